Background: an optimization exercise with open tools, aiming at small area. Do not read the settings as production practice. At most, simulation tests tie the RTL to the original design; equivalence was not proved. Order is by start time. A run may have started before the one above it ended, and the first run may already hold edits. Not every run is shown, and edits may drop behaviour that the tests do not exercise. Only the layout flow was run in run 9; the RTL was not checked for function there. Power figures rest on the tool's default switching activity, not on a simulated workload. The flow treats the clock pin as an ideal source, which a real chip does not have.

==> design/flow/config.mk <==
export PLATFORM = sky130hd
export DESIGN_NAME = iiitb_apb
export DESIGN_NICKNAME = iiitb_apb
export VERILOG_FILES = /design/flow/design.v
export SDC_FILE = /design/flow/constraint.sdc
export NUM_CORES = 4
export LEC_CHECK = 0
export CAP_MARGIN = 20
export CORE_MARGIN = 2
export CORE_UTILIZATION = 40
export SLEW_MARGIN = 20
==> design/flow/constraint.sdc <==
create_clock -name core_clock -period 10.0 [get_ports {clk}]
set_input_delay 2.0000 -clock core_clock [delete_from_list [all_inputs] [get_ports {clk}]]
set_output_delay 2.0000 -clock core_clock [all_outputs]
set_load 0.01 [all_outputs]
==> design/flow/design.v <==
module apb_master(
                  addr,
                  data_valid,
                  data,
                  data_dir,
             read_out_data,
             transaction_done,
                  apb_clk,
                  apb_reset,
                  apb_write,
                  apb_selx,
                  apb_en,
                  apb_wdata,
                  apb_rdata,
                  apb_ready,
                  apb_addr,
  				  apb_tranerr
                 );
  input     [7:0]       addr;
  input                 data_valid;  
  input     [31:0]      data;
  input                 data_dir;
  output [31:0]      read_out_data;
  output            transaction_done;
  input                 apb_clk;
  input                 apb_reset;
  output                apb_write;
  output                apb_selx;
  output                apb_en;
  output   [31:0]       apb_wdata;
  input    [31:0]       apb_rdata;
  input                 apb_ready;
  output   [7:0]        apb_addr;
  output   				apb_tranerr;
  reg [31:0]      read_out_data;
  reg            transaction_done;
  reg                apb_write;
  reg                apb_selx;
  reg                apb_en;
  reg 				 apb_tranerr;
  reg   [31:0]       apb_wdata;
  reg   [7:0]        apb_addr;
  reg   [31:0]		 timeout_cnt;
  localparam [31:0]  timeout_limit = 20;
  parameter [1:0]IDLE=2'b00;
  parameter [1:0]SETUP=2'b01;
  parameter [1:0]ACCESS=2'b10;
  reg [2:0] present_state, next_state;
  always@(posedge apb_clk)
  begin
    if( (present_state == ACCESS) && (apb_ready != 1))
    begin
       timeout_cnt <= timeout_cnt+1;    
    end
    else
    begin
       timeout_cnt <= 0;    
    end
  end
  always@(*)
  begin
      next_state = IDLE;
      apb_selx = 0;
      apb_write = 0;
      apb_en = 0;
      apb_wdata = 0;
      apb_addr = 0;
      apb_tranerr = 0;
      case(present_state)
        IDLE:
        begin
       if(apb_reset)
            begin
                next_state=IDLE;
            end
            else if(data_valid == 1)
            begin
                next_state = SETUP;
            end
            else
            begin      
               next_state=IDLE;
            end        
        end
        SETUP:
        begin
            next_state = ACCESS;
            apb_selx = 1;
            apb_tranerr = 0;
            begin
            apb_addr = addr;
            if(data_dir == 1)
            begin
                apb_wdata = data;
                apb_write = 1;
            end
            else
            begin
               apb_wdata = 0;
               apb_write = 0;
            end
            end
        end
        ACCESS:
        begin
          if((apb_ready!=1) && (timeout_cnt>=timeout_limit))
             begin
               apb_tranerr = 1; 
               next_state = IDLE;
             end
            else if(apb_ready == 1)
             begin
                next_state = IDLE;
             end
             else
             begin
                next_state = ACCESS;
             end
             apb_selx = 1;
             apb_addr = addr;
             if(data_dir == 1)
             begin
                 apb_wdata = data;
                 apb_write = 1;
             end
             else
             begin
                apb_wdata = 0;
                apb_write = 0;
             end
             apb_en = 1;
        end
        default:
        begin
           next_state=IDLE;
        end
      endcase
  end  
  always @(posedge apb_clk)
  begin
    if(apb_reset == 1)
      present_state <= IDLE;
    else
      present_state <= next_state;    
  end  
  always @(posedge apb_clk)
  begin
    if( (present_state == ACCESS) && (apb_ready == 1) )
    begin
       transaction_done <=1;
      if(data_dir == 0)
      begin
        read_out_data <= apb_rdata;
      end
    end
    else
    begin
        transaction_done <= 0;
        read_out_data <= 0;
    end
  end
endmodule
module apb_slave(
                 apb_clk,
                 apb_reset,
                 apb_addr,
                 apb_write,
                 apb_en,
                 apb_wdata,
                 apb_rdata,
                 apb_selx,
                 apb_ready,
                 apb_slverr,
  				 wait_cycle
                );
  input apb_clk;
  input apb_reset;
  input [7:0]apb_addr;
  input [31:0]apb_wdata;
  input apb_en;
  output [31:0]apb_rdata;
  output apb_ready;
  output apb_slverr;
  input apb_selx;
  input apb_write;
  input [31:0]wait_cycle;
  reg [31:0]rdata_hold;
  reg [1:0]present_state;
  reg [1:0]next_state;
  reg [31:0]mem[31:0];
  reg apb_ready;
  reg apb_slverr;
  reg mem_rd;
  reg mem_wr;
  parameter [1:0]IDLE=2'b00;
  parameter [1:0]SETUP=2'b01;
  parameter [1:0]ACCESS=2'b10;
  reg  [31:0] l_cnt;
  always@(posedge apb_clk) begin
    if(apb_reset)
      present_state<=IDLE;
    else
      present_state<=next_state;
    if( (present_state == IDLE) && (apb_selx == 1))
    begin
       l_cnt <= l_cnt + 1;    
    end
    else
    begin
       l_cnt <= 0;    
    end
  end
  always@(*) begin
    next_state = IDLE;
    apb_ready  = 0;
    apb_slverr = 0;
    mem_rd = 0;
    mem_wr = 0;
    case(present_state)      
      IDLE:
      begin
          if( (apb_selx == 1) && (l_cnt >= wait_cycle))
          begin          
              next_state = SETUP;          
          end
          else
          begin
            next_state = IDLE;            
          end
          apb_ready  = 0;  
          apb_slverr = 0;    
      end
      SETUP:
      begin
         apb_ready = 0;
         apb_slverr = 0;    
         next_state = ACCESS;
         if(apb_selx == 0)
         begin
             next_state = IDLE;
         end        
      end      
      ACCESS:
      begin
          if( (apb_selx == 1) && (apb_en == 1))
          begin
              next_state = IDLE;
          end
          else if((apb_selx == 1) && (apb_en == 0))
          begin
            next_state = ACCESS;
          end
          else
          begin
            next_state = IDLE;
          end
          apb_ready = 1;          
          if( (apb_selx == 1) && (apb_en == 1))
          begin
             if(apb_addr > 31)
             begin
                apb_slverr = 1;
             end
             else if(apb_write == 0)
             begin
                 mem_rd = 1;
             end
             else
             begin
                 mem_wr = 1;
             end
          end
      end
      default :
      begin
        next_state=IDLE;
      end
    endcase
  end    
  assign apb_rdata = mem_rd ? mem[apb_addr[4:0]] : rdata_hold;
  always @(posedge apb_clk) begin
    if (mem_wr)
      mem[apb_addr[4:0]] <= apb_wdata;
    if (apb_reset)
      rdata_hold <= 0;
    else if (mem_rd)
      rdata_hold <= mem[apb_addr[4:0]];
  end
endmodule
module iiitb_apb (
  input         clk,
  input         reset,
  input  [7:0]  addr,
  input         data_valid,
  input  [31:0] data,
  input         data_dir,
  input  [31:0] wait_cycle,
  output [31:0] read_out_data,
  output        transaction_done,
  output        tranerr,
  output        slverr
);
  wire        apb_ready;
  wire        apb_selx;
  wire        apb_en;
  wire        apb_write;
  wire [7:0]  apb_addr;
  wire [31:0] apb_rdata;
  wire [31:0] apb_wdata;
  apb_master master (
    .addr(addr),
    .data_valid(data_valid),
    .data(data),
    .data_dir(data_dir),
    .transaction_done(transaction_done),
    .read_out_data(read_out_data),
    .apb_clk(clk),
    .apb_reset(reset),
    .apb_write(apb_write),
    .apb_selx(apb_selx),
    .apb_en(apb_en),
    .apb_wdata(apb_wdata),
    .apb_rdata(apb_rdata),
    .apb_ready(apb_ready),
    .apb_addr(apb_addr),
    .apb_tranerr(tranerr)
  );
  apb_slave slave (
    .apb_clk(clk),
    .apb_reset(reset),
    .apb_addr(apb_addr),
    .apb_write(apb_write),
    .apb_en(apb_en),
    .apb_wdata(apb_wdata),
    .apb_rdata(apb_rdata),
    .apb_selx(apb_selx),
    .apb_ready(apb_ready),
    .apb_slverr(slverr),
    .wait_cycle(wait_cycle)
  );
endmodule
==> design/flow/run.sh <==
#!/bin/bash
# synth_recipe.tcl (not shown) runs the flow's synth.tcl, then flattens the netlist and writes it again
# the make line also repeats each setting of config.mk as NAME=value (left out here)
make -C /OpenROAD-flow-scripts/flow DESIGN_CONFIG=/design/flow/config.mk WORK_HOME=/design/flow/orfs CLKGATE_MAP_FILE= SYNTH_SCRIPT=/design/flow/synth_recipe.tcl finish
==> results.yml, run 1 <==
timing:
  timing.setup.tns_ns: 0
  fin_skew_ns: 0.03614
  hold_viol: 0
  setup_viol: 0
  finalMaxSlewViolations: 0
  whs_ns: 0.4644
  tightest_slew_ns: 1.154
  min_period_ns: 5.561
  rsz0062_at_grt: "false"
  max-slew-margin-rel: 0.2287
  finalCritPeriodShare: 0.5561
  fmax_mhz: 179.8
pwr:
  p_leak_nw: 17.86
  irDropWorstVdd_uv: 154.8
  p_per_area_nw_per_um2: 191.7
setup_path:
  worstRegToRegCells: 9
  cp.required_ns: 10.35
  crit_arrival_ns: 5.91
  reg2reg_setup_slack_ns: 4.44
  start_kind: "flop"
  path_max_fanout: 37
  worstSetupPathType: "reg2reg"
  end_kind: "flop"
finish:
  post-route-util: 0.4636
  syn_to_final_growth_pct: 14.92
  fin_nets: 3266
  layout-drive-gt1-share: 0.1272
  fin_cells: 4766
  num_antenna_cells: 0
detailed_routing:
  vias: 29050
  first_pass_iters: 8
  wire_per_inst_um: 30.73
  via_per_inst: 6.096
  drt_iter0_drc: 3918
  antenna_left: 0
  drc: 0
  wl_um: 146400
yosys:
  synthArstFlopShare: 0
  synth_top_cell_area_share: 0.6657
  synth_xor_xnor_area_share: 0.008722
  yosys_warnings: 2
  synth_compound_area_frac: 0.1010
  post_synth_and_or_nand_nor_area_fraction: 0.05940
  syn_area_um2: 46190
  yosysSeqAreaShare: 0.7233
  syn_nets: 3144
  synth_top_family_by_area: "compound AO/OA/AOI/OAI gates"
  ys_types: 67
  synth_area_leaders: "edfxtp_1, dfxtp_1, mux2i_1"
  synthCells: 3029
  synth_seq_cells: 1157
  synth_fa_ha_area_frac: 0.01056
  avgSynthCellArea_um2: 15.25
  synthMuxAreaShare: 0.07235
  synth-main-ff-cell: "edfxtp_1"
  synth_edf_count: 1024
  synth_top_area_cell: "edfxtp_1"
global_route:
  antenna_found_initial: 3
  grt_pass1_vias: 27810
  grtUsageTotal: 0.2442
  grt_pass1_wl_um: 206100
  grt-ovfl-total: 0
  grt_max_degree: 89
die:
  pin_count: 111
  die_w_um: 343.8
  core_um2: 114500
  start_util: 0.4034
  rows: 124
  die_h_um: 343.8
  dieArea_um2: 118200
hold_path:
  holdPathStages: 1
  hold_path_class: "reg2reg"
clocking:
  clock_latency_ns: 0.72
  clk_path_buf_depth: 3
  numCtsBuffers: 116
  cts_tree: "yes"
  cts_num_sinks: 1157
  postCtsSetupRepairBufs: 0
  holdBufCountCts: 0
  clkSlewWorstSetupHoldPaths_ns: 0.06
  cts_max_level: 3
  cts.repair.resized: 0
  cts_root_buffer: "clkbuf_16"
place:
  dp_hpwl_um: 83230
  dp.cells: 4544
  gp_congestion: 0.8339
  port_buffers: 110
outcome:
  status: "finished clean"
flow_run:
  maxCapViolations: 0
## synth_stat cells (all sizes together) (39+ instances only)
cell type	number
edfxtp	1024
mux2i	182
nor2	166
dfxtp	133
a21oi	131
nand2	125
buf	106
mux2	97
o21ai	96
clkbuf	95
a221oi	57
o221ai	54
a211oi	53
nand3	53
inv	50
o22ai	50
and3	44
a21o	41
nor2b	41
a22oi	39
ha	39
## metrics by stage
| stage | cell area [um^2] | total power [W] | setup WS (ns) |
|---|---|---|---|
| 4_1_cts | 53050 | 0.01019 | 4.478 |
| 6_report | 53090 | 0.01018 | 4.439 |
| 2_1_floorplan | 46190 | 0.005687 | 4.910 |
| 5_1_grt | 53090 | 0.01041 | 4.315 |
| 3_3_place_gp | 49280 | 0.005950 | 4.016 |
| 3_5_place_dp | 49310 | 0.005953 | 4.031 |
## path summary, 6_finish.rpt
path	to	startpoint
hold / removal	slave.l_cnt[0]$_SDFF_PN0_	slave.l_cnt[0]$_SDFF_PN0_
setup reg to reg	slave.mem[27][5]$_DFFE_PP_	master.present_state[0]$_SDFF_PP0_
hold reg to reg	slave.l_cnt[0]$_SDFF_PN0_	slave.l_cnt[0]$_SDFF_PN0_
setup / recovery	slave.mem[27][5]$_DFFE_PP_	master.present_state[0]$_SDFF_PP0_
## worst max-delay path, cell delays in order, from the launching register on
cell and delay, ns:
dfxtp_1 0.38, inv_1 0.12, ha_4 0.66, buf_4 0.57
clkinv_2 0.60, nor2_2 0.23, buf_4 0.50, nand2_1 0.59
nor2_4 0.96, buf_4 0.48
## cells in the final DEF, fill, tap and decap left out, types with 51 or more instances in the layout
master	n
a211oi_1	53
nor2_1	131
mux2_2	55
a221oi_1	56
nand3_1	51
buf_4	93
clkbuf_16	116
clkdlybuf4s50_1	105
o221ai_1	54
dfxtp_1	133
nand2_1	120
edfxtp_1	1024
a21oi_1	131
o21ai_0	54
mux2i_1	182
## flip-flops by register name, indices dropped and copies added (netlist names)
register / flops
master.present_state: 2
master.read_out_data: 32
master.timeout_cnt: 32
master.transaction_done: 1
slave.l_cnt: 32
slave.mem: 1024
slave.present_state: 2
slave.rdata_hold: 32
## cell families after synthesis
| family | count (synthesis) |
|---|---|
| flops | 1157 |
| compound gates | 671 |
| simple gates | 567 |
| mux | 298 |
| buf+inv | 251 |
| xor+xnor | 46 |
| fa+ha+maj | 39 |
## cell type report
| type | instances | area, um^2 |
|---|---|---|
| Inverter | 50 | 190.2 |
| Fill cell | 9799 | 61410 |
| Timing Repair Buffer | 205 | 1851 |
| Multi-Input combinational cell | 1621 | 12000 |
| Sequential cell | 1157 | 33410 |
| Clock buffer | 163 | 3179 |
| Tap cell | 1512 | 1892 |
| Clock inverter | 58 | 563.0 |
## routing by layer
metal / up-vias / wire length, um / global-route usage / share of wire
met1: 14910 / 60690 / 0.3437 / 0.41
met4: 2 / 4799 / 0.07826 / 0.033
met3: 294 / 14280 / 0.04708 / 0.097
li1: 12230 / - / - / -
met5: - / 12 / 0 / 0.000082
met2: 1612 / 66660 / 0.3826 / 0.46
## power by group
part	total [W]	switching, W	leakage (nW)	internal [W]
Sequential	0.00525	0.00000180	10.7	0.00524
Clock	0.00431	0.00188	1.82	0.00243
Combinational	0.000618	0.000443	5.36	0.000175
Total	0.0102	0.00233	17.9	0.00785
==> run 2: changes to the inputs <==
==> design/flow/design.v (replaced) <==
module apb_ring3 (
  input             clk,
  input      [1:0]  ph,      
  input      [2:0]  wsel,    
  input      [2:0]  rsel,    
  input      [31:0] wdata,
  output            we,
  output            re,
  output     [31:0] port
);
  reg [31:0] s0, s1, s2;
  assign we = (wsel[0] & (ph == 2'd0)) | (wsel[1] & (ph == 2'd1)) | (wsel[2] & (ph == 2'd2));
  assign re = (rsel[0] & (ph == 2'd0)) | (rsel[1] & (ph == 2'd1)) | (rsel[2] & (ph == 2'd2));
  assign port = s2;
  always @(posedge clk) begin
    s0 <= we ? wdata : s2;
    s1 <= s0;
    s2 <= s1;
  end
endmodule
module apb_ring2 (
  input             clk,
  input             ph,
  input      [1:0]  wsel,
  input      [1:0]  rsel,
  input      [31:0] wdata,
  output            we,
  output            re,
  output     [31:0] port
);
  reg [31:0] s0, s1;
  assign we = (wsel[0] & ~ph) | (wsel[1] & ph);
  assign re = (rsel[0] & ~ph) | (rsel[1] & ph);
  assign port = s1;
  always @(posedge clk) begin
    s0 <= we ? wdata : s1;
    s1 <= s0;
  end
endmodule
module iiitb_apb (
  input         clk,
  input         reset,
  input  [7:0]  addr,
  input         data_valid,
  input  [31:0] data,
  input         data_dir,
  input  [31:0] wait_cycle,
  output [31:0] read_out_data,
  output        transaction_done,
  output        tranerr,
  output        slverr
);
  reg        busy;       
  reg  [4:0] cnt;        
  reg        done;
  reg        done_rd;
  reg  [1:0] ph3;        
  reg        ph2;        
  reg [31:0] rdata;      
  wire le19 = ~|wait_cycle[31:5] & (wait_cycle[4:0] <= 5'd19);
  wire inr  = ~|addr[7:5];
  wire last = busy & (le19 ? (cnt == wait_cycle[4:0]) : (cnt == 5'd19));
  assign tranerr          = last & ~le19;
  assign slverr           = last & le19 & ~inr;
  assign transaction_done = done;
  assign read_out_data    = {32{done_rd}} & rdata;
  wire act = busy & le19 & inr;
  wire wr  = act & data_dir;
  wire rd  = act & ~data_dir;
  wire [31:0] dec = 32'd1 << addr[4:0];
  wire [31:0] wsel = {32{wr}} & dec;
  wire [31:0] rsel = {32{rd}} & dec;
  wire [10:0] we, re;
  wire [31:0] port [0:10];
  genvar r;
  generate
    for (r = 0; r < 10; r = r + 1) begin : ring
      apb_ring3 u (
        .clk(clk), .ph(ph3), .wsel(wsel[3*r+2:3*r]), .rsel(rsel[3*r+2:3*r]),
        .wdata(data), .we(we[r]), .re(re[r]), .port(port[r]));
    end
  endgenerate
  apb_ring2 ring10 (
    .clk(clk), .ph(ph2), .wsel(wsel[31:30]), .rsel(rsel[31:30]),
    .wdata(data), .we(we[10]), .re(re[10]), .port(port[10]));
  reg [31:0] rmux;
  integer k;
  always @(*) begin
    rmux = 32'd0;
    for (k = 0; k < 11; k = k + 1)
      rmux = rmux | ({32{re[k]}} & port[k]);
  end
  always @(posedge clk) begin
    busy    <= ~reset & (busy ? ~last : data_valid);
    cnt     <= busy ? cnt + 5'd1 : 5'd30;
    done    <= last & le19;
    done_rd <= last & le19 & ~data_dir;
    ph3     <= ph3[1] ? 2'd0 : ph3 + 2'd1;
    ph2     <= ~ph2;
    if (reset)
      rdata <= 32'd0;
    else if (|re)
      rdata <= rmux;
  end
endmodule
==> run 2 against run 1 <==
Compared with the run above:
- still clean on timing, DRC and antenna
- maximum frequency fell by 19%
- register-to-register slack improved by 2.0 ns
- sequential share of layout area fell by 1.6 points
- die area fell by 37%
- sequential power fell by 19%
- routed wire length fell by 52%
- non-clock buffer count fell by 66
- hold slack got worse by 0.16 ns
- synthesized area fell by 37%
- synthesized cell count fell by 34%
- largest cell class unchanged
==> results.yml, run 2 <==
outcome:
  status: "finished clean"
yosys:
  avgSynthCellArea_um2: 14.68
  yosysMostFrequentCell: "dfxtp_1"
  yosysSeqAreaShare: 0.7330
  synth_seq_cells: 1067
  synth_top_cell_area_share: 0.7330
  synthCells: 1985
  ys_types: 67
  synthArstFlopShare: 0
  synthTopCellsByCount: "dfxtp_1, mux2_2, clkbuf_1, a222oi_1, buf_2"
  synth_edf_count: 0
  yosys_warnings: 3
  synth-main-ff-cell: "dfxtp_1"
  syn_nets: 2065
  synth_top_area_cell: "dfxtp_1"
  syn_area_um2: 29140
  synth_area_leaders: "dfxtp_1, mux2_2, a222oi_1"
die:
  dieArea_um2: 75030
  die_h_um: 273.9
  core_um2: 71850
  die_w_um: 273.9
  start_util: 0.4056
  rows: 98
  pin_count: 111
timing:
  finalMaxSlewViolations: 0
  finalCritPeriodShare: 0.6829
  max-slew-margin-rel: 0.2996
  hold_viol: 0
  fmax_mhz: 146.4
  rsz0062_at_grt: "false"
  timing.setup.tns_ns: 0
  fin_skew_ns: 0.02985
  setup_viol: 0
  tightest_slew_ns: 1.048
  min_period_ns: 6.829
detailed_routing:
  met1Wirelength_um: 33180
  via_per_inst: 5.040
  drc: 0
  wl_um: 70240
  top_layer: "met5"
  wire_per_inst_um: 22.44
  antenna_left: 0
  wl_met2_um: 31630
  drt_iter0_drc: 1305
  met3_length_um: 3955
  first_pass_iters: 5
  vias: 15780
pwr:
  p_seq_frac: 0.506
  p_comb_frac: 0.011
  power_switching_w: 0.001646
  p_int_w: 0.006764
  irDropWorstVdd_uv: 138.9
  p_clk_frac: 0.484
  p_sw_frac: 0.1957
  p_per_area_nw_per_um2: 241.4
  p_leak_nw: 13.71
clocking:
  cts_tree: "yes"
  clock_latency_ns: 0.66
  cts_root_buffer: "clkbuf_16"
  postCtsSetupRepairBufs: 0
  cts_num_sinks: 1067
  clkSlewWorstSetupHoldPaths_ns: 0.06
  numCtsBuffers: 101
  cts_max_level: 3
  cts.repair.resized: 0
  clk_path_buf_depth: 3
  holdBufCountCts: 0
hold_path:
  hold_path_class: "reg2reg"
  holdPathStages: 0
  min-delay-start: "ring[7].u.s1[14]$_DFF_P_"
  worstHoldEndpoint: "ring[7].u.s2[14]$_DFF_P_"
setup_path:
  end_kind: "primary output"
  crit_arrival_ns: 4.83
  r2r-end: "rdata[26]$_SDFFE_PP0P_"
  reg2reg_setup_slack_ns: 6.48
  start_kind: "input port"
  cp.required_ns: 8.00
  worstRegToRegCells: 10
  timing.rr.start: "ph3[1]$_SDFF_PP0_"
  worstSetupPathType: "in2out"
  path_max_fanout: 6
finish:
  fin_nets: 2175
  layout_commonest_cell: "dfxtp_1"
  syn_to_final_growth_pct: 19.56
  num_antenna_cells: 0
  layout-drive-gt1-share: 0.2683
  fin_cells: 3130
  postLayoutCellArea_um2: 34840
  fillers: 6226
  final_cell_mix: "dfxtp_1, mux2_2, clkdlybuf4s50_1, clkbuf_16, a222oi_1"
  top_regs: "ring.u.s0 (320), ring.u.s1 (320), ring.u.s2 (320)"
global_route:
  grt_max_degree: 34
  grtUsageTotal: 0.1856
  antenna_found_initial: 2
  grt_pass1_vias: 16190
  grt_pass1_wl_um: 104100
  grt-ovfl-total: 0
place:
  gp_congestion: 0.7943
  postPlaceCellArea_um2: 31190
  dp_hpwl_um: 37580
  dp.cells: 2942
  port_buffers: 110
flow_run:
  maxCapViolations: 0
==> run 2: changes by cell type in the layout (fill, tap and decap cells not counted), sizes merged, moves of 43 or more <==
| cell | delta |
|---|---|
| edfxtp | -1024 |
| dfxtp | +934 |
| mux2 | +255 |
| mux2i | -179 |
| nor2 | -160 |
| a21oi | -101 |
| nand2 | -88 |
| o21ai | -88 |
| buf | -70 |
| o221ai | -52 |
| o22ai | -47 |
| a221oi | -44 |
| inv | -43 |
==> run 2: metal layers <==
layer	vias up	global-route usage
li1	7276	-
met1	7968	0.2599
met2	416	0.2917
met3	111	0.03634
met4	4	0.05249
met5	-	0
==> run 2: per-stage QoR <==
step	total power, W	util	hold slack, ns	setup WS (ns)
floorplan	0.004383	-	0.3096	4.588
global placement	0.004435	0.4339	0.3096	3.398
detailed placement	0.004437	0.4340	0.3121	3.283
CTS	0.008479	0.4849	0.3066	3.252
global route	0.008648	0.4849	0.3032	3.022
finish	0.008410	0.4849	0.3093	3.171
==> run 2: power by group through the flow <==
stage	clock [W]	combinational (W)	sequential, W
after floorplan	0	0.0000349	0.00435
after global placement	0	0.0000866	0.00435
after detailed placement	0	0.0000885	0.00435
after CTS	0.00414	0.0000888	0.00425
after global routing	0.00430	0.0000945	0.00425
final	0.00407	0.0000887	0.00425
==> run 2: worst max-delay path by stage <==
| stage | startpoint | to | slack, ns |
|---|---|---|---|
| 2_1_floorplan | wait_cycle[6] | slverr | 4.59 |
| 3_3_place_gp | wait_cycle[5] | slverr | 3.40 |
| 3_5_place_dp | wait_cycle[5] | slverr | 3.28 |
| 4_1_cts | wait_cycle[5] | slverr | 3.25 |
| 5_1_grt | wait_cycle[28] | slverr | 3.02 |
| 6_report | wait_cycle[5] | slverr | 3.17 |
==> run 2: cell families after synthesis <==
logic type / share of synthesized area
AOI/OAI and AO/OA: 0.06964
xor gates and xnor gates: 0.001503
adders and majority gates: 0.001718
buffers and inverters: 0.02134
DFF: 0.7330
muxes: 0.1379
and+or+nand+nor: 0.03487
==> run 2: area by class of cell <==
class	instances	area [um^2]	area share
clock inverter	42	694.4	0.01993
inverter	11	41.29	0.001185
sequential	1067	21360	0.6131
timing repair buffer	139	1314	0.03771
clock buffer	146	2959	0.08493
tap	950	1189	0.03412
multi-input combinational	775	7282	0.2090
==> run 2: critical path, stage by stage <==
cell and delay [ns]:
clkdlybuf4s50_1 0.42, nor4_1 0.38, nand4_1 0.31, o31ai_1 0.35, nand3_1 0.16, nor4_1 0.44
o31a_1 0.24, clkdlybuf4s50_1 0.53
==> run 3: changes to the inputs <==
--- a/design/flow/config.mk
+++ b/design/flow/config.mk
@@ -7,5 +7,6 @@
 export LEC_CHECK = 0
 export CAP_MARGIN = 20
 export CORE_MARGIN = 2
-export CORE_UTILIZATION = 40
+export CORE_UTILIZATION = 60
+export CTS_BUF_LIST = sky130_fd_sc_hd__clkbuf_4
 export SLEW_MARGIN = 20
==> run 3 against run 2 <==
Compared with the run above:
- hold slack got worse by 0.0012 ns
- utilization rose by 22 points
- clock power down 18%
- synthesized cell count unchanged
==> results.yml, run 3 <==
outcome:
  status: "finished clean"
place:
  gp_congestion: 0.7966
  place_ws_ns: 3.066
  port_buffers: 110
  dp_hpwl_um: 36110
  dp.cells: 2610
hold_path:
  hold_path_class: "reg2reg"
  holdPathStages: 0
  worstHoldEndpoint: "ring10.s1[14]$_DFF_P_"
  min-delay-start: "ring10.s0[14]$_DFF_P_"
yosys:
  synthArstFlopShare: 0
  synthCells: 1985
  yosysMostFrequentCell: "dfxtp_1"
  synth-main-ff-cell: "dfxtp_1"
  synth_top_area_cell: "dfxtp_1"
  synth_seq_cells: 1067
  yosys_warnings: 3
  avgSynthCellArea_um2: 14.68
  yosysSeqAreaShare: 0.7330
  ys_types: 67
  synthTopCellsByCount: "dfxtp_1, mux2_2, clkbuf_1, a222oi_1, buf_2"
  synth_edf_count: 0
  synth_top_cell_area_share: 0.7330
  syn_nets: 2065
  syn_area_um2: 29140
  synth_area_leaders: "dfxtp_1, mux2_2, a222oi_1"
flow_run:
  maxCapViolations: 0
global_route:
  grtUsageTotal: 0.2796
  grt_pass1_wl_um: 103600
  antenna_found_initial: 6
  grt_max_degree: 49
  grt_pass1_vias: 17510
  grt-ovfl-total: 0
detailed_routing:
  drt_iter0_drc: 1362
  via_per_inst: 5.490
  drc: 0
  wl_um: 69360
  vias: 16780
  wire_per_inst_um: 22.70
  first_pass_iters: 6
  antenna_left: 0
timing:
  max-slew-margin-rel: 0.2578
  hold_viol: 0
  finalMaxSlewViolations: 0
  tightest_slew_ns: 1.113
  whs_ns: 0.3081
  fin_skew_ns: 0.04336
  fmax_mhz: 143.0
  setup_viol: 0
  timing.setup.tns_ns: 0
  layout_setup_ws_ns: 3.006
  finalCritPeriodShare: 0.6994
  rsz0062_at_grt: "false"
  min_period_ns: 6.994
setup_path:
  worstSetupPathType: "in2out"
  worstRegToRegCells: 8
  crit_arrival_ns: 4.99
  start_kind: "input port"
  cp.required_ns: 8.00
  end_kind: "primary output"
  reg2reg_setup_slack_ns: 5.72
  path_max_fanout: 6
  timing.rr.start: "busy$_DFF_P_"
  r2r-end: "rdata[9]$_SDFFE_PP0P_"
finish:
  fin_nets: 2315
  top_regs: "ring.u.s0 (320), ring.u.s1 (320), ring.u.s2 (320)"
  fin_cells: 3056
  final_cell_mix: "dfxtp_1, clkbuf_4, mux2_2, clkdlybuf4s50_1, clkinv_1"
  syn_to_final_growth_pct: 16.37
  layout_commonest_cell: "dfxtp_1"
  layout-drive-gt1-share: 0.3290
clocking:
  clkSlewWorstSetupHoldPaths_ns: 0.07
  clk_path_buf_depth: 3
  cts_root_buffer: "clkbuf_4"
  numCtsBuffers: 238
  clock_latency_ns: 1.09
  cts_num_sinks: 1067
  cts_tree: "yes"
  cts.repair.resized: 0
  cts_max_level: 4
  holdBufCountCts: 0
  postCtsSetupRepairBufs: 0
die:
  core_um2: 47850
  die_h_um: 224.4
  start_util: 0.6090
  die_w_um: 224.4
  pin_count: 111
  rows: 80
  dieArea_um2: 50350
pwr:
  p_per_area_nw_per_um2: 226.4
  irDropWorstVdd_uv: 143.6
  p_leak_nw: 13.78
==> run 3: cell families (layout without fill, tap and decap cells) <==
| kind of cell | count (synthesis) | after routing | share of synthesized area |
|---|---|---|---|
| flip-flops | 1067 | 1067 | 0.7330 |
| multiplexers | 355 | 355 | 0.1379 |
| adder cells (fa/ha/maj) | 4 | 4 | 0.001718 |
| buffers and inverters | 143 | 593 | 0.02134 |
| AND/OR/NAND/NOR | 173 | 173 | 0.03487 |
| other | 0 | 6 | 0 |
| XOR/XNOR | 5 | 5 | 0.001503 |
| AO/OA/AOI/OAI | 238 | 238 | 0.06964 |
==> run 3: final cells by class <==
cell class                 count  area, um^2
antenna                        6       15.01
clock buffer                 364        2733
clock inverter                76       386.6
fill                        3460       13930
inverter                      11       41.29
multi-input combinational    775        7269
sequential                  1067       21360
tap                          615       769.5
timing repair buffer         142        1336
==> run 3: per-stage QoR <==
step	util	total power (W)	area (um^2)
2_1_floorplan	-	0.004383	29140
3_3_place_gp	0.6431	0.004434	30770
3_5_place_dp	0.6433	0.004436	30780
4_1_cts	0.7084	0.007756	33900
5_1_grt	0.7088	0.007986	33910
6_report	0.7088	0.007679	33910
==> run 3: report_power, final <==
group          internal [W]  switching, W  total [W]
combinational     0.0000357     0.0000521  0.0000879
sequential          0.00425    0.00000317    0.00425
clock               0.00174       0.00160    0.00334
==> run 3: layer usage <==
metal	up-vias	routed length [um]	global-route usage
met2	580	31200	0.4260
met1	8359	31660	0.3741
li1	7711	-	-
met3	122	4644	0.07877
met4	4	1835	0.1228
met5	-	24	0
==> run 3: worst max-delay path, cell delays in order <==
cell             delay (ns)
clkdlybuf4s50_1        0.41
nor4_1                 0.36
nand4_1                0.47
o31ai_1                0.43
nand3_1                0.19
nor4_1                 0.25
buf_4                  0.22
o31a_1                 0.13
clkdlybuf4s50_1        0.53
==> run 3: how the worst max path moves through the flow <==
stage	depth (start not counted)	endpoint	from
6_report	9	slverr	wait_cycle[31]
3_3_place_gp	9	slverr	wait_cycle[21]
2_1_floorplan	6	slverr	wait_cycle[6]
4_1_cts	9	slverr	wait_cycle[31]
3_5_place_dp	9	slverr	wait_cycle[31]
5_1_grt	9	slverr	wait_cycle[31]
==> run 4: changes to the inputs <==
--- a/design/flow/config.mk
+++ b/design/flow/config.mk
@@ -8,5 +8,6 @@
 export CAP_MARGIN = 20
 export CORE_MARGIN = 2
 export CORE_UTILIZATION = 60
-export CTS_BUF_LIST = sky130_fd_sc_hd__clkbuf_4
+export CTS_BUF_LIST = sky130_fd_sc_hd__clkbuf_8
+export CTS_CLUSTER_SIZE = 30
 export SLEW_MARGIN = 20
==> run 4 against run 3 <==
Compared with the run above:
- sequential share of layout area hardly changed
- setup slack got worse by 0.066 ns
- largest cell class unchanged
- clock skew is 0.023 ns lower
- critical endpoint unchanged
- register-to-register slack lost 0.05 ns
==> results.yml, run 4 <==
yosys:
  synth_compound_area_frac: 0.06964
  synth_fa_ha_area_frac: 0.001717
  synth_top_area_cell: "dfxtp_1"
  yosysSeqAreaShare: 0.7330
  synth-main-ff-cell: "dfxtp_1"
  syn_nets: 2065
  syn_area_um2: 29140
  synthArstFlopShare: 0
  synthTopCellsByCount: "dfxtp_1, mux2_2, clkbuf_1, a222oi_1, buf_2"
  yosys_warnings: 3
  synth_top_family_by_area: "multiplexers"
  avgSynthCellArea_um2: 14.68
  synth_top_cell_area_share: 0.7330
  synth_seq_cells: 1067
  synth_edf_count: 0
  ys_types: 67
  post_synth_and_or_nand_nor_area_fraction: 0.03486
  synthCells: 1985
  synth_xor_xnor_area_share: 0.001503
  yosysMostFrequentCell: "dfxtp_1"
  synth_area_leaders: "dfxtp_1, mux2_2, a222oi_1"
  synthMuxAreaShare: 0.1379
timing:
  finalCritPeriodShare: 0.7060
  fin_skew_ns: 0.02080
  fmax_mhz: 141.6
  setup_viol: 0
  whs_ns: 0.3121
  rsz0062_at_grt: "false"
  tightest_slew_ns: 1.105
  timing.setup.tns_ns: 0
  finalMaxSlewViolations: 0
  min_period_ns: 7.060
  hold_viol: 0
  max-slew-margin-rel: 0.2632
detailed_routing:
  drc: 0
  first_pass_iters: 5
  wire_per_inst_um: 23.78
  antenna_left: 0
  via_per_inst: 5.627
  vias: 16250
  drt_iter0_drc: 1345
  wl_um: 68680
place:
  gp_congestion: 0.7966
  port_buffers: 110
  dp_hpwl_um: 36110
global_route:
  grt-ovfl-total: 0
  grt_max_degree: 49
  grt_pass1_wl_um: 102400
  grtUsageTotal: 0.2751
  grt_pass1_vias: 16720
  antenna_found_initial: 4
setup_path:
  worstRegToRegCells: 8
  worstSetupPathType: "in2out"
  path_max_fanout: 6
  cp.required_ns: 8.00
  crit_slowest_cell: "clkdlybuf4s50_1"
  r2r-end: "rdata[9]$_SDFFE_PP0P_"
  cp.depth: 9
  crit_family: "simple AND/OR/NAND/NOR gates"
  crit_end: "slverr"
  worstPathCellList: "clkdlybuf4s50_1 -> nor4_1 -> nand4_1 -> o31ai_1 -> nand3_1 -> nor4_1 -> buf_4 -> o31a_1 -> clkdlybuf4s50_1"
  path_buf_inv: 3
  timing.rr.start: "busy$_DFF_P_"
  crit_arrival_ns: 5.06
  end_kind: "primary output"
  critPathLaunch: "wait_cycle[31]"
  critPathMaxStageDelay_ns: 0.53
  reg2reg_setup_slack_ns: 5.67
  start_kind: "input port"
die:
  die_w_um: 224.4
  rows: 80
  dieArea_um2: 50350
  start_util: 0.6090
  pin_count: 111
  die_h_um: 224.4
  core_um2: 47850
hold_path:
  hold_path_class: "reg2reg"
  holdPathStages: 0
outcome:
  status: "finished clean"
clocking:
  numCtsBuffers: 156
  holdBufCountCts: 0
  cts.repair.resized: 0
  clkSlewWorstSetupHoldPaths_ns: 0.06
  postCtsSetupRepairBufs: 0
  cts_tree: "yes"
  cts_num_sinks: 1067
  cts_root_buffer: "clkbuf_8"
  cts_max_level: 4
  clk_path_buf_depth: 3
  clock_latency_ns: 0.78
finish:
  syn_to_final_growth_pct: 16.37
  layout_commonest_cell: "dfxtp_1"
  top_regs: "ring.u.s0 (320), ring.u.s1 (320), ring.u.s2 (320)"
  post-route-util: 0.7087
  fillers: 3401
  layout-drive-gt1-share: 0.2827
  multi_input_area_um2: 7269
  fin_nets: 2233
  final_cell_mix: "dfxtp_1, mux2_2, clkbuf_8, clkdlybuf4s50_1, inv_1"
  register_area_um2: 21360
flow_run:
  maxCapViolations: 0
pwr:
  irDropWorstVdd_uv: 159.6
  p_leak_nw: 13.74
  p_per_area_nw_per_um2: 227.7
-- run 4: cell types whose count changed in the layout (fill, tap and decap cells not counted), moves of 55 or more --
| cell | before | now |
|---|---|---|
| clkbuf_4 | 364 | 0 |
| clkbuf_8 | 0 | 205 |
| clkinv_1 | 60 | 0 |
| inv_1 | 11 | 66 |
-- run 4: worst min-delay path by stage --
| stage | start | endpoint |
|---|---|---|
| after floorplan | ring10.s0[0]$_DFF_P_ | ring10.s1[0]$_DFF_P_ |
| after global routing | ring[8].u.s1[25]$_DFF_P_ | ring[8].u.s2[25]$_DFF_P_ |
| after detailed placement | ring[0].u.s0[21]$_DFF_P_ | ring[0].u.s1[21]$_DFF_P_ |
| after global placement | ring[9].u.s0[18]$_DFF_P_ | ring[9].u.s1[18]$_DFF_P_ |
| after CTS | ring[8].u.s1[25]$_DFF_P_ | ring[8].u.s2[25]$_DFF_P_ |
| final | ring[1].u.s1[16]$_DFF_P_ | ring[1].u.s2[16]$_DFF_P_ |
-- run 4: area by class of cell --
cell class | count | area share
diodes | 2 | 0.0001476
clock buffers | 205 | 0.08320
clock inverters | 71 | 0.009040
inverters | 11 | 0.001218
multi-input cells | 775 | 0.2144
flip-flops and latches | 1067 | 0.6299
well taps | 615 | 0.02269
repair buffers | 142 | 0.03941
-- run 4: per-stage QoR --
stage	area, um^2	power [W]	setup WS (ns)	cells
after floorplan	29140	0.004383	4.588	1985
final	33910	0.007723	2.940	2888
after detailed placement	30780	0.004436	3.066	2610
after CTS	33910	0.007785	3.050	2886
after global routing	33910	0.007966	2.760	2887
after global placement	30770	0.004434	3.242	2610
-- run 4: kinds of logic after synthesis --
| logic type | count (synthesis) |
|---|---|
| buffers and inverters | 143 |
| DFF | 1067 |
| and+or+nand+nor | 173 |
| adders and majority gates | 4 |
| muxes | 355 |
| xor gates and xnor gates | 5 |
| AOI/OAI and AO/OA | 238 |
-- run 4: report_power, final --
group	switching [W]	internal, W	total [W]
clock network	0.00156	0.00182	0.00338
registers	0.00000310	0.00425	0.00426
logic	0.0000520	0.0000357	0.0000877
total	0.00161	0.00611	0.00772
-- run 4: routing by layer --
layer  vias to the layer above  GRT usage  share of wire
li1                       7422          -              -
met4                         4     0.1186          0.030
met3                       153    0.06140          0.061
met1                      8131     0.3770           0.46
met5                         -          0        0.00038
met2                       540     0.4223           0.45
==> run 5: changes to the inputs <==
==> design/flow/flow/run.sh (new file) <==
#!/bin/bash
# Layout: the standard ORFS flow (standard.sh), with two changes:
#  - port buffers are the smallest buffer cell (buffer_ports -buffer_cell),
#  - clock tree synthesis without dummy loads and with its own buffer list
#    and sink clustering (CTS_ARGS, read by ORFS's cts.tcl).
# Each tool's output goes to a log file in the work folder.
set -euo pipefail
here=$(cd "$(dirname "$0")" && pwd)
export BUFFER_PORTS_ARGS="$(cat "$here/buffer_ports.args")"
export CTS_ARGS="$(cat "$here/cts.args")"
bash standard.sh finish > flow_standard.log 2>&1
==> design/flow/flow/buffer_ports.args (new file) <==
-buffer_cell sky130_fd_sc_hd__buf_1
==> design/flow/flow/cts.args (new file) <==
-sink_clustering_enable -repair_clock_nets -dont_use_dummy_load -buf_list {sky130_fd_sc_hd__clkbuf_4 sky130_fd_sc_hd__clkbuf_8} -sink_clustering_size 20 -sink_clustering_max_diameter 60
==> design/flow/standard.sh (new file) <==
#!/bin/bash
# synth_recipe.tcl (not shown) runs the flow's synth.tcl, then flattens the netlist and writes it again
# the make line also repeats each setting of config.mk as NAME=value (left out here)
make -C /OpenROAD-flow-scripts/flow DESIGN_CONFIG=/design/flow/config.mk WORK_HOME=/design/flow/orfs CLKGATE_MAP_FILE= SYNTH_SCRIPT=/design/flow/synth_recipe.tcl "${@:-finish}"
--- a/design/flow/config.mk
+++ b/design/flow/config.mk
@@ -8,6 +8,4 @@
 export CAP_MARGIN = 20
 export CORE_MARGIN = 2
 export CORE_UTILIZATION = 60
-export CTS_BUF_LIST = sky130_fd_sc_hd__clkbuf_8
-export CTS_CLUSTER_SIZE = 30
 export SLEW_MARGIN = 20
removed: design/flow/run.sh
==> run 5 against run 4 <==
Compared with the run above:
- sequential share of layout area is 6.1 points higher
- die area did not move
- clock skew grew 0.034 ns
- critical endpoint unchanged
- hold slack lost 0.049 ns
- critical path depth stayed put
- highest routed layer unchanged
- still clean
- total power is 22% lower
- critical path type unchanged
- cell area shrank 8.8%
- global-route usage shrank 1.1 points
- via count shrank 5.6%
==> results.yml, run 5 <==
clocking:
  numCtsBuffers: 60
  postCtsSetupRepairBufs: 0
  holdBufCountCts: 0
  cts_max_level: 2
  clkSlewWorstSetupHoldPaths_ns: 0.11
  cts.repair.resized: 0
  clock_latency_ns: 0.71
  clk_path_buf_depth: 3
  cts_num_sinks: 1067
  cts_root_buffer: "clkbuf_8"
  cts_tree: "yes"
finish:
  layout_commonest_cell: "dfxtp_1"
  syn_to_final_growth_pct: 6.071
  layout-drive-gt1-share: 0.2353
  fin_nets: 2135
  fin_cells: 2668
  final_cell_mix: "dfxtp_1, mux2_2, buf_1, clkbuf_8, a222oi_1"
  num_antenna_cells: 0
  fillers: 3645
  register_area_um2: 21360
  multi_input_area_um2: 7272
  top_regs: "ring.u.s0 (320), ring.u.s1 (320), ring.u.s2 (320)"
yosys:
  synthArstFlopShare: 0
  ys_types: 67
  synth_top_area_cell: "dfxtp_1"
  yosys_warnings: 3
  avgSynthCellArea_um2: 14.68
  yosysSeqAreaShare: 0.7330
  synthCells: 1985
  synth_seq_cells: 1067
  synth_edf_count: 0
  synth-main-ff-cell: "dfxtp_1"
  syn_nets: 2065
  synth_top_cell_area_share: 0.7330
  yosysMostFrequentCell: "dfxtp_1"
  synthTopCellsByCount: "dfxtp_1, mux2_2, clkbuf_1, a222oi_1, buf_2"
  synth_area_leaders: "dfxtp_1, mux2_2, a222oi_1"
  syn_area_um2: 29140
timing:
  fmax_mhz: 162.8
  rsz0062_at_grt: "false"
  tightest_slew_ns: 1.156
  hold_viol: 0
  max-slew-margin-rel: 0.2290
  finalCritPeriodShare: 0.6143
  fin_skew_ns: 0.05463
  timing.setup.tns_ns: 0
  finalMaxSlewViolations: 0
  setup_viol: 0
  min_period_ns: 6.143
hold_path:
  hold_path_class: "reg2reg"
  worstHoldEndpoint: "ring[4].u.s1[21]$_DFF_P_"
  min-delay-start: "ring[4].u.s0[21]$_DFF_P_"
  holdPathStages: 0
setup_path:
  reg2reg_setup_slack_ns: 6.18
  worstSetupPathType: "in2out"
  cp.required_ns: 8.00
  end_kind: "primary output"
  crit_arrival_ns: 4.14
  r2r-end: "ring[1].u.s0[27]$_DFF_P_"
  path_max_fanout: 6
  start_kind: "input port"
  worstRegToRegCells: 5
  timing.rr.start: "busy$_DFF_P_"
die:
  core_um2: 47850
  pin_count: 111
  die_h_um: 224.4
  die_w_um: 224.4
  start_util: 0.6090
  dieArea_um2: 50350
  rows: 80
global_route:
  grt_max_degree: 48
  grtUsageTotal: 0.2646
  antenna_found_initial: 1
  grt_pass1_wl_um: 98840
  grt_pass1_vias: 15300
  grt-ovfl-total: 0
pwr:
  p_leak_nw: 12.08
  p_per_area_nw_per_um2: 195.7
  irDropWorstVdd_uv: 141.9
place:
  port_buffers: 110
  gp_congestion: 0.7616
  dp_hpwl_um: 35670
  dp.cells: 2608
detailed_routing:
  first_pass_iters: 6
  vias: 15340
  via_per_inst: 5.749
  drt_iter0_drc: 1215
  drc: 0
  antenna_left: 0
  wire_per_inst_um: 25.09
  wl_um: 66940
flow_run:
  maxCapViolations: 0
outcome:
  status: "finished clean"
run 5: logic make-up after synthesis:
| kind of cell | Yosys count | synth area share |
|---|---|---|
| simple gates | 173 | 0.03487 |
| fa+ha+maj | 4 | 0.001718 |
| flops | 1067 | 0.7330 |
| compound gates | 238 | 0.06964 |
| mux | 355 | 0.1379 |
| buf+inv | 143 | 0.02134 |
| xor+xnor | 5 | 0.001503 |
run 5: worst max-delay path: stages:
cell,delay [ns]
buf_1,0.07
nor4_1,0.37
nand4_1,0.46
nor3_1,0.36
o22ai_1,0.15
nor4_1,0.24
buf_4,0.20
o31a_1,0.13
buf_1,0.15
run 5: area by class of cell:
| cell class | count | area share |
|---|---|---|
| clock buffer | 60 | 0.02672 |
| inverter | 11 | 0.001336 |
| multi-input combinational | 775 | 0.2353 |
| sequential | 1067 | 0.6911 |
| tap | 615 | 0.02489 |
| timing repair buffer | 140 | 0.02068 |
run 5: through the flow:
stage | hold slack, ns | cell area (um^2) | total power, W | setup slack (ns) | util
5_1_grt | 0.2627 | 30910 | 0.006249 | 3.635 | 0.6460
3_3_place_gp | 0.3097 | 30080 | 0.004416 | 3.964 | 0.6287
3_5_place_dp | 0.3121 | 30080 | 0.004417 | 3.838 | 0.6287
6_report | 0.2628 | 30910 | 0.006048 | 3.857 | 0.6460
2_1_floorplan | 0.3096 | 29140 | 0.004383 | 4.588 | -
4_1_cts | 0.2654 | 30910 | 0.006092 | 3.824 | 0.6460
run 5: power by group:
part	switching, W	internal (W)
Sequential	0.00000310	0.00425
Clock	0.00119	0.000539
Combinational	0.0000516	0.0000168
run 5: how the worst max path moves through the flow:
stage / start / endpoint / slack, ns / cells past startpoint
2_1_floorplan: wait_cycle[6] / slverr / 4.59 / 6
6_report: wait_cycle[28] / slverr / 3.86 / 9
3_3_place_gp: wait_cycle[21] / slverr / 3.96 / 9
5_1_grt: wait_cycle[20] / slverr / 3.64 / 9
4_1_cts: wait_cycle[28] / slverr / 3.82 / 9
3_5_place_dp: wait_cycle[28] / slverr / 3.84 / 9
run 5: per-layer routing:
layer / share of wire / wire, um / GRT usage / up-vias
li1: - / - / - / 7096
met1: 0.47 / 31320 / 0.3821 / 7669
met2: 0.45 / 30100 / 0.4181 / 452
met3: 0.059 / 3983 / 0.04010 / 118
met4: 0.023 / 1534 / 0.07093 / 2
met5: 0.00016 / 11 / 0 / -
==> run 6: changes to the inputs <==
==> design/flow/flow/cts.args (replaced) <==
-sink_clustering_enable -repair_clock_nets -dont_use_dummy_load -buf_list {sky130_fd_sc_hd__clkbuf_8} -sink_clustering_size 16 -sink_clustering_max_diameter 50
==> run 6 against run 5 <==
Compared with the run above:
- die area did not move
- sequential power barely moved
- largest power group unchanged
- clock-buffer cell count is 17 higher
- still clean on timing, DRC and antenna
- clock power rose by about 10%
- hold slack improved by 0.040 ns
- maximum frequency decreased by 0.32%
==> results.yml, run 6 <==
outcome:
  status: "finished clean"
yosys:
  synthTopCellsByCount: "dfxtp_1, mux2_2, clkbuf_1, a222oi_1, buf_2"
  synth_top_area_cell: "dfxtp_1"
  synthCells: 1985
  synth_area_leaders: "dfxtp_1, mux2_2, a222oi_1"
  synth-main-ff-cell: "dfxtp_1"
  synth_edf_count: 0
  avgSynthCellArea_um2: 14.68
  yosys_warnings: 3
  syn_area_um2: 29140
  synthArstFlopShare: 0
  synth_seq_cells: 1067
  yosysMostFrequentCell: "dfxtp_1"
  synth_top_cell_area_share: 0.7330
  ys_types: 67
  syn_nets: 2065
  yosysSeqAreaShare: 0.7330
finish:
  final_cell_mix: "dfxtp_1, mux2_2, buf_1, clkbuf_8, a222oi_1"
  layout-drive-gt1-share: 0.2415
  layout_commonest_cell: "dfxtp_1"
  top_regs: "ring.u.s0 (320), ring.u.s1 (320), ring.u.s2 (320)"
  fillers: 3634
  syn_to_final_growth_pct: 6.883
  fin_nets: 2152
global_route:
  grt-ovfl-total: 0
  antenna_found_initial: 2
  grt_pass1_wl_um: 99330
  grt_max_degree: 48
  grtUsageTotal: 0.2673
  grt_pass1_vias: 15420
clocking:
  clk_path_buf_depth: 3
  cts_max_level: 3
  clkSlewWorstSetupHoldPaths_ns: 0.10
  cts_tree: "yes"
  numCtsBuffers: 77
  holdBufCountCts: 0
  cts_root_buffer: "clkbuf_8"
  clock_latency_ns: 0.69
  cts_num_sinks: 1067
  cts.repair.resized: 0
  postCtsSetupRepairBufs: 0
pwr:
  p_leak_nw: 12.20
  p_comb_frac: 0.011
  p_int_w: 0.004957
  p_seq_frac: 0.682
  p_per_area_nw_per_um2: 200.0
  p_sw_frac: 0.2044
  p_clk_frac: 0.307
  irDropWorstVdd_uv: 149.5
  power_switching_w: 0.001273
hold_path:
  holdPathStages: 0
  hold_path_class: "reg2reg"
  worstHoldEndpoint: "ring[4].u.s2[0]$_DFF_P_"
  min-delay-start: "ring[4].u.s1[0]$_DFF_P_"
setup_path:
  crit_arrival_ns: 4.16
  path_max_fanout: 6
  r2r-end: "ring[1].u.s0[20]$_DFF_P_"
  timing.rr.start: "busy$_DFF_P_"
  start_kind: "input port"
  worstSetupPathType: "in2out"
  cp.required_ns: 8.00
  end_kind: "primary output"
  reg2reg_setup_slack_ns: 6.18
  worstRegToRegCells: 5
detailed_routing:
  via_per_inst: 5.747
  drc: 0
  drt_iter0_drc: 1225
  wire_per_inst_um: 24.94
  first_pass_iters: 6
  vias: 15440
  antenna_left: 0
  wl_um: 67000
timing:
  fmax_mhz: 162.3
  hold_viol: 0
  whs_ns: 0.3025
  rsz0062_at_grt: "false"
  min_period_ns: 6.162
  finalCritPeriodShare: 0.6162
  setup_viol: 0
  fin_skew_ns: 0.04435
  finalMaxSlewViolations: 0
  max-slew-margin-rel: 0.2395
  tightest_slew_ns: 1.141
  timing.setup.tns_ns: 0
die:
  die_w_um: 224.4
  core_um2: 47850
  pin_count: 111
  rows: 80
  dieArea_um2: 50350
  die_h_um: 224.4
  start_util: 0.6090
place:
  gp_congestion: 0.7616
  dp_hpwl_um: 35670
  port_buffers: 110
flow_run:
  maxCapViolations: 0
[run 6: cell counts after synthesis]
Identical to the previous run, type by type.
[run 6: layout make-up]
type	count	area [um^2]	area share
diodes	1	2.502	0.00008034
clock buffers	77	1060	0.03403
inverters	11	41.29	0.001326
multi-input cells	775	7272	0.2335
flip-flops and latches	1067	21360	0.6859
well taps	615	769.5	0.02471
repair buffers	140	639.4	0.02053
[run 6: through the flow]
step | total power, W | utilization | setup slack (ns) | instances | instance area, um^2
3_5_place_dp | 0.004417 | 0.6287 | 3.838 | 2608 | 30080
3_3_place_gp | 0.004416 | 0.6287 | 3.964 | 2608 | 30080
2_1_floorplan | 0.004383 | - | 4.588 | 1985 | 29140
5_1_grt | 0.006438 | 0.6510 | 3.635 | 2686 | 31150
6_report | 0.006230 | 0.6510 | 3.838 | 2686 | 31150
4_1_cts | 0.006277 | 0.6509 | 3.824 | 2685 | 31140
[run 6: per-layer routing]
metal | share of wire | global-route usage
met4 | 0.022 | 0.07541
met2 | 0.45 | 0.4193
met1 | 0.47 | 0.3842
met5 | 0.00016 | 0
met3 | 0.055 | 0.04507
[run 6: how the worst max path moves through the flow]
stage	start	endpoint	slack, ns	cells past startpoint
final	wait_cycle[28]	slverr	3.84	9
after detailed placement	wait_cycle[28]	slverr	3.84	9
after floorplan	wait_cycle[6]	slverr	4.59	6
after global routing	wait_cycle[20]	slverr	3.64	9
after CTS	wait_cycle[28]	slverr	3.82	9
after global placement	wait_cycle[21]	slverr	3.96	9
[run 6: logic make-up (layout without fill, tap and decap cells)]
logic type | count (synthesis) | in the layout | synth area share
AND/OR/NAND/NOR | 173 | 173 | 0.03487
buffers and inverters | 143 | 228 | 0.02134
flip-flops | 1067 | 1067 | 0.7330
adder cells (fa/ha/maj) | 4 | 4 | 0.001718
other | 0 | 1 | 0
AO/OA/AOI/OAI | 238 | 238 | 0.06964
multiplexers | 355 | 355 | 0.1379
XOR/XNOR | 5 | 5 | 0.001503
[run 6: worst max-delay path: stages]
cell	delay, ns
buf_1	0.07
nor4_1	0.38
nand4_1	0.46
nor3_1	0.36
o22ai_1	0.15
nor4_1	0.24
buf_4	0.21
o31a_1	0.14
buf_1	0.15
[run 6: power groups by stage]
stage          Clock [W]  Combinational [W]  Sequential [W]
2_1_floorplan          0          0.0000349         0.00435
3_3_place_gp           0          0.0000665         0.00435
3_5_place_dp           0          0.0000675         0.00435
4_1_cts          0.00196          0.0000677         0.00425
5_1_grt          0.00211          0.0000737         0.00425
6_report         0.00191          0.0000683         0.00425
==> run 7: changes to the inputs <==
==> design/flow/flow/cts.args (replaced) <==
-sink_clustering_enable -repair_clock_nets -dont_use_dummy_load -buf_list {sky130_fd_sc_hd__clkbuf_4 sky130_fd_sc_hd__clkbuf_8} -sink_clustering_size 12 -sink_clustering_max_diameter 40
==> run 7 against run 6 <==
Compared with the run above:
- still clean on timing, DRC and antenna
- clock power is 21% higher
- hold slack got worse by 0.016 ns
- register-to-register slack got worse by 0.03 ns
- global-route usage increased by 0.20 points
==> results.yml, run 7 <==
yosys:
  ys_types: 67
  synth_xor_xnor_area_share: 0.001503
  synthArstFlopShare: 0
  synth_fa_ha_area_frac: 0.001717
  synth_area_leaders: "dfxtp_1, mux2_2, a222oi_1"
  synthTopCellsByCount: "dfxtp_1, mux2_2, clkbuf_1, a222oi_1, buf_2"
  syn_area_um2: 29140
  post_synth_and_or_nand_nor_area_fraction: 0.03486
  yosysSeqAreaShare: 0.7330
  synth_edf_count: 0
  synth-main-ff-cell: "dfxtp_1"
  synth_top_cell_area_share: 0.7330
  synthCells: 1985
  synth_top_family_by_area: "multiplexers"
  synth_top_area_cell: "dfxtp_1"
  syn_nets: 2065
  yosys_warnings: 3
  synth_compound_area_frac: 0.06964
  avgSynthCellArea_um2: 14.68
  yosysMostFrequentCell: "dfxtp_1"
  synthMuxAreaShare: 0.1379
  synth_seq_cells: 1067
setup_path:
  crit_family: "simple AND/OR/NAND/NOR gates"
  cp.required_ns: 8.00
  worstRegToRegCells: 5
  path_max_fanout: 6
  start_kind: "input port"
  path_buf_inv: 3
  crit_slowest_cell: "nand4_1"
  timing.rr.start: "busy$_DFF_P_"
  r2r-end: "ring[1].u.s0[16]$_DFF_P_"
  crit_arrival_ns: 4.19
  end_kind: "primary output"
  worstSetupPathType: "in2out"
  reg2reg_setup_slack_ns: 6.15
  critPathMaxStageDelay_ns: 0.48
  worstPathCellList: "buf_1 -> nor4_1 -> nand4_1 -> o31ai_1 -> nand3_1 -> nor4_1 -> buf_4 -> o31a_1 -> buf_1"
hold_path:
  min-delay-start: "ring[0].u.s1[27]$_DFF_P_"
  worstHoldEndpoint: "ring[0].u.s2[27]$_DFF_P_"
  hold_path_class: "reg2reg"
  holdPathStages: 0
timing:
  finalCritPeriodShare: 0.6194
  setup_viol: 0
  timing.setup.tns_ns: 0
  fmax_mhz: 161.4
  hold_viol: 0
  min_period_ns: 6.194
  fin_skew_ns: 0.06503
  max-slew-margin-rel: 0.2339
  rsz0062_at_grt: "false"
  tightest_slew_ns: 1.149
  layout_setup_ws_ns: 3.806
  finalMaxSlewViolations: 0
global_route:
  grt_pass1_wl_um: 100400
  grt_max_degree: 48
  antenna_found_initial: 1
  grtUsageMet3: 0.04833
  grtUsageTotal: 0.2694
  grt_pass1_vias: 15820
  grt_use_met1: 0.3836
  grt-ovfl-total: 0
  met2_usage: 0.4221
  grt.busiest_layer: "met2"
clocking:
  cts_max_level: 3
  holdBufCountCts: 0
  clkSlewWorstSetupHoldPaths_ns: 0.07
  postCtsSetupRepairBufs: 0
  cts_num_sinks: 1067
  cts.repair.resized: 0
  clock_latency_ns: 0.72
  numCtsBuffers: 116
  cts_root_buffer: "clkbuf_8"
  cts_tree: "yes"
  clk_path_buf_depth: 3
detailed_routing:
  first_pass_iters: 5
  wire_per_inst_um: 24.85
  antenna_left: 0
  via_per_inst: 5.747
  drc: 0
  wl_um: 67690
  drt_iter0_drc: 1115
  vias: 15650
place:
  gp_congestion: 0.7616
  dp_hpwl_um: 35670
  port_buffers: 110
  place_ws_ns: 3.838
finish:
  syn_to_final_growth_pct: 8.716
  layout_commonest_cell: "dfxtp_1"
  final_cell_mix: "dfxtp_1, mux2_2, clkbuf_8, buf_1, a222oi_1"
  register_area_um2: 21360
  top_regs: "ring.u.s0 (320), ring.u.s1 (320), ring.u.s2 (320)"
  num_antenna_cells: 0
  fin_nets: 2191
  fillers: 3595
  multi_input_area_um2: 7272
  layout-drive-gt1-share: 0.2556
die:
  pin_count: 111
  dieArea_um2: 50350
  die_h_um: 224.4
  start_util: 0.6090
  core_um2: 47850
  die_w_um: 224.4
  rows: 80
flow_run:
  maxCapViolations: 0
pwr:
  irDropWorstVdd_uv: 155.4
  p_per_area_nw_per_um2: 209.6
  p_leak_nw: 12.48
outcome:
  status: "finished clean"
run 7: cell counts after synthesis:
Identical to the previous run, type by type.
run 7: kinds of logic (layout without fill, tap and decap cells):
kind of cell	after synthesis	count (layout)
mux	355	355
xor+xnor	5	5
compound gates	238	238
simple gates	173	173
flops	1067	1067
fa+ha+maj	4	4
buf+inv	143	267
run 7: area by class of cell:
type	count	area share
sequential	1067	0.6743
multi-input combinational	775	0.2295
clock buffer	116	0.05039
tap	615	0.02429
timing repair buffer	140	0.02018
inverter	11	0.001303
run 7: worst max-delay path by stage:
| stage | start | to | depth (start not counted) |
|---|---|---|---|
| after floorplan | wait_cycle[6] | slverr | 6 |
| after global placement | wait_cycle[21] | slverr | 9 |
| after detailed placement | wait_cycle[28] | slverr | 9 |
| after CTS | wait_cycle[28] | slverr | 9 |
| after global routing | wait_cycle[20] | slverr | 9 |
| final | wait_cycle[28] | slverr | 9 |
run 7: through the flow:
step	cell area [um^2]	instances	util	hold slack (ns)	power, W
after global routing	31680	2724	0.6621	0.3010	0.006862
after global placement	30080	2608	0.6287	0.3097	0.004416
after detailed placement	30080	2608	0.6287	0.3121	0.004417
after floorplan	29140	1985	-	0.3096	0.004383
final	31680	2724	0.6621	0.2866	0.006640
after CTS	31680	2724	0.6621	0.2928	0.006692
run 7: where the power goes:
group / internal [W] / switching [W] / total [W]
clock: 0.00102 / 0.00130 / 0.00232
sequential: 0.00425 / 0.00000310 / 0.00425
combinational: 0.0000167 / 0.0000520 / 0.0000687
run 7: routing by layer:
layer,part of all wire,vias to the layer above
met5,0.00016,-
met4,0.023,2
met3,0.055,121
met2,0.45,452
met1,0.47,7872
li1,-,7207
==> run 8: changes to the inputs <==
==> design/flow/flow/cts.args (replaced) <==
-sink_clustering_enable -repair_clock_nets -dont_use_dummy_load -buf_list {sky130_fd_sc_hd__clkbuf_8 sky130_fd_sc_hd__clkbuf_16} -sink_clustering_size 30 -sink_clustering_max_diameter 80
==> run 8 against run 7 <==
Compared with the run above:
- register-to-register slack gained 0.02 ns
- combinational power about the same
- clock-buffer cell count down 75
- final cell count fell by 2.8%
==> results.yml, run 8 <==
setup_path:
  start_kind: "input port"
  crit_arrival_ns: 4.18
  cp.required_ns: 8.00
  timing.rr.start: "busy$_DFF_P_"
  path_max_fanout: 6
  reg2reg_setup_slack_ns: 6.17
  worstSetupPathType: "in2out"
  end_kind: "primary output"
  r2r-end: "ring[1].u.s0[3]$_DFF_P_"
  worstRegToRegCells: 5
pwr:
  irDropWorstVdd_uv: 161.6
  p_comb_frac: 0.011
  p_sw_frac: 0.1981
  p_clk_frac: 0.308
  power_switching_w: 0.001238
  p_seq_frac: 0.681
  p_leak_nw: 12.15
  p_int_w: 0.005009
  p_per_area_nw_per_um2: 200.8
timing:
  hold_viol: 0
  fin_skew_ns: 0.03270
  min_period_ns: 6.178
  setup_viol: 0
  fmax_mhz: 161.9
  max-slew-margin-rel: 0.2450
  finalCritPeriodShare: 0.6178
  whs_ns: 0.3013
  layout_setup_ws_ns: 3.822
  rsz0062_at_grt: "false"
  timing.setup.tns_ns: 0
  finalMaxSlewViolations: 0
  tightest_slew_ns: 1.133
yosys:
  post_synth_and_or_nand_nor_area_fraction: 0.03486
  synth_area_leaders: "dfxtp_1, mux2_2, a222oi_1"
  synth_top_family_by_area: "multiplexers"
  synth_compound_area_frac: 0.06964
  synth_xor_xnor_area_share: 0.001503
  syn_area_um2: 29140
  synth_top_cell_area_share: 0.7330
  synth_edf_count: 0
  yosysSeqAreaShare: 0.7330
  avgSynthCellArea_um2: 14.68
  synth-main-ff-cell: "dfxtp_1"
  synthMuxAreaShare: 0.1379
  syn_nets: 2065
  ys_types: 67
  synth_seq_cells: 1067
  synth_fa_ha_area_frac: 0.001717
  synthArstFlopShare: 0
  synthTopCellsByCount: "dfxtp_1, mux2_2, clkbuf_1, a222oi_1, buf_2"
  synth_top_area_cell: "dfxtp_1"
  yosysMostFrequentCell: "dfxtp_1"
  synthCells: 1985
  yosys_warnings: 3
finish:
  layout_commonest_cell: "dfxtp_1"
  fin_nets: 2116
  layout-drive-gt1-share: 0.2281
  num_antenna_cells: 0
  fin_cells: 2649
  fillers: 3629
  top_regs: "ring.u.s0 (320), ring.u.s1 (320), ring.u.s2 (320)"
  final_cell_mix: "dfxtp_1, mux2_2, buf_1, a222oi_1"
  syn_to_final_growth_pct: 6.758
clocking:
  clk_path_buf_depth: 3
  cts_tree: "yes"
  holdBufCountCts: 0
  cts_max_level: 2
  clkSlewWorstSetupHoldPaths_ns: 0.10
  postCtsSetupRepairBufs: 0
  numCtsBuffers: 41
  cts.repair.resized: 0
  cts_root_buffer: "clkbuf_16"
  cts_num_sinks: 1067
  clock_latency_ns: 0.61
global_route:
  grt_max_degree: 48
  grt-ovfl-total: 0
  grt_pass1_vias: 15090
  grt_pass1_wl_um: 98350
  grtUsageTotal: 0.2639
  antenna_found_initial: 1
die:
  die_w_um: 224.4
  start_util: 0.6090
  dieArea_um2: 50350
  rows: 80
  pin_count: 111
  die_h_um: 224.4
  core_um2: 47850
detailed_routing:
  vias: 15300
  drc: 0
  wl_um: 66740
  wire_per_inst_um: 25.19
  antenna_left: 0
  first_pass_iters: 5
  drt_iter0_drc: 1161
  via_per_inst: 5.775
place:
  dp.cells: 2608
  port_buffers: 110
  place_ws_ns: 3.838
  gp_congestion: 0.7616
  dp_hpwl_um: 35670
outcome:
  status: "finished clean"
hold_path:
  holdPathStages: 0
  worstHoldEndpoint: "ring[9].u.s2[21]$_DFF_P_"
  hold_path_class: "reg2reg"
  min-delay-start: "ring[9].u.s1[21]$_DFF_P_"
flow_run:
  maxCapViolations: 0
-- run 8: cell type report --
class | instances | area, um^2 | area share
Inverter | 11 | 41.29 | 0.001327
Tap cell | 615 | 769.5 | 0.02473
Sequential cell | 1067 | 21360 | 0.6867
Multi-Input combinational cell | 775 | 7272 | 0.2338
Clock buffer | 41 | 1026 | 0.03298
Timing Repair Buffer | 140 | 639.4 | 0.02055
-- run 8: cell families (layout without fill, tap and decap cells) --
family | Yosys count | in the layout
multiplexers | 355 | 355
buffers and inverters | 143 | 192
adder cells (fa/ha/maj) | 4 | 4
XOR/XNOR | 5 | 5
AO/OA/AOI/OAI | 238 | 238
AND/OR/NAND/NOR | 173 | 173
flip-flops | 1067 | 1067
-- run 8: power by group through the flow --
stage,clock network (W),logic [W],registers [W]
after floorplan,0,0.0000349,0.00435
after global placement,0,0.0000665,0.00435
after detailed placement,0,0.0000675,0.00435
after CTS,0.00197,0.0000677,0.00425
after global routing,0.00212,0.0000737,0.00425
final,0.00193,0.0000687,0.00425
-- run 8: metal layers --
metal / track usage / share of wire / vias up
met5: 0 / 0.00016 / -
met4: 0.06943 / 0.021 / 2
met3: 0.03658 / 0.055 / 84
met2: 0.4184 / 0.45 / 435
met1: 0.3827 / 0.47 / 7705
li1: - / - / 7073
-- run 8: metrics by stage --
step | instance area, um^2 | utilization | power (W)
4_1_cts | 31110 | 0.6502 | 0.006292
5_1_grt | 31110 | 0.6502 | 0.006446
2_1_floorplan | 29140 | - | 0.004383
6_report | 31110 | 0.6502 | 0.006247
3_5_place_dp | 30080 | 0.6287 | 0.004417
3_3_place_gp | 30080 | 0.6287 | 0.004416
-- run 8: how the worst max path moves through the flow --
stage                        end  slack [ns]           start
final                     slverr        3.82  wait_cycle[21]
after global routing      slverr        3.64  wait_cycle[20]
after CTS                 slverr        3.82  wait_cycle[28]
after detailed placement  slverr        3.84  wait_cycle[28]
after global placement    slverr        3.96  wait_cycle[21]
after floorplan           slverr        4.59   wait_cycle[6]
-- run 8: worst max-delay path: stages --
cell	delay (ns)
buf_1	0.07
nor4_1	0.37
nand4_1	0.46
o31ai_1	0.39
nand3_1	0.18
nor4_1	0.21
buf_4	0.21
o31a_1	0.13
buf_1	0.15
==> run 9: changes to the inputs <==
==> design/flow/design.v (replaced) <==
module apb_ring6 (
  input             clk,
  input             wea,
  input             web,
  input      [31:0] wdata,      
  input      [31:0] wdata_n,    
  output     [31:0] porta,      
  output     [31:0] portb       
);
  reg [31:0] s0, s1, s2, s3, s4, s5;
  wire [31:0] s3_d = ~(web ? wdata_n : s2);
  assign porta = s5;
  assign portb = s3_d;
  always @(posedge clk) begin
    s0 <= ~(wea ? wdata : s5);
    s1 <= s0;
    s2 <= s1;
    s3 <= s3_d;
    s4 <= s3;
    s5 <= s4;
  end
endmodule
module apb_ring2 (
  input             clk,
  input             we,
  input      [31:0] wdata,
  output     [31:0] port
);
  reg [31:0] s0, s1;
  assign port = s1;
  always @(posedge clk) begin
    s0 <= we ? wdata : s1;
    s1 <= s0;
  end
endmodule
module iiitb_apb (
  input         clk,
  input         reset,
  input  [7:0]  addr,
  input         data_valid,
  input  [31:0] data,
  input         data_dir,
  input  [31:0] wait_cycle,
  output [31:0] read_out_data,
  output        transaction_done,
  output        tranerr,
  output        slverr
);
  reg        busy;       
  reg  [4:0] cnt;        
  reg        done;
  reg        done_rd;
  reg  [1:0] ph3;        
  reg        lap;        
  reg        ph2;        
  reg [31:0] rdata;      
  wire le19 = ~|wait_cycle[31:5] & (wait_cycle[4:0] <= 5'd19);
  wire inr  = ~|addr[7:5];
  wire last = busy & (le19 ? (cnt == wait_cycle[4:0]) : (cnt == 5'd19));
  assign tranerr          = last & ~le19;
  assign slverr           = last & le19 & ~inr;
  assign transaction_done = done;
  assign read_out_data    = {32{done_rd}} & rdata;
  wire act = busy & le19 & inr;
  wire wr  = act & data_dir;
  wire rd  = act & ~data_dir;
  wire [31:0] dec = 32'd1 << addr[4:0];
  wire [2:0]  phs = {ph3 == 2'd2, ph3 == 2'd1, ph3 == 2'd0};
  wire [5:0]  at_a = {{3{lap}} & phs, {3{~lap}} & phs};
  wire [5:0]  at_b = {{3{~lap}} & phs, {3{lap}} & phs};
  wire [4:0]  hit_a, hit_b;
  wire [31:0] porta   [0:4];
  wire [31:0] portb   [0:4];
  wire [31:0] data_n = ~data;
  genvar r;
  generate
    for (r = 0; r < 5; r = r + 1) begin : ring
      assign hit_a[r] = |(dec[6*r+5:6*r] & at_a);
      assign hit_b[r] = |(dec[6*r+5:6*r] & at_b);
      apb_ring6 u (
        .clk(clk), .wea(wr & hit_a[r]), .web(wr & hit_b[r]),
        .wdata(data), .wdata_n(data_n),
        .porta(porta[r]), .portb(portb[r]));
    end
  endgenerate
  wire hit2 = (dec[30] & ~ph2) | (dec[31] & ph2);
  wire [31:0] port2;
  apb_ring2 ring2 (.clk(clk), .we(wr & hit2), .wdata(data), .port(port2));
  reg [31:0] rword;
  integer k;
  always @(*) begin
    rword = {32{hit2}} & port2;
    for (k = 0; k < 5; k = k + 1)
      rword = rword | ({32{hit_a[k]}} & porta[k]) | ({32{hit_b[k]}} & portb[k]);
  end
  always @(posedge clk) begin
    busy    <= ~reset & (busy ? ~last : data_valid);
    cnt     <= busy ? cnt + 5'd1 : 5'd30;
    done    <= last & le19;
    done_rd <= last & le19 & ~data_dir;
    ph3     <= ph3[1] ? 2'd0 : ph3 + 2'd1;
    lap     <= lap ^ ph3[1];
    ph2     <= ~ph2;
    if (reset)
      rdata <= 32'd0;
    else if (rd & (|hit_a | |hit_b | hit2))
      rdata <= rword;
  end
endmodule
==> run 9 against run 8 <==
Compared with the run above:
- still clean
- final cell count is 14% higher
- clock-buffer cell count is 1 higher
- die area is 1.1% higher
- clock skew is 0.016 ns higher
- register-to-register slack worse by 0.35 ns
- global-route usage is 0.32 points lower
- synthesized cell count is 18% higher
- setup slack worse by 0.68 ns
- sequential power hardly changed
- via count is 12% higher
- critical endpoint unchanged
- largest power group unchanged
- highest routed layer unchanged
==> results.yml, run 9 <==
pwr:
  p_per_area_nw_per_um2: 199.8
  p_leak_nw: 13.20
  irDropWorstVdd_uv: 169.5
yosys:
  avgSynthCellArea_um2: 12.54
  synth_top_area_cell: "dfxtp_1"
  syn_area_um2: 29450
  ys_types: 65
  yosysMostFrequentCell: "dfxtp_1"
  synthTopCellsByCount: "dfxtp_1, nor2_1, a21oi_1, mux2i_1, clkbuf_1"
  synth_seq_cells: 1068
  synth-main-ff-cell: "dfxtp_1"
  synth_area_leaders: "dfxtp_1, mux2i_1, a21oi_1"
  synth_edf_count: 0
  syn_nets: 2428
  synth_top_cell_area_share: 0.7259
  synthArstFlopShare: 0
  yosysSeqAreaShare: 0.7259
  yosys_warnings: 3
  synthCells: 2348
clocking:
  holdBufCountCts: 0
  cts_num_sinks: 1068
  cts_root_buffer: "clkbuf_16"
  cts_tree: "yes"
  numCtsBuffers: 42
  clk_path_buf_depth: 3
  postCtsSetupRepairBufs: 0
  clock_latency_ns: 0.61
  clkSlewWorstSetupHoldPaths_ns: 0.10
  cts.repair.resized: 0
  cts_max_level: 2
timing:
  timing.setup.tns_ns: 0
  min_period_ns: 6.861
  finalMaxSlewViolations: 0
  setup_viol: 0
  rsz0062_at_grt: "false"
  whs_ns: 0.3023
  fin_skew_ns: 0.04895
  tightest_slew_ns: 1.236
  hold_viol: 0
  max-slew-margin-rel: 0.1763
  finalCritPeriodShare: 0.6861
  fmax_mhz: 145.8
detailed_routing:
  via_per_inst: 5.661
  drc: 0
  first_pass_iters: 5
  antenna_left: 0
  wire_per_inst_um: 21.86
  drt_iter0_drc: 1310
  wl_um: 66240
  vias: 17150
global_route:
  grt_max_degree: 66
  grt_use_met1: 0.3882
  grt_pass1_vias: 16640
  antenna_found_initial: 2
  grtUsageMet3: 0.03442
  grt.busiest_layer: "met2"
  grt-ovfl-total: 0
  met2_usage: 0.3983
  grtUsageTotal: 0.2607
  grt_pass1_wl_um: 100100
setup_path:
  cp.required_ns: 8.00
  start_kind: "input port"
  path_max_fanout: 34
  worstSetupPathType: "in2out"
  worstRegToRegCells: 7
  r2r-end: "ring2.s0[14]$_DFF_P_"
  end_kind: "primary output"
  crit_arrival_ns: 4.86
  timing.rr.start: "busy$_DFF_P_"
  reg2reg_setup_slack_ns: 5.82
finish:
  final_cell_mix: "dfxtp_1, nor2_1, a21oi_1, mux2i_1, buf_1"
  register_area_um2: 21380
  multi_input_area_um2: 7473
  syn_to_final_growth_pct: 6.839
  postLayoutCellArea_um2: 31470
  layout_commonest_cell: "dfxtp_1"
  fillers: 3809
  layout-drive-gt1-share: 0.05833
  fin_nets: 2448
  fin_cells: 3030
  num_antenna_cells: 0
die:
  rows: 81
  core_um2: 48750
  dieArea_um2: 50880
  pin_count: 111
  die_h_um: 225.6
  start_util: 0.6042
  die_w_um: 225.6
place:
  port_buffers: 110
  dp.cells: 2986
  postPlaceCellArea_um2: 30360
  gp_congestion: 0.8271
  dp_hpwl_um: 35460
flow_run:
  maxCapViolations: 0
hold_path:
  worstHoldEndpoint: "ring[4].u.s4[30]$_DFF_P_"
  min-delay-start: "ring[4].u.s3[30]$_DFF_P_"
  hold_path_class: "reg2reg"
  holdPathStages: 0
outcome:
  status: "finished clean"
[run 9: cell types whose count changed after synthesis, moves of 25 or more]
cell,previous run,this run
a21oi_1,30,166
a221oi_1,13,62
a222oi_1,59,1
a31oi_1,4,35
buf_2,53,28
clkbuf_1,69,121
mux2_2,345,33
mux2i_1,1,160
nand2b_1,8,41
nor2_1,5,177
nor3_1,5,39
o21ai_0,4,64
o21bai_1,0,32
o22ai_1,3,33
[run 9: cells by family after synthesis]
logic type / after synthesis / synth area share
muxes: 196 / 0.06852
adders and majority gates: 4 / 0.001699
buffers and inverters: 179 / 0.02494
and+or+nand+nor: 410 / 0.07158
AOI/OAI and AO/OA: 486 / 0.1059
DFF: 1068 / 0.7259
xor gates and xnor gates: 5 / 0.001487
[run 9: routing by layer]
layer | up-vias | part of all wire
met4 | 2 | 0.023
met2 | 418 | 0.44
li1 | 8129 | -
met1 | 8508 | 0.48
met5 | - | 0.00018
met3 | 97 | 0.051
[run 9: critical path, cell delays in order]
cell and delay [ns]:
buf_1 0.07, nor4_1 0.42, nand4_1 0.50, nor2_4 0.19
buf_4 0.53, a21oi_1 0.16, nor4_1 0.48, and2_1 0.22
o31a_1 0.14, buf_1 0.15
[run 9: area by class of cell]
type	instances	area share
clock buffer	42	0.03340
sequential	1068	0.6794
inverter	14	0.001670
timing repair buffer	141	0.02159
multi-input combinational	1101	0.2375
tap	664	0.02640
[run 9: worst max-delay path by stage]
stage | depth (start not counted) | start | slack [ns] | to
floorplan | 7 | wait_cycle[27] | 4.37 | slverr
global placement | 10 | wait_cycle[23] | 3.35 | slverr
detailed placement | 10 | wait_cycle[23] | 3.21 | slverr
CTS | 10 | wait_cycle[23] | 3.19 | slverr
global route | 10 | wait_cycle[14] | 3.00 | slverr
finish | 10 | wait_cycle[23] | 3.14 | slverr
[run 9: per-stage QoR]
| step | worst slack, ns | total power [W] | util |
|---|---|---|---|
| 2_1_floorplan | 4.370 | 0.004404 | - |
| 3_3_place_gp | 3.354 | 0.004438 | 0.6229 |
| 3_5_place_dp | 3.210 | 0.004440 | 0.6229 |
| 4_1_cts | 3.194 | 0.006333 | 0.6444 |
| 5_1_grt | 3.000 | 0.006492 | 0.6455 |
| 6_report | 3.139 | 0.006288 | 0.6455 |
[run 9: power breakdown]
part | leakage, nW | switching, W | internal, W
sequential | 8.99 | 0.00000259 | 0.00425
combinational | 3.70 | 0.0000609 | 0.0000268
clock | 0.518 | 0.00118 | 0.000761
total | 13.2 | 0.00125 | 0.00504
==> run 10: changes to the inputs <==
--- a/design/flow/design.v
+++ b/design/flow/design.v
@@ -8,14 +8,14 @@
   output     [31:0] portb       
 );
   reg [31:0] s0, s1, s2, s3, s4, s5;
-  wire [31:0] s3_d = ~(web ? wdata_n : s2);
-  assign porta = s5;
-  assign portb = s3_d;
+  wire [31:0] s0_d = wea ? wdata : ~s5;
+  assign porta = s0_d;
+  assign portb = s2;
   always @(posedge clk) begin
-    s0 <= ~(wea ? wdata : s5);
+    s0 <= s0_d;
     s1 <= s0;
     s2 <= s1;
-    s3 <= s3_d;
+    s3 <= web ? wdata_n : ~s2;
     s4 <= s3;
     s5 <= s4;
   end
==> run 10 against run 9 <==
Compared with the run above:
- final cell count is 2.5% higher
- maximum frequency up 8.4%
- die area rose by 0.88%
- synthesized area increased by 0.89%
==> results.yml, run 10 <==
outcome:
  status: "finished clean"
yosys:
  synth-main-ff-cell: "dfxtp_1"
  yosysSeqAreaShare: 0.7195
  synth_seq_cells: 1068
  synth_top_cell_area_share: 0.7195
  avgSynthCellArea_um2: 12.25
  syn_area_um2: 29720
  synth_top_area_cell: "dfxtp_1"
  synthTopCellsByCount: "dfxtp_1, a21oi_1, nor2_1, mux2i_1, inv_1"
  synthCells: 2426
  synth_area_leaders: "dfxtp_1, mux2i_1, a21oi_1"
  synthArstFlopShare: 0
  ys_types: 68
  synth_edf_count: 0
  yosys_warnings: 3
  yosysMostFrequentCell: "dfxtp_1"
  syn_nets: 2506
flow_run:
  maxCapViolations: 0
place:
  dp_hpwl_um: 35420
  gp_congestion: 0.7693
  postPlaceCellArea_um2: 30580
  port_buffers: 110
  place_ws_ns: 3.509
detailed_routing:
  drt_iter0_drc: 1516
  antenna_left: 0
  drc: 0
  vias: 17240
  via_per_inst: 5.551
  wl_um: 67050
  first_pass_iters: 9
  wire_per_inst_um: 21.59
finish:
  layout-drive-gt1-share: 0.05326
  fin_nets: 2523
  postLayoutCellArea_um2: 31640
  final_cell_mix: "dfxtp_1, a21oi_1, nor2_1, mux2i_1, inv_1"
  syn_to_final_growth_pct: 6.463
  fillers: 3905
  post-route-util: 0.6463
  layout_commonest_cell: "dfxtp_1"
timing:
  layout_setup_ws_ns: 3.671
  finalCritPeriodShare: 0.6329
  tightest_slew_ns: 1.195
  timing.setup.tns_ns: 0
  rsz0062_at_grt: "false"
  finalMaxSlewViolations: 0
  max-slew-margin-rel: 0.2030
  setup_viol: 0
  hold_viol: 0
  fin_skew_ns: 0.04188
  min_period_ns: 6.329
  whs_ns: 0.2818
  fmax_mhz: 158.0
die:
  pin_count: 111
  rows: 81
  start_util: 0.6071
  die_h_um: 226.5
  die_w_um: 226.5
  core_um2: 48950
  dieArea_um2: 51320
pwr:
  irDropWorstVdd_uv: 113.9
  p_per_area_nw_per_um2: 198.5
  p_leak_nw: 12.60
global_route:
  grt_pass1_vias: 16410
  antenna_found_initial: 2
  grt_max_degree: 65
  grt-ovfl-total: 0
  grtUsageTotal: 0.2602
  grt_pass1_wl_um: 99500
clocking:
  clock_latency_ns: 0.60
  holdBufCountCts: 0
  numCtsBuffers: 42
  cts_root_buffer: "clkbuf_16"
  postCtsSetupRepairBufs: 0
  cts.repair.resized: 0
  cts_max_level: 2
  cts_tree: "yes"
  clkSlewWorstSetupHoldPaths_ns: 0.11
  cts_num_sinks: 1068
  clk_path_buf_depth: 3
hold_path:
  hold_path_class: "reg2reg"
setup_path:
  path_max_fanout: 4
  start_kind: "input port"
  end_kind: "primary output"
  worstSetupPathType: "in2out"
  crit_arrival_ns: 4.33
  cp.required_ns: 8.00
[run 10: cell types whose count changed after synthesis, moves of 33 or more]
cell | before | now
inv_1 | 14 | 135
o22ai_1 | 33 | 0
a31oi_1 | 35 | 2
o21ai_0 | 64 | 11
a22oi_1 | 64 | 1
a222oi_1 | 1 | 63
nand2_1 | 24 | 112
[run 10: area by class of cell]
| class | instances | area, um^2 | area share |
|---|---|---|---|
| clock buffers | 42 | 1051 | 0.03322 |
| diodes | 1 | 2.502 | 0.00007910 |
| well taps | 664 | 830.8 | 0.02626 |
| repair buffers | 133 | 588.1 | 0.01859 |
| inverters | 135 | 506.7 | 0.01602 |
| flip-flops and latches | 1068 | 21380 | 0.6758 |
| multi-input cells | 1063 | 7277 | 0.2300 |
[run 10: where the power goes]
part | switching [W] | internal (W) | leakage, nW | total, W
combinational | 0.0000506 | 0.0000190 | 3.09 | 0.0000697
clock | 0.00119 | 0.000761 | 0.518 | 0.00195
sequential | 0.00000258 | 0.00425 | 8.99 | 0.00426
total | 0.00125 | 0.00503 | 12.6 | 0.00628
[run 10: final timing paths]
path / depth (start not counted) / end / slack [ns] / from
max reg2reg: 8 / rdata[6]$_SDFFE_PP0P_ / 5.36 / lap$_DFF_P_
min: 0 / ring[2].u.s5[21]$_DFF_P_ / 0.28 / ring[2].u.s4[21]$_DFF_P_
max: 9 / slverr / 3.67 / wait_cycle[22]
min reg2reg: 0 / ring[2].u.s5[21]$_DFF_P_ / 0.28 / ring[2].u.s4[21]$_DFF_P_
[run 10: worst max-delay path: stages]
cell and delay, ns:
buf_1 0.07, nor4_1 0.36, nand4_1 0.26, nor2_1 0.24, a21oi_1 0.09, a2111oi_0 0.74
and2_1 0.26, o31a_1 0.14, buf_1 0.16
[run 10: per-stage QoR]
stage	instances	power (W)
global placement	3063	0.004420
detailed placement	3063	0.004422
global route	3105	0.006468
CTS	3105	0.006319
finish	3106	0.006279
floorplan	2426	0.004393
[run 10: cell families (layout without fill, tap and decap cells)]
family / Yosys count / count (layout) / synth area share
AO/OA/AOI/OAI: 423 / 423 / 0.1002
XOR/XNOR: 6 / 6 / 0.001768
flip-flops: 1068 / 1068 / 0.7195
adder cells (fa/ha/maj): 4 / 4 / 0.001684
AND/OR/NAND/NOR: 435 / 435 / 0.07032
buffers and inverters: 295 / 310 / 0.03954
other: 0 / 1 / 0
multiplexers: 195 / 195 / 0.06703
[run 10: layer usage]
metal | wire length (um) | vias to the layer above | GRT usage
met5 | 27 | - | 0
met4 | 1588 | 4 | 0.07619
met3 | 3616 | 102 | 0.03317
met2 | 29760 | 479 | 0.4058
met1 | 32060 | 8423 | 0.3809
li1 | - | 8234 | -
==> run 11: changes to the inputs <==
==> design/flow/flow/run.sh (replaced) <==
#!/bin/bash
# Layout: the standard ORFS flow (standard.sh), with these changes:
#  - synthesis maps logic with ABC's area mapper (abc_override.tcl, area.abc)
#    around the standard flow's own synthesis script, synth_recipe.tcl;
#  - port buffers are the smallest buffer cell (buffer_ports -buffer_cell);
#  - clock tree synthesis without dummy loads and with its own buffer list
#    and sink clustering (CTS_ARGS, read by ORFS's cts.tcl).
# Each tool's output goes to a log file in the work folder.
set -euo pipefail
work=$(pwd)
here=$(cd "$(dirname "$0")" && pwd)
export FLOW_ABC_SCRIPT="$here/area.abc"
export FLOW_SYNTH_TCL="$work/synth_recipe.tcl"
export BUFFER_PORTS_ARGS="$(cat "$here/buffer_ports.args")"
export CTS_ARGS="$(cat "$here/cts.args")"
# standard.sh with its synthesis script swapped for abc_override.tcl
sed "s#SYNTH_SCRIPT=[^ ]*#SYNTH_SCRIPT=$here/abc_override.tcl#" standard.sh > standard_area.sh
grep -q "SYNTH_SCRIPT=$here/abc_override.tcl" standard_area.sh
bash standard_area.sh finish > flow_standard.log 2>&1
==> design/flow/flow/abc_override.tcl (new file) <==
# Synthesis: the standard flow's own synthesis script (synth_recipe.tcl, sourced last),
# with one change: ORFS's technology mapping call, abc, runs the area-oriented
# mapper of the ABC script in area.abc in place of ORFS's speed script.
# Flip-flops are mapped before abc, so the registers, their names and their
# cells are those of the standard synthesis.
proc abc {args} {
  set keep {}
  set skip 0
  foreach a $args {
    if {$skip} { set skip 0; continue }
    if {$a eq "-script"} { set skip 1; continue }
    lappend keep $a
  }
  yosys abc -script $::env(FLOW_ABC_SCRIPT) {*}$keep
}
source $::env(FLOW_SYNTH_TCL)
==> design/flow/flow/area.abc (new file) <==
strash; dch; amap -m; topo
==> run 11 against run 10 <==
Compared with the run above:
- still clean
- total power rose by 1.9%
- sequential share of layout area up 4.8 points
- clock-buffer cell count unchanged
- sequential power about the same
- utilization rose by 2.1 points
- first-iteration DRC count up 36%
- register-to-register slack better by 0.14 ns
- global-route usage grew 4.1 points
- die area decreased by 8.9%
- non-clock buffer count is 6 higher
- hold slack improved by 0.028 ns
- combinational power grew to 2.9 times the previous value
- largest power group unchanged
- highest routed layer unchanged
==> results.yml, run 11 <==
yosys:
  syn_nets: 2095
  synthTopCellsByCount: "dfxtp_1, o22ai_1, nand2_1, clkinv_1, nor2_1"
  synthCells: 2015
  ys_types: 26
  synth-main-ff-cell: "dfxtp_1"
  avgSynthCellArea_um2: 13.40
  synth_top_area_cell: "dfxtp_1"
  synth_area_leaders: "dfxtp_1, o22ai_1, a222oi_1"
  yosysMostFrequentCell: "dfxtp_1"
  synth_top_cell_area_share: 0.7916
  synthArstFlopShare: 0
  yosys_warnings: 3
  synth_edf_count: 0
  syn_area_um2: 27010
  yosysSeqAreaShare: 0.7916
  synth_seq_cells: 1068
die:
  core_um2: 44320
  pin_count: 111
  start_util: 0.6095
  rows: 77
  die_w_um: 216.2
  die_h_um: 216.2
  dieArea_um2: 46730
clocking:
  cts_max_level: 2
  cts_tree: "yes"
  clkSlewWorstSetupHoldPaths_ns: 0.10
  clk_path_buf_depth: 3
  holdBufCountCts: 0
  cts_root_buffer: "clkbuf_16"
  cts_num_sinks: 1068
  clock_latency_ns: 0.62
  postCtsSetupRepairBufs: 0
  cts.repair.resized: 0
  numCtsBuffers: 42
finish:
  layout_commonest_cell: "dfxtp_1"
  final_cell_mix: "dfxtp_1, o22ai_1, buf_1, nand2_1, clkinv_1"
  layout-drive-gt1-share: 0.04281
  fin_nets: 2278
  num_antenna_cells: 0
  register_area_um2: 21380
  postLayoutCellArea_um2: 29550
  post-route-util: 0.6668
  syn_to_final_growth_pct: 9.403
  multi_input_area_um2: 5431
  fillers: 3326
setup_path:
  end_kind: "primary output"
  worstPathCellList: "buf_1 -> nor4_1 -> nand4_1 -> nor3_1 -> clkinv_1 -> nor2_1 -> nor2_1 -> a221oi_1 -> o2111ai_1 -> a2111oi_0 -> clkinv_1 -> nor2_1 -> clkinv_1 -> nor2_1 -> buf_1"
  reg2reg_setup_slack_ns: 5.50
  crit_family: "simple AND/OR/NAND/NOR gates"
  path_buf_inv: 5
  crit_slowest_cell: "a2111oi_0"
  crit_arrival_ns: 5.23
  worstSetupPathType: "in2out"
  r2r-end: "rdata[0]$_SDFFE_PP0P_"
  critPathMaxStageDelay_ns: 0.55
  timing.rr.start: "ph3[1]$_SDFF_PP0_"
  path_max_fanout: 6
  cp.required_ns: 8.00
  critPathLaunch: "wait_cycle[8]"
  worstRegToRegCells: 13
  cp_common_cell: "nor2_1"
  start_kind: "input port"
timing:
  rsz0062_at_grt: "false"
  max-slew-margin-rel: 0.1735
  hold_viol: 0
  layout_setup_ws_ns: 2.773
  min_period_ns: 7.227
  fin_skew_ns: 0.09152
  setup_viol: 0
  timing.setup.tns_ns: 0
  finalCritPeriodShare: 0.7227
  finalMaxSlewViolations: 0
  tightest_slew_ns: 1.238
  fmax_mhz: 138.4
global_route:
  grtUsageTotal: 0.3011
  grt_max_degree: 65
  antenna_found_initial: 1
  grt-ovfl-total: 0
  grt_pass1_vias: 16510
  grt_pass1_wl_um: 104000
detailed_routing:
  vias: 17220
  first_pass_iters: 6
  wire_per_inst_um: 25.76
  via_per_inst: 6.175
  drc: 0
  wl_um: 71810
  antenna_left: 0
  drt_iter0_drc: 2057
hold_path:
  worstHoldEndpoint: "ring[0].u.s1[3]$_DFF_P_"
  hold_path_class: "reg2reg"
  min-delay-start: "ring[0].u.s0[3]$_DFF_P_"
  holdPathStages: 0
pwr:
  p_comb_frac: 0.032
  p_sw_frac: 0.2083
  irDropWorstVdd_uv: 190.6
  p_per_area_nw_per_um2: 216.6
  power_switching_w: 0.001333
  p_seq_frac: 0.665
  p_leak_nw: 11.09
  p_int_w: 0.005068
  p_clk_frac: 0.303
place:
  port_buffers: 110
  dp_hpwl_um: 35200
  place_ws_ns: 2.768
  postPlaceCellArea_um2: 28480
  gp_congestion: 0.8241
flow_run:
  maxCapViolations: 0
outcome:
  status: "finished clean"
==> run 11: logic make-up (layout without fill, tap and decap cells) <==
group           after synthesis  in the layout  synth area share
flops                      1068           1068            0.7916
compound gates              575            575            0.1452
simple gates                287            287           0.05017
buf+inv                      81            262           0.01126
fa+ha+maj                     4              4          0.001853
==> run 11: stage by stage <==
| stage | instances | hold slack [ns] | power [W] |
|---|---|---|---|
| after floorplan | 2015 | 0.3096 | 0.004450 |
| after global placement | 2745 | 0.3097 | 0.004549 |
| after detailed placement | 2745 | 0.3121 | 0.004551 |
| after CTS | 2787 | 0.3083 | 0.006431 |
| after global routing | 2788 | 0.3043 | 0.006584 |
| final | 2788 | 0.3100 | 0.006401 |
==> run 11: routing by layer <==
| layer | wire length [um] | vias to the layer above | track usage |
|---|---|---|---|
| li1 | - | 7743 | - |
| met1 | 30830 | 8428 | 0.4204 |
| met2 | 32030 | 825 | 0.4679 |
| met3 | 5652 | 217 | 0.04168 |
| met4 | 3288 | 2 | 0.1422 |
| met5 | 12 | - | 0 |
==> run 11: worst register-to-register path, stage by stage, from the launching register on <==
cell and delay [ns]:
dfxtp_1 0.41, clkinv_1 0.14, ha_1 0.22, nand2_1 0.32, o22ai_1 0.15, nor3_1 0.59
nor2_4 0.02, buf_4 0.36, inv_2 0.96, o22ai_1 0.23, a221o_1 0.37, a221o_1 0.26
a221oi_1 0.24, a31oi_1 0.13
==> run 11: power groups by stage <==
stage	registers, W	logic, W	clock network, W
final	0.00425	0.000204	0.00194
after floorplan	0.00435	0.0000985	0
after detailed placement	0.00435	0.000199	0
after CTS	0.00425	0.000200	0.00198
after global routing	0.00426	0.000215	0.00211
after global placement	0.00435	0.000197	0
==> run 11: final cells by class <==
type / count / share of cell area
timing repair buffer: 139 / 0.02176
inverter: 81 / 0.01029
sequential: 1068 / 0.7235
multi-input combinational: 866 / 0.1838
clock buffer: 42 / 0.03557
tap: 592 / 0.02507
==> run 11: worst max path at each step <==
| stage | end | cells past startpoint |
|---|---|---|
| 6_report | slverr | 15 |
| 5_1_grt | slverr | 15 |
| 2_1_floorplan | rdata[13]$_SDFFE_PP0P_ | 8 |
| 3_5_place_dp | slverr | 15 |
| 3_3_place_gp | slverr | 15 |
| 4_1_cts | slverr | 15 |
==> run 12: changes to the inputs <==
==> design/flow/flow/cts.args (replaced) <==
-sink_clustering_enable -repair_clock_nets -dont_use_dummy_load -buf_list {sky130_fd_sc_hd__clkbuf_4 sky130_fd_sc_hd__clkbuf_8 sky130_fd_sc_hd__clkbuf_16}
==> run 12 against run 11 <==
Compared with the run above:
- die area unchanged
- final cell count rose by 1.9%
- global-route usage grew 0.87 points
- sequential share of layout area down 3.0 points
- via count increased by 1.9%
- total power grew 17%
- non-clock buffer count fell by 1
- routed wire length up 2.2%
- combinational power hardly changed
- synthesized area did not move
- critical path depth unchanged
- register-to-register slack got worse by 0.04 ns
==> results.yml, run 12 <==
detailed_routing:
  wire_per_inst_um: 25.81
  vias: 17540
  via_per_inst: 6.172
  wl_um: 73360
  drc: 0
  first_pass_iters: 7
  antenna_left: 0
  drt_iter0_drc: 1815
global_route:
  grt_pass1_wl_um: 107000
  antenna_found_initial: 2
  grtUsageTotal: 0.3098
  grt_pass1_vias: 17100
  grt-ovfl-total: 0
  grt_max_degree: 65
yosys:
  yosys_warnings: 3
  syn_nets: 2095
  syn_area_um2: 27010
  synth_seq_cells: 1068
  synthCells: 2015
  synth_top_cell_area_share: 0.7916
  yosysSeqAreaShare: 0.7916
  synth_edf_count: 0
  yosysMostFrequentCell: "dfxtp_1"
  ys_types: 26
  synth_area_leaders: "dfxtp_1, o22ai_1, a222oi_1"
  synth_top_area_cell: "dfxtp_1"
  synthArstFlopShare: 0
  synth-main-ff-cell: "dfxtp_1"
  avgSynthCellArea_um2: 13.40
  synthTopCellsByCount: "dfxtp_1, o22ai_1, nand2_1, clkinv_1, nor2_1"
timing:
  min_period_ns: 7.230
  hold_viol: 0
  finalCritPeriodShare: 0.7230
  fmax_mhz: 138.3
  tightest_slew_ns: 1.216
  rsz0062_at_grt: "false"
  finalMaxSlewViolations: 0
  setup_viol: 0
  timing.setup.tns_ns: 0
  fin_skew_ns: 0.03044
  max-slew-margin-rel: 0.1879
setup_path:
  crit_arrival_ns: 5.23
  worstSetupPathType: "in2out"
  timing.rr.start: "ph3[1]$_SDFF_PP0_"
  end_kind: "primary output"
  path_max_fanout: 6
  cp_common_cell: "nor2_1"
  r2r-end: "rdata[0]$_SDFFE_PP0P_"
  start_kind: "input port"
  critPathLaunch: "wait_cycle[8]"
  worstPathCellList: "buf_1 -> nor4_1 -> nand4_1 -> nor3_1 -> clkinv_1 -> nor2_1 -> nor2_1 -> a221oi_1 -> o2111ai_1 -> a2111oi_0 -> clkinv_1 -> nor2_1 -> clkinv_1 -> nor2_1 -> buf_1"
  reg2reg_setup_slack_ns: 5.46
  crit_end: "slverr"
  crit_slowest_cell: "a2111oi_0"
  worstRegToRegCells: 13
  critPathMaxStageDelay_ns: 0.55
  cp.required_ns: 8.00
pwr:
  p_leak_nw: 11.72
  irDropWorstVdd_uv: 171.8
  p_per_area_nw_per_um2: 242.6
clocking:
  clock_latency_ns: 0.63
  clk_path_buf_depth: 3
  cts_tree: "yes"
  cts_max_level: 3
  numCtsBuffers: 94
  postCtsSetupRepairBufs: 0
  clkSlewWorstSetupHoldPaths_ns: 0.06
  holdBufCountCts: 0
  cts_root_buffer: "clkbuf_16"
  cts.repair.resized: 0
  cts_num_sinks: 1068
finish:
  fin_cells: 2842
  final_cell_mix: "dfxtp_1, o22ai_1, buf_1, nand2_1, clkbuf_16"
  fin_nets: 2329
  layout-drive-gt1-share: 0.06453
  layout_commonest_cell: "dfxtp_1"
  fillers: 3188
  post-route-util: 0.6959
  syn_to_final_growth_pct: 14.18
place:
  dp.cells: 2745
  gp_congestion: 0.8241
  port_buffers: 110
  dp_hpwl_um: 35200
outcome:
  status: "finished clean"
die:
  pin_count: 111
  core_um2: 44320
  die_h_um: 216.2
  rows: 77
  start_util: 0.6095
  dieArea_um2: 46730
  die_w_um: 216.2
flow_run:
  maxCapViolations: 0
hold_path:
  hold_path_class: "reg2reg"
==> run 12: changes by cell type in the layout (fill, tap and decap cells not counted), sizes merged <==
| cell | delta |
|---|---|
| clkbuf | +52 |
| diode | +3 |
| buf | -1 |
| inv | -1 |
| clkinv | +1 |
==> run 12: cells by family after synthesis <==
logic type / synth area share
AND/OR/NAND/NOR: 0.05017
buffers and inverters: 0.01126
AO/OA/AOI/OAI: 0.1452
flip-flops: 0.7916
adder cells (fa/ha/maj): 0.001853
==> run 12: final cells by class <==
| class | instances | area (um^2) | share of cell area |
|---|---|---|---|
| Sequential cell | 1068 | 21380 | 0.6933 |
| Clock buffer | 94 | 2352 | 0.07627 |
| Antenna cell | 3 | 7.507 | 0.0002434 |
| Timing Repair Buffer | 138 | 623.1 | 0.02020 |
| Tap cell | 592 | 740.7 | 0.02402 |
| Inverter | 81 | 305.3 | 0.009899 |
| Multi-Input combinational cell | 866 | 5431 | 0.1761 |
==> run 12: worst max-delay path: cells and delay by family <==
kind / cells / cell delay (ns)
buf+inv: 5 / 0.75
simple gates: 7 / 1.58
compound gates: 3 / 0.89
==> run 12: worst min-delay path by stage <==
stage	slack [ns]	from	endpoint	cells past startpoint
after floorplan	0.31	ring2.s0[0]$_DFF_P_	ring2.s1[0]$_DFF_P_	0
after global placement	0.31	ring[3].u.s4[1]$_DFF_P_	ring[3].u.s5[1]$_DFF_P_	0
after detailed placement	0.31	ring[1].u.s1[20]$_DFF_P_	ring[1].u.s2[20]$_DFF_P_	0
after CTS	0.30	ring[3].u.s1[31]$_DFF_P_	ring[3].u.s2[31]$_DFF_P_	0
after global routing	0.30	ring[3].u.s4[30]$_DFF_P_	ring[3].u.s5[30]$_DFF_P_	0
final	0.30	ring[3].u.s1[31]$_DFF_P_	ring[3].u.s2[31]$_DFF_P_	0
==> run 12: per-layer routing <==
metal,GRT usage,part of all wire
met1,0.4241,0.43
met2,0.4812,0.45
met3,0.05881,0.081
met4,0.1413,0.047
met5,0,0.00018
==> run 12: stage by stage <==
step	total power [W]	instance area (um^2)	setup WS (ns)	hold WS, ns
finish	0.007482	30840	2.770	0.3016
floorplan	0.004450	27010	2.162	0.3096
global route	0.007691	30840	2.257	0.3009
global placement	0.004549	28480	2.956	0.3097
detailed placement	0.004551	28480	2.768	0.3121
CTS	0.007509	30830	2.752	0.3026
==> run 12: where the power goes <==
| part | switching [W] | internal, W |
|---|---|---|
| clock network | 0.00137 | 0.00165 |
| registers | 0.00000203 | 0.00426 |
| logic | 0.000149 | 0.0000551 |
| total | 0.00152 | 0.00596 |
==> run 13: changes to the inputs <==
==> design/flow/flow/cts.args (replaced) <==
-sink_clustering_enable -repair_clock_nets -dont_use_dummy_load -buf_list {sky130_fd_sc_hd__clkbuf_8 sky130_fd_sc_hd__clkbuf_16} -sink_clustering_size 30 -sink_clustering_max_diameter 80
--- a/design/flow/config.mk
+++ b/design/flow/config.mk
@@ -5,7 +5,7 @@
 export SDC_FILE = /design/flow/constraint.sdc
 export NUM_CORES = 4
 export LEC_CHECK = 0
-export CAP_MARGIN = 20
+export CAP_MARGIN = 0
 export CORE_MARGIN = 2
 export CORE_UTILIZATION = 60
-export SLEW_MARGIN = 20
+export SLEW_MARGIN = 0
==> run 13 against run 12 <==
Compared with the run above:
- still clean
- cell area fell by 4.2%
- utilization decreased by 3.0 points
- via count down 1.8%
- die area unchanged
- register-to-register slack about the same
- maximum frequency hardly changed
- global-route usage is 0.87 points lower
- routed wire length shrank 2.2%
- critical path type unchanged
- largest cell class unchanged
- highest routed layer unchanged
==> results.yml, run 13 <==
yosys:
  synth_xor_xnor_area_share: 0
  synthMuxAreaShare: 0
  synth_fa_ha_area_frac: 0.001853
  synthTopCellsByCount: "dfxtp_1, o22ai_1, nand2_1, clkinv_1, nor2_1"
  synthArstFlopShare: 0
  synth_compound_area_frac: 0.1452
  yosysSeqAreaShare: 0.7916
  post_synth_and_or_nand_nor_area_fraction: 0.05017
  syn_nets: 2095
  syn_area_um2: 27010
  synth_top_cell_area_share: 0.7916
  synth_seq_cells: 1068
  synth-main-ff-cell: "dfxtp_1"
  synth_top_family_by_area: "compound AO/OA/AOI/OAI gates"
  yosys_warnings: 3
  synth_edf_count: 0
  synth_top_area_cell: "dfxtp_1"
  synth_area_leaders: "dfxtp_1, o22ai_1, a222oi_1"
  yosysMostFrequentCell: "dfxtp_1"
  avgSynthCellArea_um2: 13.40
  synthCells: 2015
  ys_types: 26
pwr:
  power_switching_w: 0.001332
  p_leak_nw: 11.08
  p_clk_frac: 0.303
  irDropWorstVdd_uv: 188.5
  p_comb_frac: 0.032
  p_seq_frac: 0.665
  p_per_area_nw_per_um2: 216.7
  p_int_w: 0.005068
  p_sw_frac: 0.2082
detailed_routing:
  wire_per_inst_um: 25.75
  drc: 0
  drt_iter0_drc: 2056
  via_per_inst: 6.182
  first_pass_iters: 6
  wl_um: 71780
  antenna_left: 0
  vias: 17230
clocking:
  numCtsBuffers: 42
  cts.repair.resized: 0
  cts_max_level: 2
  cts_root_buffer: "clkbuf_16"
  clock_latency_ns: 0.62
  cts_tree: "yes"
  clk_path_buf_depth: 3
  holdBufCountCts: 0
  clkSlewWorstSetupHoldPaths_ns: 0.10
  cts_num_sinks: 1068
  postCtsSetupRepairBufs: 0
setup_path:
  cp_common_cell: "nor2_1"
  start_kind: "input port"
  crit_slowest_cell: "a2111oi_0"
  critPathMaxStageDelay_ns: 0.55
  worstPathCellList: "buf_1 -> nor4_1 -> nand4_1 -> nor3_1 -> clkinv_1 -> nor2_1 -> nor2_1 -> a221oi_1 -> o2111ai_1 -> a2111oi_0 -> clkinv_1 -> nor2_1 -> clkinv_1 -> nor2_1 -> buf_1"
  crit_arrival_ns: 5.23
  end_kind: "primary output"
  path_max_fanout: 6
  worstSetupPathType: "in2out"
  cp.required_ns: 8.00
finish:
  syn_to_final_growth_pct: 9.329
  num_antenna_cells: 0
  layout_commonest_cell: "dfxtp_1"
  fillers: 3328
  layout-drive-gt1-share: 0.04237
  multi_input_area_um2: 5431
  register_area_um2: 21380
  final_cell_mix: "dfxtp_1, o22ai_1, buf_1, nand2_1, clkinv_1"
  fin_nets: 2277
global_route:
  grt_pass1_wl_um: 104000
  grt_pass1_vias: 16510
  grt-ovfl-total: 0
  grtUsageTotal: 0.3011
  grt_max_degree: 65
  antenna_found_initial: 1
place:
  dp_hpwl_um: 35200
  port_buffers: 110
  gp_congestion: 0.8241
  place_ws_ns: 2.768
timing:
  hold_viol: 0
  fin_skew_ns: 0.09355
  setup_viol: 0
  min_period_ns: 7.228
  timing.setup.tns_ns: 0
  fmax_mhz: 138.4
  layout_setup_ws_ns: 2.772
  max-slew-margin-rel: 0.1598
  tightest_slew_ns: 1.258
  finalCritPeriodShare: 0.7228
  rsz0062_at_grt: "false"
  finalMaxSlewViolations: 0
die:
  dieArea_um2: 46730
  die_h_um: 216.2
  pin_count: 111
  core_um2: 44320
  rows: 77
  start_util: 0.6095
  die_w_um: 216.2
hold_path:
  hold_path_class: "reg2reg"
flow_run:
  maxCapViolations: 0
outcome:
  status: "finished clean"
## run 13: cell count changes in the layout (fill, tap and decap cells not counted), sizes merged
cell,change
clkbuf,-52
inv,+1
diode,-3
clkinv,-1
## run 13: cell families (layout without fill, tap and decap cells)
family          after synthesis  after routing
fa+ha+maj                     4              4
buf+inv                      81            261
simple gates                287            287
flops                      1068           1068
compound gates              575            575
## run 13: power groups by stage
stage	clock network, W	registers (W)	logic [W]
global route	0.00211	0.00426	0.000215
CTS	0.00198	0.00425	0.000200
floorplan	0	0.00435	0.0000985
global placement	0	0.00435	0.000197
finish	0.00194	0.00425	0.000204
detailed placement	0	0.00435	0.000199
## run 13: layout make-up
type	count	area share
timing repair buffer	138	0.02110
tap	592	0.02508
multi-input combinational	866	0.1839
sequential	1068	0.7240
inverter	81	0.01030
clock buffer	42	0.03559
## run 13: per-stage QoR
stage                     hold slack [ns]    util  area [um^2]  total power, W  instances
after floorplan                    0.3096       -        27010        0.004450       2015
after global placement             0.3097  0.6426        28480        0.004549       2745
after detailed placement           0.3121  0.6426        28480        0.004551       2745
after CTS                          0.3083  0.6663        29530        0.006431       2787
after global routing               0.3043  0.6663        29530        0.006584       2787
final                              0.3097  0.6663        29530        0.006400       2787
## run 13: critical path, delay by kind of cell
family	cells	cell delay, ns
AND/OR/NAND/NOR	7	1.58
buffers and inverters	5	0.75
AO/OA/AOI/OAI	3	0.89
## run 13: worst paths after layout
path	start	to	slack (ns)	cells past startpoint
max	wait_cycle[8]	slverr	2.77	15
max reg2reg	ph3[1]$_SDFF_PP0_	rdata[0]$_SDFFE_PP0P_	5.47	13
min	ring[0].u.s0[3]$_DFF_P_	ring[0].u.s1[3]$_DFF_P_	0.31	0
min reg2reg	ring[0].u.s0[3]$_DFF_P_	ring[0].u.s1[3]$_DFF_P_	0.31	0
## run 13: metal layers
metal | part of all wire | vias to the layer above | global-route usage
met2 | 0.44 | 868 | 0.4679
met5 | 0.00017 | - | 0
met3 | 0.078 | 225 | 0.04168
met1 | 0.43 | 8391 | 0.4204
met4 | 0.047 | 2 | 0.1422
li1 | - | 7744 | -
==> run 14: changes to the inputs <==
==> design/flow/flow/cts.args (replaced) <==
-sink_clustering_enable -repair_clock_nets -dont_use_dummy_load -buf_list {sky130_fd_sc_hd__clkbuf_16} -sink_clustering_size 34 -sink_clustering_max_diameter 90
--- a/design/flow/config.mk
+++ b/design/flow/config.mk
@@ -5,7 +5,7 @@
 export SDC_FILE = /design/flow/constraint.sdc
 export NUM_CORES = 4
 export LEC_CHECK = 0
-export CAP_MARGIN = 0
+export CAP_MARGIN = 20
 export CORE_MARGIN = 2
 export CORE_UTILIZATION = 60
-export SLEW_MARGIN = 0
+export SLEW_MARGIN = 20
==> run 14 against run 13 <==
Compared with the run above:
- still clean on timing, DRC and antenna
- hold slack got worse by 0.034 ns
- clock-buffer cell count shrank 5
- maximum frequency hardly changed
==> results.yml, run 14 <==
outcome:
  status: "finished clean"
finish:
  final_cell_mix: "dfxtp_1, o22ai_1, buf_1, nand2_1, clkinv_1"
  fillers: 3345
  multi_input_area_um2: 5431
  register_area_um2: 21380
  fin_nets: 2272
  syn_to_final_growth_pct: 8.889
  layout-drive-gt1-share: 0.04018
  layout_commonest_cell: "dfxtp_1"
place:
  port_buffers: 110
  dp_hpwl_um: 35200
  gp_congestion: 0.8241
yosys:
  synth_seq_cells: 1068
  synth_area_leaders: "dfxtp_1, o22ai_1, a222oi_1"
  synth_edf_count: 0
  syn_nets: 2095
  synth_top_cell_area_share: 0.7916
  synthArstFlopShare: 0
  yosysMostFrequentCell: "dfxtp_1"
  synthCells: 2015
  synthTopCellsByCount: "dfxtp_1, o22ai_1, nand2_1, clkinv_1, nor2_1"
  yosys_warnings: 3
  yosysSeqAreaShare: 0.7916
  synth_top_area_cell: "dfxtp_1"
  ys_types: 26
  synth-main-ff-cell: "dfxtp_1"
  syn_area_um2: 27010
  avgSynthCellArea_um2: 13.40
clocking:
  holdBufCountCts: 0
  clk_path_buf_depth: 3
  clock_latency_ns: 0.61
  cts_max_level: 2
  cts_num_sinks: 1068
  cts.repair.resized: 0
  numCtsBuffers: 37
  postCtsSetupRepairBufs: 0
  clkSlewWorstSetupHoldPaths_ns: 0.12
  cts_root_buffer: "clkbuf_16"
  cts_tree: "yes"
detailed_routing:
  wl_um: 71700
  via_per_inst: 6.171
  antenna_left: 0
  vias: 17180
  wire_per_inst_um: 25.75
  drc: 0
  drt_iter0_drc: 1881
  first_pass_iters: 7
global_route:
  grt_max_degree: 65
  grt_pass1_vias: 16370
  grtUsageTotal: 0.3003
  grt_pass1_wl_um: 103800
  antenna_found_initial: 2
  grt-ovfl-total: 0
timing:
  min_period_ns: 7.230
  timing.setup.tns_ns: 0
  whs_ns: 0.2757
  fin_skew_ns: 0.05004
  finalCritPeriodShare: 0.7230
  tightest_slew_ns: 1.230
  hold_viol: 0
  rsz0062_at_grt: "false"
  finalMaxSlewViolations: 0
  setup_viol: 0
  fmax_mhz: 138.3
  max-slew-margin-rel: 0.1787
setup_path:
  path_max_fanout: 6
  worstSetupPathType: "in2out"
  worstRegToRegCells: 13
  end_kind: "primary output"
  start_kind: "input port"
  crit_arrival_ns: 5.23
  cp.required_ns: 8.00
pwr:
  p_leak_nw: 11.02
  irDropWorstVdd_uv: 186.2
  p_per_area_nw_per_um2: 214.2
die:
  core_um2: 44320
  start_util: 0.6095
  pin_count: 111
  die_w_um: 216.2
  die_h_um: 216.2
  dieArea_um2: 46730
  rows: 77
hold_path:
  holdPathStages: 0
  hold_path_class: "reg2reg"
flow_run:
  maxCapViolations: 0
[run 14: cell counts after synthesis]
No cell type changed its count.
[run 14: layer usage]
metal / up-vias / part of all wire / track usage
li1: 7735 / - / -
met1: 8423 / 0.43 / 0.4180
met2: 812 / 0.45 / 0.4718
met3: 209 / 0.080 / 0.04477
met4: 2 / 0.044 / 0.1290
met5: - / 0.00017 / 0
[run 14: worst max-delay path, cell delays in order]
cell,delay (ns)
buf_1,0.07
nor4_1,0.39
nand4_1,0.16
nor3_1,0.50
clkinv_1,0.25
nor2_1,0.19
nor2_1,0.06
a221oi_1,0.21
o2111ai_1,0.13
a2111oi_0,0.55
clkinv_1,0.18
nor2_1,0.19
clkinv_1,0.10
nor2_1,0.09
buf_1,0.15
[run 14: worst paths after layout]
check | from | to | slack [ns]
setup reg to reg | ph3[1]$_SDFF_PP0_ | rdata[0]$_SDFFE_PP0P_ | 5.47
hold reg to reg | ring[2].u.s4[14]$_DFF_P_ | ring[2].u.s5[14]$_DFF_P_ | 0.28
hold / removal | ring[2].u.s4[14]$_DFF_P_ | ring[2].u.s5[14]$_DFF_P_ | 0.28
setup / recovery | wait_cycle[8] | slverr | 2.77
[run 14: power by group]
group,leakage [nW],switching [W],internal (W)
Clock,0.456,0.00116,0.000677
Combinational,1.57,0.000150,0.0000551
Sequential,8.99,0.00000203,0.00425
[run 14: final cells by class]
cell class | instances | share of cell area
sequential | 1068 | 0.7269
multi-input combinational | 866 | 0.1847
clock buffer | 37 | 0.03148
tap | 592 | 0.02518
timing repair buffer | 138 | 0.02119
inverter | 81 | 0.01038
antenna | 2 | 0.0001702
[run 14: stage by stage]
stage,area (um^2),util,power (W),cells,setup slack [ns]
finish,29410,0.6637,0.006301,2784,2.770
global route,29410,0.6636,0.006475,2783,2.257
CTS,29410,0.6635,0.006318,2782,2.752
floorplan,27010,-,0.004450,2015,2.162
global placement,28480,0.6426,0.004549,2745,2.956
detailed placement,28480,0.6426,0.004551,2745,2.768
[run 14: logic make-up (layout without fill, tap and decap cells)]
group / after synthesis / after routing / share of synthesized area
adder cells (fa/ha/maj): 4 / 4 / 0.001853
buffers and inverters: 81 / 256 / 0.01126
AO/OA/AOI/OAI: 575 / 575 / 0.1452
flip-flops: 1068 / 1068 / 0.7916
other: 0 / 2 / 0
AND/OR/NAND/NOR: 287 / 287 / 0.05017
==> run 15: changes to the inputs <==
==> design/flow/flow/cts.args (replaced) <==
-sink_clustering_enable -repair_clock_nets -dont_use_dummy_load -buf_list {sky130_fd_sc_hd__clkbuf_16} -sink_clustering_size 30 -sink_clustering_max_diameter 60
==> run 15 against run 14 <==
Compared with the run above:
- die area did not move
- largest cell class unchanged
- combinational power about the same
- hold slack better by 0.015 ns
- first-iteration DRC count grew 1.5%
- non-clock buffer count unchanged
- synthesized cell count did not move
- largest power group unchanged
- total power rose by 3.2%
==> results.yml, run 15 <==
clocking:
  clock_latency_ns: 0.63
  cts_root_buffer: "clkbuf_16"
  cts_max_level: 2
  numCtsBuffers: 47
  clk_path_buf_depth: 3
  postCtsSetupRepairBufs: 0
  cts.repair.resized: 0
  cts_num_sinks: 1068
  clkSlewWorstSetupHoldPaths_ns: 0.10
  holdBufCountCts: 0
  cts_tree: "yes"
detailed_routing:
  antenna_left: 0
  wl_um: 71780
  via_per_inst: 6.186
  first_pass_iters: 7
  vias: 17270
  drt_iter0_drc: 1910
  drc: 0
  wire_per_inst_um: 25.71
place:
  place_ws_ns: 2.768
  postPlaceCellArea_um2: 28480
  dp_hpwl_um: 35200
  port_buffers: 110
  gp_congestion: 0.8241
flow_run:
  maxCapViolations: 0
timing:
  timing.setup.tns_ns: 0
  tightest_slew_ns: 1.199
  layout_setup_ws_ns: 2.769
  finalMaxSlewViolations: 0
  setup_viol: 0
  min_period_ns: 7.231
  fin_skew_ns: 0.07648
  hold_viol: 0
  fmax_mhz: 138.3
  finalCritPeriodShare: 0.7231
  max-slew-margin-rel: 0.1995
  rsz0062_at_grt: "false"
yosys:
  ys_types: 26
  yosysMostFrequentCell: "dfxtp_1"
  syn_nets: 2095
  yosys_warnings: 3
  syn_area_um2: 27010
  yosysSeqAreaShare: 0.7916
  synth_area_leaders: "dfxtp_1, o22ai_1, a222oi_1"
  synthTopCellsByCount: "dfxtp_1, o22ai_1, nand2_1, clkinv_1, nor2_1"
  synthArstFlopShare: 0
  synth_top_cell_area_share: 0.7916
  synth_edf_count: 0
  synthCells: 2015
  synth_seq_cells: 1068
  avgSynthCellArea_um2: 13.40
  synth-main-ff-cell: "dfxtp_1"
  synth_top_area_cell: "dfxtp_1"
global_route:
  antenna_found_initial: 1
  grtUsageTotal: 0.3016
  grt-ovfl-total: 0
  grt_pass1_vias: 16550
  grt_pass1_wl_um: 104300
  grt_max_degree: 65
setup_path:
  cp.required_ns: 8.00
  crit_family: "simple AND/OR/NAND/NOR gates"
  end_kind: "primary output"
  start_kind: "input port"
  crit_slowest_cell: "a2111oi_0"
  cp_common_cell: "nor2_1"
  path_buf_inv: 5
  critPathMaxStageDelay_ns: 0.55
  worstSetupPathType: "in2out"
  path_max_fanout: 6
  timing.rr.start: "ph3[1]$_SDFF_PP0_"
  critPathLaunch: "wait_cycle[8]"
  worstPathCellList: "buf_1 -> nor4_1 -> nand4_1 -> nor3_1 -> clkinv_1 -> nor2_1 -> nor2_1 -> a221oi_1 -> o2111ai_1 -> a2111oi_0 -> clkinv_1 -> nor2_1 -> clkinv_1 -> nor2_1 -> buf_1"
  crit_arrival_ns: 5.23
finish:
  postLayoutCellArea_um2: 29660
  fillers: 3321
  num_antenna_cells: 0
  fin_nets: 2282
  layout_commonest_cell: "dfxtp_1"
  final_cell_mix: "dfxtp_1, o22ai_1, buf_1, nand2_1, clkinv_1"
  layout-drive-gt1-share: 0.04455
  syn_to_final_growth_pct: 9.797
  post-route-util: 0.6692
die:
  pin_count: 111
  die_h_um: 216.2
  dieArea_um2: 46730
  die_w_um: 216.2
  start_util: 0.6095
  rows: 77
  core_um2: 44320
pwr:
  p_leak_nw: 11.14
  irDropWorstVdd_uv: 226.2
  p_per_area_nw_per_um2: 219.2
outcome:
  status: "finished clean"
hold_path:
  hold_path_class: "reg2reg"
  min-delay-start: "ring[1].u.s0[12]$_DFF_P_"
==> run 15: cell counts after synthesis <==
Identical to the previous run, type by type.
==> run 15: kinds of logic (layout without fill, tap and decap cells) <==
logic type / Yosys count / after routing / synth area share
DFF: 1068 / 1068 / 0.7916
adders and majority gates: 4 / 4 / 0.001853
and+or+nand+nor: 287 / 287 / 0.05017
AOI/OAI and AO/OA: 575 / 575 / 0.1452
buffers and inverters: 81 / 266 / 0.01126
==> run 15: path summary, 6_finish.rpt <==
check | to | slack [ns] | depth (start not counted)
setup / recovery | slverr | 2.77 | 15
hold / removal | ring[1].u.s1[12]$_DFF_P_ | 0.29 | 0
setup reg to reg | rdata[0]$_SDFFE_PP0P_ | 5.52 | 13
hold reg to reg | ring[1].u.s1[12]$_DFF_P_ | 0.29 | 0
==> run 15: per-stage QoR <==
| stage | cells | total power [W] | hold WS [ns] |
|---|---|---|---|
| floorplan | 2015 | 0.004450 | 0.3096 |
| global placement | 2745 | 0.004549 | 0.3097 |
| detailed placement | 2745 | 0.004551 | 0.3121 |
| CTS | 2792 | 0.006530 | 0.2896 |
| global route | 2792 | 0.006685 | 0.2992 |
| finish | 2792 | 0.006502 | 0.2902 |
==> run 15: final cells by class <==
class,instances,area (um^2),share of cell area
Sequential cell,1068,21380,0.7209
Clock buffer,47,1176,0.03966
Timing Repair Buffer,138,623.1,0.02101
Multi-Input combinational cell,866,5431,0.1831
Tap cell,592,740.7,0.02498
Inverter,81,305.3,0.01029
==> run 15: routing by layer <==
layer,track usage,vias up,part of all wire
met1,0.4193,8445,0.43
met2,0.4714,848,0.45
met4,0.1320,2,0.045
met5,0,-,0.00017
met3,0.04744,219,0.081
li1,-,7758,-
==> run 15: power breakdown <==
group | internal (W) | total (W) | switching (W)
Sequential | 0.00425 | 0.00425 | 0.00000204
Clock | 0.000843 | 0.00204 | 0.00120
Combinational | 0.0000551 | 0.000203 | 0.000148
Total | 0.00515 | 0.00650 | 0.00135
==> run 16: changes to the inputs <==
--- a/design/flow/design.v
+++ b/design/flow/design.v
@@ -32,6 +32,18 @@
     s0 <= we ? wdata : s1;
     s1 <= s0;
   end
+endmodule
+module apb_aoi222 (
+  input  a1, a2, b1, b2, c1, c2,
+  output y
+);
+  assign y = ~((a1 & a2) | (b1 & b2) | (c1 & c2));
+endmodule
+module apb_nand4 (
+  input  a, b, c, d,
+  output y
+);
+  assign y = ~(a & b & c & d);
 endmodule
 module iiitb_apb (
   input         clk,
@@ -86,13 +98,33 @@
   wire hit2 = (dec[30] & ~ph2) | (dec[31] & ph2);
   wire [31:0] port2;
   apb_ring2 ring2 (.clk(clk), .we(wr & hit2), .wdata(data), .port(port2));
-  reg [31:0] rword;
-  integer k;
-  always @(*) begin
-    rword = {32{hit2}} & port2;
-    for (k = 0; k < 5; k = k + 1)
-      rword = rword | ({32{hit_a[k]}} & porta[k]) | ({32{hit_b[k]}} & portb[k]);
-  end
+  wire        cap  = rd & (|hit_a | |hit_b | hit2);
+  wire        go   = rd & ~reset;
+  wire [11:0] h    = {~reset & ~cap, go & hit2, {5{go}} & hit_b, {5{go}} & hit_a};
+  wire [31:0] t [0:11];
+  wire [31:0] rnext;
+  genvar g, b;
+  generate
+    for (g = 0; g < 5; g = g + 1) begin : src
+      assign t[g]     = porta[g];
+      assign t[g + 5] = portb[g];
+    end
+  endgenerate
+  assign t[10] = port2;
+  assign t[11] = rdata;
+  generate
+    for (b = 0; b < 32; b = b + 1) begin : rbit
+      wire [3:0] grp;
+      for (g = 0; g < 4; g = g + 1) begin : grp3
+        apb_aoi222 u (
+          .a1(h[3*g]),     .a2(t[3*g][b]),
+          .b1(h[3*g + 1]), .b2(t[3*g + 1][b]),
+          .c1(h[3*g + 2]), .c2(t[3*g + 2][b]),
+          .y(grp[g]));
+      end
+      apb_nand4 n (.a(grp[0]), .b(grp[1]), .c(grp[2]), .d(grp[3]), .y(rnext[b]));
+    end
+  endgenerate
   always @(posedge clk) begin
     busy    <= ~reset & (busy ? ~last : data_valid);
     cnt     <= busy ? cnt + 5'd1 : 5'd30;
@@ -101,9 +133,6 @@
     ph3     <= ph3[1] ? 2'd0 : ph3 + 2'd1;
     lap     <= lap ^ ph3[1];
     ph2     <= ~ph2;
-    if (reset)
-      rdata <= 32'd0;
-    else if (rd & (|hit_a | |hit_b | hit2))
-      rdata <= rword;
+    rdata   <= rnext;
   end
 endmodule
--- a/design/flow/flow/run.sh
+++ b/design/flow/flow/run.sh
@@ -2,6 +2,9 @@
 # Layout: the standard ORFS flow (standard.sh), with these changes:
 #  - synthesis maps logic with ABC's area mapper (abc_override.tcl, area.abc)
 #    around the standard flow's own synthesis script, synth_recipe.tcl;
+#  - the read-data selection's gate modules (apb_aoi222, apb_nand4) are kept
+#    as modules through mapping (SYNTH_KEEP_MODULES), so each maps to its
+#    own cell; synth_recipe.tcl then flattens the design as usual;
 #  - port buffers are the smallest buffer cell (buffer_ports -buffer_cell);
 #  - clock tree synthesis without dummy loads and with its own buffer list
 #    and sink clustering (CTS_ARGS, read by ORFS's cts.tcl).
@@ -11,6 +14,7 @@
 here=$(cd "$(dirname "$0")" && pwd)
 export FLOW_ABC_SCRIPT="$here/area.abc"
 export FLOW_SYNTH_TCL="$work/synth_recipe.tcl"
+export SYNTH_KEEP_MODULES="apb_aoi222 apb_nand4"
 export BUFFER_PORTS_ARGS="$(cat "$here/buffer_ports.args")"
 export CTS_ARGS="$(cat "$here/cts.args")"
 # standard.sh with its synthesis script swapped for abc_override.tcl
==> design/flow/flow/cts.args (replaced) <==
-sink_clustering_enable -repair_clock_nets -dont_use_dummy_load -buf_list {sky130_fd_sc_hd__clkbuf_8 sky130_fd_sc_hd__clkbuf_16} -sink_clustering_size 30 -sink_clustering_max_diameter 80
==> run 16 against run 15 <==
Compared with the run above:
- non-clock buffer count is the same
- via count shrank 2.9%
- clock power shrank 5%
- synthesized area shrank 1.7%
- critical endpoint unchanged
- highest routed layer is now met4
- cell area shrank 1.8%
- clock skew shrank 0.030 ns
- clock-buffer cell count shrank 6
- routed wire length grew 1.1%
- synthesized cell count shrank 6.9%
- die area shrank 1.7%
- sequential power is essentially flat
- still clean on timing, DRC and antenna
- maximum frequency shrank 1.1%
==> results.yml, run 16 <==
die:
  die_h_um: 214.3
  die_w_um: 214.3
  core_um2: 43930
  rows: 77
  pin_count: 111
  start_util: 0.6042
  dieArea_um2: 45940
yosys:
  yosysMostFrequentCell: "dfxtp_1"
  synth_top_family_by_area: "compound AO/OA/AOI/OAI gates"
  syn_nets: 1955
  syn_area_um2: 26550
  synthCells: 1875
  synth_xor_xnor_area_share: 0
  synth_seq_cells: 1068
  synth-main-ff-cell: "dfxtp_1"
  ys_types: 23
  synthMuxAreaShare: 0
  synth_area_leaders: "dfxtp_1, o22ai_1, a222oi_1"
  synthTopCellsByCount: "dfxtp_1, o22ai_1, a222oi_1, nor2_1, clkinv_1"
  synth_top_cell_area_share: 0.8054
  synth_top_area_cell: "dfxtp_1"
  synthArstFlopShare: 0
  post_synth_and_or_nand_nor_area_fraction: 0.04355
  synth_fa_ha_area_frac: 0.001885
  synth_edf_count: 0
  synth_compound_area_frac: 0.1405
  yosysSeqAreaShare: 0.8054
  yosys_warnings: 3
  avgSynthCellArea_um2: 14.16
setup_path:
  crit_arrival_ns: 5.31
  worstRegToRegCells: 11
  r2r-end: "rdata[19]$_DFF_P_"
  reg2reg_setup_slack_ns: 5.59
  timing.rr.start: "ph3[1]$_SDFF_PP0_"
  end_kind: "primary output"
  cp.required_ns: 8.00
  path_max_fanout: 6
  worstSetupPathType: "in2out"
  start_kind: "input port"
finish:
  layout-drive-gt1-share: 0.04966
  syn_to_final_growth_pct: 9.762
  fin_nets: 2136
  final_cell_mix: "dfxtp_1, o22ai_1, a222oi_1, buf_1, nand4_1"
  layout_commonest_cell: "dfxtp_1"
  post-route-util: 0.6632
  num_antenna_cells: 0
place:
  gp_congestion: 0.8619
  port_buffers: 110
  dp_hpwl_um: 34830
detailed_routing:
  wire_per_inst_um: 27.43
  drt_iter0_drc: 2542
  wl_um: 72590
  vias: 16770
  via_per_inst: 6.337
  first_pass_iters: 6
  antenna_left: 0
  drc: 0
clocking:
  numCtsBuffers: 41
  cts.repair.resized: 0
  cts_root_buffer: "clkbuf_16"
  cts_max_level: 2
  postCtsSetupRepairBufs: 0
  clk_path_buf_depth: 3
  clock_latency_ns: 0.62
  clkSlewWorstSetupHoldPaths_ns: 0.11
  holdBufCountCts: 0
  cts_num_sinks: 1068
  cts_tree: "yes"
outcome:
  status: "finished clean"
pwr:
  p_per_area_nw_per_um2: 214.6
  p_leak_nw: 10.76
  irDropWorstVdd_uv: 185.7
timing:
  fin_skew_ns: 0.04663
  fmax_mhz: 136.8
  min_period_ns: 7.310
  rsz0062_at_grt: "false"
  finalMaxSlewViolations: 0
  setup_viol: 0
  timing.setup.tns_ns: 0
  hold_viol: 0
  finalCritPeriodShare: 0.7310
  tightest_slew_ns: 1.172
  max-slew-margin-rel: 0.2175
global_route:
  antenna_found_initial: 0
  grtUsageTotal: 0.3088
  grt_pass1_vias: 16000
  grt_pass1_wl_um: 103800
  grt_max_degree: 47
  grt-ovfl-total: 0
hold_path:
  worstHoldEndpoint: "ring[2].u.s4[14]$_DFF_P_"
  holdPathStages: 0
  hold_path_class: "reg2reg"
  min-delay-start: "ring[2].u.s3[14]$_DFF_P_"
flow_run:
  maxCapViolations: 0
run 16: cell count changes in the layout (fill, tap and decap cells not counted), sizes merged, moves of 15 or more:
cell / change
a221o: -15
a221oi: -37
a41oi: -15
a31oi: -16
nand2: -96
clkinv: -20
a222oi: +81
o21ai: -32
nand4: +29
run 16: cell type report:
cell class,instances,area (um^2)
clock buffer,41,1026
fill,3353,14800
inverter,61,232.7
multi-input combinational,746,5109
sequential,1068,21380
tap,592,740.7
timing repair buffer,138,648.1
run 16: per-stage QoR:
| stage | area, um^2 | hold slack [ns] | instances | total power (W) | setup WS [ns] |
|---|---|---|---|---|---|
| floorplan | 26550 | 0.3096 | 1875 | 0.004383 | 3.631 |
| global placement | 28070 | 0.3095 | 2603 | 0.004423 | 2.948 |
| detailed placement | 28070 | 0.3121 | 2603 | 0.004424 | 2.770 |
| CTS | 29100 | 0.3068 | 2644 | 0.006274 | 2.753 |
| global route | 29140 | 0.3108 | 2646 | 0.006425 | 2.293 |
| finish | 29140 | 0.2925 | 2646 | 0.006254 | 2.690 |
run 16: worst max-delay path by stage:
| stage | from | end | slack (ns) | cells past startpoint |
|---|---|---|---|---|
| 6_report | wait_cycle[8] | slverr | 2.69 | 14 |
| 5_1_grt | wait_cycle[8] | slverr | 2.29 | 14 |
| 3_5_place_dp | wait_cycle[8] | slverr | 2.77 | 14 |
| 3_3_place_gp | wait_cycle[8] | slverr | 2.95 | 14 |
| 2_1_floorplan | wait_cycle[8] | slverr | 3.63 | 12 |
| 4_1_cts | wait_cycle[8] | slverr | 2.75 | 14 |
run 16: cell families after synthesis:
family,count (synthesis)
flip-flops,1068
AO/OA/AOI/OAI,523
AND/OR/NAND/NOR,219
buffers and inverters,61
adder cells (fa/ha/maj),4
run 16: power by group:
group	leakage [nW]	switching, W	internal, W	total [W]
logic	1.27	0.0000534	0.0000207	0.0000741
registers	8.99	0.00000184	0.00425	0.00425
clock network	0.505	0.00118	0.000744	0.00193
total	10.8	0.00124	0.00502	0.00625
run 16: modules after synthesis, one instance, submodules excluded:
module | cells | copies in the design | area (um^2) | flip-flops and latches
iiitb_apb | 1715 | 1 | 25060 | 1068
apb_aoi222 | 1 | 128 | 10.01 | 0
apb_nand4 | 1 | 32 | 6.256 | 0
run 16: critical path, cell delays in order:
cell and delay [ns]:
buf_1 0.07, nor4_1 0.45, nand4_1 0.21, nor3_1 0.59, clkinv_1 0.29, nor2_1 0.20, o221a_1 0.20, o2111ai_1 0.09
a2111oi_0 0.51, clkinv_1 0.18, nor2_1 0.17, clkinv_1 0.10, nor2_1 0.09, buf_1 0.15
run 16: layer usage:
layer / GRT usage / part of all wire
met5: 0 / 0
met4: 0.1380 / 0.040
met3: 0.04993 / 0.094
met2: 0.4543 / 0.43
met1: 0.4531 / 0.43
==> run 17: changes to the inputs <==
==> design/flow/flow/cts.args (replaced) <==
-sink_clustering_enable -repair_clock_nets -dont_use_dummy_load -buf_list {sky130_fd_sc_hd__clkbuf_16} -sink_clustering_size 34 -sink_clustering_max_diameter 90
==> run 17 against run 16 <==
Compared with the run above:
- combinational power about the same
- final cell count down 0.15%
- global-route usage about the same
- first-iteration DRC count down 0.79%
- sequential power about the same
==> results.yml, run 17 <==
finish:
  final_cell_mix: "dfxtp_1, o22ai_1, a222oi_1, buf_1, nand4_1"
  multi_input_area_um2: 5109
  postLayoutCellArea_um2: 29020
  fin_nets: 2131
  layout_commonest_cell: "dfxtp_1"
  layout-drive-gt1-share: 0.04734
  fillers: 3376
  register_area_um2: 21380
  syn_to_final_growth_pct: 9.323
yosys:
  yosysMostFrequentCell: "dfxtp_1"
  synth_top_family_by_area: "compound AO/OA/AOI/OAI gates"
  synthMuxAreaShare: 0
  synthCells: 1875
  avgSynthCellArea_um2: 14.16
  synth_top_cell_area_share: 0.8054
  synth_seq_cells: 1068
  yosys_warnings: 3
  synth_area_leaders: "dfxtp_1, o22ai_1, a222oi_1"
  synthArstFlopShare: 0
  post_synth_and_or_nand_nor_area_fraction: 0.04355
  synthTopCellsByCount: "dfxtp_1, o22ai_1, a222oi_1, nor2_1, clkinv_1"
  synth_top_area_cell: "dfxtp_1"
  synth-main-ff-cell: "dfxtp_1"
  syn_area_um2: 26550
  syn_nets: 1955
  synth_edf_count: 0
  synth_compound_area_frac: 0.1405
  synth_fa_ha_area_frac: 0.001885
  ys_types: 23
  yosysSeqAreaShare: 0.8054
  synth_xor_xnor_area_share: 0
setup_path:
  worstSetupPathType: "in2out"
  cp.required_ns: 8.00
  critPathMaxStageDelay_ns: 0.60
  worstPathCellList: "buf_1 -> nor4_1 -> nand4_1 -> nor3_1 -> clkinv_1 -> nor2_1 -> o221a_1 -> o2111ai_1 -> a2111oi_0 -> clkinv_1 -> nor2_1 -> clkinv_1 -> nor2_1 -> buf_1"
  crit_arrival_ns: 5.29
  end_kind: "primary output"
  start_kind: "input port"
  path_max_fanout: 6
  crit_slowest_cell: "nor3_1"
place:
  port_buffers: 110
  place_ws_ns: 2.770
  gp_congestion: 0.8619
  dp_hpwl_um: 34830
  postPlaceCellArea_um2: 28070
clocking:
  holdBufCountCts: 0
  postCtsSetupRepairBufs: 0
  cts_max_level: 2
  numCtsBuffers: 37
  clk_path_buf_depth: 3
  clock_latency_ns: 0.61
  clkSlewWorstSetupHoldPaths_ns: 0.12
  cts_tree: "yes"
  cts_num_sinks: 1068
  cts.repair.resized: 0
  cts_root_buffer: "clkbuf_16"
detailed_routing:
  vias: 16750
  wire_per_inst_um: 27.54
  first_pass_iters: 9
  drt_iter0_drc: 2522
  via_per_inst: 6.339
  antenna_left: 0
  drc: 0
  wl_um: 72760
die:
  pin_count: 111
  die_h_um: 214.3
  core_um2: 43930
  dieArea_um2: 45940
  start_util: 0.6042
  rows: 77
  die_w_um: 214.3
timing:
  finalMaxSlewViolations: 0
  hold_viol: 0
  fmax_mhz: 137.1
  max-slew-margin-rel: 0.2191
  finalCritPeriodShare: 0.7292
  rsz0062_at_grt: "false"
  min_period_ns: 7.292
  timing.setup.tns_ns: 0
  tightest_slew_ns: 1.170
  fin_skew_ns: 0.04435
  layout_setup_ws_ns: 2.708
  setup_viol: 0
pwr:
  p_leak_nw: 10.70
  irDropWorstVdd_uv: 168.2
  p_per_area_nw_per_um2: 212.9
global_route:
  grtUsageTotal: 0.3090
  grt_pass1_wl_um: 104000
  antenna_found_initial: 1
  grt_max_degree: 47
  grt_pass1_vias: 15980
  grt-ovfl-total: 0
flow_run:
  maxCapViolations: 0
hold_path:
  hold_path_class: "reg2reg"
outcome:
  status: "finished clean"
[run 17: final cells by class]
| class | instances | share of cell area |
|---|---|---|
| inverter | 61 | 0.008062 |
| tap | 592 | 0.02552 |
| sequential | 1068 | 0.7367 |
| clock buffer | 37 | 0.03190 |
| timing repair buffer | 137 | 0.02164 |
| multi-input combinational | 746 | 0.1760 |
| antenna | 1 | 0.00008623 |
[run 17: worst paths after layout]
check | startpoint | to | slack, ns | depth (start not counted)
hold reg to reg | ring[0].u.s4[28]$_DFF_P_ | ring[0].u.s5[28]$_DFF_P_ | 0.30 | 0
setup reg to reg | ph3[1]$_SDFF_PP0_ | rdata[19]$_DFF_P_ | 5.60 | 11
hold / removal | ring[0].u.s4[28]$_DFF_P_ | ring[0].u.s5[28]$_DFF_P_ | 0.30 | 0
setup / recovery | wait_cycle[8] | slverr | 2.71 | 14
[run 17: cell families after synthesis]
family,after synthesis
buf+inv,61
fa+ha+maj,4
compound gates,523
simple gates,219
flops,1068
[run 17: routing by layer]
layer | up-vias | track usage | share of wire
li1 | 7390 | - | -
met1 | 8314 | 0.4511 | 0.44
met2 | 871 | 0.4622 | 0.44
met3 | 173 | 0.04922 | 0.087
met4 | 0 | 0.1285 | 0.038
met5 | - | 0 | 0
[run 17: worst max-delay path, delay by kind of cell]
family | cells | cell delay [ns]
AND/OR/NAND/NOR | 6 | 1.69
AO/OA/AOI/OAI | 3 | 0.80
buffers and inverters | 5 | 0.79
[run 17: power by group]
group	leakage [nW]	internal [W]	switching [W]
registers	8.99	0.00425	0.00000185
clock network	0.456	0.000677	0.00117
logic	1.26	0.0000207	0.0000531
[run 17: modules after synthesis, one instance, submodules excluded]
module | flip-flops and latches | area [um^2]
iiitb_apb | 1068 | 25060
apb_aoi222 | 0 | 10.01
apb_nand4 | 0 | 6.256
[run 17: stage by stage]
| step | std cells | power (W) | hold WS (ns) | utilization |
|---|---|---|---|---|
| after CTS | 2640 | 0.006201 | 0.3140 | 0.6600 |
| final | 2642 | 0.006180 | 0.3049 | 0.6606 |
| after floorplan | 1875 | 0.004383 | 0.3096 | - |
| after global placement | 2603 | 0.004423 | 0.3095 | 0.6389 |
| after global routing | 2642 | 0.006344 | 0.3094 | 0.6606 |
| after detailed placement | 2603 | 0.004424 | 0.3121 | 0.6389 |
==> run 18: changes to the inputs <==
--- a/design/flow/config.mk
+++ b/design/flow/config.mk
@@ -7,5 +7,5 @@
 export LEC_CHECK = 0
 export CAP_MARGIN = 20
 export CORE_MARGIN = 2
-export CORE_UTILIZATION = 60
+export CORE_UTILIZATION = 75
 export SLEW_MARGIN = 20
==> run 18 against run 17 <==
Compared with the run above:
- still clean
- die area is 20% lower
- sequential share of layout area is 0.33 points higher
- synthesized area unchanged
- clock-buffer cell count is the same
- setup slack improved by 0.29 ns
- sequential power about the same
- non-clock buffer count rose by 8
- critical path depth unchanged
- clock skew grew 0.0039 ns
- largest cell class unchanged
- largest power group unchanged
- highest routed layer unchanged
==> results.yml, run 18 <==
clocking:
  cts_max_level: 2
  clk_path_buf_depth: 3
  cts_tree: "yes"
  clock_latency_ns: 0.59
  holdBufCountCts: 0
  cts_num_sinks: 1068
  cts_root_buffer: "clkbuf_16"
  clkSlewWorstSetupHoldPaths_ns: 0.11
  postCtsSetupRepairBufs: 0
  cts.repair.resized: 0
  numCtsBuffers: 37
timing:
  max-slew-margin-rel: 0.3001
  rsz0062_at_grt: "false"
  tightest_slew_ns: 1.050
  fin_skew_ns: 0.04825
  finalCritPeriodShare: 0.7001
  timing.setup.tns_ns: 0
  fmax_mhz: 142.8
  min_period_ns: 7.001
  whs_ns: 0.2772
  setup_viol: 0
  hold_viol: 0
  layout_setup_ws_ns: 2.999
  finalMaxSlewViolations: 0
place:
  dp_hpwl_um: 36310
  gp_congestion: 0.8538
  place_ws_ns: 3.033
  port_buffers: 110
finish:
  syn_to_final_growth_pct: 8.838
  register_area_um2: 21380
  multi_input_area_um2: 5109
  layout-drive-gt1-share: 0.04618
  post-route-util: 0.8323
  final_cell_mix: "dfxtp_1, o22ai_1, a222oi_1, buf_1, clkinv_1"
  fin_nets: 2139
  fillers: 1813
  layout_commonest_cell: "dfxtp_1"
pwr:
  power_switching_w: 0.001206
  p_comb_frac: 0.012
  p_sw_frac: 0.1959
  p_clk_frac: 0.297
  irDropWorstVdd_uv: 236.6
  p_per_area_nw_per_um2: 213.1
  p_seq_frac: 0.691
  p_int_w: 0.004950
  p_leak_nw: 10.73
global_route:
  antenna_found_initial: 1
  grt_pass1_vias: 16780
  grt_pass1_wl_um: 104100
  grtUsageTotal: 0.3864
  grt-ovfl-total: 0
  grt_max_degree: 65
die:
  die_h_um: 192.1
  die_w_um: 192.1
  start_util: 0.7647
  dieArea_um2: 36910
  pin_count: 111
  rows: 68
  core_um2: 34710
setup_path:
  end_kind: "primary output"
  worstSetupPathType: "in2out"
  path_max_fanout: 6
  start_kind: "input port"
  crit_arrival_ns: 5.00
  cp.required_ns: 8.00
yosys:
  synthArstFlopShare: 0
  yosysMostFrequentCell: "dfxtp_1"
  synthCells: 1875
  syn_nets: 1955
  ys_types: 23
  synth_seq_cells: 1068
  yosys_warnings: 3
  synth_top_cell_area_share: 0.8054
  synth_area_leaders: "dfxtp_1, o22ai_1, a222oi_1"
  avgSynthCellArea_um2: 14.16
  yosysSeqAreaShare: 0.8054
  synthTopCellsByCount: "dfxtp_1, o22ai_1, a222oi_1, nor2_1, clkinv_1"
  synth_top_area_cell: "dfxtp_1"
  syn_area_um2: 26550
  synth-main-ff-cell: "dfxtp_1"
  synth_edf_count: 0
detailed_routing:
  drt_iter0_drc: 2528
  first_pass_iters: 9
  vias: 17330
  wl_um: 71530
  via_per_inst: 6.896
  wire_per_inst_um: 28.46
  drc: 0
  antenna_left: 0
outcome:
  status: "finished clean"
hold_path:
  hold_path_class: "reg2reg"
flow_run:
  maxCapViolations: 0
==> run 18: cell types whose count changed in the layout (fill, tap and decap cells not counted), sizes merged <==
| cell | before | now |
|---|---|---|
| buf | 137 | 145 |
| clkinv | 53 | 61 |
| inv | 8 | 0 |
==> run 18: per-module statistics from Yosys, one instance, submodules excluded <==
module      area, um^2  cells
iiitb_apb        25060   1715
apb_nand4        6.256      1
apb_aoi222       10.01      1
==> run 18: logic make-up after synthesis <==
family                   synth area share
buffers and inverters            0.008626
flip-flops                         0.8054
AND/OR/NAND/NOR                   0.04355
adder cells (fa/ha/maj)          0.001885
AO/OA/AOI/OAI                      0.1405
==> run 18: power by group through the flow <==
stage,Combinational [W],Clock (W),Sequential (W)
5_1_grt,0.0000790,0.00196,0.00426
6_report,0.0000738,0.00183,0.00426
4_1_cts,0.0000721,0.00183,0.00426
2_1_floorplan,0.0000311,0,0.00435
3_5_place_dp,0.0000712,0,0.00435
3_3_place_gp,0.0000689,0,0.00435
==> run 18: worst max-delay path: stages <==
cell	delay (ns)
buf_1	0.07
nor4_1	0.27
nand4_1	0.12
nor3_1	0.54
clkinv_1	0.28
nor2_1	0.19
o221a_1	0.21
o2111ai_1	0.10
a2111oi_0	0.50
clkinv_1	0.18
nor2_1	0.18
clkinv_1	0.12
nor2_1	0.09
buf_1	0.15
==> run 18: metal layers <==
layer / global-route usage / up-vias / wire, um
met2: 0.5891 / 1248 / 32230
met4: 0.1732 / 0 / 2981
li1: - / 7424 / -
met1: 0.5356 / 8420 / 28140
met5: 0 / - / 0
met3: 0.08441 / 237 / 8186
==> run 18: final cells by class <==
type,instances,area share
inverter,61,0.007925
multi-input combinational,746,0.1768
clock buffer,37,0.03205
tap,455,0.01970
antenna,1,0.00008661
timing repair buffer,145,0.02339
sequential,1068,0.7400
==> run 18: path summary, 6_finish.rpt <==
check | to | cells after the start | startpoint | slack (ns)
max | slverr | 14 | wait_cycle[14] | 3.00
min reg2reg | ring[2].u.s4[28]$_DFF_P_ | 0 | ring[2].u.s3[28]$_DFF_P_ | 0.28
min | ring[2].u.s4[28]$_DFF_P_ | 0 | ring[2].u.s3[28]$_DFF_P_ | 0.28
max reg2reg | rdata[14]$_DFF_P_ | 12 | ph3[1]$_SDFF_PP0_ | 5.74
==> run 18: through the flow <==
stage               instances  power [W]  cell area [um^2]
global placement         2475   0.004421             27960
finish                   2513   0.006156             28890
detailed placement       2475   0.004423             27960
global route             2513   0.006297             28890
CTS                      2512   0.006158             28890
floorplan                1875   0.004383             26550
==> run 19: changes to the inputs <==
--- a/design/flow/config.mk
+++ b/design/flow/config.mk
@@ -7,5 +7,6 @@
 export LEC_CHECK = 0
 export CAP_MARGIN = 20
 export CORE_MARGIN = 2
-export CORE_UTILIZATION = 75
+export CORE_UTILIZATION = 60
+export GPL_TIMING_DRIVEN = 0
 export SLEW_MARGIN = 20
==> run 19 against run 18 <==
Compared with the run above:
- still clean
- synthesized cell count unchanged
- non-clock buffer count is 18 higher
- synthesized area is the same
- first-iteration DRC count decreased by 0.95%
- sequential share of layout area is 2.9 points lower
- utilization fell by 15 points
- sequential cell count stayed put
- combinational power is 3.9% higher
- routed wire length up 2.3%
- sequential power barely moved
- clock-buffer cell count unchanged
- critical endpoint unchanged
==> results.yml, run 19 <==
clocking:
  postCtsSetupRepairBufs: 0
  cts_max_level: 2
  holdBufCountCts: 0
  cts_root_buffer: "clkbuf_16"
  clk_path_buf_depth: 3
  clkSlewWorstSetupHoldPaths_ns: 0.11
  clock_latency_ns: 0.60
  numCtsBuffers: 37
  cts_num_sinks: 1068
  cts.repair.resized: 0
  cts_tree: "yes"
detailed_routing:
  wire_per_inst_um: 27.44
  via_per_inst: 6.355
  first_pass_iters: 7
  wl_um: 73200
  drc: 0
  vias: 16960
  drt_iter0_drc: 2504
  antenna_left: 0
timing:
  setup_viol: 0
  finalCritPeriodShare: 0.7449
  hold_viol: 0
  rsz0062_at_grt: "false"
  fmax_mhz: 134.2
  max-slew-margin-rel: 0.2981
  tightest_slew_ns: 1.053
  layout_setup_ws_ns: 2.551
  finalMaxSlewViolations: 0
  min_period_ns: 7.449
  fin_skew_ns: 0.04165
finish:
  fin_nets: 2157
  layout-drive-gt1-share: 0.05976
  layout_commonest_cell: "dfxtp_1"
  final_cell_mix: "dfxtp_1, o22ai_1, a222oi_1, buf_1, nand4_1"
  syn_to_final_growth_pct: 13.23
  postLayoutCellArea_um2: 30060
  fillers: 3226
setup_path:
  crit_slowest_cell: "a2111oi_0"
  crit_arrival_ns: 5.45
  path_buf_inv: 5
  worstPathCellList: "buf_1 -> nor4_1 -> nand4_1 -> nor3_1 -> clkinv_1 -> nor2_1 -> o221a_1 -> o2111ai_1 -> a2111oi_0 -> clkinv_1 -> nor2_1 -> clkinv_1 -> nor2_1 -> buf_1"
  end_kind: "primary output"
  path_max_fanout: 6
  crit_family: "simple AND/OR/NAND/NOR gates"
  start_kind: "input port"
  worstSetupPathType: "in2out"
  cp.required_ns: 8.00
  critPathMaxStageDelay_ns: 0.60
place:
  port_buffers: 110
  place_ws_ns: 2.678
  postPlaceCellArea_um2: 29130
  gp_congestion: 0.8593
  dp_hpwl_um: 44720
pwr:
  p_per_area_nw_per_um2: 205.7
  irDropWorstVdd_uv: 177.6
  p_leak_nw: 11.10
yosys:
  synth_edf_count: 0
  ys_types: 23
  yosysSeqAreaShare: 0.8054
  avgSynthCellArea_um2: 14.16
  syn_area_um2: 26550
  yosys_warnings: 3
  synth_area_leaders: "dfxtp_1, o22ai_1, a222oi_1"
  synthArstFlopShare: 0
  synth_top_cell_area_share: 0.8054
  synth_seq_cells: 1068
  yosysMostFrequentCell: "dfxtp_1"
  synthCells: 1875
  synth_top_area_cell: "dfxtp_1"
  synth-main-ff-cell: "dfxtp_1"
  synthTopCellsByCount: "dfxtp_1, o22ai_1, a222oi_1, nor2_1, clkinv_1"
  syn_nets: 1955
global_route:
  antenna_found_initial: 1
  grt_pass1_wl_um: 104600
  grt_pass1_vias: 16180
  grt-ovfl-total: 0
  grt_max_degree: 35
  grtUsageTotal: 0.3114
die:
  die_h_um: 214.3
  core_um2: 43930
  dieArea_um2: 45940
  die_w_um: 214.3
  start_util: 0.6042
  pin_count: 111
  rows: 77
flow_run:
  maxCapViolations: 0
hold_path:
  hold_path_class: "reg2reg"
outcome:
  status: "finished clean"
==> run 19: layer usage <==
metal  vias up  routed length, um  track usage
li1       7461                  -            -
met1      8397              31580       0.4507
met2       923              31970       0.4693
met3       175               6884      0.05248
met4         0               2760       0.1271
met5         -                  0            0
==> run 19: final timing paths <==
kind | start | endpoint | slack (ns) | cells past startpoint
max | wait_cycle[8] | slverr | 2.55 | 14
min | ring[1].u.s0[28]$_DFF_P_ | ring[1].u.s1[28]$_DFF_P_ | 0.29 | 0
max reg2reg | ph3[1]$_SDFF_PP0_ | rdata[16]$_DFF_P_ | 5.93 | 13
min reg2reg | ring[1].u.s0[28]$_DFF_P_ | ring[1].u.s1[28]$_DFF_P_ | 0.29 | 0
==> run 19: where the power goes <==
| group | internal (W) | switching [W] |
|---|---|---|
| Sequential | 0.00425 | 0.00000196 |
| Clock | 0.000677 | 0.00117 |
| Combinational | 0.0000227 | 0.0000540 |
==> run 19: cell type report <==
| cell class | count | area, um^2 | share of cell area |
|---|---|---|---|
| flip-flops and latches | 1068 | 21380 | 0.7113 |
| well taps | 592 | 740.7 | 0.02464 |
| repair buffers | 163 | 1655 | 0.05507 |
| clock buffers | 37 | 925.9 | 0.03081 |
| multi-input cells | 746 | 5109 | 0.1700 |
| inverters | 61 | 242.7 | 0.008076 |
| diodes | 1 | 2.502 | 0.00008326 |
==> run 19: Yosys stat by module (local to each module, per instance) <==
module | cells inside | times used
iiitb_apb | 1715 | 1
apb_aoi222 | 1 | 128
apb_nand4 | 1 | 32
==> run 19: kinds of logic after synthesis <==
kind of cell	Yosys count	synth area share
fa+ha+maj	4	0.001885
buf+inv	61	0.008626
flops	1068	0.8054
simple gates	219	0.04355
compound gates	523	0.1405
==> run 19: worst reg2reg max path: cells and delay by family (launching register included) <==
family	cells	cell delay [ns]
adders and majority gates	1	0.22
and+or+nand+nor	4	1.43
AOI/OAI and AO/OA	3	0.67
buffers and inverters	5	1.20
DFF	1	0.42
==> run 19: through the flow <==
stage          total power, W  TNS [ns]  hold WS [ns]    util  instances
3_3_place_gp         0.004417   -418.98        0.3096  0.6305       2577
3_5_place_dp         0.004427         0        0.3121  0.6630       2630
6_report             0.006184         0        0.2855  0.6842       2668
2_1_floorplan        0.004383         0        0.3096       -       1875
4_1_cts              0.006204         0        0.2861  0.6841       2667
5_1_grt              0.006354         0        0.2762  0.6842       2668
==> run 20: changes to the inputs <==
--- a/design/flow/design.v
+++ b/design/flow/design.v
@@ -76,10 +76,14 @@
   wire act = busy & le19 & inr;
   wire wr  = act & data_dir;
   wire rd  = act & ~data_dir;
-  wire [31:0] dec = 32'd1 << addr[4:0];
-  wire [2:0]  phs = {ph3 == 2'd2, ph3 == 2'd1, ph3 == 2'd0};
-  wire [5:0]  at_a = {{3{lap}} & phs, {3{~lap}} & phs};
-  wire [5:0]  at_b = {{3{~lap}} & phs, {3{lap}} & phs};
+  wire [3:0]  q    = addr[4:1];
+  wire        lo3  = q[1:0] == 2'd3;
+  wire        hi3  = q[3:2] == 2'd3;
+  wire        mlo  = ph3 == q[1:0];            
+  wire        mhi  = ph3 == q[3:2];            
+  wire        lm   = lap == addr[0];           
+  wire [4:0]  rsel = {lo3 & ~hi3, {4{~lo3}} & (4'd1 << q[3:2])};
+  wire [4:0]  pm   = {mhi, {4{mlo}}};
   wire [4:0]  hit_a, hit_b;
   wire [31:0] porta   [0:4];
   wire [31:0] portb   [0:4];
@@ -87,15 +91,15 @@
   genvar r;
   generate
     for (r = 0; r < 5; r = r + 1) begin : ring
-      assign hit_a[r] = |(dec[6*r+5:6*r] & at_a);
-      assign hit_b[r] = |(dec[6*r+5:6*r] & at_b);
+      assign hit_a[r] = rsel[r] & pm[r] & lm;
+      assign hit_b[r] = rsel[r] & pm[r] & ~lm;
       apb_ring6 u (
         .clk(clk), .wea(wr & hit_a[r]), .web(wr & hit_b[r]),
         .wdata(data), .wdata_n(data_n),
         .porta(porta[r]), .portb(portb[r]));
     end
   endgenerate
-  wire hit2 = (dec[30] & ~ph2) | (dec[31] & ph2);
+  wire hit2 = lo3 & hi3 & (ph2 == addr[0]);
   wire [31:0] port2;
   apb_ring2 ring2 (.clk(clk), .we(wr & hit2), .wdata(data), .port(port2));
   wire        cap  = rd & (|hit_a | |hit_b | hit2);
--- a/design/flow/config.mk
+++ b/design/flow/config.mk
@@ -8,5 +8,4 @@
 export CAP_MARGIN = 20
 export CORE_MARGIN = 2
 export CORE_UTILIZATION = 60
-export GPL_TIMING_DRIVEN = 0
 export SLEW_MARGIN = 20
==> run 20 against run 19 <==
Compared with the run above:
- global-route usage decreased by 0.15 points
- clock power about the same
- maximum frequency increased by 7.9%
- setup slack improved by 0.55 ns
- cell area decreased by 4.9%
- largest cell class unchanged
==> results.yml, run 20 <==
setup_path:
  cp.required_ns: 8.00
  path_buf_inv: 5
  end_kind: "primary output"
  crit_arrival_ns: 4.90
  worstSetupPathType: "in2out"
  worstPathCellList: "buf_1 -> nor4_1 -> nand4_1 -> nor3_1 -> clkinv_1 -> nor2_1 -> o221a_1 -> o2111ai_1 -> a2111oi_0 -> clkinv_1 -> nor2_1 -> clkinv_1 -> nor2_1 -> buf_1"
  crit_slowest_cell: "nor3_1"
  critPathMaxStageDelay_ns: 0.53
  start_kind: "input port"
  crit_family: "simple AND/OR/NAND/NOR gates"
  path_max_fanout: 6
timing:
  tightest_slew_ns: 1.168
  fmax_mhz: 144.9
  min_period_ns: 6.901
  max-slew-margin-rel: 0.2215
  hold_viol: 0
  finalMaxSlewViolations: 0
  rsz0062_at_grt: "false"
  finalCritPeriodShare: 0.6901
  timing.setup.tns_ns: 0
  setup_viol: 0
  fin_skew_ns: 0.06883
yosys:
  synth_seq_cells: 1068
  synth_top_cell_area_share: 0.8191
  synth-main-ff-cell: "dfxtp_1"
  ys_types: 25
  syn_area_um2: 26100
  avgSynthCellArea_um2: 14.47
  synthCells: 1804
  yosysSeqAreaShare: 0.8191
  yosys_warnings: 3
  yosysMostFrequentCell: "dfxtp_1"
  synth_area_leaders: "dfxtp_1, o22ai_1, a222oi_1"
  synth_edf_count: 0
  synthArstFlopShare: 0
  syn_nets: 1881
  synthTopCellsByCount: "dfxtp_1, o22ai_1, a222oi_1, nor2_1, clkinv_1"
  synth_top_area_cell: "dfxtp_1"
detailed_routing:
  via_per_inst: 6.250
  drt_iter0_drc: 2325
  wl_um: 70640
  drc: 0
  vias: 16030
  wire_per_inst_um: 27.55
  antenna_left: 0
  first_pass_iters: 10
place:
  dp.cells: 2527
  dp_hpwl_um: 34990
  gp_congestion: 0.8108
  postPlaceCellArea_um2: 27650
  port_buffers: 110
pwr:
  p_per_area_nw_per_um2: 215.9
  p_int_w: 0.004949
  p_comb_frac: 0.009
  p_seq_frac: 0.690
  p_sw_frac: 0.1978
  p_leak_nw: 10.57
  irDropWorstVdd_uv: 160.2
  power_switching_w: 0.001220
  p_clk_frac: 0.301
die:
  core_um2: 42980
  rows: 76
  start_util: 0.6073
  dieArea_um2: 45190
  pin_count: 111
  die_w_um: 212.6
  die_h_um: 212.6
finish:
  layout_commonest_cell: "dfxtp_1"
  fin_nets: 2058
  multi_input_area_um2: 4661
  syn_to_final_growth_pct: 9.487
  num_antenna_cells: 0
  final_cell_mix: "dfxtp_1, o22ai_1, a222oi_1, buf_1, clkinv_1"
  layout-drive-gt1-share: 0.05003
  register_area_um2: 21380
  fillers: 3282
  fin_cells: 2564
  postLayoutCellArea_um2: 28580
clocking:
  clock_latency_ns: 0.61
  holdBufCountCts: 0
  clkSlewWorstSetupHoldPaths_ns: 0.12
  cts_root_buffer: "clkbuf_16"
  clk_path_buf_depth: 3
  cts.repair.resized: 0
  cts_tree: "yes"
  postCtsSetupRepairBufs: 0
  cts_max_level: 2
  numCtsBuffers: 37
  cts_num_sinks: 1068
global_route:
  grt_pass1_vias: 15510
  antenna_found_initial: 0
  grt-ovfl-total: 0
  grt_max_degree: 65
  grtUsageTotal: 0.3099
  grt_pass1_wl_um: 99880
flow_run:
  maxCapViolations: 0
outcome:
  status: "finished clean"
hold_path:
  hold_path_class: "reg2reg"
run 20: changes by cell type in the layout (fill, tap and decap cells not counted), sizes merged, moves of 2 or more:
cell | previous run | this run
buf | 163 | 138
clkinv | 61 | 53
ha | 4 | 1
inv | 0 | 9
nand2 | 10 | 4
nand4 | 52 | 35
nor2 | 68 | 72
nor3 | 15 | 5
o21ai | 1 | 3
o22ai | 351 | 324
or2 | 32 | 13
or3 | 0 | 2
or4 | 0 | 2
run 20: area by class of cell:
class                      instances  area share
timing repair buffer             138     0.02250
clock buffer                      37     0.03240
tap                              585     0.02561
multi-input combinational        674      0.1631
sequential                      1068      0.7482
inverter                          62    0.008231
run 20: per-layer routing:
metal | vias to the layer above | global-route usage | routed length (um)
met3 | 201 | 0.06514 | 6207
met2 | 819 | 0.4742 | 31460
met1 | 7892 | 0.4284 | 29970
met4 | 0 | 0.1350 | 3002
li1 | 7113 | - | -
met5 | - | 0 | 0
run 20: per-module statistics from Yosys (local to each module, per instance):
| module | cells | flip-flops and latches | copies in the design | area (um^2) |
|---|---|---|---|---|
| apb_aoi222 | 1 | 0 | 128 | 10.01 |
| iiitb_apb | 1644 | 1068 | 1 | 24620 |
| apb_nand4 | 1 | 0 | 32 | 6.256 |
run 20: cells by family (layout without fill, tap and decap cells):
kind of cell               after synthesis  in the layout  share of synthesized area
AOI/OAI and AO/OA                      499            499                     0.1372
buffers and inverters                   62            237                   0.008916
adders and majority gates                1              1                  0.0004793
DFF                                   1068           1068                     0.8191
and+or+nand+nor                        174            174                    0.03427
run 20: metrics by stage:
stage | total power, W | worst slack [ns] | util | hold slack, ns
6_report | 0.006169 | 3.099 | 0.6649 | 0.2761
5_1_grt | 0.006343 | 2.681 | 0.6649 | 0.2788
4_1_cts | 0.006191 | 3.135 | 0.6648 | 0.2828
3_5_place_dp | 0.004409 | 3.143 | 0.6433 | 0.3121
3_3_place_gp | 0.004408 | 3.215 | 0.6426 | 0.3096
2_1_floorplan | 0.004375 | 3.631 | - | 0.3096
run 20: worst paths after layout:
kind	startpoint	to	slack [ns]	cells past startpoint
worst max-delay path	wait_cycle[12]	slverr	3.10	14
worst min-delay path	ring[0].u.s4[19]$_DFF_P_	ring[0].u.s5[19]$_DFF_P_	0.28	0
worst max register to register	ph3[1]$_SDFF_PP0_	rdata[22]$_DFF_P_	6.05	13
worst min register to register	ring[0].u.s4[19]$_DFF_P_	ring[0].u.s5[19]$_DFF_P_	0.28	0
run 20: power groups by stage:
| stage | combinational [W] | clock (W) | sequential, W |
|---|---|---|---|
| 6_report | 0.0000579 | 0.00185 | 0.00426 |
| 5_1_grt | 0.0000625 | 0.00202 | 0.00426 |
| 4_1_cts | 0.0000570 | 0.00188 | 0.00426 |
| 3_5_place_dp | 0.0000569 | 0 | 0.00435 |
| 3_3_place_gp | 0.0000563 | 0 | 0.00435 |
| 2_1_floorplan | 0.0000239 | 0 | 0.00435 |
==> run 21: changes to the inputs <==
--- a/design/flow/config.mk
+++ b/design/flow/config.mk
@@ -5,7 +5,7 @@
 export SDC_FILE = /design/flow/constraint.sdc
 export NUM_CORES = 4
 export LEC_CHECK = 0
-export CAP_MARGIN = 20
+export CAP_MARGIN = 0
 export CORE_MARGIN = 2
 export CORE_UTILIZATION = 60
-export SLEW_MARGIN = 20
+export SLEW_MARGIN = 0
==> run 21 against run 20 <==
Compared with the run above:
- sequential power hardly changed
- final cell count stayed put
- clock-buffer cell count stayed put
- clock power hardly changed
- synthesized cell count stayed put
- critical path type unchanged
- first-iteration DRC count is 9.1% lower
- clock skew is 0.0058 ns higher
- sequential cell count stayed put
==> results.yml, run 21 <==
pwr:
  irDropWorstVdd_uv: 160.3
  p_leak_nw: 10.56
  p_per_area_nw_per_um2: 216.0
setup_path:
  worstPathCellList: "buf_1 -> nor4_1 -> nand4_1 -> nor3_1 -> clkinv_1 -> nor2_1 -> o221a_1 -> o2111ai_1 -> a2111oi_0 -> clkinv_1 -> nor2_1 -> clkinv_1 -> nor2_1 -> buf_1"
  path_buf_inv: 5
  critPathLaunch: "wait_cycle[8]"
  crit_arrival_ns: 4.92
  end_kind: "primary output"
  crit_slowest_cell: "nor3_1"
  path_max_fanout: 6
  cp.required_ns: 8.00
  crit_family: "simple AND/OR/NAND/NOR gates"
  critPathMaxStageDelay_ns: 0.51
  timing.rr.start: "ph3[1]$_SDFF_PP0_"
  start_kind: "input port"
  worstSetupPathType: "in2out"
finish:
  layout-drive-gt1-share: 0.04954
  postLayoutCellArea_um2: 28550
  post-route-util: 0.6642
  layout_commonest_cell: "dfxtp_1"
  final_cell_mix: "dfxtp_1, o22ai_1, a222oi_1, buf_1, clkinv_1"
  fin_cells: 2564
  syn_to_final_growth_pct: 9.381
  fin_nets: 2057
detailed_routing:
  wl_um: 70760
  antenna_left: 0
  vias: 16070
  wire_per_inst_um: 27.60
  drt_iter0_drc: 2114
  drc: 0
  first_pass_iters: 7
  via_per_inst: 6.266
yosys:
  yosys_warnings: 3
  syn_nets: 1881
  avgSynthCellArea_um2: 14.47
  syn_area_um2: 26100
  synth_area_leaders: "dfxtp_1, o22ai_1, a222oi_1"
  synth_seq_cells: 1068
  synth_xor_xnor_area_share: 0
  synth_top_cell_area_share: 0.8191
  ys_types: 25
  synthTopCellsByCount: "dfxtp_1, o22ai_1, a222oi_1, nor2_1, clkinv_1"
  post_synth_and_or_nand_nor_area_fraction: 0.03427
  synth_edf_count: 0
  synthCells: 1804
  synth_compound_area_frac: 0.1372
  synth-main-ff-cell: "dfxtp_1"
  synth_top_area_cell: "dfxtp_1"
  yosysMostFrequentCell: "dfxtp_1"
  yosysSeqAreaShare: 0.8191
  synthArstFlopShare: 0
  synth_fa_ha_area_frac: 0.0004794
  synthMuxAreaShare: 0
  synth_top_family_by_area: "compound AO/OA/AOI/OAI gates"
global_route:
  grt_max_degree: 65
  grt_pass1_vias: 15390
  grt_pass1_wl_um: 100200
  grtUsageTotal: 0.3098
  grt-ovfl-total: 0
  antenna_found_initial: 1
place:
  dp.cells: 2526
  port_buffers: 110
  gp_congestion: 0.8108
  dp_hpwl_um: 34700
  place_ws_ns: 3.136
  postPlaceCellArea_um2: 27620
clocking:
  clkSlewWorstSetupHoldPaths_ns: 0.12
  numCtsBuffers: 37
  cts_tree: "yes"
  cts.repair.resized: 0
  postCtsSetupRepairBufs: 0
  cts_root_buffer: "clkbuf_16"
  clock_latency_ns: 0.61
  cts_num_sinks: 1068
  holdBufCountCts: 0
  cts_max_level: 2
  clk_path_buf_depth: 3
hold_path:
  hold_path_class: "reg2reg"
  min-delay-start: "ring[0].u.s4[19]$_DFF_P_"
timing:
  timing.setup.tns_ns: 0
  fmax_mhz: 144.5
  max-slew-margin-rel: 0.1835
  layout_setup_ws_ns: 3.077
  finalCritPeriodShare: 0.6923
  rsz0062_at_grt: "false"
  hold_viol: 0
  fin_skew_ns: 0.07460
  min_period_ns: 6.923
  tightest_slew_ns: 1.225
  finalMaxSlewViolations: 0
  setup_viol: 0
die:
  dieArea_um2: 45190
  pin_count: 111
  die_h_um: 212.6
  start_util: 0.6073
  core_um2: 42980
  die_w_um: 212.6
  rows: 76
flow_run:
  maxCapViolations: 0
outcome:
  status: "finished clean"
[run 21: cell counts after synthesis]
No cell type changed its count.
[run 21: per-stage QoR]
stage / hold WS, ns / total power, W
2_1_floorplan: 0.3096 / 0.004375
3_3_place_gp: 0.3096 / 0.004408
3_5_place_dp: 0.3121 / 0.004409
4_1_cts: 0.2839 / 0.006190
5_1_grt: 0.2771 / 0.006343
6_report: 0.2828 / 0.006166
[run 21: worst register-to-register path, delay by kind of cell, from the launching register on]
family / cells / cell delay, ns
buffers and inverters: 3 / 1.46
and+or+nand+nor: 5 / 1.12
AOI/OAI and AO/OA: 4 / 0.90
DFF: 1 / 0.46
[run 21: worst paths after layout]
kind	slack (ns)	endpoint	cells past startpoint
min reg2reg	0.28	ring[0].u.s5[19]$_DFF_P_	0
min	0.28	ring[0].u.s5[19]$_DFF_P_	0
max	3.08	slverr	14
max reg2reg	6.00	rdata[27]$_DFF_P_	12
[run 21: layout make-up]
type | count | area (um^2)
Timing Repair Buffer | 137 | 615.6
Antenna cell | 1 | 2.502
Multi-Input combinational cell | 674 | 4661
Tap cell | 585 | 732.0
Sequential cell | 1068 | 21380
Inverter | 62 | 232.7
Clock buffer | 37 | 925.9
Fill cell | 3244 | 14430
[run 21: logic make-up (layout without fill, tap and decap cells)]
logic type	after synthesis	after routing
AOI/OAI and AO/OA	499	499
adders and majority gates	1	1
buffers and inverters	62	236
DFF	1068	1068
other	0	1
and+or+nand+nor	174	174
[run 21: modules after synthesis (local to each module, per instance)]
module | cells inside | flops+latches
apb_aoi222 | 1 | 0
apb_nand4 | 1 | 0
iiitb_apb | 1644 | 1068
[run 21: power breakdown]
group / total [W] / internal, W / switching (W)
sequential: 0.00426 / 0.00425 / 0.00000199
combinational: 0.0000579 / 0.0000175 / 0.0000404
clock: 0.00185 / 0.000677 / 0.00118
[run 21: per-layer routing]
layer | GRT usage | up-vias | wire, um
met1 | 0.4264 | 7930 | 29720
met4 | 0.1283 | 0 | 2991
met3 | 0.05953 | 193 | 6430
met5 | 0 | - | 0
met2 | 0.4833 | 843 | 31620
li1 | - | 7101 | -
==> run 22: changes to the inputs <==
--- a/design/flow/design.v
+++ b/design/flow/design.v
@@ -64,7 +64,6 @@
   reg        done_rd;
   reg  [1:0] ph3;        
   reg        lap;        
-  reg        ph2;        
   reg [31:0] rdata;      
   wire le19 = ~|wait_cycle[31:5] & (wait_cycle[4:0] <= 5'd19);
   wire inr  = ~|addr[7:5];
@@ -99,6 +98,7 @@
         .porta(porta[r]), .portb(portb[r]));
     end
   endgenerate
+  wire ph2  = ph3[0] ^ lap;
   wire hit2 = lo3 & hi3 & (ph2 == addr[0]);
   wire [31:0] port2;
   apb_ring2 ring2 (.clk(clk), .we(wr & hit2), .wdata(data), .port(port2));
@@ -136,7 +136,6 @@
     done_rd <= last & le19 & ~data_dir;
     ph3     <= ph3[1] ? 2'd0 : ph3 + 2'd1;
     lap     <= lap ^ ph3[1];
-    ph2     <= ~ph2;
     rdata   <= rnext;
   end
 endmodule
==> design/flow/flow/cts.args (replaced) <==
-sink_clustering_enable -repair_clock_nets -dont_use_dummy_load -buf_list {sky130_fd_sc_hd__clkbuf_16} -sink_clustering_size 36 -sink_clustering_max_diameter 90
==> run 22 against run 21 <==
Compared with the run above:
- still clean on timing, DRC and antenna
- routed wire length up 0.38%
- total power down 0.89%
- cell area down 0.37%
- hold slack better by 0.030 ns
- sequential power about the same
- highest routed layer unchanged
==> results.yml, run 22 <==
place:
  port_buffers: 110
  gp_congestion: 0.8188
  dp_hpwl_um: 34740
  place_ws_ns: 2.549
finish:
  register_area_um2: 21360
  fillers: 3254
  final_cell_mix: "dfxtp_1, o22ai_1, a222oi_1, buf_1, nor2_1"
  fin_nets: 2057
  layout-drive-gt1-share: 0.04803
  syn_to_final_growth_pct: 9.178
  layout_commonest_cell: "dfxtp_1"
  multi_input_area_um2: 4636
global_route:
  grt_max_degree: 51
  grt_use_met1: 0.4499
  grt_pass1_vias: 15440
  met2_usage: 0.4741
  grt_pass1_wl_um: 101200
  grtUsageMet3: 0.05303
  grt-ovfl-total: 0
  grt.busiest_layer: "met2"
  grtUsageTotal: 0.3133
  antenna_found_initial: 1
timing:
  hold_viol: 0
  setup_viol: 0
  timing.setup.tns_ns: 0
  layout_setup_ws_ns: 2.486
  rsz0062_at_grt: "false"
  fmax_mhz: 133.1
  min_period_ns: 7.514
  finalCritPeriodShare: 0.7514
  fin_skew_ns: 0.03813
  whs_ns: 0.3130
  tightest_slew_ns: 1.223
  finalMaxSlewViolations: 0
  max-slew-margin-rel: 0.1834
clocking:
  clkSlewWorstSetupHoldPaths_ns: 0.12
  cts_tree: "yes"
  clock_latency_ns: 0.60
  holdBufCountCts: 0
  cts_num_sinks: 1067
  cts_max_level: 2
  cts.repair.resized: 0
  cts_root_buffer: "clkbuf_16"
  numCtsBuffers: 35
  clk_path_buf_depth: 3
  postCtsSetupRepairBufs: 0
detailed_routing:
  wire_per_inst_um: 27.70
  drc: 0
  via_per_inst: 6.280
  antenna_left: 0
  drt_iter0_drc: 2379
  vias: 16100
  wl_um: 71030
  first_pass_iters: 7
setup_path:
  cp.depth: 14
  worstRegToRegCells: 12
  timing.rr.start: "ph3[1]$_SDFF_PP0_"
  crit_slowest_cell: "a2111oi_0"
  worstSetupPathType: "in2out"
  start_kind: "input port"
  path_max_fanout: 6
  end_kind: "primary output"
  critPathLaunch: "wait_cycle[8]"
  crit_arrival_ns: 5.51
  critPathMaxStageDelay_ns: 0.64
  path_buf_inv: 5
  worstPathCellList: "buf_1 -> nor4_1 -> nand4_1 -> nor3_1 -> clkinv_1 -> nor2_1 -> o21ai_0 -> or4_1 -> a2111oi_0 -> clkinv_1 -> nor2_1 -> clkinv_1 -> nor2_1 -> buf_1"
  cp.required_ns: 8.00
  crit_family: "simple AND/OR/NAND/NOR gates"
hold_path:
  holdPathStages: 0
  min-delay-start: "ring[4].u.s3[30]$_DFF_P_"
  hold_path_class: "reg2reg"
yosys:
  syn_nets: 1884
  synth_edf_count: 0
  synth_top_cell_area_share: 0.8199
  synth-main-ff-cell: "dfxtp_1"
  synth_top_area_cell: "dfxtp_1"
  yosysMostFrequentCell: "dfxtp_1"
  synth_seq_cells: 1067
  yosysSeqAreaShare: 0.8199
  ys_types: 22
  synthArstFlopShare: 0
  yosys_warnings: 3
  synth_area_leaders: "dfxtp_1, o22ai_1, a222oi_1"
  syn_area_um2: 26050
  synthCells: 1807
  avgSynthCellArea_um2: 14.42
  synthTopCellsByCount: "dfxtp_1, o22ai_1, a222oi_1, nor2_1, clkinv_1"
die:
  die_h_um: 212.4
  die_w_um: 212.4
  core_um2: 42980
  start_util: 0.6061
  rows: 76
  pin_count: 111
  dieArea_um2: 45100
outcome:
  status: "finished clean"
pwr:
  power_w: 0.006111
  p_leak_nw: 10.53
  p_per_area_nw_per_um2: 214.9
  irDropWorstVdd_uv: 165.8
flow_run:
  maxCapViolations: 0
==> run 22: power by group <==
part / switching [W] / internal (W)
Combinational: 0.0000410 / 0.0000171
Clock: 0.00116 / 0.000643
Sequential: 0.00000187 / 0.00425
==> run 22: per-module statistics from Yosys (local to each module, per instance) <==
| module | times used | flops+latches |
|---|---|---|
| iiitb_apb | 1 | 1067 |
| apb_aoi222 | 128 | 0 |
| apb_nand4 | 32 | 0 |
==> run 22: final cells by class <==
type                    instances  share of cell area
diodes                          1          0.00008798
flip-flops and latches       1067              0.7510
well taps                     585             0.02573
multi-input cells             679              0.1630
repair buffers                136             0.02138
inverters                      61            0.008050
clock buffers                  35             0.03079
==> run 22: final timing paths <==
check                                  end  slack (ns)
setup / recovery                    slverr        2.49
hold / removal    ring[4].u.s4[30]$_DFF_P_        0.31
setup reg to reg         rdata[31]$_DFF_P_        5.81
hold reg to reg   ring[4].u.s4[30]$_DFF_P_        0.31
==> run 22: routing by layer <==
| metal | vias to the layer above | share of wire |
|---|---|---|
| li1 | 7104 | - |
| met1 | 7898 | 0.42 |
| met2 | 927 | 0.44 |
| met3 | 173 | 0.099 |
| met4 | 0 | 0.041 |
| met5 | - | 0 |
==> run 22: stage by stage <==
| stage | util | cell area, um^2 | std cells |
|---|---|---|---|
| after floorplan | - | 26050 | 1807 |
| after global placement | 0.6413 | 27570 | 2528 |
| after detailed placement | 0.6413 | 27570 | 2528 |
| after CTS | 0.6617 | 28440 | 2563 |
| after global routing | 0.6618 | 28440 | 2564 |
| final | 0.6618 | 28440 | 2564 |
==> run 22: logic make-up after synthesis <==
logic type,Yosys count,synth area share
AO/OA/AOI/OAI,497,0.1364
adder cells (fa/ha/maj),1,0.0004802
buffers and inverters,61,0.008789
flip-flops,1067,0.8199
AND/OR/NAND/NOR,181,0.03439
==> run 22: worst register-to-register path: stages (launching register included) <==
cell and delay, ns:
dfxtp_1 0.45, clkinv_1 0.14, o22ai_1 0.12, o221ai_1 0.17, or2_0 0.26, nor2_1 0.20
nand2_1 0.19, nor2_4 0.75, buf_4 0.56, inv_2 0.60, o22ai_1 0.40, a222oi_1 0.16
nand4_1 0.12
==> run 23: changes to the inputs <==
==> design/flow/flow/cts.args (replaced) <==
-sink_clustering_enable -repair_clock_nets -dont_use_dummy_load -buf_list {sky130_fd_sc_hd__clkbuf_16} -sink_clustering_size 34 -sink_clustering_max_diameter 70
==> run 23 against run 22 <==
Compared with the run above:
- total power is 1.4% higher
- sequential cell count unchanged
- routed wire length about the same
- global-route usage hardly changed
==> results.yml, run 23 <==
outcome:
  status: "finished clean"
setup_path:
  worstRegToRegCells: 12
  crit_arrival_ns: 5.54
  timing.rr.start: "ph3[1]$_SDFF_PP0_"
  cp.required_ns: 8.00
  worstSetupPathType: "in2out"
  end_kind: "primary output"
  reg2reg_setup_slack_ns: 5.82
  r2r-end: "rdata[31]$_DFF_P_"
  path_max_fanout: 6
  start_kind: "input port"
yosys:
  yosys_warnings: 3
  syn_area_um2: 26050
  yosysSeqAreaShare: 0.8199
  yosysMostFrequentCell: "dfxtp_1"
  synth_top_cell_area_share: 0.8199
  synth-main-ff-cell: "dfxtp_1"
  synth_edf_count: 0
  avgSynthCellArea_um2: 14.42
  synthArstFlopShare: 0
  synth_top_area_cell: "dfxtp_1"
  synthCells: 1807
  syn_nets: 1884
  ys_types: 22
  synthTopCellsByCount: "dfxtp_1, o22ai_1, a222oi_1, nor2_1, clkinv_1"
  synth_area_leaders: "dfxtp_1, o22ai_1, a222oi_1"
  synth_seq_cells: 1067
timing:
  min_period_ns: 7.544
  finalMaxSlewViolations: 0
  fmax_mhz: 132.6
  timing.setup.tns_ns: 0
  max-slew-margin-rel: 0.1534
  fin_skew_ns: 0.06483
  hold_viol: 0
  rsz0062_at_grt: "false"
  finalCritPeriodShare: 0.7544
  whs_ns: 0.2778
  layout_setup_ws_ns: 2.456
  tightest_slew_ns: 1.268
  setup_viol: 0
clocking:
  cts_root_buffer: "clkbuf_16"
  cts_tree: "yes"
  clkSlewWorstSetupHoldPaths_ns: 0.11
  holdBufCountCts: 0
  clock_latency_ns: 0.62
  cts_num_sinks: 1067
  cts.repair.resized: 0
  cts_max_level: 2
  numCtsBuffers: 39
  postCtsSetupRepairBufs: 0
  clk_path_buf_depth: 3
hold_path:
  hold_path_class: "reg2reg"
  min-delay-start: "ring[4].u.s4[31]$_DFF_P_"
  holdPathStages: 0
  worstHoldEndpoint: "ring[4].u.s5[31]$_DFF_P_"
finish:
  multi_input_area_um2: 4636
  layout_commonest_cell: "dfxtp_1"
  syn_to_final_growth_pct: 9.552
  layout-drive-gt1-share: 0.04995
  final_cell_mix: "dfxtp_1, o22ai_1, a222oi_1, buf_1, nor2_1"
  post-route-util: 0.6640
  register_area_um2: 21360
  fillers: 3266
  num_antenna_cells: 0
  postLayoutCellArea_um2: 28540
  fin_nets: 2061
global_route:
  grt_pass1_wl_um: 101300
  grtUsageMet3: 0.05391
  grt-ovfl-total: 0
  grt_pass1_vias: 15470
  grt_use_met1: 0.4552
  antenna_found_initial: 0
  grtUsageTotal: 0.3132
  met2_usage: 0.4701
  grt.busiest_layer: "met2"
  grt_max_degree: 51
place:
  port_buffers: 110
  gp_congestion: 0.8188
  place_ws_ns: 2.549
  postPlaceCellArea_um2: 27570
  dp_hpwl_um: 34740
die:
  die_w_um: 212.4
  start_util: 0.6061
  core_um2: 42980
  die_h_um: 212.4
  rows: 76
  pin_count: 111
  dieArea_um2: 45100
detailed_routing:
  drc: 0
  drt_iter0_drc: 2484
  antenna_left: 0
  first_pass_iters: 6
  vias: 16130
  via_per_inst: 6.284
  wire_per_inst_um: 27.64
  wl_um: 70960
pwr:
  p_leak_nw: 10.58
  p_per_area_nw_per_um2: 217.2
  irDropWorstVdd_uv: 142.0
flow_run:
  maxCapViolations: 0
[run 23: power by group]
group	internal, W	switching (W)
sequential	0.00425	0.00000187
clock	0.000710	0.00118
combinational	0.0000171	0.0000411
[run 23: per-module statistics from Yosys, one instance, submodules excluded]
module / flops+latches / cells / cell area, um^2 / times used
apb_aoi222: 0 / 1 / 10.01 / 128
apb_nand4: 0 / 1 / 6.256 / 32
iiitb_apb: 1067 / 1647 / 24570 / 1
[run 23: critical path, stage by stage]
cell,delay (ns)
buf_1,0.07
nor4_1,0.37
nand4_1,0.14
nor3_1,0.58
clkinv_1,0.29
nor2_1,0.17
o21ai_0,0.08
or4_1,0.46
a2111oi_0,0.67
clkinv_1,0.20
nor2_1,0.17
clkinv_1,0.10
nor2_1,0.09
buf_1,0.15
[run 23: worst max-delay path by stage]
stage                     depth (start not counted)          start      to
after floorplan                                  12  wait_cycle[8]  slverr
after global placement                           14  wait_cycle[8]  slverr
after detailed placement                         14  wait_cycle[8]  slverr
after CTS                                        14  wait_cycle[8]  slverr
after global routing                             14  wait_cycle[8]  slverr
final                                            14  wait_cycle[8]  slverr
[run 23: cells by family after synthesis]
logic type	share of synthesized area
AO/OA/AOI/OAI	0.1364
adder cells (fa/ha/maj)	0.0004802
buffers and inverters	0.008789
flip-flops	0.8199
AND/OR/NAND/NOR	0.03439
[run 23: area by class of cell]
type                            instances  area share
Timing Repair Buffer                  136     0.02131
Tap cell                              585     0.02565
Multi-Input combinational cell        679      0.1624
Inverter                               61    0.008022
Sequential cell                      1067      0.7484
Clock buffer                           39     0.03419
[run 23: routing by layer]
metal / up-vias / part of all wire / wire (um)
li1: 7104 / - / -
met1: 7938 / 0.42 / 30080
met2: 924 / 0.44 / 30980
met3: 165 / 0.10 / 7309
met4: 0 / 0.036 / 2590
met5: - / 0 / 0
[run 23: metrics by stage]
stage	instances	total power (W)
5_1_grt	2567	0.006372
3_5_place_dp	2528	0.004405
6_report	2567	0.006198
3_3_place_gp	2528	0.004405
4_1_cts	2567	0.006221
2_1_floorplan	1807	0.004371
==> run 24: changes to the inputs <==
==> design/flow/flow/cts.args (replaced) <==
-sink_clustering_enable -repair_clock_nets -dont_use_dummy_load -buf_list {sky130_fd_sc_hd__clkbuf_16} -sink_clustering_size 34 -sink_clustering_max_diameter 90
==> run 24 against run 23 <==
Compared with the run above:
- cell area is 0.18% lower
- synthesized area did not move
- critical path type unchanged
- maximum frequency up 0.34%
- clock-buffer cell count decreased by 2
==> results.yml, run 24 <==
timing:
  max-slew-margin-rel: 0.1683
  rsz0062_at_grt: "false"
  hold_viol: 0
  whs_ns: 0.2958
  tightest_slew_ns: 1.246
  min_period_ns: 7.518
  fmax_mhz: 133.0
  finalMaxSlewViolations: 0
  setup_viol: 0
  fin_skew_ns: 0.05173
  finalCritPeriodShare: 0.7518
  timing.setup.tns_ns: 0
pwr:
  p_leak_nw: 10.55
  p_per_area_nw_per_um2: 216.2
  irDropWorstVdd_uv: 206.3
clocking:
  cts_tree: "yes"
  clock_latency_ns: 0.62
  holdBufCountCts: 0
  cts_max_level: 2
  clkSlewWorstSetupHoldPaths_ns: 0.11
  cts.repair.resized: 0
  numCtsBuffers: 37
  postCtsSetupRepairBufs: 0
  clk_path_buf_depth: 3
  cts_root_buffer: "clkbuf_16"
  cts_num_sinks: 1067
yosys:
  synthCells: 1807
  ys_types: 22
  syn_nets: 1884
  synth_top_cell_area_share: 0.8199
  yosysMostFrequentCell: "dfxtp_1"
  synth_seq_cells: 1067
  synth_top_area_cell: "dfxtp_1"
  yosys_warnings: 3
  synth_area_leaders: "dfxtp_1, o22ai_1, a222oi_1"
  yosysSeqAreaShare: 0.8199
  synthArstFlopShare: 0
  synth_edf_count: 0
  synth-main-ff-cell: "dfxtp_1"
  avgSynthCellArea_um2: 14.42
  syn_area_um2: 26050
  synthTopCellsByCount: "dfxtp_1, o22ai_1, a222oi_1, nor2_1, clkinv_1"
global_route:
  grt_pass1_vias: 15490
  grt.busiest_layer: "met2"
  met2_usage: 0.4695
  antenna_found_initial: 0
  grt-ovfl-total: 0
  grtUsageMet3: 0.05908
  grt_pass1_wl_um: 101500
  grt_max_degree: 51
  grtUsageTotal: 0.3141
  grt_use_met1: 0.4524
die:
  core_um2: 42980
  pin_count: 111
  die_h_um: 212.4
  dieArea_um2: 45100
  rows: 76
  start_util: 0.6061
  die_w_um: 212.4
detailed_routing:
  wl_um: 71230
  drt_iter0_drc: 2563
  antenna_left: 0
  vias: 16170
  first_pass_iters: 9
  wire_per_inst_um: 27.77
  drc: 0
  via_per_inst: 6.303
finish:
  fin_cells: 2565
  num_antenna_cells: 0
  fin_nets: 2059
  post-route-util: 0.6629
  final_cell_mix: "dfxtp_1, o22ai_1, a222oi_1, buf_1, nor2_1"
  layout_commonest_cell: "dfxtp_1"
  syn_to_final_growth_pct: 9.360
  layout-drive-gt1-share: 0.04899
  fillers: 3281
setup_path:
  path_max_fanout: 6
  reg2reg_setup_slack_ns: 5.88
  worstRegToRegCells: 12
  critPathLaunch: "wait_cycle[8]"
  crit_end: "slverr"
  end_kind: "primary output"
  timing.rr.start: "ph3[1]$_SDFF_PP0_"
  r2r-end: "rdata[3]$_DFF_P_"
  worstSetupPathType: "in2out"
  start_kind: "input port"
  crit_arrival_ns: 5.52
  cp.required_ns: 8.00
place:
  dp_hpwl_um: 34740
  gp_congestion: 0.8188
  dp.cells: 2528
  port_buffers: 110
outcome:
  status: "finished clean"
hold_path:
  hold_path_class: "reg2reg"
flow_run:
  maxCapViolations: 0
## run 24: cell counts after synthesis
No cell type changed its count.
## run 24: worst min path at each step
stage,from,endpoint,depth (start not counted)
after detailed placement,ring[0].u.s1[14]$_DFF_P_,ring[0].u.s2[14]$_DFF_P_,0
after CTS,ring[3].u.s4[16]$_DFF_P_,ring[3].u.s5[16]$_DFF_P_,0
after floorplan,ring2.s0[0]$_DFF_P_,ring2.s1[0]$_DFF_P_,0
after global placement,ring[2].u.s1[6]$_DFF_P_,ring[2].u.s2[6]$_DFF_P_,0
final,ring[3].u.s4[16]$_DFF_P_,ring[3].u.s5[16]$_DFF_P_,0
after global routing,ring[2].u.s4[31]$_DFF_P_,ring[2].u.s5[31]$_DFF_P_,0
## run 24: layer usage
layer  part of all wire  up-vias
met1               0.42     7906
met5                  0        -
li1                   -     7102
met3               0.11      186
met4              0.039        0
met2               0.44      972
## run 24: critical path, cell delays in order
cell and delay [ns]:
buf_1 0.07, nor4_1 0.37, nand4_1 0.14, nor3_1 0.57, clkinv_1 0.29, nor2_1 0.17, o21ai_0 0.08, or4_1 0.46
a2111oi_0 0.65, clkinv_1 0.20, nor2_1 0.17, clkinv_1 0.10, nor2_1 0.09, buf_1 0.15
## run 24: area by class of cell
class / instances / area [um^2] / area share
multi-input cells: 679 / 4636 / 0.1627
repair buffers: 136 / 608.1 / 0.02134
well taps: 585 / 732.0 / 0.02569
inverters: 61 / 229.0 / 0.008037
clock buffers: 37 / 925.9 / 0.03250
flip-flops and latches: 1067 / 21360 / 0.7497
## run 24: per-stage QoR
stage                     power, W  worst slack [ns]  cell area, um^2
after CTS                 0.006182             2.532            28490
after detailed placement  0.004405             2.549            27570
final                     0.006161             2.482            28490
after global routing      0.006332             2.111            28490
after global placement    0.004405             2.794            27570
after floorplan           0.004371             3.323            26050
## run 24: per-module statistics from Yosys, one instance, submodules excluded
module      area [um^2]  cells  flip-flops and latches  times used
iiitb_apb         24570   1647                    1067           1
apb_aoi222        10.01      1                       0         128
apb_nand4         6.256      1                       0          32
## run 24: kinds of logic after synthesis
logic type                 synth area share
AOI/OAI and AO/OA                    0.1364
adders and majority gates         0.0004802
buffers and inverters              0.008789
DFF                                  0.8199
and+or+nand+nor                     0.03439
## run 24: where the power goes
group / switching, W / leakage (nW) / total (W) / internal, W
Clock: 0.00117 / 0.456 / 0.00185 / 0.000677
Combinational: 0.0000413 / 1.11 / 0.0000584 / 0.0000172
Sequential: 0.00000187 / 8.98 / 0.00425 / 0.00425
Total: 0.00122 / 10.6 / 0.00616 / 0.00494
==> run 25: changes to the inputs <==
--- a/design/flow/config.mk
+++ b/design/flow/config.mk
@@ -8,4 +8,5 @@
 export CAP_MARGIN = 0
 export CORE_MARGIN = 2
 export CORE_UTILIZATION = 60
+export PLACE_DENSITY = 0.8
 export SLEW_MARGIN = 0
==> run 25 against run 24 <==
Compared with the run above:
- still clean
- sequential share of layout area decreased by 0.20 points
- critical endpoint unchanged
- critical path depth stayed put
- maximum frequency is 2.2% higher
- utilization up 0.17 points
- global-route usage fell by 1.4 points
==> results.yml, run 25 <==
timing:
  fin_skew_ns: 0.04704
  tightest_slew_ns: 1.061
  setup_viol: 0
  max-slew-margin-rel: 0.2928
  rsz0062_at_grt: "false"
  timing.setup.tns_ns: 0
  finalMaxSlewViolations: 0
  hold_viol: 0
  fmax_mhz: 136.0
  min_period_ns: 7.355
  finalCritPeriodShare: 0.7355
detailed_routing:
  wl_um: 69040
  drt_iter0_drc: 2711
  vias: 16560
  via_per_inst: 6.424
  drc: 0
  wire_per_inst_um: 26.79
  first_pass_iters: 9
  antenna_left: 0
setup_path:
  r2r-end: "rdata[29]$_DFF_P_"
  path_max_fanout: 6
  crit_arrival_ns: 5.35
  end_kind: "primary output"
  worstRegToRegCells: 13
  cp.required_ns: 8.00
  timing.rr.start: "ph3[1]$_SDFF_PP0_"
  worstSetupPathType: "in2out"
  reg2reg_setup_slack_ns: 5.77
  start_kind: "input port"
yosys:
  synth_xor_xnor_area_share: 0
  synthTopCellsByCount: "dfxtp_1, o22ai_1, a222oi_1, nor2_1, clkinv_1"
  synth_top_area_cell: "dfxtp_1"
  synth_area_leaders: "dfxtp_1, o22ai_1, a222oi_1"
  synthCells: 1807
  yosysMostFrequentCell: "dfxtp_1"
  synth-main-ff-cell: "dfxtp_1"
  synth_top_family_by_area: "compound AO/OA/AOI/OAI gates"
  post_synth_and_or_nand_nor_area_fraction: 0.03439
  avgSynthCellArea_um2: 14.42
  synthArstFlopShare: 0
  synth_edf_count: 0
  syn_area_um2: 26050
  ys_types: 22
  synthMuxAreaShare: 0
  synth_fa_ha_area_frac: 0.0004803
  synth_top_cell_area_share: 0.8199
  syn_nets: 1884
  yosysSeqAreaShare: 0.8199
  synth_seq_cells: 1067
  synth_compound_area_frac: 0.1364
  yosys_warnings: 3
pwr:
  p_seq_frac: 0.692
  p_int_w: 0.004943
  p_leak_nw: 10.59
  power_switching_w: 0.001202
  power_w: 0.006145
  irDropWorstVdd_uv: 136.7
  p_per_area_nw_per_um2: 215.1
  p_sw_frac: 0.1956
  p_comb_frac: 0.010
  p_clk_frac: 0.299
clocking:
  numCtsBuffers: 37
  cts_tree: "yes"
  clkSlewWorstSetupHoldPaths_ns: 0.11
  cts.repair.resized: 0
  cts_num_sinks: 1067
  holdBufCountCts: 0
  cts_root_buffer: "clkbuf_16"
  postCtsSetupRepairBufs: 0
  clk_path_buf_depth: 3
  clock_latency_ns: 0.59
  cts_max_level: 2
global_route:
  grt-ovfl-total: 0
  antenna_found_initial: 4
  grt_use_met1: 0.4113
  grt_pass1_vias: 16200
  grtUsageTotal: 0.3006
  grt_max_degree: 65
  grt.busiest_layer: "met2"
  met2_usage: 0.4606
  grtUsageMet3: 0.07400
  grt_pass1_wl_um: 99640
hold_path:
  hold_path_class: "reg2reg"
  holdPathStages: 0
  min-delay-start: "ring[4].u.s3[19]$_DFF_P_"
  worstHoldEndpoint: "ring[4].u.s4[19]$_DFF_P_"
place:
  gp_congestion: 0.8028
  dp_hpwl_um: 34940
  port_buffers: 110
die:
  pin_count: 111
  start_util: 0.6061
  rows: 76
  die_w_um: 212.4
  die_h_um: 212.4
  dieArea_um2: 45100
  core_um2: 42980
finish:
  layout-drive-gt1-share: 0.04776
  fin_nets: 2068
  final_cell_mix: "dfxtp_1, o22ai_1, a222oi_1, buf_1, clkinv_1"
  register_area_um2: 21360
  layout_commonest_cell: "dfxtp_1"
  syn_to_final_growth_pct: 9.648
  fillers: 2995
  multi_input_area_um2: 4636
flow_run:
  maxCapViolations: 0
outcome:
  status: "finished clean"
[run 25: cell counts after synthesis]
Identical to the previous run, type by type.
[run 25: metal layers]
| metal | vias up | share of wire |
|---|---|---|
| li1 | 7120 | - |
| met1 | 7975 | 0.40 |
| met2 | 1205 | 0.45 |
| met3 | 251 | 0.12 |
| met4 | 4 | 0.041 |
| met5 | - | 0.00036 |
[run 25: cell type report]
type | count | share of cell area
flip-flops and latches | 1067 | 0.7478
multi-input cells | 679 | 0.1623
clock buffers | 37 | 0.03241
well taps | 585 | 0.02562
repair buffers | 145 | 0.02365
inverters | 61 | 0.008015
diodes | 3 | 0.0002628
[run 25: per-module statistics from Yosys (local to each module, per instance)]
module / copies in the design / flops+latches / cells / cell area, um^2
apb_nand4: 32 / 0 / 1 / 6.256
apb_aoi222: 128 / 0 / 1 / 10.01
iiitb_apb: 1 / 1067 / 1647 / 24570
[run 25: per-stage QoR]
step / setup slack (ns) / area (um^2) / utilization / hold WS (ns) / instances
floorplan: 3.323 / 26050 / - / 0.3096 / 1807
global placement: 2.842 / 27630 / 0.6429 / 0.3097 / 2537
detailed placement: 2.673 / 27630 / 0.6429 / 0.3121 / 2537
CTS: 2.663 / 28560 / 0.6644 / 0.2780 / 2574
global route: 2.263 / 28560 / 0.6644 / 0.2778 / 2574
finish: 2.645 / 28570 / 0.6646 / 0.2733 / 2577
[run 25: worst max path at each step]
stage | cells past startpoint | endpoint | from
2_1_floorplan | 12 | slverr | wait_cycle[8]
3_3_place_gp | 14 | slverr | wait_cycle[18]
3_5_place_dp | 14 | slverr | wait_cycle[18]
4_1_cts | 14 | slverr | wait_cycle[18]
5_1_grt | 14 | slverr | wait_cycle[18]
6_report | 14 | slverr | wait_cycle[18]
[run 25: worst max-delay path, stage by stage]
cell and delay, ns:
buf_1 0.07, nor4_1 0.32, nand4_1 0.12, nor3_1 0.58
clkinv_1 0.26, nor2_1 0.19, o21ai_0 0.09, or4_1 0.49
a2111oi_0 0.52, clkinv_1 0.18, nor2_1 0.18, clkinv_1 0.10
nor2_1 0.08, buf_1 0.15
[run 25: logic make-up (layout without fill, tap and decap cells)]
logic type | after synthesis | in the layout
and+or+nand+nor | 181 | 181
DFF | 1067 | 1067
buffers and inverters | 61 | 243
adders and majority gates | 1 | 1
other | 0 | 3
AOI/OAI and AO/OA | 497 | 497
[run 25: power by group through the flow]
stage / combinational (W) / sequential [W] / clock [W]
finish: 0.0000584 / 0.00425 / 0.00184
global route: 0.0000629 / 0.00425 / 0.00198
CTS: 0.0000571 / 0.00425 / 0.00183
detailed placement: 0.0000567 / 0.00435 / 0
global placement: 0.0000548 / 0.00435 / 0
floorplan: 0.0000238 / 0.00435 / 0

## port drivers added, routing unchanged
The flow's constraints put no driver on any port. The routed layouts listed below were extracted and timed again, unchanged, in two steps.
Step 1, drivers: a clkbuf_16 drives clk and a buf_2 each remaining input, both assumed.
Step 2 adds t to the input delays and takes it off the output delays; t is the mean of the earliest and latest rising clock arrival at the registers after step 1. Input paths then give back, and output paths get back, about the clock's delay inside the block.
Slacks: ideal ports / drivers / drivers and shift; pairs: ideal ports / drivers.
run | t (ns) | slack for setup (ns) | worst slew at a driven data input, ns | cell pins on the clock port's net
run 1 | 0.768 | 4.439 / 4.418 / 3.780 | 0.10 | 1
run 2 | 0.707 | 3.171 / 3.145 / 3.145 | 0.11 | 1
run 3 | 1.122 | 3.006 / 2.980 / 2.980 | 0.11 | 1
run 4 | 0.827 | 2.940 / 2.914 / 2.914 | 0.10 | 1
run 5 | 0.736 | 3.857 / 3.835 / 3.835 | 0.10 | 1
run 6 | 0.720 | 3.838 / 3.815 / 3.815 | 0.10 | 1
run 7 | 0.740 | 3.806 / 3.783 / 3.783 | 0.10 | 1
run 8 | 0.651 | 3.822 / 3.800 / 3.800 | 0.10 | 1
run 9 | 0.643 | 3.139 / 3.118 / 3.118 | 0.08 | 1
run 10 | 0.646 | 3.671 / 3.651 / 3.651 | 0.10 | 1
run 11 | 0.630 | 2.773 / 2.752 / 2.752 | 0.07 | 1
run 12 | 0.671 | 2.770 / 2.749 / 2.749 | 0.08 | 1
run 13 | 0.630 | 2.772 / 2.751 / 2.751 | 0.07 | 1
run 14 | 0.641 | 2.770 / 2.749 / 2.749 | 0.08 | 1
run 15 | 0.652 | 2.769 / 2.748 / 2.748 | 0.08 | 1
run 16 | 0.652 | 2.690 / 2.668 / 2.668 | 0.09 | 1
run 17 | 0.647 | 2.708 / 2.686 / 2.686 | 0.09 | 1
run 18 | 0.627 | 2.999 / 2.967 / 2.967 | 0.08 | 1
run 19 | 0.644 | 2.551 / 2.532 / 2.532 | 0.08 | 1
run 20 | 0.631 | 3.099 / 3.078 / 3.078 | 0.09 | 1
run 21 | 0.629 | 3.077 / 3.056 / 3.056 | 0.09 | 1
run 22 | 0.641 | 2.486 / 2.464 / 2.464 | 0.08 | 1
run 23 | 0.641 | 2.456 / 2.434 / 2.434 | 0.07 | 1
run 24 | 0.649 | 2.482 / 2.459 / 2.459 | 0.07 | 1
run 25 | 0.626 | 2.645 / 2.624 / 2.624 | 0.14 | 1
After both steps setup and hold are still met in every run listed. The setup slack of run 1, which loses most, moves by -0.021 ns with the drivers and by -0.659 ns with both steps.
